Background: an optimization exercise with open tools, aiming at small area. Do not read the settings as production practice. At most, simulation tests tie the RTL to the original design; equivalence was not proved. Runs are listed by start time; runs that overlapped did not see each other's results, and the first one shown may already differ from the original design. Not every run is shown, and edits may drop behaviour that the tests do not exercise. The RTL of runs 8 and 9 was laid out without a check of its function. No activity file was given, so power comes from the tool's default toggle rates.

--- design/flow/design.v ---
`timescale 1ns / 1ps
module Clk1Hz(
    input clk,
    input rst,
    output reg clk1Hz,
    output clk1Hz_rise
  );
  parameter HALF = 50000;
  localparam W = $clog2(HALF);
  reg [W-1:0] counter;
  assign clk1Hz_rise = (counter == 0) && !clk1Hz;
  always @(posedge clk)
  begin
    if (rst)
    begin
      counter <= 0;
      clk1Hz <= 0;
    end
    else if (counter == 0)
    begin
      counter <= HALF - 1;
      clk1Hz <= ~clk1Hz;
    end
    else
    begin
      counter <= counter - 1;
    end
  end
endmodule
`timescale 1ns / 1ps
module Clk1Khz(
    input clk,
    input rst,
    output reg clk1Khz,
    output clk1Khz_rise
  );
  parameter HALF = 50;
  localparam W = $clog2(HALF);
  reg [W-1:0] counter;
  assign clk1Khz_rise = (counter == 0) && !clk1Khz;
  always @(posedge clk)
  begin
    if (rst)
    begin
      counter <= 0;
      clk1Khz <= 0;
    end
    else if (counter == 0)
    begin
      counter <= HALF - 1;
      clk1Khz <= ~clk1Khz;
    end
    else
    begin
      counter <= counter - 1;
    end
  end
endmodule
`timescale 1ns / 1ps
module Clk5Hz(
    input clk,
    input rst,
    output reg clk5Hz,
    output clk5Hz_rise
  );
  parameter HALF = 250;
  localparam W = $clog2(HALF);
  reg [W-1:0] counter;
  assign clk5Hz_rise = (counter == 0) && !clk5Hz;
  always @(posedge clk)
  begin
    if (rst)
    begin
      counter <= 0;
      clk5Hz <= 0;
    end
    else if (counter == 0)
    begin
      counter <= HALF - 1;
      clk5Hz <= ~clk5Hz;
    end
    else
    begin
      counter <= counter - 1;
    end
  end
endmodule
`timescale 1ns / 1ps
module RandomNumberGenerator (
    input clk,
    input rst,
    input enable,
    input [13:0] seed,
    output reg [13:0] lfsr_out,
    output reg calculatedRandomNumber
  );
  always @(posedge clk)
  begin
    if (rst)
    begin
      lfsr_out <= 0;
      calculatedRandomNumber <= 0;
    end
    else if (enable && !calculatedRandomNumber)
    begin
      lfsr_out <= {seed[12:0], seed[0] ^ seed[13] ^ seed[12] ^ seed[2]};
      calculatedRandomNumber <= 1;
    end
    else
    begin
      lfsr_out <= lfsr_out;
    end
  end
endmodule
`timescale 1ns / 1ps
module TimerManager(
    input clk,
    input rst,
    input clk1Khz_rise,
    input ck_reset,
    input [3:0] btn,
    output reg waitingToStart,
    output reg turnOnLEDForTest,
    output reg turnOnDigitsAfterTest,
    output reg [12:0] timeElapsed
  );
  parameter [2:0] A = 3'b000, B = 3'b001, C = 3'b010, D = 3'b011, E = 3'b100, F = 3'b101, G = 3'b110, H = 3'b111;
  reg calculateRandomNumber;
  reg [2:0] currentState;
  reg [2:0] nextState;
  reg [15:0] timeToStart;
  wire [13:0] timeToWait;
  wire randomNumberReady;
  reg [15:0] timeSinceStart;
  RandomNumberGenerator rng(
                          .clk(clk),
                          .rst(rst),
                          .enable(calculateRandomNumber),
                          .seed(timeToStart[13:0]),
                          .lfsr_out(timeToWait),
                          .calculatedRandomNumber(randomNumberReady)
                        );
  always @( * )
  begin
    waitingToStart = 0;
    calculateRandomNumber = 0;
    turnOnLEDForTest = 0;
    turnOnDigitsAfterTest = 0;
    case (currentState)
      A:
      begin
        waitingToStart = 1;
      end
      B:
      begin
        waitingToStart = 1;
      end
      C:
      begin
        calculateRandomNumber = 1;
      end
      D:
      begin
        turnOnLEDForTest = 1;
      end
      E:
      begin
        turnOnDigitsAfterTest = 1;
      end
      default:
      begin
      end
    endcase
  end
  always @(posedge clk)
  begin
    if (rst)
    begin
      timeToStart <= 0;
      currentState <= A;
    end
    else
    begin
      timeToStart <= timeToStart + 1;
      currentState <= nextState;
    end
  end
  always @(posedge clk)
  begin
    if (rst)
    begin
      timeElapsed <= 0;
      timeSinceStart <= 0;
    end
    else if (clk1Khz_rise)
    begin
      if (turnOnLEDForTest)
        timeElapsed <= timeElapsed + 1;
      if (!waitingToStart)
        timeSinceStart <= timeSinceStart + 1;
    end
  end
  always @( * )
  begin
    nextState = currentState;
    case (currentState)
      A:
        if (!ck_reset)
          nextState = B;
        else
          nextState = A;
      B:
        if (ck_reset)
          nextState = C;
        else
          nextState = B;
      C:
        if (randomNumberReady && (timeSinceStart >= {2'b00, timeToWait}) && !waitingToStart)
          nextState = D;
        else
          nextState = C;
      D:
        if (turnOnLEDForTest && btn[0])
          nextState = E;
        else
          nextState = D;
      E:
        nextState = E;
      default:
        nextState = currentState;
    endcase
  end
endmodule
`timescale 1ns / 1ps
module LEDBlinker(
    input clk,
    input rst,
    input waitingToStart,
    input turnOnLEDForTest,
    output reg [3:0] leds
  );
  parameter HALF = 50000;
  localparam W = $clog2(HALF);
  reg [3:0] leds_val;
  reg [W-1:0] counter;
  always @(posedge clk)
  begin
    if (rst)
    begin
      counter <= 0;
      leds <= 4'b1111;
      leds_val <= 4'b1111;
    end
    else if (waitingToStart)
    begin
      if (counter == 0)
      begin
        counter <= HALF - 1;
        leds <= leds_val;
        leds_val <= ~leds_val;
      end
      else
      begin
        counter <= counter - 1;
      end
    end
    else if (turnOnLEDForTest)
    begin
      leds <= 4'b0001;
    end
  end
endmodule
`timescale 1ns / 1ps
module DigitManager(
    input clk,
    input rst,
    input clk5Hz_rise,
    input reset_n,
    input w,
    output reg [3:0] z
  );
  parameter [2:0] A = 3'b000, B = 3'b001, C = 3'b010, D = 3'b011, E = 3'b100, F = 3'b101, G = 3'b110, H = 3'b111;
  reg [2:0] currentState;
  reg [2:0] nextState;
  always @( * )
  begin
    z = 4'b0000;
    case (currentState)
      B:
        z = 4'b0001;
      C:
        z = 4'b0010;
      D:
        z = 4'b0100;
      E:
        z = 4'b1000;
      default:
        z = 4'b0000;
    endcase
  end
  always @(posedge clk)
  begin
    if (rst)
      currentState <= A;
    else if (clk5Hz_rise)
    begin
      if (!reset_n)
        currentState <= A;
      else
        currentState <= nextState;
    end
  end
  always @( * )
  begin
    nextState = currentState;
    case (currentState)
      A:
        if (w)
          nextState = B;
        else
          nextState = A;
      B:
        if (w)
          nextState = C;
        else
          nextState = A;
      C:
        if (w)
          nextState = D;
        else
          nextState = A;
      D:
        if (w)
          nextState = E;
        else
          nextState = A;
      E:
        if (w)
          nextState = B;
        else
          nextState = A;
      F:
        nextState = A;
      G:
        nextState = A;
      H:
        nextState = A;
    endcase
  end
endmodule
`timescale 1ns / 1ps
module SevenSegDecoder(
    input [3:0] digit,
    output reg [6:0] segments
  );
  always @( * )
  begin
    case(digit)
      4'b0000:
        segments = 7'b1111110;
      4'b0001:
        segments = 7'b0110000;
      4'b0010:
        segments = 7'b1101101;
      4'b0011:
        segments = 7'b1111001;
      4'b0100:
        segments = 7'b0110011;
      4'b0101:
        segments = 7'b1011011;
      4'b0110:
        segments = 7'b1011111;
      4'b0111:
        segments = 7'b1110000;
      4'b1000:
        segments = 7'b1111111;
      4'b1001:
        segments = 7'b1111011;
      4'b1010:
        segments = 7'b1110111;
      4'b1011:
        segments = 7'b0011111;
      4'b1100:
        segments = 7'b1001110;
      4'b1101:
        segments = 7'b0111101;
      4'b1110:
        segments = 7'b1001111;
      4'b1111:
        segments = 7'b1000111;
      default:
        segments = 7'b0000000;
    endcase
  end
endmodule
`timescale 1ns / 1ps
module SevenSeg (
    input [3:0] digits,
    input [12:0] timeToDisplay,
    output reg onesDigit,
    output reg tensDigit,
    output reg hundredsDigit,
    output reg thousandsDigit,
    output reg aSegment,
    output reg bSegment,
    output reg cSegment,
    output reg dSegment,
    output reg eSegment,
    output reg fSegment,
    output reg gSegment,
    output reg decimalPoint
  );
  reg [3:0] digitToDisplay;
  wire [6:0] segmentsToDisplay;
  SevenSegDecoder ssd(.digit(digitToDisplay), .segments(segmentsToDisplay));
  always @( * )
  begin
    onesDigit = 1;
    tensDigit = 1;
    hundredsDigit = 1;
    thousandsDigit = 1;
    digitToDisplay = 0;
    aSegment = 0;
    bSegment = 0;
    cSegment = 0;
    dSegment = 0;
    eSegment = 0;
    fSegment = 0;
    gSegment = 0;
    decimalPoint = 0;
    case(digits)
      4'b0001:
      begin
        onesDigit = 0;
        digitToDisplay = timeToDisplay % 10;
        aSegment = segmentsToDisplay[6];
        bSegment = segmentsToDisplay[5];
        cSegment = segmentsToDisplay[4];
        dSegment = segmentsToDisplay[3];
        eSegment = segmentsToDisplay[2];
        fSegment = segmentsToDisplay[1];
        gSegment = segmentsToDisplay[0];
        decimalPoint = 0;
      end
      4'b0010:
      begin
        tensDigit = 0;
        digitToDisplay = (timeToDisplay % 100) / 10;
        aSegment = segmentsToDisplay[6];
        bSegment = segmentsToDisplay[5];
        cSegment = segmentsToDisplay[4];
        dSegment = segmentsToDisplay[3];
        eSegment = segmentsToDisplay[2];
        fSegment = segmentsToDisplay[1];
        gSegment = segmentsToDisplay[0];
        decimalPoint = 0;
      end
      4'b0100:
      begin
        hundredsDigit = 0;
        digitToDisplay = (timeToDisplay % 1000) / 100;
        aSegment = segmentsToDisplay[6];
        bSegment = segmentsToDisplay[5];
        cSegment = segmentsToDisplay[4];
        dSegment = segmentsToDisplay[3];
        eSegment = segmentsToDisplay[2];
        fSegment = segmentsToDisplay[1];
        gSegment = segmentsToDisplay[0];
        decimalPoint = 0;
      end
      4'b1000:
      begin
        thousandsDigit = 0;
        digitToDisplay = timeToDisplay / 1000;
        if (digitToDisplay == 0)
        begin
          aSegment = 0;
          bSegment = 0;
          cSegment = 0;
          dSegment = 0;
          eSegment = 0;
          fSegment = 0;
          gSegment = 0;
          decimalPoint = 0;
        end
        else
        begin
          aSegment = segmentsToDisplay[6];
          bSegment = segmentsToDisplay[5];
          cSegment = segmentsToDisplay[4];
          dSegment = segmentsToDisplay[3];
          eSegment = segmentsToDisplay[2];
          fSegment = segmentsToDisplay[1];
          gSegment = segmentsToDisplay[0];
          decimalPoint = 0;
        end
      end
      default:
      begin
      end
    endcase
  end
endmodule
`timescale 1ns / 1ps
module ReactionTimer(
    input clk,
    input rst,
    input ck_rst,
    input [3:0] btn,
    output ck_io0,
    output ck_io1,
    output ck_io2,
    output ck_io3,
    output ck_io4,
    output ck_io5,
    output ck_io6,
    output ck_io7,
    output ck_io8,
    output ck_io9,
    output ck_io10,
    output ck_io11,
    output [3:0] leds
  );
  wire [3:0] digits;
  wire clk5Hz;
  wire clk5Hz_rise;
  wire clk1Hz;
  wire clk1Hz_rise;
  wire clk1Khz;
  wire clk1Khz_rise;
  wire waitingToStart;
  wire turnOnLEDForTest;
  wire turnOnDigitsAfterTest;
  wire [12:0] timeElapsed;
  Clk5Hz c5Hz(.clk(clk),
              .rst(rst),
              .clk5Hz(clk5Hz),
              .clk5Hz_rise(clk5Hz_rise)
             );
  Clk1Hz c1Hz(.clk(clk),
              .rst(rst),
              .clk1Hz(clk1Hz),
              .clk1Hz_rise(clk1Hz_rise)
             );
  Clk1Khz c1Khz(.clk(clk),
                .rst(rst),
                .clk1Khz(clk1Khz),
                .clk1Khz_rise(clk1Khz_rise)
               );
  TimerManager tm(
                 .clk(clk),
                 .rst(rst),
                 .clk1Khz_rise(clk1Khz_rise),
                 .ck_reset(ck_rst),
                 .btn(btn),
                 .waitingToStart(waitingToStart),
                 .turnOnLEDForTest(turnOnLEDForTest),
                 .turnOnDigitsAfterTest(turnOnDigitsAfterTest),
                 .timeElapsed(timeElapsed)
               );
  LEDBlinker ledb(
               .clk(clk),
               .rst(rst),
               .waitingToStart(waitingToStart),
               .turnOnLEDForTest(turnOnLEDForTest),
               .leds(leds)
             );
  DigitManager dm(
                 .clk(clk),
                 .rst(rst),
                 .clk5Hz_rise(clk5Hz_rise),
                 .reset_n(turnOnDigitsAfterTest),
                 .w(turnOnDigitsAfterTest),
                 .z(digits)
               );
  SevenSeg ss(.digits(digits),
              .timeToDisplay(timeElapsed),
              .onesDigit(ck_io0),
              .tensDigit(ck_io1),
              .hundredsDigit(ck_io2),
              .thousandsDigit(ck_io3),
              .aSegment(ck_io4),
              .bSegment(ck_io5),
              .cSegment(ck_io6),
              .dSegment(ck_io7),
              .eSegment(ck_io8),
              .fSegment(ck_io9),
              .gSegment(ck_io10),
              .decimalPoint(ck_io11)
             );
endmodule
--- design/flow/run.sh ---
#!/bin/bash
# synth_recipe.tcl (not shown) runs the flow's synth.tcl, then flattens the netlist and writes it again
# the make line also repeats each setting of config.mk as NAME=value (left out here)
make -C /OpenROAD-flow-scripts/flow DESIGN_CONFIG=/design/flow/config.mk WORK_HOME=/design/flow/orfs CLKGATE_MAP_FILE= SYNTH_SCRIPT=/design/flow/synth_recipe.tcl finish
--- design/flow/config.mk ---
export PLATFORM = sky130hd
export DESIGN_NAME = ReactionTimer
export DESIGN_NICKNAME = ReactionTimer
export VERILOG_FILES = /design/flow/design.v
export SDC_FILE = /design/flow/constraint.sdc
export NUM_CORES = 4
export LEC_CHECK = 0
export CAP_MARGIN = 20
export CORE_MARGIN = 2
export CORE_UTILIZATION = 40
export SLEW_MARGIN = 20
--- design/flow/constraint.sdc ---
create_clock -name core_clock -period 20.0 [get_ports {clk}]
set_input_delay 4.0000 -clock core_clock [delete_from_list [all_inputs] [get_ports {clk}]]
set_output_delay 4.0000 -clock core_clock [all_outputs]
set_load 0.01 [all_outputs]
==> run_summary.xml, run 1 <==
<?xml version="1.0" encoding="UTF-8"?>
<metrics>
  <group name="outcome">
    <metric name="run_status" unit="">finished clean</metric>
  </group>
  <group name="pwr">
    <metric name="static-leakage-power" unit="nW">4.581</metric>
    <metric name="totalPowerFinal" unit="W">0.0005946</metric>
    <metric name="power.ir.vdd_worst" unit="µV">68.27</metric>
    <metric name="powerDensity" unit="mW/mm²">48.07</metric>
  </group>
  <group name="setup_path">
    <metric name="crit_required" unit="ns">16.00</metric>
    <metric name="timing.critical_path.slowest_cell_delay" unit="ns">0.96</metric>
    <metric name="path_class" unit="">reg -&gt; out</metric>
    <metric name="setup.worst_path.start_class" unit="">register</metric>
    <metric name="worst-endpoint-arrival" unit="ns">12.04</metric>
    <metric name="worst-path-max-fanout" unit="">29</metric>
    <metric name="worst_path_most_repeated_cell" unit="">a21oi_1</metric>
    <metric name="critical_path.slowest_cell" unit="">dfxtp_1</metric>
    <metric name="reg2regPathDepth" unit="">22</metric>
    <metric name="crit_path_end_kind" unit="">output pin</metric>
  </group>
  <group name="logic_synthesis">
    <metric name="synth-async-reset-ratio" unit="%">0</metric>
    <metric name="ys_seq_area_share" unit="%">17.85</metric>
    <metric name="synth_enable_flop_cells" unit="">0</metric>
    <metric name="yosysUniqueCellTypes" unit="">100</metric>
    <metric name="ys_seq_elements" unit="">104</metric>
    <metric name="top_area_cell_type_share_of_the_netlist_area" unit="%">17.85</metric>
    <metric name="syn-cell-area" unit="mm²">0.01166</metric>
    <metric name="netlist_top_cells_area" unit="">dfxtp_1 18%, nor2_1 6.4%, xnor2_1 5.9%</metric>
    <metric name="syn-mean-instance-area" unit="µm²">6.939</metric>
    <metric name="library_cell_with_the_largest_summed_area_after_synthesis" unit="">dfxtp_1</metric>
    <metric name="synth_flop_cell" unit="">dfxtp_1</metric>
    <metric name="ys.warnings.count" unit="">9</metric>
    <metric name="mappedNetlistNets" unit="">1722</metric>
    <metric name="postSynthCellCount" unit="">1681</metric>
  </group>
  <group name="floorplanning">
    <metric name="io_pins" unit="">23</metric>
    <metric name="fp.coreArea" unit="mm²">0.02870</metric>
    <metric name="die_width" unit="µm">174.8</metric>
    <metric name="die_outline_area" unit="mm²">0.03054</metric>
    <metric name="start_util" unit="%">40.64</metric>
    <metric name="fp.dieH" unit="µm">174.8</metric>
    <metric name="fp-row-count" unit="">62</metric>
  </group>
  <group name="global_routing">
    <metric name="initial_antenna_violation_count" unit="">0</metric>
    <metric name="grt_util_all_layers" unit="%">19.87</metric>
    <metric name="global_route_wire_length_before_repair" unit="mm">53.00</metric>
    <metric name="globalRouteOverflowTotal" unit="">0</metric>
    <metric name="via_count_of_the_first_global_routing_pass" unit="">11040</metric>
    <metric name="grt_max_degree" unit="">97</metric>
  </group>
  <group name="sta">
    <metric name="final_period_minus_worst_setup_slack" unit="ns">16.04</metric>
    <metric name="period_share" unit="%">80.18</metric>
    <metric name="final.setup_skew" unit="ns">0.007609</metric>
    <metric name="grt_setup_unrepaired" unit="">false</metric>
    <metric name="slew_headroom" unit="%">31.15</metric>
    <metric name="totalNegativeSetupSlack" unit="ns">0</metric>
    <metric name="slew_viol_final" unit="">0</metric>
    <metric name="final-setup-viol-count" unit="">0</metric>
    <metric name="final-hold-violation-count" unit="">0</metric>
    <metric name="max_slew.worst_pin.slew" unit="ns">1.023</metric>
    <metric name="max_freq" unit="GHz">0.06236</metric>
  </group>
  <group name="routing">
    <metric name="route.vias.total" unit="">12160</metric>
    <metric name="routed_wire_length_per_instance" unit="µm">15.44</metric>
    <metric name="drt-initial-drc-count" unit="">892</metric>
    <metric name="drt_first_pass_iters" unit="">5</metric>
    <metric name="detail_route.wirelength" unit="mm">31.17</metric>
    <metric name="drt-vias-per-instance" unit="">6.025</metric>
    <metric name="route.antenna.remaining_nets" unit="">0</metric>
    <metric name="detailed_route_drc_error_count" unit="">0</metric>
  </group>
  <group name="cells_and_area">
    <metric name="non_filler_cells_final" unit="">2019</metric>
    <metric name="n_fill_cell" unit="">3034</metric>
    <metric name="final_area" unit="mm²">0.01237</metric>
    <metric name="nets" unit="">1671</metric>
    <metric name="sequential_cell_area" unit="mm²">0.002082</metric>
    <metric name="area_growth_syn_to_layout" unit="%">6.028</metric>
    <metric name="fraction_of_layout_instances_using_a_drive_strength_above_1" unit="%">4.954</metric>
    <metric name="postLayoutCoreUtil" unit="%">43.09</metric>
    <metric name="multi_input_area" unit="mm²">0.008959</metric>
    <metric name="diodes" unit="">0</metric>
  </group>
  <group name="place">
    <metric name="post-place-cells" unit="">2003</metric>
    <metric name="post_dp_cell_area" unit="mm²">0.01204</metric>
    <metric name="detailed_place_hpwl" unit="mm">22.54</metric>
    <metric name="io_buffers" unit="">18</metric>
    <metric name="gp_congestion" unit="">0.8945</metric>
  </group>
  <group name="clock_network">
    <metric name="cts_sinks" unit="">104</metric>
    <metric name="cts.repair.resized" unit="">0</metric>
    <metric name="cts_tree" unit="">done</metric>
    <metric name="holdBufCountCts" unit="">0</metric>
    <metric name="cts_root_buffer" unit="">clkbuf_16</metric>
    <metric name="postCtsSetupBuffers" unit="">0</metric>
    <metric name="cts_made_buffers" unit="">9</metric>
    <metric name="clk_pin_slew_worst_paths" unit="ns">0.08</metric>
    <metric name="clock_insertion_delay_worst_skew" unit="ns">0.35</metric>
    <metric name="htreeDepth" unit="">3</metric>
    <metric name="clk_buf_depth" unit="">2</metric>
  </group>
  <group name="job">
    <metric name="timing.max_cap.violations" unit="">0</metric>
  </group>
  <group name="hold_path">
    <metric name="hold_class" unit="">reg -&gt; reg</metric>
    <metric name="worst_hold_path_cell_count" unit="">2</metric>
  </group>
</metrics>
-- cell usage in the layout, fill, tap and decap left out, types with 9 or more instances in the layout --
master | netlist | routed
nor2b_1 | 13 | 12
nand3_1 | 60 | 60
nand3b_1 | 10 | 10
ha_1 | 34 | 34
and2_1 | 18 | 18
dfxtp_1 | 104 | 104
mux2i_1 | 28 | 28
a21oi_1 | 129 | 129
clkdlybuf4s50_1 | 0 | 17
o31ai_1 | 11 | 11
nor2_1 | 200 | 200
o21a_1 | 15 | 15
a2111oi_0 | 10 | 10
nor4_1 | 29 | 28
a211o_1 | 13 | 13
nand2b_1 | 29 | 29
a31oi_1 | 21 | 21
buf_4 | 2 | 16
o211ai_1 | 19 | 19
a21o_1 | 19 | 19
a211oi_1 | 31 | 31
or2_2 | 14 | 14
nor3_1 | 67 | 67
o22ai_1 | 12 | 12
o21ai_0 | 99 | 99
a221oi_1 | 10 | 10
clkbuf_16 | 0 | 9
nand2_1 | 159 | 159
or3_1 | 24 | 24
xor2_1 | 45 | 45
xnor2_1 | 78 | 78
nand4_1 | 26 | 26
and3_1 | 27 | 27
inv_1 | 58 | 58
-- final timing paths --
path	start	to	slack, ns
worst min register to register	tm.rng.lfsr_out[8]	tm.rng.lfsr_out[8]	0.46
worst min-delay path	tm.rng.lfsr_out[8]	tm.rng.lfsr_out[8]	0.46
worst max-delay path	tm.timeElapsed[8]	ck_io5	3.96
worst max register to register	tm.timeSinceStart[0]	tm.currentState[0]	16.81
-- stage by stage --
step,hold WS [ns],setup WS (ns)
final,0.4573,3.965
after detailed placement,0.4491,4.527
after global placement,0.4447,4.782
after floorplan,0.4363,6.800
after global routing,0.4693,3.066
after CTS,0.4604,4.149
-- synthesized netlist by cell type, types with 15 or more instances --
library cell / instances
nor2_1: 200
nand2_1: 159
a21oi_1: 129
dfxtp_1: 104
o21ai_0: 99
xnor2_1: 78
clkbuf_1: 69
nor3_1: 67
nand3_1: 60
inv_1: 58
xor2_1: 45
ha_1: 34
a211oi_1: 31
nand2b_1: 29
nor4_1: 29
mux2i_1: 28
and3_1: 27
nand4_1: 26
or3_1: 24
a31oi_1: 21
a21o_1: 19
o211ai_1: 19
and2_1: 18
o21a_1: 15
-- kinds of logic (layout without fill, tap and decap cells) --
group           after synthesis  in the layout  share of synthesized area (%)
simple gates                709            709                          29.74
compound gates              516            516                          30.63
buf+inv                     157            111                          5.427
xor+xnor                    124            124                          9.428
flops                       104            104                          17.85
fa+ha+maj                    37             37                          3.904
mux                          33             33                          2.982
other cells                   1              1                        0.03215
-- power breakdown --
part	internal, W	switching, W
sequential	0.000240	0.0000259
combinational	0.0000655	0.0000763
clock	0.000101	0.0000864
total	0.000406	0.000189
-- registers in the layout, summed over array words and instances (netlist names) --
register and cells:
c5Hz.clk5Hz 1, c1Khz.counter 6, c1Khz.clk1Khz 1, c5Hz.counter 8, tm.rng.lfsr_out 14, tm.currentState 3, ledb.counter 16, ledb.leds_val 4
dm.currentState 3, tm.timeToStart 14, ledb.leds 4, tm.rng.calculatedRandomNumber 1, tm.timeSinceStart 16, tm.timeElapsed 13
-- final cells by class --
type | count | area share [%]
Multi-Input combinational cell | 1420 | 72.43
Sequential cell | 104 | 16.83
Tap cell | 384 | 3.885
Timing Repair Buffer | 34 | 2.387
Inverter | 61 | 1.851
Clock buffer | 9 | 1.821
Clock inverter | 7 | 0.7891
-- worst max-delay path: cells and delay by family (launching register included) --
| kind | cells | cell delay [ns] |
|---|---|---|
| AND/OR/NAND/NOR | 10 | 3.61 |
| buffers and inverters | 3 | 0.63 |
| flip-flops | 1 | 0.96 |
| multiplexers | 2 | 0.55 |
| AO/OA/AOI/OAI | 18 | 5.40 |
| adder cells (fa/ha/maj) | 2 | 0.55 |
-- routing by layer --
layer  GRT usage [%]  part of all wire, %  up-vias
li1                -                    -     6136
met1           27.13                   47     5670
met2           34.07                   47      323
met3           1.719                  4.5       35
met4           4.306                  1.1        0
met5               0                    0        -
==> run 2: changes to the inputs <==
==> design/flow/design.v (replaced) <==
`timescale 1ns / 1ps
module ReactionTimer(
    input clk,
    input rst,
    input ck_rst,
    input [3:0] btn,
    output ck_io0,
    output ck_io1,
    output ck_io2,
    output ck_io3,
    output ck_io4,
    output ck_io5,
    output ck_io6,
    output ck_io7,
    output ck_io8,
    output ck_io9,
    output ck_io10,
    output ck_io11,
    output [3:0] leds
  );
  localparam [2:0] S_A = 3'b000, S_B = 3'b001, S_C0 = 3'b010, S_C1 = 3'b011,
                   S_D0 = 3'b100, S_D1 = 3'b101, S_E0 = 3'b111, S_E1 = 3'b110;
  reg [2:0] st;
  reg [6:0] P;
  reg [2:0] Q;
  reg [6:0] BK;
  reg [15:0] R;
  reg [1:0] dsel;
  reg L;
  wire tick = (P == 7'd0);
  wire scan = tick && (Q == 3'd0);
  wire blink = scan && (BK == 7'd0);
  wire waiting = ~st[2] & ~st[1];
  wire in_c0 = (st == S_C0);
  wire in_c1 = (st == S_C1);
  wire bcd = st[2];
  wire in_e = st[2] & st[1];
  wire in_e1 = (st == S_E1);
  wire ledon = st[2] & (st[1] | st[0]);
  always @(posedge clk)
  begin
    if (rst)
    begin
      P <= 7'd0;
      Q <= 3'd0;
      BK <= 7'd100;
    end
    else
    begin
      P <= tick ? 7'd99 : P - 7'd1;
      if (tick)
        Q <= (Q == 3'd0) ? 3'd4 : Q - 3'd1;
      if (scan)
        BK <= (BK == 7'd0) ? 7'd99 : BK - 7'd1;
    end
  end
  wire [13:0] s = R[13:0];
  wire [13:0] W = {s[12:0], s[0] ^ s[13] ^ s[12] ^ s[2]};
  wire done = R[14] | (&R[13:0]);
  wire [15:0] X = in_c0 ? {R[15], 1'b0, ~W} : R;
  wire cin = waiting | (~in_e & tick);
  wire [3:0] d0 = R[3:0], d1 = R[7:4], d2 = R[11:8], d3 = R[15:12];
  wire at8191 = d3[3] & (d2 == 4'd1) & d1[3] & d1[0] & (d0 == 4'd1);
  wire [4:0] gc;
  wire [15:0] sum;
  assign gc[0] = cin;
  genvar k;
  generate
    for (k = 0; k < 4; k = k + 1)
    begin : grp
      wire [3:0] g = X[4*k+3:4*k];
      wire c1 = gc[k] & g[0];
      wire c2 = c1 & g[1];
      wire c3 = c2 & g[2];
      wire m = bcd & c1 & g[3];
      assign gc[k+1] = bcd ? m : (c3 & g[3]);
      assign sum[4*k] = g[0] ^ gc[k];
      assign sum[4*k+1] = (g[1] ^ c1) & ~m;
      assign sum[4*k+2] = g[2] ^ c2;
      assign sum[4*k+3] = (g[3] ^ c3) & ~m;
    end
  endgenerate
  wire clr = (in_c1 & done) | (bcd & cin & at8191);
  always @(posedge clk)
  begin
    if (rst | clr)
      R <= 16'd0;
    else
      R <= sum;
  end
  always @(posedge clk)
  begin
    if (rst)
      st <= S_A;
    else
    begin
      case (st)
        S_A:  if (!ck_rst) st <= S_B;
        S_B:  if (ck_rst) st <= S_C0;
        S_C0: st <= S_C1;
        S_C1: if (done) st <= S_D0;
        S_D0: st <= btn[0] ? S_E0 : S_D1;
        S_D1: if (btn[0]) st <= S_E0;
        S_E0: if (scan) st <= S_E1;
        default: st <= S_E1;
      endcase
    end
  end
  always @(posedge clk)
  begin
    if (rst)
      L <= 1'b1;
    else if (bcd)
      L <= 1'b1;
    else if (waiting & blink)
      L <= ~L;
  end
  assign leds = {{3{L & ~ledon}}, L};
  always @(posedge clk)
  begin
    if (rst)
      dsel <= 2'd0;
    else if (scan & in_e1)
      dsel <= dsel + 2'd1;
  end
  reg [3:0] dig;
  always @( * )
  begin
    case (dsel)
      2'd0: dig = d0;
      2'd1: dig = d1;
      2'd2: dig = d2;
      default: dig = d3;
    endcase
  end
  reg [6:0] seg;
  always @( * )
  begin
    case (dig)
      4'd0: seg = 7'b1111110;
      4'd1: seg = 7'b0110000;
      4'd2: seg = 7'b1101101;
      4'd3: seg = 7'b1111001;
      4'd4: seg = 7'b0110011;
      4'd5: seg = 7'b1011011;
      4'd6: seg = 7'b1011111;
      4'd7: seg = 7'b1110000;
      4'd8: seg = 7'b1111111;
      4'd9: seg = 7'b1111011;
      default: seg = 7'bxxxxxxx;
    endcase
  end
  wire blank = (dsel == 2'd3) && (d3 == 4'd0);
  wire [6:0] segs = blank ? 7'd0 : seg;
  assign ck_io0 = ~(in_e1 & (dsel == 2'd0));
  assign ck_io1 = ~(in_e1 & (dsel == 2'd1));
  assign ck_io2 = ~(in_e1 & (dsel == 2'd2));
  assign ck_io3 = ~(in_e1 & (dsel == 2'd3));
  assign {ck_io4, ck_io5, ck_io6, ck_io7, ck_io8, ck_io9, ck_io10} = segs;
  assign ck_io11 = 1'b0;
endmodule
==> run 2 against run 1 <==
Still clean. Area after synthesis fell by 78%. Maximum frequency rose by 130%. Global-route usage fell by 3.2 points. Die area shrank 77%. Largest cell class unchanged. Highest routed layer unchanged.
==> run_summary.xml, run 2 <==
<?xml version="1.0" encoding="UTF-8"?>
<metrics>
  <group name="logic_synthesis">
    <metric name="library_cell_with_the_largest_summed_area_after_synthesis" unit="">dfxtp_1</metric>
    <metric name="yosysMostFrequentCell" unit="">dfxtp_1</metric>
    <metric name="postSynthCellCount" unit="">304</metric>
    <metric name="post_synth_most_frequent_cells" unit="">39 x dfxtp_1, 30 x ha_1, 27 x nand2_1</metric>
    <metric name="ys_seq_elements" unit="">39</metric>
    <metric name="top_area_cell_type_share_of_the_netlist_area" unit="%">30.45</metric>
    <metric name="mappedNetlistNets" unit="">341</metric>
    <metric name="synth_enable_flop_cells" unit="">0</metric>
    <metric name="synth-async-reset-ratio" unit="%">0</metric>
    <metric name="syn-cell-area" unit="mm²">0.002564</metric>
    <metric name="ys_seq_area_share" unit="%">30.45</metric>
    <metric name="yosysUniqueCellTypes" unit="">48</metric>
    <metric name="ys.warnings.count" unit="">1</metric>
    <metric name="synth_flop_cell" unit="">dfxtp_1</metric>
    <metric name="syn-mean-instance-area" unit="µm²">8.433</metric>
    <metric name="netlist_top_cells_area" unit="">dfxtp_1 30%, ha_1 15%, nand2_1 4.0%</metric>
  </group>
  <group name="clock_network">
    <metric name="cts_tree" unit="">done</metric>
    <metric name="holdBufCountCts" unit="">0</metric>
    <metric name="postCtsSetupBuffers" unit="">0</metric>
    <metric name="cts_root_buffer" unit="">clkbuf_8</metric>
    <metric name="htreeDepth" unit="">2</metric>
    <metric name="clk_buf_depth" unit="">2</metric>
    <metric name="cts_sinks" unit="">39</metric>
    <metric name="cts_made_buffers" unit="">5</metric>
    <metric name="cts.repair.resized" unit="">0</metric>
    <metric name="clock_insertion_delay_worst_skew" unit="ns">0.30</metric>
    <metric name="clk_pin_slew_worst_paths" unit="ns">0.08</metric>
  </group>
  <group name="setup_path">
    <metric name="path_class" unit="">reg -&gt; out</metric>
    <metric name="timing.critical_path.slowest_cell_delay" unit="ns">0.54</metric>
    <metric name="worst-path-max-fanout" unit="">6</metric>
    <metric name="worstPathCellList" unit="">inv_1 -&gt; ha_1 -&gt; a222oi_1 -&gt; mux2_2 -&gt; inv_1 -&gt; ha_1 -&gt; mux2_2 -&gt; a21oi_1 -&gt; clkdlybuf4s50_1</metric>
    <metric name="crit_path_end_kind" unit="">output pin</metric>
    <metric name="critical_path.slowest_cell" unit="">clkdlybuf4s50_1</metric>
    <metric name="crit_required" unit="ns">16.00</metric>
    <metric name="setup.worst_path.start_class" unit="">register</metric>
    <metric name="worst-endpoint-arrival" unit="ns">3.00</metric>
  </group>
  <group name="sta">
    <metric name="final.setup_skew" unit="ns">0.006230</metric>
    <metric name="final-hold-violation-count" unit="">0</metric>
    <metric name="fin_hold_ws" unit="ns">0.4519</metric>
    <metric name="slew_headroom" unit="%">34.92</metric>
    <metric name="slew_viol_final" unit="">0</metric>
    <metric name="grt_setup_unrepaired" unit="">false</metric>
    <metric name="period_share" unit="%">35.00</metric>
    <metric name="totalNegativeSetupSlack" unit="ns">0</metric>
    <metric name="final_period_minus_worst_setup_slack" unit="ns">6.999</metric>
    <metric name="final-setup-viol-count" unit="">0</metric>
    <metric name="post-route-worst-setup-slack" unit="ns">13.00</metric>
    <metric name="max_freq" unit="GHz">0.1429</metric>
    <metric name="max_slew.worst_pin.slew" unit="ns">0.9762</metric>
  </group>
  <group name="floorplanning">
    <metric name="die_width" unit="µm">84.06</metric>
    <metric name="die_outline_area" unit="mm²">0.007065</metric>
    <metric name="fp.coreArea" unit="mm²">0.006277</metric>
    <metric name="start_util" unit="%">40.84</metric>
    <metric name="fp.dieH" unit="µm">84.06</metric>
    <metric name="io_pins" unit="">23</metric>
    <metric name="fp-row-count" unit="">29</metric>
  </group>
  <group name="global_routing">
    <metric name="grt_util_all_layers" unit="%">16.63</metric>
    <metric name="globalRouteOverflowTotal" unit="">0</metric>
    <metric name="initial_antenna_violation_count" unit="">0</metric>
    <metric name="grt_max_degree" unit="">39</metric>
    <metric name="via_count_of_the_first_global_routing_pass" unit="">2075</metric>
    <metric name="global_route_wire_length_before_repair" unit="mm">9.708</metric>
  </group>
  <group name="routing">
    <metric name="routed_wire_length_per_instance" unit="µm">14.38</metric>
    <metric name="drt-vias-per-instance" unit="">5.653</metric>
    <metric name="drt-initial-drc-count" unit="">118</metric>
    <metric name="route.vias.total" unit="">2199</metric>
    <metric name="detailed_route_drc_error_count" unit="">0</metric>
    <metric name="route.antenna.remaining_nets" unit="">0</metric>
    <metric name="detail_route.wirelength" unit="mm">5.595</metric>
    <metric name="drt_first_pass_iters" unit="">4</metric>
  </group>
  <group name="pwr">
    <metric name="power.ir.vdd_worst" unit="µV">46.64</metric>
    <metric name="static-leakage-power" unit="nW">1.145</metric>
    <metric name="powerDensity" unit="mW/mm²">98.79</metric>
  </group>
  <group name="cells_and_area">
    <metric name="layout_commonest_cell" unit="">dfxtp_1</metric>
    <metric name="area_growth_syn_to_layout" unit="%">11.52</metric>
    <metric name="reg_top3" unit="">R (16), BK (7), P (7)</metric>
    <metric name="layout_common_cells" unit="">39 x dfxtp_1, 30 x ha_1, 27 x nand2_1</metric>
    <metric name="diodes" unit="">0</metric>
    <metric name="nets" unit="">349</metric>
    <metric name="largest_register_ff_count" unit="">16</metric>
    <metric name="n_fill_cell" unit="">626</metric>
    <metric name="non_filler_cells_final" unit="">389</metric>
    <metric name="register_with_the_most_flip_flops" unit="">R</metric>
    <metric name="fraction_of_layout_instances_using_a_drive_strength_above_1" unit="%">7.051</metric>
  </group>
  <group name="place">
    <metric name="io_buffers" unit="">18</metric>
    <metric name="gp_congestion" unit="">0.7909</metric>
    <metric name="detailed_place_hpwl" unit="mm">3.928</metric>
    <metric name="dp_worst_setup_slack" unit="ns">13.37</metric>
    <metric name="post-place-cells" unit="">382</metric>
  </group>
  <group name="hold_path">
    <metric name="hold_class" unit="">reg -&gt; reg</metric>
  </group>
  <group name="outcome">
    <metric name="run_status" unit="">finished clean</metric>
  </group>
  <group name="job">
    <metric name="timing.max_cap.violations" unit="">0</metric>
  </group>
</metrics>
## run 2: path summary, 6_finish.rpt
check | start | end | slack [ns] | cells after the start
setup / recovery | dsel[0] | ck_io4 | 13.00 | 9
hold / removal | BK[6] | BK[6] | 0.45 | 1
setup reg to reg | st[2] | R[15] | 14.54 | 25
hold reg to reg | BK[6] | BK[6] | 0.45 | 1
## run 2: layer usage
| layer | share of wire, % | track usage (%) |
|---|---|---|
| met1 | 50 | 22.13 |
| met2 | 46 | 26.91 |
| met3 | 3.1 | 2.770 |
| met4 | 1.5 | 6.158 |
| met5 | 0 | 0 |
## run 2: kinds of logic after synthesis
group / count (synthesis) / share of synthesized area [%]
compound gates: 60 / 16.11
xor+xnor: 10 / 3.416
fa+ha+maj: 30 / 14.64
buf+inv: 40 / 6.686
flops: 39 / 30.45
mux: 8 / 3.367
other cells: 1 / 0.1463
simple gates: 116 / 25.18
## run 2: worst max-delay path: cells and delay by family (launching register included)
| family | cells | cell delay (ns) |
|---|---|---|
| muxes | 2 | 0.56 |
| buffers and inverters | 3 | 0.71 |
| AOI/OAI and AO/OA | 2 | 0.51 |
| adders and majority gates | 2 | 0.48 |
| DFF | 1 | 0.44 |
## run 2: power breakdown
group / total (W) / internal [W] / switching (W)
combinational: 0.000116 / 0.0000543 / 0.0000613
sequential: 0.000110 / 0.0000924 / 0.0000176
clock: 0.0000569 / 0.0000277 / 0.0000291
total: 0.000282 / 0.000174 / 0.000108
## run 2: final cells by class
cell class | count | area [µm²] | share of cell area [%]
clock buffers | 6 | 82.58 | 2.888
clock inverters | 1 | 8.758 | 0.3063
inverters | 21 | 78.83 | 2.757
multi-input cells | 225 | 1617 | 56.54
flip-flops and latches | 39 | 780.7 | 27.31
well taps | 77 | 96.34 | 3.370
repair buffers | 20 | 195.2 | 6.827
## run 2: per-stage QoR
| step | instance area (µm²) | util (%) | total power [W] |
|---|---|---|---|
| final | 2859 | 45.55 | 0.0002824 |
| after detailed placement | 2763 | 44.01 | 0.0002267 |
| after global placement | 2763 | 44.01 | 0.0002248 |
| after floorplan | 2564 | - | 0.0001957 |
| after global routing | 2859 | 45.55 | 0.0003050 |
| after CTS | 2854 | 45.47 | 0.0002847 |
==> run 3: changes to the inputs <==
--- a/design/flow/design.v
+++ b/design/flow/design.v
@@ -27,9 +27,9 @@
   reg [15:0] R;
   reg [1:0] dsel;
   reg L;
-  wire tick = (P == 7'd0);
-  wire scan = tick && (Q == 3'd0);
-  wire blink = scan && (BK == 7'd0);
+  wire tick = (P[4:0] == 5'b10110);
+  wire scan = tick & ~Q[2] & ~Q[0];
+  wire blink = scan & (BK[4:0] == 5'b10110);
   wire waiting = ~st[2] & ~st[1];
   wire in_c0 = (st == S_C0);
   wire in_c1 = (st == S_C1);
@@ -41,17 +41,17 @@
   begin
     if (rst)
     begin
-      P <= 7'd0;
-      Q <= 3'd0;
-      BK <= 7'd100;
+      P <= 7'd22;
+      Q <= 3'b000;
+      BK <= 7'd18;
     end
     else
     begin
-      P <= tick ? 7'd99 : P - 7'd1;
+      P <= tick ? 7'd36 : {P[5:0], P[6] ^ P[0]};
       if (tick)
-        Q <= (Q == 3'd0) ? 3'd4 : Q - 3'd1;
+        Q <= {Q[1:0], ~Q[2] & ~Q[1]};
       if (scan)
-        BK <= (BK == 7'd0) ? 7'd99 : BK - 7'd1;
+        BK <= (BK[4:0] == 5'b10110) ? 7'd36 : {BK[5:0], BK[6] ^ BK[0]};
     end
   end
   wire [13:0] s = R[13:0];
==> run 3 against run 2 <==
Still clean. Global-route usage down 0.72 points. Total power down 25%. Sequential cell count unchanged. Count of clock-buffer cells in the layout unchanged. Critical endpoint unchanged. Largest cell class unchanged.
==> run_summary.xml, run 3 <==
<?xml version="1.0" encoding="UTF-8"?>
<metrics>
  <group name="outcome">
    <metric name="run_status" unit="">finished clean</metric>
  </group>
  <group name="sta">
    <metric name="final-hold-violation-count" unit="">0</metric>
    <metric name="final.setup_skew" unit="ns">0.004089</metric>
    <metric name="max_slew.worst_pin.slew" unit="ns">1.075</metric>
    <metric name="slew_viol_final" unit="">0</metric>
    <metric name="final_period_minus_worst_setup_slack" unit="ns">7.008</metric>
    <metric name="period_share" unit="%">35.04</metric>
    <metric name="slew_headroom" unit="%">27.97</metric>
    <metric name="fin_hold_ws" unit="ns">0.4480</metric>
    <metric name="grt_setup_unrepaired" unit="">false</metric>
    <metric name="max_freq" unit="GHz">0.1427</metric>
    <metric name="totalNegativeSetupSlack" unit="ns">0</metric>
    <metric name="final-setup-viol-count" unit="">0</metric>
  </group>
  <group name="logic_synthesis">
    <metric name="library_cell_with_the_largest_summed_area_after_synthesis" unit="">dfxtp_1</metric>
    <metric name="ys_seq_elements" unit="">39</metric>
    <metric name="yosysMostFrequentCell" unit="">dfxtp_1</metric>
    <metric name="synth_enable_flop_cells" unit="">0</metric>
    <metric name="ys_seq_area_share" unit="%">32.48</metric>
    <metric name="netlist_top_cells_area" unit="">dfxtp_1 32%, ha_1 14%, nand2_1 4.5%</metric>
    <metric name="postSynthCellCount" unit="">278</metric>
    <metric name="post_synth_most_frequent_cells" unit="">39 x dfxtp_1, 29 x nand2_1, 26 x ha_1</metric>
    <metric name="ys.warnings.count" unit="">1</metric>
    <metric name="mappedNetlistNets" unit="">311</metric>
    <metric name="synth_flop_cell" unit="">dfxtp_1</metric>
    <metric name="syn-mean-instance-area" unit="µm²">8.646</metric>
    <metric name="syn-cell-area" unit="mm²">0.002404</metric>
    <metric name="yosysUniqueCellTypes" unit="">48</metric>
    <metric name="top_area_cell_type_share_of_the_netlist_area" unit="%">32.48</metric>
    <metric name="synth-async-reset-ratio" unit="%">0</metric>
  </group>
  <group name="floorplanning">
    <metric name="fp-row-count" unit="">28</metric>
    <metric name="fp.coreArea" unit="mm²">0.005851</metric>
    <metric name="fp.dieH" unit="µm">81.52</metric>
    <metric name="die_outline_area" unit="mm²">0.006645</metric>
    <metric name="die_width" unit="µm">81.52</metric>
    <metric name="io_pins" unit="">23</metric>
    <metric name="start_util" unit="%">41.08</metric>
  </group>
  <group name="cells_and_area">
    <metric name="nets" unit="">316</metric>
    <metric name="register_with_the_most_flip_flops" unit="">R</metric>
    <metric name="fraction_of_layout_instances_using_a_drive_strength_above_1" unit="%">7.746</metric>
    <metric name="final_area" unit="mm²">0.002679</metric>
    <metric name="postLayoutCoreUtil" unit="%">45.79</metric>
    <metric name="area_growth_syn_to_layout" unit="%">11.45</metric>
    <metric name="reg_top3" unit="">R (16), BK (7), P (7)</metric>
    <metric name="diodes" unit="">0</metric>
    <metric name="layout_commonest_cell" unit="">dfxtp_1</metric>
    <metric name="largest_register_ff_count" unit="">16</metric>
    <metric name="layout_common_cells" unit="">39 x dfxtp_1, 29 x nand2_1, 26 x ha_1</metric>
  </group>
  <group name="place">
    <metric name="detailed_place_hpwl" unit="mm">3.403</metric>
    <metric name="gp_congestion" unit="">0.8040</metric>
    <metric name="io_buffers" unit="">18</metric>
    <metric name="post_dp_cell_area" unit="mm²">0.002561</metric>
  </group>
  <group name="clock_network">
    <metric name="cts_tree" unit="">done</metric>
    <metric name="cts_sinks" unit="">39</metric>
    <metric name="holdBufCountCts" unit="">0</metric>
    <metric name="cts_root_buffer" unit="">clkbuf_8</metric>
    <metric name="cts_made_buffers" unit="">5</metric>
    <metric name="clk_pin_slew_worst_paths" unit="ns">0.08</metric>
    <metric name="clock_insertion_delay_worst_skew" unit="ns">0.29</metric>
    <metric name="clk_buf_depth" unit="">2</metric>
    <metric name="postCtsSetupBuffers" unit="">0</metric>
    <metric name="htreeDepth" unit="">2</metric>
    <metric name="cts.repair.resized" unit="">0</metric>
  </group>
  <group name="routing">
    <metric name="drt-initial-drc-count" unit="">100</metric>
    <metric name="routed_wire_length_per_instance" unit="µm">13.48</metric>
    <metric name="route.antenna.remaining_nets" unit="">0</metric>
    <metric name="detailed_route_drc_error_count" unit="">0</metric>
    <metric name="route.vias.total" unit="">1942</metric>
    <metric name="drt_first_pass_iters" unit="">5</metric>
    <metric name="drt-vias-per-instance" unit="">5.409</metric>
    <metric name="detail_route.wirelength" unit="mm">4.840</metric>
  </group>
  <group name="hold_path">
    <metric name="hold_class" unit="">reg -&gt; reg</metric>
  </group>
  <group name="setup_path">
    <metric name="worst-path-max-fanout" unit="">5</metric>
    <metric name="crit_path_end_kind" unit="">output pin</metric>
    <metric name="worst-endpoint-arrival" unit="ns">3.01</metric>
    <metric name="crit_required" unit="ns">16.00</metric>
    <metric name="setup.worst_path.start_class" unit="">register</metric>
    <metric name="path_class" unit="">reg -&gt; out</metric>
  </group>
  <group name="global_routing">
    <metric name="grt_max_degree" unit="">39</metric>
    <metric name="global_route_wire_length_before_repair" unit="mm">8.259</metric>
    <metric name="grt_util_all_layers" unit="%">15.91</metric>
    <metric name="globalRouteOverflowTotal" unit="">0</metric>
    <metric name="initial_antenna_violation_count" unit="">0</metric>
    <metric name="via_count_of_the_first_global_routing_pass" unit="">1770</metric>
  </group>
  <group name="pwr">
    <metric name="int_pwr" unit="W">0.0001515</metric>
    <metric name="netSwitchingFraction" unit="%">28.43</metric>
    <metric name="power.share.combinational" unit="%">25.1</metric>
    <metric name="clock_power_share" unit="%">32.3</metric>
    <metric name="p_seq_share" unit="%">42.6</metric>
    <metric name="static-leakage-power" unit="nW">1.065</metric>
    <metric name="powerDensity" unit="mW/mm²">79.00</metric>
    <metric name="power_switching" unit="W">0.00006017</metric>
    <metric name="power.ir.vdd_worst" unit="µV">48.95</metric>
  </group>
  <group name="job">
    <metric name="timing.max_cap.violations" unit="">0</metric>
  </group>
</metrics>
run 3: cell count changes in the layout (fill, tap and decap cells not counted), sizes merged, moves of 5 or more:
cell and change:
nand2b -6, inv -7, nand4 -5, nor2 -5
run 3: power by group through the flow:
stage | logic, W | registers, W | clock network, W
4_1_cts | 0.0000533 | 0.0000902 | 0.0000698
6_report | 0.0000530 | 0.0000903 | 0.0000683
2_1_floorplan | 0.0000375 | 0.0000896 | 0
3_5_place_dp | 0.0000527 | 0.0000920 | 0
5_1_grt | 0.0000603 | 0.0000915 | 0.0000734
3_3_place_gp | 0.0000525 | 0.0000920 | 0
run 3: worst paths after layout:
path,endpoint,start,cells after the start,slack (ns)
max,ck_io4,dsel[0],9,12.99
min,P[2],P[1],1,0.45
max reg2reg,R[15],st[2],26,14.57
min reg2reg,P[2],P[1],1,0.45
run 3: metrics by stage:
stage                     total power, W  cells  worst slack (ns)
after floorplan                0.0001271    278             14.01
after global placement         0.0001444    351             13.35
after detailed placement       0.0001447    351             13.34
after CTS                      0.0002133    359             12.99
after global routing           0.0002252    359             12.81
final                          0.0002116    359             12.99
run 3: routing by layer:
metal  track usage [%]  routed length, µm  up-vias
met5                 0                  0        -
met4             5.085                 70        0
met3             3.297                188        7
met2             26.97               2229       41
met1             20.16               2351      903
li1                  -                  -      991
run 3: cells by family after synthesis:
| kind of cell | after synthesis | synth area share, % |
|---|---|---|
| buffers and inverters | 35 | 7.340 |
| AND/OR/NAND/NOR | 113 | 27.12 |
| multiplexers | 11 | 4.841 |
| other | 1 | 0.1560 |
| XOR/XNOR | 6 | 2.186 |
| flip-flops | 39 | 32.48 |
| adder cells (fa/ha/maj) | 27 | 13.95 |
| AO/OA/AOI/OAI | 46 | 11.92 |
run 3: final cells by class:
cell class,instances,area [µm²]
Sequential cell,39,780.7
Fill cell,578,3172
Timing Repair Buffer,19,187.7
Clock buffer,6,82.58
Inverter,14,52.55
Multi-Input combinational cell,204,1446
Clock inverter,2,35.03
Tap cell,75,93.84
run 3: worst max-delay path: stages, from the launching register on:
cell	delay, ns
dfxtp_1	0.39
inv_1	0.11
ha_1	0.28
a222oi_1	0.39
mux2_2	0.28
inv_1	0.09
ha_1	0.21
mux2_2	0.27
a21oi_1	0.14
clkdlybuf4s50_1	0.54
==> run 4: changes to the inputs <==
==> design/flow/flow/run.sh (new file) <==
#!/bin/bash
# Layout flow: the standard ORFS flow with two changes.
#  - Synthesis is the standard flow's (same passes, same registers) except that ABC
#    maps the combinational logic with an area-oriented script (area.abc).
#  - Port buffers are sky130_fd_sc_hd__buf_1 cells.
# Each tool's output goes to its own log file in this folder.
set -euo pipefail
W=$PWD
# ORFS synth.tcl with ABC's script argument replaced by flow/area.abc
sed "/log_cmd abc {\*}\$abc_args/i set abc_args [lreplace \$abc_args 1 1 $W/flow/area.abc]" \
  "$FLOW_HOME/scripts/synth.tcl" > "$W/synth_area.tcl"
grep -q "flow/area.abc" "$W/synth_area.tcl"
# The standard flow's synthesis script, sourcing the modified synth.tcl
sed "s#^source \$::env(SCRIPTS_DIR)/synth.tcl#source $W/synth_area.tcl#" synth_recipe.tcl > "$W/synth_top.tcl"
grep -q "synth_area.tcl" "$W/synth_top.tcl"
# The standard flow's layout script, using that synthesis script
sed "s#SYNTH_SCRIPT=[^ ]*#SYNTH_SCRIPT=$W/synth_top.tcl#" standard.sh > "$W/layout.sh"
grep -q "synth_top.tcl" "$W/layout.sh"
export BUFFER_PORTS_ARGS="-buffer_cell sky130_fd_sc_hd__buf_1"
bash "$W/layout.sh" > "$W/layout.log" 2>&1
==> design/flow/flow/area.abc (new file) <==
strash
dc2
dc2
dch -f
amap
topo
==> design/flow/standard.sh (new file) <==
#!/bin/bash
# synth_recipe.tcl (not shown) runs the flow's synth.tcl, then flattens the netlist and writes it again
# the make line also repeats each setting of config.mk as NAME=value (left out here)
make -C /OpenROAD-flow-scripts/flow DESIGN_CONFIG=/design/flow/config.mk WORK_HOME=/design/flow/orfs CLKGATE_MAP_FILE= SYNTH_SCRIPT=/design/flow/synth_recipe.tcl "${@:-finish}"
--- a/design/flow/config.mk
+++ b/design/flow/config.mk
@@ -8,4 +8,7 @@
 export CAP_MARGIN = 20
 export CORE_MARGIN = 2
 export CORE_UTILIZATION = 40
+export CTS_BUF_LIST = sky130_fd_sc_hd__clkbuf_4
+export CTS_CLUSTER_DIAMETER = 100
+export CTS_CLUSTER_SIZE = 40
 export SLEW_MARGIN = 20
removed: design/flow/run.sh
==> run 4 against run 3 <==
Core utilization shrank 0.37 points. Die area is 11% lower. Count of clock-buffer cells in the layout is the same. Non-clock buffer count did not move. Clock power decreased by 39%. Register-to-register slack better by 0.11 ns. Still clean on timing, DRC and antenna. Total power grew 24%.
==> run_summary.xml, run 4 <==
<?xml version="1.0" encoding="UTF-8"?>
<metrics>
  <group name="outcome">
    <metric name="run_status" unit="">finished clean</metric>
  </group>
  <group name="cells_and_area">
    <metric name="layout_commonest_cell" unit="">dfxtp_1</metric>
    <metric name="non_filler_cells_final" unit="">357</metric>
    <metric name="final_area" unit="mm²">0.002320</metric>
    <metric name="largest_register_ff_count" unit="">16</metric>
    <metric name="reg_top3" unit="">R (16), BK (7), P (7)</metric>
    <metric name="fraction_of_layout_instances_using_a_drive_strength_above_1" unit="%">3.136</metric>
    <metric name="layout_common_cells" unit="">39 x dfxtp_1, 37 x nor2_1, 31 x clkinv_1</metric>
    <metric name="register_with_the_most_flip_flops" unit="">R</metric>
    <metric name="diodes" unit="">0</metric>
    <metric name="nets" unit="">319</metric>
    <metric name="area_growth_syn_to_layout" unit="%">8.930</metric>
  </group>
  <group name="sta">
    <metric name="final-hold-violation-count" unit="">0</metric>
    <metric name="final-setup-viol-count" unit="">0</metric>
    <metric name="final_period_minus_worst_setup_slack" unit="ns">6.623</metric>
    <metric name="grt_setup_unrepaired" unit="">false</metric>
    <metric name="slew_viol_final" unit="">0</metric>
    <metric name="slew_headroom" unit="%">39.76</metric>
    <metric name="max_freq" unit="GHz">0.1510</metric>
    <metric name="post-route-worst-setup-slack" unit="ns">13.38</metric>
    <metric name="totalNegativeSetupSlack" unit="ns">0</metric>
    <metric name="final.setup_skew" unit="ns">0.006614</metric>
    <metric name="fin_hold_ws" unit="ns">0.4438</metric>
    <metric name="period_share" unit="%">33.11</metric>
    <metric name="max_slew.worst_pin.slew" unit="ns">0.8967</metric>
  </group>
  <group name="job">
    <metric name="timing.max_cap.violations" unit="">0</metric>
  </group>
  <group name="global_routing">
    <metric name="global_route_wire_length_before_repair" unit="mm">7.969</metric>
    <metric name="via_count_of_the_first_global_routing_pass" unit="">1786</metric>
    <metric name="globalRouteOverflowTotal" unit="">0</metric>
    <metric name="grt_util_all_layers" unit="%">16.77</metric>
    <metric name="initial_antenna_violation_count" unit="">0</metric>
    <metric name="grt_max_degree" unit="">18</metric>
  </group>
  <group name="clock_network">
    <metric name="cts_sinks" unit="">39</metric>
    <metric name="cts_root_buffer" unit="">clkbuf_4</metric>
    <metric name="cts_made_buffers" unit="">5</metric>
    <metric name="postCtsSetupBuffers" unit="">0</metric>
    <metric name="clock_insertion_delay_worst_skew" unit="ns">0.35</metric>
    <metric name="clk_pin_slew_worst_paths" unit="ns">0.12</metric>
    <metric name="clk_buf_depth" unit="">2</metric>
    <metric name="cts.repair.resized" unit="">0</metric>
    <metric name="cts_tree" unit="">done</metric>
    <metric name="htreeDepth" unit="">2</metric>
    <metric name="holdBufCountCts" unit="">0</metric>
  </group>
  <group name="routing">
    <metric name="route.vias.total" unit="">1891</metric>
    <metric name="detail_route.wirelength" unit="mm">4.503</metric>
    <metric name="routed_wire_length_per_instance" unit="µm">12.61</metric>
    <metric name="detailed_route_drc_error_count" unit="">0</metric>
    <metric name="route.antenna.remaining_nets" unit="">0</metric>
    <metric name="drt-initial-drc-count" unit="">121</metric>
    <metric name="drt_first_pass_iters" unit="">4</metric>
    <metric name="drt-vias-per-instance" unit="">5.297</metric>
  </group>
  <group name="logic_synthesis">
    <metric name="yosysMostFrequentCell" unit="">dfxtp_1</metric>
    <metric name="syn-cell-area" unit="mm²">0.002130</metric>
    <metric name="ys_seq_area_share" unit="%">36.66</metric>
    <metric name="synth_enable_flop_cells" unit="">0</metric>
    <metric name="ys.warnings.count" unit="">1</metric>
    <metric name="syn-mean-instance-area" unit="µm²">8.066</metric>
    <metric name="postSynthCellCount" unit="">264</metric>
    <metric name="post_synth_most_frequent_cells" unit="">39 x dfxtp_1, 37 x nor2_1, 31 x clkinv_1</metric>
    <metric name="synth_flop_cell" unit="">dfxtp_1</metric>
    <metric name="netlist_top_cells_area" unit="">dfxtp_1 37%, ha_1 15%, nor2_1 6.5%</metric>
    <metric name="mappedNetlistNets" unit="">297</metric>
    <metric name="top_area_cell_type_share_of_the_netlist_area" unit="%">36.66</metric>
    <metric name="yosysUniqueCellTypes" unit="">32</metric>
    <metric name="library_cell_with_the_largest_summed_area_after_synthesis" unit="">dfxtp_1</metric>
    <metric name="ys_seq_elements" unit="">39</metric>
    <metric name="synth-async-reset-ratio" unit="%">0</metric>
  </group>
  <group name="setup_path">
    <metric name="setup.worst_path.start" unit="">dsel[0]</metric>
    <metric name="critical-path-top-delay-family" unit="">compound AO/OA/AOI/OAI gates</metric>
    <metric name="critical_path.reg2reg.startpoint" unit="">st[1]</metric>
    <metric name="path_class" unit="">reg -&gt; out</metric>
    <metric name="worstPathCellList" unit="">clkinv_1 -&gt; ha_1 -&gt; a222oi_1 -&gt; o22ai_1 -&gt; clkinv_1 -&gt; ha_1 -&gt; nor2_1 -&gt; nor2_1 -&gt; nor2_1 -&gt; buf_1</metric>
    <metric name="setup.worst_path.start_class" unit="">register</metric>
    <metric name="crit_path_end_kind" unit="">output pin</metric>
    <metric name="critical_path.slowest_cell" unit="">dfxtp_1</metric>
    <metric name="worst_path_most_repeated_cell" unit="">nor2_1</metric>
    <metric name="crit_buf_inv" unit="">3</metric>
    <metric name="worst-path-max-fanout" unit="">5</metric>
    <metric name="crit_required" unit="ns">16.00</metric>
    <metric name="worst-endpoint-arrival" unit="ns">2.62</metric>
    <metric name="timing.critical_path.slowest_cell_delay" unit="ns">0.43</metric>
  </group>
  <group name="pwr">
    <metric name="static-leakage-power" unit="nW">0.9497</metric>
    <metric name="powerDensity" unit="mW/mm²">112.7</metric>
    <metric name="power.ir.vdd_worst" unit="µV">34.00</metric>
  </group>
  <group name="hold_path">
    <metric name="hp-start" unit="">P[2]</metric>
    <metric name="hold_class" unit="">reg -&gt; reg</metric>
  </group>
  <group name="floorplanning">
    <metric name="io_pins" unit="">23</metric>
    <metric name="fp.dieH" unit="µm">76.97</metric>
    <metric name="die_width" unit="µm">76.97</metric>
    <metric name="fp.coreArea" unit="mm²">0.005107</metric>
    <metric name="start_util" unit="%">41.70</metric>
    <metric name="fp-row-count" unit="">26</metric>
    <metric name="die_outline_area" unit="mm²">0.005924</metric>
  </group>
  <group name="place">
    <metric name="post-place-cells" unit="">349</metric>
    <metric name="detailed_place_hpwl" unit="mm">3.424</metric>
    <metric name="post_dp_cell_area" unit="mm²">0.002262</metric>
    <metric name="gp_congestion" unit="">0.7841</metric>
    <metric name="io_buffers" unit="">18</metric>
    <metric name="dp_worst_setup_slack" unit="ns">13.75</metric>
  </group>
</metrics>
[run 4: final timing paths]
check | to | slack, ns | cells after the start
setup reg to reg | R[15] | 14.68 | 28
hold / removal | P[3] | 0.44 | 2
setup / recovery | ck_io7 | 13.38 | 10
hold reg to reg | P[3] | 0.44 | 2
[run 4: power by group]
| part | switching (W) | total, W | internal (W) |
|---|---|---|---|
| Clock | 0.0000269 | 0.0000418 | 0.0000149 |
| Combinational | 0.0000643 | 0.000110 | 0.0000456 |
| Sequential | 0.0000173 | 0.000110 | 0.0000925 |
| Total | 0.000108 | 0.000261 | 0.000153 |
[run 4: logic make-up after synthesis]
logic type / Yosys count / synth area share, %
AND/OR/NAND/NOR: 106 / 22.97
AO/OA/AOI/OAI: 57 / 18.04
flip-flops: 39 / 36.66
buffers and inverters: 35 / 6.874
adder cells (fa/ha/maj): 26 / 15.28
other: 1 / 0.1761
[run 4: through the flow]
step                utilization, %  total power [W]
floorplan                        -        0.0001922
global placement             44.29        0.0002204
detailed placement           44.29        0.0002216
CTS                          45.42        0.0002642
global route                 45.42        0.0002879
finish                       45.42        0.0002614
[run 4: layout make-up]
| cell class | instances | area [µm²] |
|---|---|---|
| fillers | 527 | 2788 |
| multi-input cells | 190 | 1202 |
| flip-flops and latches | 39 | 780.7 |
| inverters | 31 | 116.4 |
| well taps | 70 | 87.58 |
| repair buffers | 19 | 75.07 |
| clock buffers | 6 | 45.04 |
| clock inverters | 2 | 12.51 |
[run 4: tightest hold or removal path, delay by kind of cell (launching register included)]
family	cells	cell delay, ns
flip-flops	1	0.33
buffers and inverters	1	0.05
AND/OR/NAND/NOR	1	0.04
[run 4: per-layer routing]
metal,global-route usage (%),wire (µm),share of wire [%]
met4,8.000,85,1.9
met2,25.96,1915,43
met5,0,0,0
met1,22.30,2253,50
met3,3.412,249,5.5
==> run 5: changes to the inputs <==
--- a/design/flow/config.mk
+++ b/design/flow/config.mk
@@ -8,7 +8,4 @@
 export CAP_MARGIN = 20
 export CORE_MARGIN = 2
 export CORE_UTILIZATION = 40
-export CTS_BUF_LIST = sky130_fd_sc_hd__clkbuf_4
-export CTS_CLUSTER_DIAMETER = 100
-export CTS_CLUSTER_SIZE = 40
 export SLEW_MARGIN = 20
==> run 5 against run 4 <==
Sequential share of layout area is 0.39 points lower. Area after synthesis stayed put. Still clean. Via count is 0.32% higher. Maximum frequency is 0.98% higher. Register-to-register slack hardly changed. Die area stayed put. Clock power is 26% higher. Core utilization is 0.54 points higher. Combinational power hardly changed.
==> run_summary.xml, run 5 <==
<?xml version="1.0" encoding="UTF-8"?>
<metrics>
  <group name="outcome">
    <metric name="run_status" unit="">finished clean</metric>
  </group>
  <group name="pwr">
    <metric name="power.ir.vdd_worst" unit="µV">34.10</metric>
    <metric name="powerDensity" unit="mW/mm²">116.1</metric>
    <metric name="static-leakage-power" unit="nW">0.9592</metric>
  </group>
  <group name="global_routing">
    <metric name="globalRouteOverflowTotal" unit="">0</metric>
    <metric name="grt_max_degree" unit="">18</metric>
    <metric name="initial_antenna_violation_count" unit="">0</metric>
    <metric name="via_count_of_the_first_global_routing_pass" unit="">1785</metric>
    <metric name="grt_util_all_layers" unit="%">16.82</metric>
    <metric name="global_route_wire_length_before_repair" unit="mm">8.004</metric>
  </group>
  <group name="logic_synthesis">
    <metric name="yosysUniqueCellTypes" unit="">32</metric>
    <metric name="top_area_cell_type_share_of_the_netlist_area" unit="%">36.66</metric>
    <metric name="ys_seq_area_share" unit="%">36.66</metric>
    <metric name="post_synth_most_frequent_cells" unit="">39 x dfxtp_1, 37 x nor2_1, 31 x clkinv_1</metric>
    <metric name="ys.warnings.count" unit="">1</metric>
    <metric name="mappedNetlistNets" unit="">297</metric>
    <metric name="synthSimpleGateAreaFrac" unit="%">22.97</metric>
    <metric name="syn-mean-instance-area" unit="µm²">8.066</metric>
    <metric name="share_of_the_synthesized_area_in_compound_gates_ao_oa_aoi_oai" unit="%">18.04</metric>
    <metric name="ys_seq_elements" unit="">39</metric>
    <metric name="syn-cell-area" unit="mm²">0.002130</metric>
    <metric name="post_synth_xor_area_fraction" unit="%">0</metric>
    <metric name="postSynthCellCount" unit="">264</metric>
    <metric name="synth-async-reset-ratio" unit="%">0</metric>
    <metric name="synth_top_family_by_area" unit="">simple AND/OR/NAND/NOR gates</metric>
    <metric name="library_cell_with_the_largest_summed_area_after_synthesis" unit="">dfxtp_1</metric>
    <metric name="yosys.area_share.adder" unit="%">15.28</metric>
    <metric name="synth_mux_area_share" unit="%">0</metric>
    <metric name="synth_enable_flop_cells" unit="">0</metric>
    <metric name="synth_flop_cell" unit="">dfxtp_1</metric>
    <metric name="netlist_top_cells_area" unit="">dfxtp_1 37%, ha_1 15%, nor2_1 6.5%</metric>
    <metric name="yosysMostFrequentCell" unit="">dfxtp_1</metric>
  </group>
  <group name="routing">
    <metric name="drt_first_pass_iters" unit="">4</metric>
    <metric name="detail_route.wirelength" unit="mm">4.524</metric>
    <metric name="route.antenna.remaining_nets" unit="">0</metric>
    <metric name="routed_wire_length_per_instance" unit="µm">12.67</metric>
    <metric name="drt-vias-per-instance" unit="">5.314</metric>
    <metric name="drt-initial-drc-count" unit="">122</metric>
    <metric name="detailed_route_drc_error_count" unit="">0</metric>
    <metric name="route.vias.total" unit="">1897</metric>
  </group>
  <group name="setup_path">
    <metric name="path_class" unit="">reg -&gt; out</metric>
    <metric name="setup.worst_path.start_class" unit="">register</metric>
    <metric name="worstPathCellList" unit="">clkinv_1 -&gt; ha_1 -&gt; a222oi_1 -&gt; o22ai_1 -&gt; clkinv_1 -&gt; ha_1 -&gt; nor2_1 -&gt; nor2_1 -&gt; nor2_1 -&gt; buf_1</metric>
    <metric name="critical_path.slowest_cell" unit="">dfxtp_1</metric>
    <metric name="crit_required" unit="ns">16.00</metric>
    <metric name="worst-path-max-fanout" unit="">5</metric>
    <metric name="worst-endpoint-arrival" unit="ns">2.56</metric>
    <metric name="worst_path_most_repeated_cell" unit="">nor2_1</metric>
    <metric name="crit_path_end_kind" unit="">output pin</metric>
    <metric name="timing.critical_path.slowest_cell_delay" unit="ns">0.42</metric>
  </group>
  <group name="floorplanning">
    <metric name="fp-row-count" unit="">26</metric>
    <metric name="fp.dieH" unit="µm">76.97</metric>
    <metric name="start_util" unit="%">41.70</metric>
    <metric name="die_width" unit="µm">76.97</metric>
    <metric name="io_pins" unit="">23</metric>
    <metric name="die_outline_area" unit="mm²">0.005924</metric>
    <metric name="fp.coreArea" unit="mm²">0.005107</metric>
  </group>
  <group name="clock_network">
    <metric name="cts_made_buffers" unit="">5</metric>
    <metric name="cts.repair.resized" unit="">0</metric>
    <metric name="cts_tree" unit="">done</metric>
    <metric name="clock_insertion_delay_worst_skew" unit="ns">0.29</metric>
    <metric name="cts_root_buffer" unit="">clkbuf_8</metric>
    <metric name="cts_sinks" unit="">39</metric>
    <metric name="clk_buf_depth" unit="">2</metric>
    <metric name="holdBufCountCts" unit="">0</metric>
    <metric name="postCtsSetupBuffers" unit="">0</metric>
    <metric name="htreeDepth" unit="">2</metric>
    <metric name="clk_pin_slew_worst_paths" unit="ns">0.08</metric>
  </group>
  <group name="sta">
    <metric name="slew_headroom" unit="%">40.56</metric>
    <metric name="fin_hold_ws" unit="ns">0.4339</metric>
    <metric name="grt_setup_unrepaired" unit="">false</metric>
    <metric name="totalNegativeSetupSlack" unit="ns">0</metric>
    <metric name="max_slew.worst_pin.slew" unit="ns">0.8848</metric>
    <metric name="final-setup-viol-count" unit="">0</metric>
    <metric name="max_freq" unit="GHz">0.1525</metric>
    <metric name="final_period_minus_worst_setup_slack" unit="ns">6.558</metric>
    <metric name="final.setup_skew" unit="ns">0.004052</metric>
    <metric name="slew_viol_final" unit="">0</metric>
    <metric name="final-hold-violation-count" unit="">0</metric>
    <metric name="period_share" unit="%">32.79</metric>
  </group>
  <group name="place">
    <metric name="detailed_place_hpwl" unit="mm">3.424</metric>
    <metric name="gp_congestion" unit="">0.7841</metric>
    <metric name="io_buffers" unit="">18</metric>
  </group>
  <group name="cells_and_area">
    <metric name="layout_commonest_cell" unit="">dfxtp_1</metric>
    <metric name="nets" unit="">319</metric>
    <metric name="register_with_the_most_flip_flops" unit="">R</metric>
    <metric name="area_growth_syn_to_layout" unit="%">10.22</metric>
    <metric name="reg_top3" unit="">R (16), BK (7), P (7)</metric>
    <metric name="fraction_of_layout_instances_using_a_drive_strength_above_1" unit="%">2.787</metric>
    <metric name="n_fill_cell" unit="">525</metric>
    <metric name="largest_register_ff_count" unit="">16</metric>
    <metric name="layout_common_cells" unit="">39 x dfxtp_1, 37 x nor2_1, 31 x clkinv_1</metric>
    <metric name="diodes" unit="">0</metric>
  </group>
  <group name="job">
    <metric name="timing.max_cap.violations" unit="">0</metric>
  </group>
  <group name="hold_path">
    <metric name="hold_class" unit="">reg -&gt; reg</metric>
  </group>
</metrics>
-- run 5: cell counts after synthesis --
No cell type changed its count.
-- run 5: final timing paths --
path,startpoint,to,slack [ns],cells past startpoint
max reg2reg,st[1],R[15],14.69,28
min,P[2],P[3],0.43,2
max,dsel[0],ck_io7,13.44,10
min reg2reg,P[2],P[3],0.43,2
-- run 5: routing by layer --
layer	up-vias	GRT usage, %	share of wire (%)
met2	55	25.79	43
met5	-	0	0
met4	0	8.000	1.9
met3	7	3.412	5.5
li1	985	-	-
met1	850	22.60	50
-- run 5: final cells by class --
class	count	area, µm²	share of cell area [%]
Clock buffer	6	72.57	3.092
Clock inverter	2	12.51	0.5330
Inverter	31	116.4	4.957
Multi-Input combinational cell	190	1202	51.23
Sequential cell	39	780.7	33.26
Tap cell	70	87.58	3.731
Timing Repair Buffer	19	75.07	3.198
-- run 5: logic make-up (layout without fill, tap and decap cells) --
group / after synthesis / count (layout)
compound gates: 57 / 57
flops: 39 / 39
other cells: 1 / 1
simple gates: 106 / 106
buf+inv: 35 / 58
fa+ha+maj: 26 / 26
-- run 5: worst max-delay path: cells and delay by family, from the launching register on --
| family | cells | cell delay, ns |
|---|---|---|
| AO/OA/AOI/OAI | 2 | 0.59 |
| adder cells (fa/ha/maj) | 2 | 0.53 |
| buffers and inverters | 3 | 0.43 |
| flip-flops | 1 | 0.42 |
| AND/OR/NAND/NOR | 3 | 0.29 |
-- run 5: per-stage QoR --
| stage | power, W | instance area, µm² | instances | worst slack (ns) | utilization (%) |
|---|---|---|---|---|---|
| after floorplan | 0.0001922 | 2130 | 264 | 14.09 | - |
| after global placement | 0.0002204 | 2262 | 349 | 13.73 | 44.29 |
| after detailed placement | 0.0002216 | 2262 | 349 | 13.75 | 44.29 |
| after CTS | 0.0002747 | 2347 | 357 | 13.43 | 45.96 |
| after global routing | 0.0002992 | 2347 | 357 | 13.20 | 45.96 |
| final | 0.0002725 | 2347 | 357 | 13.44 | 45.96 |
-- run 5: report_power, final --
part | internal [W] | total, W | switching, W
sequential | 0.0000925 | 0.000110 | 0.0000173
clock | 0.0000244 | 0.0000527 | 0.0000283
combinational | 0.0000456 | 0.000110 | 0.0000644
==> run 6: changes to the inputs <==
--- a/design/flow/design.v
+++ b/design/flow/design.v
@@ -25,7 +25,6 @@
   reg [2:0] Q;
   reg [6:0] BK;
   reg [15:0] R;
-  reg [1:0] dsel;
   reg L;
   wire tick = (P[4:0] == 5'b10110);
   wire scan = tick & ~Q[2] & ~Q[0];
@@ -51,7 +50,13 @@
       if (tick)
         Q <= {Q[1:0], ~Q[2] & ~Q[1]};
       if (scan)
-        BK <= (BK[4:0] == 5'b10110) ? 7'd36 : {BK[5:0], BK[6] ^ BK[0]};
+      begin
+        BK[6:2] <= (BK[4:0] == 5'b10110) ? 5'b01001 : BK[5:1];
+        if (waiting)
+          BK[1:0] <= (BK[4:0] == 5'b10110) ? 2'b00 : {BK[0], BK[6] ^ BK[0]};
+        else
+          BK[1:0] <= {BK[0] & in_e1, ~BK[1] & in_e1};
+      end
     end
   end
   wire [13:0] s = R[13:0];
@@ -116,21 +121,16 @@
       L <= ~L;
   end
   assign leds = {{3{L & ~ledon}}, L};
-  always @(posedge clk)
-  begin
-    if (rst)
-      dsel <= 2'd0;
-    else if (scan & in_e1)
-      dsel <= dsel + 2'd1;
-  end
+  wire [1:0] dsel = BK[1:0];
+  wire [3:0] d3b = (d3 == 4'd0) ? 4'd10 : d3;
   reg [3:0] dig;
   always @( * )
   begin
     case (dsel)
-      2'd0: dig = d0;
-      2'd1: dig = d1;
-      2'd2: dig = d2;
-      default: dig = d3;
+      2'b00: dig = d0;
+      2'b01: dig = d1;
+      2'b11: dig = d2;
+      default: dig = d3b;
     endcase
   end
   reg [6:0] seg;
@@ -147,15 +147,14 @@
       4'd7: seg = 7'b1110000;
       4'd8: seg = 7'b1111111;
       4'd9: seg = 7'b1111011;
-      default: seg = 7'bxxxxxxx;
+      default: seg = 7'b0000000;
     endcase
   end
-  wire blank = (dsel == 2'd3) && (d3 == 4'd0);
-  wire [6:0] segs = blank ? 7'd0 : seg;
-  assign ck_io0 = ~(in_e1 & (dsel == 2'd0));
-  assign ck_io1 = ~(in_e1 & (dsel == 2'd1));
-  assign ck_io2 = ~(in_e1 & (dsel == 2'd2));
-  assign ck_io3 = ~(in_e1 & (dsel == 2'd3));
+  wire [6:0] segs = seg;
+  assign ck_io0 = ~(in_e1 & (dsel == 2'b00));
+  assign ck_io1 = ~(in_e1 & (dsel == 2'b01));
+  assign ck_io2 = ~(in_e1 & (dsel == 2'b11));
+  assign ck_io3 = ~(in_e1 & (dsel == 2'b10));
   assign {ck_io4, ck_io5, ck_io6, ck_io7, ck_io8, ck_io9, ck_io10} = segs;
   assign ck_io11 = 1'b0;
 endmodule
==> design/flow/flow/area.abc (replaced) <==
strash
&get -n
&st
&deepsyn -T 10
&put
dch -f
amap
topo
--- a/design/flow/config.mk
+++ b/design/flow/config.mk
@@ -8,4 +8,7 @@
 export CAP_MARGIN = 20
 export CORE_MARGIN = 2
 export CORE_UTILIZATION = 40
+export CTS_BUF_LIST = sky130_fd_sc_hd__clkbuf_4
+export CTS_CLUSTER_DIAMETER = 50
+export CTS_CLUSTER_SIZE = 10
 export SLEW_MARGIN = 20
==> run 6 against run 5 <==
Clock skew rose by 0.0089 ns. Die area is 4.1% lower. Via count is 6.2% lower. Highest routed layer unchanged. Largest power group unchanged. Clock power is 31% lower. Count of clock-buffer cells in the layout fell by 1. Sequential cell count decreased by 2.
==> run_summary.xml, run 6 <==
<?xml version="1.0" encoding="UTF-8"?>
<metrics>
  <group name="place">
    <metric name="gp_congestion" unit="">0.8793</metric>
    <metric name="post_dp_cell_area" unit="mm²">0.002167</metric>
    <metric name="dp_worst_setup_slack" unit="ns">13.30</metric>
    <metric name="detailed_place_hpwl" unit="mm">3.336</metric>
    <metric name="io_buffers" unit="">18</metric>
  </group>
  <group name="sta">
    <metric name="totalNegativeSetupSlack" unit="ns">0</metric>
    <metric name="post-route-worst-setup-slack" unit="ns">12.95</metric>
    <metric name="fin_hold_ws" unit="ns">0.4344</metric>
    <metric name="final-hold-violation-count" unit="">0</metric>
    <metric name="slew_headroom" unit="%">41.17</metric>
    <metric name="final.setup_skew" unit="ns">0.01299</metric>
    <metric name="period_share" unit="%">35.25</metric>
    <metric name="max_slew.worst_pin.slew" unit="ns">0.8744</metric>
    <metric name="final-setup-viol-count" unit="">0</metric>
    <metric name="max_freq" unit="GHz">0.1418</metric>
    <metric name="final_period_minus_worst_setup_slack" unit="ns">7.050</metric>
    <metric name="slew_viol_final" unit="">0</metric>
    <metric name="grt_setup_unrepaired" unit="">false</metric>
  </group>
  <group name="clock_network">
    <metric name="clk_buf_depth" unit="">2</metric>
    <metric name="clock_insertion_delay_worst_skew" unit="ns">0.34</metric>
    <metric name="cts_made_buffers" unit="">5</metric>
    <metric name="cts.repair.resized" unit="">0</metric>
    <metric name="holdBufCountCts" unit="">0</metric>
    <metric name="cts_root_buffer" unit="">clkbuf_4</metric>
    <metric name="postCtsSetupBuffers" unit="">0</metric>
    <metric name="htreeDepth" unit="">2</metric>
    <metric name="cts_tree" unit="">done</metric>
    <metric name="clk_pin_slew_worst_paths" unit="ns">0.11</metric>
    <metric name="cts_sinks" unit="">37</metric>
  </group>
  <group name="cells_and_area">
    <metric name="layout_common_cells" unit="">46 x clkinv_1, 37 x dfxtp_1, 26 x nor2_1</metric>
    <metric name="register_with_the_most_flip_flops" unit="">R</metric>
    <metric name="n_fill_cell" unit="">510</metric>
    <metric name="final_area" unit="mm²">0.002216</metric>
    <metric name="largest_register_ff_count" unit="">16</metric>
    <metric name="reg_top3" unit="">R (16), BK (7), P (7)</metric>
    <metric name="diodes" unit="">0</metric>
    <metric name="nets" unit="">310</metric>
    <metric name="layout_commonest_cell" unit="">clkinv_1</metric>
    <metric name="area_growth_syn_to_layout" unit="%">8.717</metric>
    <metric name="fraction_of_layout_instances_using_a_drive_strength_above_1" unit="%">2.482</metric>
  </group>
  <group name="logic_synthesis">
    <metric name="library_cell_with_the_largest_summed_area_after_synthesis" unit="">dfxtp_1</metric>
    <metric name="post_synth_most_frequent_cells" unit="">45 x clkinv_1, 37 x dfxtp_1, 26 x nor2_1</metric>
    <metric name="mappedNetlistNets" unit="">288</metric>
    <metric name="syn-cell-area" unit="mm²">0.002038</metric>
    <metric name="top_area_cell_type_share_of_the_netlist_area" unit="%">36.34</metric>
    <metric name="postSynthCellCount" unit="">260</metric>
    <metric name="ys_seq_elements" unit="">37</metric>
    <metric name="synth-async-reset-ratio" unit="%">0</metric>
    <metric name="ys_seq_area_share" unit="%">36.34</metric>
    <metric name="yosysUniqueCellTypes" unit="">30</metric>
    <metric name="synth_enable_flop_cells" unit="">0</metric>
    <metric name="synth_flop_cell" unit="">dfxtp_1</metric>
    <metric name="syn-mean-instance-area" unit="µm²">7.839</metric>
    <metric name="yosysMostFrequentCell" unit="">clkinv_1</metric>
    <metric name="netlist_top_cells_area" unit="">dfxtp_1 36%, ha_1 13%, clkinv_1 8.3%</metric>
    <metric name="ys.warnings.count" unit="">1</metric>
  </group>
  <group name="setup_path">
    <metric name="crit_required" unit="ns">16.00</metric>
    <metric name="worst-path-max-fanout" unit="">8</metric>
    <metric name="critical_path.reg2reg.startpoint" unit="">st[1]</metric>
    <metric name="crit_path_end_kind" unit="">output pin</metric>
    <metric name="path_class" unit="">reg -&gt; out</metric>
    <metric name="setup.worst_path.start" unit="">BK[0]</metric>
    <metric name="worst-endpoint-arrival" unit="ns">3.05</metric>
    <metric name="setup.worst_path.start_class" unit="">register</metric>
  </group>
  <group name="routing">
    <metric name="detailed_route_drc_error_count" unit="">0</metric>
    <metric name="drt-initial-drc-count" unit="">86</metric>
    <metric name="detail_route.wirelength" unit="mm">4.237</metric>
    <metric name="route.vias.total" unit="">1780</metric>
    <metric name="routed_wire_length_per_instance" unit="µm">12.14</metric>
    <metric name="drt-vias-per-instance" unit="">5.100</metric>
    <metric name="drt_first_pass_iters" unit="">4</metric>
    <metric name="route.antenna.remaining_nets" unit="">0</metric>
  </group>
  <group name="global_routing">
    <metric name="grt_util_met3" unit="%">3.968</metric>
    <metric name="initial_antenna_violation_count" unit="">0</metric>
    <metric name="global_route_wire_length_before_repair" unit="mm">7.355</metric>
    <metric name="grt_util_all_layers" unit="%">16.82</metric>
    <metric name="grt_max_degree" unit="">16</metric>
    <metric name="via_count_of_the_first_global_routing_pass" unit="">1620</metric>
    <metric name="top_usage_layer" unit="">met2</metric>
    <metric name="globalRouteMet2Util" unit="%">25.41</metric>
    <metric name="globalRouteOverflowTotal" unit="">0</metric>
    <metric name="grt_use_met1" unit="%">23.68</metric>
  </group>
  <group name="floorplanning">
    <metric name="fp.coreArea" unit="mm²">0.004817</metric>
    <metric name="die_outline_area" unit="mm²">0.005682</metric>
    <metric name="io_pins" unit="">23</metric>
    <metric name="start_util" unit="%">42.31</metric>
    <metric name="fp.dieH" unit="µm">75.38</metric>
    <metric name="fp-row-count" unit="">25</metric>
    <metric name="die_width" unit="µm">75.38</metric>
  </group>
  <group name="pwr">
    <metric name="power.ir.vdd_worst" unit="µV">36.95</metric>
    <metric name="powerDensity" unit="mW/mm²">72.04</metric>
    <metric name="static-leakage-power" unit="nW">0.9085</metric>
  </group>
  <group name="hold_path">
    <metric name="hp-start" unit="">P[4]</metric>
    <metric name="hold_class" unit="">reg -&gt; reg</metric>
  </group>
  <group name="job">
    <metric name="timing.max_cap.violations" unit="">0</metric>
  </group>
  <group name="outcome">
    <metric name="run_status" unit="">finished clean</metric>
  </group>
</metrics>
run 6: cell types whose count changed in the layout (fill, tap and decap cells not counted), moves of 6 or more:
cell | previous run | this run
clkinv_1 | 31 | 46
nor2_1 | 37 | 26
nor3_1 | 13 | 7
or2_0 | 1 | 7
run 6: per-layer routing:
layer  wire (µm)  up-vias
met1        2103      807
met4          55        0
li1            -      935
met5           0        -
met2        1910       29
met3         168        9
run 6: layout make-up:
type                       instances  area [µm²]  share of cell area (%)
timing repair buffer              19       75.07                   3.388
tap                               67       83.83                   3.783
multi-input combinational        174        1099                   49.58
sequential                        37       740.7                   33.43
clock buffer                       5       37.54                   1.694
clock inverter                     2       11.26                  0.5082
inverter                          45       168.9                   7.623
run 6: report_power, final:
group / switching, W / total (W) / internal, W
Sequential: 0.00000491 / 0.0000844 / 0.0000795
Combinational: 0.0000238 / 0.0000387 / 0.0000149
Clock: 0.0000239 / 0.0000366 / 0.0000126
run 6: kinds of logic (layout without fill, tap and decap cells):
group	after synthesis	after routing	synth area share [%]
flip-flops	37	37	36.34
AND/OR/NAND/NOR	97	97	23.20
adder cells (fa/ha/maj)	21	21	12.89
buffers and inverters	49	71	9.761
other	1	1	0.1840
AO/OA/AOI/OAI	55	55	17.62
run 6: metrics by stage:
stage	total power [W]	instances	utilization [%]
floorplan	0.0001138	260	-
global placement	0.0001248	342	44.99
detailed placement	0.0001249	342	44.99
CTS	0.0001618	349	46.00
global route	0.0001719	349	46.00
finish	0.0001596	349	46.00
run 6: worst max-delay path, cell delays in order, from the launching register on:
cell and delay [ns]:
dfxtp_1 0.48, clkinv_1 0.17, nand2_1 0.17, nor2_1 0.05, nor4_1 0.76, clkinv_1 0.31, ha_1 0.26, o21ai_0 0.19
o21bai_1 0.14, buf_1 0.17
run 6: worst paths after layout:
check,endpoint,cells after the start,slack (ns)
hold / removal,P[5],2,0.43
setup / recovery,ck_io4,9,12.95
hold reg to reg,P[5],2,0.43
setup reg to reg,R[14],25,14.47
==> run 7: changes to the inputs <==
--- a/design/flow/config.mk
+++ b/design/flow/config.mk
@@ -9,6 +9,4 @@
 export CORE_MARGIN = 2
 export CORE_UTILIZATION = 40
 export CTS_BUF_LIST = sky130_fd_sc_hd__clkbuf_4
-export CTS_CLUSTER_DIAMETER = 50
-export CTS_CLUSTER_SIZE = 10
 export SLEW_MARGIN = 20
==> run 7 against run 6 <==
Still clean. Hold slack is the same. Synthesized cell count is the same. Maximum frequency did not move. Register-to-register slack is essentially flat. Core utilization is the same. Clock power barely moved. Combinational power about the same. Cell count unchanged. Clock skew stayed put. Sequential cell count did not move.
==> run_summary.xml, run 7 <==
<?xml version="1.0" encoding="UTF-8"?>
<metrics>
  <group name="outcome">
    <metric name="run_status" unit="">finished clean</metric>
  </group>
  <group name="cells_and_area">
    <metric name="sequential_cell_area" unit="µm²">740.7</metric>
    <metric name="layout_common_cells" unit="">46 x clkinv_1, 37 x dfxtp_1, 26 x nor2_1</metric>
    <metric name="fraction_of_layout_instances_using_a_drive_strength_above_1" unit="%">2.482</metric>
    <metric name="multi_input_area" unit="mm²">0.001099</metric>
    <metric name="n_fill_cell" unit="">510</metric>
    <metric name="diodes" unit="">0</metric>
    <metric name="area_growth_syn_to_layout" unit="%">8.717</metric>
    <metric name="layout_commonest_cell" unit="">clkinv_1</metric>
    <metric name="register_with_the_most_flip_flops" unit="">R</metric>
    <metric name="nets" unit="">310</metric>
    <metric name="reg_top3" unit="">R (16), BK (7), P (7)</metric>
    <metric name="largest_register_ff_count" unit="">16</metric>
  </group>
  <group name="hold_path">
    <metric name="hold_class" unit="">reg -&gt; reg</metric>
  </group>
  <group name="clock_network">
    <metric name="cts_tree" unit="">done</metric>
    <metric name="cts_sinks" unit="">37</metric>
    <metric name="cts_made_buffers" unit="">5</metric>
    <metric name="clock_insertion_delay_worst_skew" unit="ns">0.34</metric>
    <metric name="holdBufCountCts" unit="">0</metric>
    <metric name="htreeDepth" unit="">2</metric>
    <metric name="postCtsSetupBuffers" unit="">0</metric>
    <metric name="cts_root_buffer" unit="">clkbuf_4</metric>
    <metric name="clk_buf_depth" unit="">2</metric>
    <metric name="clk_pin_slew_worst_paths" unit="ns">0.11</metric>
    <metric name="cts.repair.resized" unit="">0</metric>
  </group>
  <group name="logic_synthesis">
    <metric name="post_synth_most_frequent_cells" unit="">45 x clkinv_1, 37 x dfxtp_1, 26 x nor2_1</metric>
    <metric name="ys_seq_elements" unit="">37</metric>
    <metric name="ys_seq_area_share" unit="%">36.34</metric>
    <metric name="yosysUniqueCellTypes" unit="">30</metric>
    <metric name="library_cell_with_the_largest_summed_area_after_synthesis" unit="">dfxtp_1</metric>
    <metric name="yosysMostFrequentCell" unit="">clkinv_1</metric>
    <metric name="synth-async-reset-ratio" unit="%">0</metric>
    <metric name="ys.warnings.count" unit="">1</metric>
    <metric name="synth_enable_flop_cells" unit="">0</metric>
    <metric name="mappedNetlistNets" unit="">288</metric>
    <metric name="syn-mean-instance-area" unit="µm²">7.839</metric>
    <metric name="synth_flop_cell" unit="">dfxtp_1</metric>
    <metric name="top_area_cell_type_share_of_the_netlist_area" unit="%">36.34</metric>
    <metric name="postSynthCellCount" unit="">260</metric>
    <metric name="netlist_top_cells_area" unit="">dfxtp_1 36%, ha_1 13%, clkinv_1 8.3%</metric>
    <metric name="syn-cell-area" unit="mm²">0.002038</metric>
  </group>
  <group name="place">
    <metric name="detailed_place_hpwl" unit="mm">3.336</metric>
    <metric name="io_buffers" unit="">18</metric>
    <metric name="gp_congestion" unit="">0.8793</metric>
    <metric name="dp_worst_setup_slack" unit="ns">13.30</metric>
  </group>
  <group name="sta">
    <metric name="grt_setup_unrepaired" unit="">false</metric>
    <metric name="slew_headroom" unit="%">41.17</metric>
    <metric name="post-route-worst-setup-slack" unit="ns">12.95</metric>
    <metric name="totalNegativeSetupSlack" unit="ns">0</metric>
    <metric name="final-setup-viol-count" unit="">0</metric>
    <metric name="period_share" unit="%">35.25</metric>
    <metric name="final-hold-violation-count" unit="">0</metric>
    <metric name="slew_viol_final" unit="">0</metric>
    <metric name="max_freq" unit="GHz">0.1418</metric>
    <metric name="max_slew.worst_pin.slew" unit="ns">0.8744</metric>
    <metric name="final_period_minus_worst_setup_slack" unit="ns">7.050</metric>
    <metric name="final.setup_skew" unit="ns">0.01299</metric>
  </group>
  <group name="global_routing">
    <metric name="via_count_of_the_first_global_routing_pass" unit="">1620</metric>
    <metric name="initial_antenna_violation_count" unit="">0</metric>
    <metric name="globalRouteOverflowTotal" unit="">0</metric>
    <metric name="grt_max_degree" unit="">16</metric>
    <metric name="global_route_wire_length_before_repair" unit="mm">7.355</metric>
    <metric name="grt_util_all_layers" unit="%">16.82</metric>
  </group>
  <group name="setup_path">
    <metric name="crit_path_end_kind" unit="">output pin</metric>
    <metric name="setup.worst_path.start_class" unit="">register</metric>
    <metric name="crit_required" unit="ns">16.00</metric>
    <metric name="worst-endpoint-arrival" unit="ns">3.05</metric>
    <metric name="worst-path-max-fanout" unit="">8</metric>
    <metric name="path_class" unit="">reg -&gt; out</metric>
  </group>
  <group name="floorplanning">
    <metric name="die_outline_area" unit="mm²">0.005682</metric>
    <metric name="fp.dieH" unit="µm">75.38</metric>
    <metric name="die_width" unit="µm">75.38</metric>
    <metric name="fp.coreArea" unit="mm²">0.004817</metric>
    <metric name="start_util" unit="%">42.31</metric>
    <metric name="fp-row-count" unit="">25</metric>
    <metric name="io_pins" unit="">23</metric>
  </group>
  <group name="pwr">
    <metric name="static-leakage-power" unit="nW">0.9085</metric>
    <metric name="powerDensity" unit="mW/mm²">72.04</metric>
    <metric name="power.ir.vdd_worst" unit="µV">36.95</metric>
  </group>
  <group name="routing">
    <metric name="detail_route.wirelength" unit="mm">4.237</metric>
    <metric name="drt-vias-per-instance" unit="">5.100</metric>
    <metric name="detailed_route_drc_error_count" unit="">0</metric>
    <metric name="routed_wire_length_per_instance" unit="µm">12.14</metric>
    <metric name="route.vias.total" unit="">1780</metric>
    <metric name="drt-initial-drc-count" unit="">86</metric>
    <metric name="route.antenna.remaining_nets" unit="">0</metric>
    <metric name="drt_first_pass_iters" unit="">4</metric>
  </group>
  <group name="job">
    <metric name="timing.max_cap.violations" unit="">0</metric>
  </group>
</metrics>
run 7: cell counts after synthesis:
No cell type changed its count.
run 7: metal layers:
metal,part of all wire [%],vias to the layer above,GRT usage [%]
met5,0,-,0
li1,-,935,-
met4,1.3,0,5.458
met2,45,29,25.41
met3,4.0,9,3.968
met1,50,807,23.68
run 7: cell families (layout without fill, tap and decap cells):
family	after synthesis	after routing	share of synthesized area [%]
AOI/OAI and AO/OA	55	55	17.62
other	1	1	0.1840
buffers and inverters	49	71	9.761
DFF	37	37	36.34
adders and majority gates	21	21	12.89
and+or+nand+nor	97	97	23.20
run 7: path summary, 6_finish.rpt:
path / from / cells after the start / slack, ns / end
worst max-delay path: BK[0] / 9 / 12.95 / ck_io4
worst min-delay path: P[4] / 2 / 0.43 / P[5]
worst max register to register: st[1] / 25 / 14.47 / R[14]
worst min register to register: P[4] / 2 / 0.43 / P[5]
run 7: area by class of cell:
class                      count  share of cell area, %
multi-input combinational    174                  49.58
sequential                    37                  33.43
inverter                      45                  7.623
tap                           67                  3.783
timing repair buffer          19                  3.388
clock buffer                   5                  1.694
clock inverter                 2                 0.5082
run 7: worst max-delay path, cell delays in order (launching register included):
cell and delay [ns]:
dfxtp_1 0.48, clkinv_1 0.17, nand2_1 0.17, nor2_1 0.05, nor4_1 0.76, clkinv_1 0.31, ha_1 0.26, o21ai_0 0.19
o21bai_1 0.14, buf_1 0.17
run 7: report_power, final:
part	total [W]	switching, W	internal [W]
clock network	0.0000366	0.0000239	0.0000126
registers	0.0000844	0.00000491	0.0000795
logic	0.0000387	0.0000238	0.0000149
total	0.000160	0.0000527	0.000107
run 7: per-stage QoR:
step           cell area [µm²]  cells  power (W)  hold WS [ns]  utilization [%]
6_report                  2216    349  0.0001596        0.4344            46.00
5_1_grt                   2216    349  0.0001719        0.4585            46.00
4_1_cts                   2216    349  0.0001618        0.4394            46.00
3_5_place_dp              2167    342  0.0001249        0.4218            44.99
3_3_place_gp              2167    342  0.0001248        0.4184            44.99
2_1_floorplan             2038    260  0.0001138        0.4013                -
==> run 8: changes to the inputs <==
--- a/design/flow/design.v
+++ b/design/flow/design.v
@@ -122,7 +122,7 @@
   end
   assign leds = {{3{L & ~ledon}}, L};
   wire [1:0] dsel = BK[1:0];
-  wire [3:0] d3b = (d3 == 4'd0) ? 4'd10 : d3;
+  wire [3:0] d3b = (d3 == 4'd0) ? 4'd15 : d3;
   reg [3:0] dig;
   always @( * )
   begin
@@ -133,23 +133,14 @@
       default: dig = d3b;
     endcase
   end
-  reg [6:0] seg;
-  always @( * )
-  begin
-    case (dig)
-      4'd0: seg = 7'b1111110;
-      4'd1: seg = 7'b0110000;
-      4'd2: seg = 7'b1101101;
-      4'd3: seg = 7'b1111001;
-      4'd4: seg = 7'b0110011;
-      4'd5: seg = 7'b1011011;
-      4'd6: seg = 7'b1011111;
-      4'd7: seg = 7'b1110000;
-      4'd8: seg = 7'b1111111;
-      4'd9: seg = 7'b1111011;
-      default: seg = 7'b0000000;
-    endcase
-  end
+  wire [6:0] seg;
+  assign seg[6] = ~((~dig[3] & ~dig[2] & ~dig[1] & dig[0]) | (dig[3] & dig[2]) | (dig[2] & ~dig[1] & ~dig[0]));
+  assign seg[5] = (~dig[3] & dig[1] & dig[0]) | (~dig[2]) | (~dig[1] & ~dig[0]);
+  assign seg[4] = ~((dig[3] & dig[2]) | (~dig[2] & dig[1] & ~dig[0]));
+  assign seg[3] = ~((~dig[3] & ~dig[2] & ~dig[1] & dig[0]) | (dig[2] & ~dig[1] & ~dig[0]) | (dig[2] & dig[1] & dig[0]));
+  assign seg[2] = ~((dig[2] & ~dig[1]) | (dig[0]));
+  assign seg[1] = ~((~dig[3] & ~dig[2] & dig[0]) | (~dig[2] & dig[1]) | (dig[1] & dig[0]));
+  assign seg[0] = ~((~dig[3] & ~dig[2] & ~dig[1]) | (dig[2] & dig[1] & dig[0]));
   wire [6:0] segs = seg;
   assign ck_io0 = ~(in_e1 & (dsel == 2'b00));
   assign ck_io1 = ~(in_e1 & (dsel == 2'b01));
--- a/design/flow/flow/run.sh
+++ b/design/flow/flow/run.sh
@@ -17,4 +17,5 @@
 sed "s#SYNTH_SCRIPT=[^ ]*#SYNTH_SCRIPT=$W/synth_top.tcl#" standard.sh > "$W/layout.sh"
 grep -q "synth_top.tcl" "$W/layout.sh"
 export BUFFER_PORTS_ARGS="-buffer_cell sky130_fd_sc_hd__buf_1"
+export CTS_ARGS="-buf_list sky130_fd_sc_hd__clkbuf_16 -root_buf sky130_fd_sc_hd__clkbuf_16 -sink_clustering_enable -sink_clustering_size 50 -sink_clustering_max_diameter 500 -repair_clock_nets"
 bash "$W/layout.sh" > "$W/layout.log" 2>&1
==> run 8 against run 7 <==
Largest power group is now the clock network. Die area is 4.9% lower. Worst setup slack better by 0.29 ns. Sequential cell count stayed put. Core utilization is 1.3 points higher. Highest routed layer unchanged. Sequential power is 0.7% higher. First-iteration DRC count is 9.3% lower.
==> run_summary.xml, run 8 <==
<?xml version="1.0" encoding="UTF-8"?>
<metrics>
  <group name="outcome">
    <metric name="run_status" unit="">finished clean</metric>
  </group>
  <group name="clock_network">
    <metric name="postCtsSetupBuffers" unit="">0</metric>
    <metric name="clk_buf_depth" unit="">2</metric>
    <metric name="clk_pin_slew_worst_paths" unit="ns">0.06</metric>
    <metric name="htreeDepth" unit="">2</metric>
    <metric name="holdBufCountCts" unit="">0</metric>
    <metric name="cts_root_buffer" unit="">clkbuf_16</metric>
    <metric name="clock_insertion_delay_worst_skew" unit="ns">0.28</metric>
    <metric name="cts_tree" unit="">done</metric>
    <metric name="cts_sinks" unit="">37</metric>
    <metric name="cts.repair.resized" unit="">0</metric>
    <metric name="cts_made_buffers" unit="">5</metric>
  </group>
  <group name="place">
    <metric name="gp_congestion" unit="">0.9005</metric>
    <metric name="dp_worst_setup_slack" unit="ns">13.56</metric>
    <metric name="io_buffers" unit="">18</metric>
    <metric name="detailed_place_hpwl" unit="mm">3.073</metric>
  </group>
  <group name="setup_path">
    <metric name="setup.worst_path.start_class" unit="">register</metric>
    <metric name="worstPathCellList" unit="">clkinv_1 -&gt; nand2_1 -&gt; nor2_1 -&gt; nand2_1 -&gt; nor3_1 -&gt; o2111ai_1 -&gt; clkinv_1 -&gt; nor3_1 -&gt; nor2_1 -&gt; nor2_1 -&gt; a21oi_1 -&gt; buf_1</metric>
    <metric name="timing.critical_path.slowest_cell_delay" unit="ns">0.46</metric>
    <metric name="critical-path-top-delay-family" unit="">simple AND/OR/NAND/NOR gates</metric>
    <metric name="worst_path_most_repeated_cell" unit="">nor2_1</metric>
    <metric name="path_class" unit="">reg -&gt; out</metric>
    <metric name="worst-path-max-fanout" unit="">9</metric>
    <metric name="critical_path.slowest_cell" unit="">dfxtp_1</metric>
    <metric name="crit_buf_inv" unit="">3</metric>
    <metric name="worst-endpoint-arrival" unit="ns">2.76</metric>
    <metric name="worst_r2r_setup_slack" unit="ns">14.56</metric>
    <metric name="crit_required" unit="ns">16.00</metric>
    <metric name="crit_path_end_kind" unit="">output pin</metric>
  </group>
  <group name="pwr">
    <metric name="static-leakage-power" unit="nW">0.9357</metric>
    <metric name="power.ir.vdd_worst" unit="µV">77.56</metric>
    <metric name="totalPowerFinal" unit="W">0.0002122</metric>
    <metric name="powerDensity" unit="mW/mm²">95.57</metric>
  </group>
  <group name="logic_synthesis">
    <metric name="syn-mean-instance-area" unit="µm²">7.790</metric>
    <metric name="mappedNetlistNets" unit="">270</metric>
    <metric name="postSynthCellCount" unit="">248</metric>
    <metric name="synth_enable_flop_cells" unit="">0</metric>
    <metric name="ys_seq_area_share" unit="%">38.34</metric>
    <metric name="synth_flop_cell" unit="">dfxtp_1</metric>
    <metric name="syn-cell-area" unit="mm²">0.001932</metric>
    <metric name="synth-async-reset-ratio" unit="%">0</metric>
    <metric name="ys_seq_elements" unit="">37</metric>
    <metric name="ys.warnings.count" unit="">1</metric>
    <metric name="netlist_top_cells_area" unit="">dfxtp_1 38%, ha_1 9.7%, nor2_1 8.2%</metric>
    <metric name="top_area_cell_type_share_of_the_netlist_area" unit="%">38.34</metric>
    <metric name="library_cell_with_the_largest_summed_area_after_synthesis" unit="">dfxtp_1</metric>
    <metric name="yosysMostFrequentCell" unit="">nor2_1</metric>
    <metric name="yosysUniqueCellTypes" unit="">29</metric>
    <metric name="post_synth_most_frequent_cells" unit="">42 x nor2_1, 37 x dfxtp_1, 30 x clkinv_1</metric>
  </group>
  <group name="cells_and_area">
    <metric name="layout_common_cells" unit="">42 x nor2_1, 37 x dfxtp_1, 30 x clkinv_1</metric>
    <metric name="sequential_cell_area" unit="µm²">740.7</metric>
    <metric name="largest_register_ff_count" unit="">16</metric>
    <metric name="nets" unit="">292</metric>
    <metric name="area_growth_syn_to_layout" unit="%">14.96</metric>
    <metric name="reg_top3" unit="">R (16), BK (7), P (7)</metric>
    <metric name="layout_commonest_cell" unit="">nor2_1</metric>
    <metric name="diodes" unit="">0</metric>
    <metric name="postLayoutCoreUtil" unit="%">47.33</metric>
    <metric name="multi_input_area" unit="mm²">0.001054</metric>
    <metric name="fraction_of_layout_instances_using_a_drive_strength_above_1" unit="%">3.690</metric>
    <metric name="register_with_the_most_flip_flops" unit="">R</metric>
    <metric name="n_fill_cell" unit="">476</metric>
  </group>
  <group name="routing">
    <metric name="drt-vias-per-instance" unit="">5.274</metric>
    <metric name="routed_wire_length_per_instance" unit="µm">12.38</metric>
    <metric name="route.vias.total" unit="">1714</metric>
    <metric name="detail_route.wirelength" unit="mm">4.022</metric>
    <metric name="drt_first_pass_iters" unit="">4</metric>
    <metric name="drt-initial-drc-count" unit="">78</metric>
    <metric name="detailed_route_drc_error_count" unit="">0</metric>
    <metric name="route.antenna.remaining_nets" unit="">0</metric>
  </group>
  <group name="global_routing">
    <metric name="globalRouteOverflowTotal" unit="">0</metric>
    <metric name="via_count_of_the_first_global_routing_pass" unit="">1542</metric>
    <metric name="grt_util_all_layers" unit="%">16.16</metric>
    <metric name="global_route_wire_length_before_repair" unit="mm">6.906</metric>
    <metric name="grt_max_degree" unit="">22</metric>
    <metric name="initial_antenna_violation_count" unit="">0</metric>
  </group>
  <group name="hold_path">
    <metric name="hold_class" unit="">reg -&gt; reg</metric>
  </group>
  <group name="sta">
    <metric name="max_freq" unit="GHz">0.1480</metric>
    <metric name="final-setup-viol-count" unit="">0</metric>
    <metric name="totalNegativeSetupSlack" unit="ns">0</metric>
    <metric name="post-route-worst-setup-slack" unit="ns">13.24</metric>
    <metric name="final-hold-violation-count" unit="">0</metric>
    <metric name="final.setup_skew" unit="ns">0.004623</metric>
    <metric name="slew_headroom" unit="%">56.40</metric>
    <metric name="final_period_minus_worst_setup_slack" unit="ns">6.756</metric>
    <metric name="period_share" unit="%">33.78</metric>
    <metric name="max_slew.worst_pin.slew" unit="ns">0.6456</metric>
    <metric name="grt_setup_unrepaired" unit="">false</metric>
    <metric name="slew_viol_final" unit="">0</metric>
  </group>
  <group name="floorplanning">
    <metric name="fp.dieH" unit="µm">73.50</metric>
    <metric name="fp-row-count" unit="">25</metric>
    <metric name="start_util" unit="%">41.17</metric>
    <metric name="fp.coreArea" unit="mm²">0.004692</metric>
    <metric name="die_width" unit="µm">73.50</metric>
    <metric name="die_outline_area" unit="mm²">0.005402</metric>
    <metric name="io_pins" unit="">23</metric>
  </group>
  <group name="job">
    <metric name="timing.max_cap.violations" unit="">0</metric>
  </group>
</metrics>
==> run 8: cell count changes after synthesis, moves of 5 or more <==
cell	delta
nor2_1	+16
a21oi_1	+6
ha_1	-6
o21ai_0	-7
clkinv_1	-15
nand2_1	-5
==> run 8: final timing paths <==
path | start | to | cells after the start
setup / recovery | BK[0] | ck_io4 | 12
hold / removal | P[4] | P[5] | 2
setup reg to reg | st[1] | R[14] | 25
hold reg to reg | P[4] | P[5] | 2
==> run 8: routing by layer <==
| metal | vias up | GRT usage, % | wire (µm) |
|---|---|---|---|
| met5 | - | 0 | 0 |
| met1 | 775 | 22.46 | 2040 |
| met2 | 27 | 25.20 | 1816 |
| li1 | 908 | - | - |
| met3 | 4 | 4.801 | 137 |
| met4 | 0 | 2.626 | 28 |
==> run 8: cell families after synthesis <==
family                     synth area share, %
and+or+nand+nor                          27.07
adders and majority gates                9.715
AOI/OAI and AO/OA                        17.29
other                                   0.1941
buffers and inverters                    7.384
DFF                                      38.34
==> run 8: cell type report <==
class	instances	share of cell area, %
Timing Repair Buffer	19	3.380
Clock buffer	5	5.634
Multi-Input combinational cell	177	47.44
Sequential cell	37	33.35
Clock inverter	3	2.085
Tap cell	54	3.042
Inverter	30	5.070
==> run 8: where the power goes <==
group / leakage [nW] / total (W) / internal [W] / switching, W
registers: 0.303 / 0.0000850 / 0.0000794 / 0.00000558
clock network: 0.0800 / 0.0000891 / 0.0000589 / 0.0000301
logic: 0.553 / 0.0000382 / 0.0000147 / 0.0000235
total: 0.936 / 0.000212 / 0.000153 / 0.0000592
==> run 8: worst reg2reg max path, delay by kind of cell, from the launching register on <==
kind	cells	cell delay, ns
AND/OR/NAND/NOR	2	0.32
adder cells (fa/ha/maj)	15	2.99
buffers and inverters	3	0.69
AO/OA/AOI/OAI	5	0.96
flip-flops	1	0.36
==> run 8: stage by stage <==
step	hold slack (ns)	cells	instance area (µm²)
global placement	0.4239	317	2049
global route	0.4489	325	2221
CTS	0.4282	325	2221
finish	0.4248	325	2221
floorplan	0.4013	248	1932
detailed placement	0.4200	317	2049
==> run 9: changes to the inputs <==
--- a/design/flow/flow/run.sh
+++ b/design/flow/flow/run.sh
@@ -17,5 +17,5 @@
 sed "s#SYNTH_SCRIPT=[^ ]*#SYNTH_SCRIPT=$W/synth_top.tcl#" standard.sh > "$W/layout.sh"
 grep -q "synth_top.tcl" "$W/layout.sh"
 export BUFFER_PORTS_ARGS="-buffer_cell sky130_fd_sc_hd__buf_1"
-export CTS_ARGS="-buf_list sky130_fd_sc_hd__clkbuf_16 -root_buf sky130_fd_sc_hd__clkbuf_16 -sink_clustering_enable -sink_clustering_size 50 -sink_clustering_max_diameter 500 -repair_clock_nets"
+export CTS_ARGS="-buf_list sky130_fd_sc_hd__clkbuf_8 -root_buf sky130_fd_sc_hd__clkbuf_8 -sink_clustering_enable -sink_clustering_size 50 -sink_clustering_max_diameter 500 -repair_clock_nets"
 bash "$W/layout.sh" > "$W/layout.log" 2>&1
==> run 9 against run 8 <==
Still clean. Combinational power is essentially flat. Maximum frequency shrank 0.38%. First-iteration DRC count grew 42%. Sequential share of layout area grew 0.87 points. Largest power group is now registers.
==> run_summary.xml, run 9 <==
<?xml version="1.0" encoding="UTF-8"?>
<metrics>
  <group name="outcome">
    <metric name="run_status" unit="">finished clean</metric>
  </group>
  <group name="floorplanning">
    <metric name="io_pins" unit="">23</metric>
    <metric name="fp.dieH" unit="µm">73.50</metric>
    <metric name="start_util" unit="%">41.17</metric>
    <metric name="die_outline_area" unit="mm²">0.005402</metric>
    <metric name="die_width" unit="µm">73.50</metric>
    <metric name="fp.coreArea" unit="mm²">0.004692</metric>
    <metric name="fp-row-count" unit="">25</metric>
  </group>
  <group name="place">
    <metric name="gp_congestion" unit="">0.9005</metric>
    <metric name="post-place-cells" unit="">317</metric>
    <metric name="detailed_place_hpwl" unit="mm">3.073</metric>
    <metric name="io_buffers" unit="">18</metric>
  </group>
  <group name="pwr">
    <metric name="int_pwr" unit="W">0.0001314</metric>
    <metric name="totalPowerFinal" unit="W">0.0001881</metric>
    <metric name="powerDensity" unit="mW/mm²">86.91</metric>
    <metric name="power_switching" unit="W">0.00005678</metric>
    <metric name="power.ir.vdd_worst" unit="µV">40.29</metric>
    <metric name="netSwitchingFraction" unit="%">30.18</metric>
    <metric name="p_seq_share" unit="%">45.1</metric>
    <metric name="clock_power_share" unit="%">34.6</metric>
    <metric name="static-leakage-power" unit="nW">0.9101</metric>
    <metric name="power.share.combinational" unit="%">20.3</metric>
  </group>
  <group name="logic_synthesis">
    <metric name="syn-mean-instance-area" unit="µm²">7.790</metric>
    <metric name="ys.warnings.count" unit="">1</metric>
    <metric name="postSynthCellCount" unit="">248</metric>
    <metric name="post_synth_most_frequent_cells" unit="">42 x nor2_1, 37 x dfxtp_1, 30 x clkinv_1</metric>
    <metric name="synth-async-reset-ratio" unit="%">0</metric>
    <metric name="netlist_top_cells_area" unit="">dfxtp_1 38%, ha_1 9.7%, nor2_1 8.2%</metric>
    <metric name="yosysUniqueCellTypes" unit="">29</metric>
    <metric name="yosysMostFrequentCell" unit="">nor2_1</metric>
    <metric name="library_cell_with_the_largest_summed_area_after_synthesis" unit="">dfxtp_1</metric>
    <metric name="synth_flop_cell" unit="">dfxtp_1</metric>
    <metric name="ys_seq_elements" unit="">37</metric>
    <metric name="top_area_cell_type_share_of_the_netlist_area" unit="%">38.34</metric>
    <metric name="mappedNetlistNets" unit="">270</metric>
    <metric name="syn-cell-area" unit="mm²">0.001932</metric>
    <metric name="ys_seq_area_share" unit="%">38.34</metric>
    <metric name="synth_enable_flop_cells" unit="">0</metric>
  </group>
  <group name="cells_and_area">
    <metric name="non_filler_cells_final" unit="">325</metric>
    <metric name="multi_input_area" unit="mm²">0.001054</metric>
    <metric name="postLayoutCoreUtil" unit="%">46.13</metric>
    <metric name="fraction_of_layout_instances_using_a_drive_strength_above_1" unit="%">3.690</metric>
    <metric name="register_with_the_most_flip_flops" unit="">R</metric>
    <metric name="reg_top3" unit="">R (16), BK (7), P (7)</metric>
    <metric name="largest_register_ff_count" unit="">16</metric>
    <metric name="diodes" unit="">0</metric>
    <metric name="n_fill_cell" unit="">483</metric>
    <metric name="area_growth_syn_to_layout" unit="%">12.05</metric>
    <metric name="nets" unit="">292</metric>
    <metric name="layout_common_cells" unit="">42 x nor2_1, 37 x dfxtp_1, 30 x clkinv_1</metric>
    <metric name="layout_commonest_cell" unit="">nor2_1</metric>
    <metric name="sequential_cell_area" unit="µm²">740.7</metric>
  </group>
  <group name="clock_network">
    <metric name="htreeDepth" unit="">2</metric>
    <metric name="holdBufCountCts" unit="">0</metric>
    <metric name="cts_root_buffer" unit="">clkbuf_8</metric>
    <metric name="clk_pin_slew_worst_paths" unit="ns">0.08</metric>
    <metric name="cts_tree" unit="">done</metric>
    <metric name="cts.repair.resized" unit="">0</metric>
    <metric name="postCtsSetupBuffers" unit="">0</metric>
    <metric name="cts_made_buffers" unit="">5</metric>
    <metric name="clk_buf_depth" unit="">2</metric>
    <metric name="clock_insertion_delay_worst_skew" unit="ns">0.29</metric>
    <metric name="cts_sinks" unit="">37</metric>
  </group>
  <group name="hold_path">
    <metric name="hold_class" unit="">reg -&gt; reg</metric>
    <metric name="hp-start" unit="">P[4]</metric>
    <metric name="worst_hold_path_cell_count" unit="">2</metric>
    <metric name="whs_endpoint" unit="">P[5]</metric>
  </group>
  <group name="global_routing">
    <metric name="global_route_wire_length_before_repair" unit="mm">6.955</metric>
    <metric name="via_count_of_the_first_global_routing_pass" unit="">1565</metric>
    <metric name="globalRouteOverflowTotal" unit="">0</metric>
    <metric name="grt_util_all_layers" unit="%">16.36</metric>
    <metric name="grt_max_degree" unit="">22</metric>
    <metric name="initial_antenna_violation_count" unit="">0</metric>
  </group>
  <group name="sta">
    <metric name="final.setup_skew" unit="ns">0.005296</metric>
    <metric name="period_share" unit="%">33.91</metric>
    <metric name="final_period_minus_worst_setup_slack" unit="ns">6.781</metric>
    <metric name="max_freq" unit="GHz">0.1475</metric>
    <metric name="final-hold-violation-count" unit="">0</metric>
    <metric name="max_slew.worst_pin.slew" unit="ns">0.6594</metric>
    <metric name="slew_headroom" unit="%">55.47</metric>
    <metric name="final-setup-viol-count" unit="">0</metric>
    <metric name="grt_setup_unrepaired" unit="">false</metric>
    <metric name="slew_viol_final" unit="">0</metric>
    <metric name="totalNegativeSetupSlack" unit="ns">0</metric>
    <metric name="fin_hold_ws" unit="ns">0.4265</metric>
  </group>
  <group name="routing">
    <metric name="drt-vias-per-instance" unit="">5.302</metric>
    <metric name="met3_wirelength" unit="µm">132</metric>
    <metric name="drt-initial-drc-count" unit="">111</metric>
    <metric name="wl_met2" unit="mm">1.876</metric>
    <metric name="route.antenna.remaining_nets" unit="">0</metric>
    <metric name="detail_route.wirelength" unit="mm">4.071</metric>
    <metric name="highest-signal-layer" unit="">met4</metric>
    <metric name="routed_wire_length_per_instance" unit="µm">12.53</metric>
    <metric name="detailed_route_wire_length_on_metal_1" unit="mm">2.039</metric>
    <metric name="route.vias.total" unit="">1723</metric>
    <metric name="detailed_route_drc_error_count" unit="">0</metric>
    <metric name="drt_first_pass_iters" unit="">4</metric>
  </group>
  <group name="setup_path">
    <metric name="crit_required" unit="ns">16.00</metric>
    <metric name="path_class" unit="">reg -&gt; out</metric>
    <metric name="worst-path-max-fanout" unit="">9</metric>
    <metric name="worst_r2r_setup_slack" unit="ns">14.52</metric>
    <metric name="reg2reg_to" unit="">R[14]</metric>
    <metric name="reg2regPathDepth" unit="">25</metric>
    <metric name="crit_path_end_kind" unit="">output pin</metric>
    <metric name="critical_path.reg2reg.startpoint" unit="">st[1]</metric>
    <metric name="setup.worst_path.start_class" unit="">register</metric>
    <metric name="worst-endpoint-arrival" unit="ns">2.78</metric>
  </group>
  <group name="job">
    <metric name="timing.max_cap.violations" unit="">0</metric>
  </group>
</metrics>
[run 9: cell counts after synthesis]
No cell type changed its count.
[run 9: layout make-up]
class	instances	area share (%)
clock buffers	5	3.179
inverters	30	5.202
well taps	54	3.121
flip-flops and latches	37	34.22
multi-input cells	177	48.67
repair buffers	19	3.468
clock inverters	3	2.139
[run 9: power by group through the flow]
stage	sequential (W)	clock (W)	combinational [W]
2_1_floorplan	0.0000848	0	0.0000291
3_3_place_gp	0.0000865	0	0.0000379
3_5_place_dp	0.0000866	0	0.0000379
4_1_cts	0.0000849	0.0000667	0.0000383
5_1_grt	0.0000857	0.0000702	0.0000444
6_report	0.0000849	0.0000651	0.0000382
[run 9: worst max-delay path, cell delays in order, from the launching register on]
cell	delay [ns]
dfxtp_1	0.47
clkinv_1	0.28
nand2_1	0.22
nor2_1	0.08
nand2_1	0.11
nor3_1	0.08
o2111ai_1	0.42
clkinv_1	0.21
nor3_1	0.23
nor2_1	0.07
nor2_1	0.13
a21oi_1	0.05
buf_1	0.16
[run 9: worst max path at each step]
stage                     start     end  slack (ns)  depth (start not counted)
after floorplan           st[1]   R[14]       13.86                         24
final                     BK[0]  ck_io4       13.22                         12
after detailed placement  BK[0]  ck_io4       13.56                         12
after global placement    BK[0]  ck_io4       13.59                         12
after global routing      BK[0]  ck_io9       12.85                         12
after CTS                 BK[0]  ck_io4       13.23                         12
[run 9: metal layers]
metal | vias up | GRT usage, %
met5 | - | 0
met1 | 784 | 22.12
li1 | 910 | -
met4 | 0 | 3.838
met2 | 25 | 25.99
met3 | 4 | 4.390
[run 9: logic make-up (layout without fill, tap and decap cells)]
logic type | Yosys count | after routing | synth area share, %
AOI/OAI and AO/OA | 51 | 51 | 17.29
adders and majority gates | 15 | 15 | 9.715
buffers and inverters | 34 | 57 | 7.384
DFF | 37 | 37 | 38.34
other | 1 | 1 | 0.1941
and+or+nand+nor | 110 | 110 | 27.07
[run 9: metrics by stage]
stage / setup slack, ns / area, µm²
after global routing: 12.85 / 2165
final: 13.22 / 2165
after detailed placement: 13.56 / 2049
after global placement: 13.59 / 2049
after CTS: 13.23 / 2165
after floorplan: 13.86 / 1932
==> run 10: changes to the inputs <==
--- a/design/flow/design.v
+++ b/design/flow/design.v
@@ -59,33 +59,39 @@
       end
     end
   end
-  wire [13:0] s = R[13:0];
-  wire [13:0] W = {s[12:0], s[0] ^ s[13] ^ s[12] ^ s[2]};
-  wire done = R[14] | (&R[13:0]);
-  wire [15:0] X = in_c0 ? {R[15], 1'b0, ~W} : R;
-  wire cin = waiting | (~in_e & tick);
+  wire fbit = R[0] ^ R[13] ^ R[12] ^ R[2];
+  wire done = (&R[12:0]) & (R[15] | ~R[14]);
+  wire in_d = st[2] & ~st[1];
+  wire cin = waiting | (tick & (in_d | (in_c1 & R[15])));
   wire [3:0] d0 = R[3:0], d1 = R[7:4], d2 = R[11:8], d3 = R[15:12];
   wire at8191 = d3[3] & (d2 == 4'd1) & d1[3] & d1[0] & (d0 == 4'd1);
-  wire [4:0] gc;
+  wire [3:0] gc;
   wire [15:0] sum;
   assign gc[0] = cin;
   genvar k;
   generate
-    for (k = 0; k < 4; k = k + 1)
+    for (k = 0; k < 3; k = k + 1)
     begin : grp
-      wire [3:0] g = X[4*k+3:4*k];
+      wire [3:0] g = R[4*k+3:4*k];
       wire c1 = gc[k] & g[0];
       wire c2 = c1 & g[1];
       wire c3 = c2 & g[2];
       wire m = bcd & c1 & g[3];
       assign gc[k+1] = bcd ? m : (c3 & g[3]);
-      assign sum[4*k] = g[0] ^ gc[k];
-      assign sum[4*k+1] = (g[1] ^ c1) & ~m;
-      assign sum[4*k+2] = g[2] ^ c2;
-      assign sum[4*k+3] = (g[3] ^ c3) & ~m;
+      assign sum[4*k] = g[0] ^ (gc[k] | in_c0);
+      assign sum[4*k+1] = (g[1] ^ (c1 | in_c0)) & ~m;
+      assign sum[4*k+2] = g[2] ^ (c2 | in_c0);
+      assign sum[4*k+3] = (g[3] ^ (c3 | in_c0)) & ~m;
     end
   endgenerate
-  wire clr = (in_c1 & done) | (bcd & cin & at8191);
+  wire t1 = gc[3] & R[12];
+  wire t2 = t1 & R[13] & bcd;
+  wire t3 = t2 & R[14];
+  assign sum[12] = R[12] ^ (gc[3] | in_c0);
+  assign sum[13] = R[13] ^ (t1 | in_c0);
+  assign sum[14] = in_c0 ? fbit : R[14] ^ t2;
+  assign sum[15] = in_c0 ? tick : R[15] ^ (in_c1 ? tick : t3);
+  wire clr = (in_c1 & done) | (in_d & tick & at8191);
   always @(posedge clk)
   begin
     if (rst | clr)
--- a/design/flow/flow/run.sh
+++ b/design/flow/flow/run.sh
@@ -1,8 +1,9 @@
 #!/bin/bash
-# Layout flow: the standard ORFS flow with two changes.
+# Layout flow: the standard ORFS flow with these changes.
 #  - Synthesis is the standard flow's (same passes, same registers) except that ABC
 #    maps the combinational logic with an area-oriented script (area.abc).
 #  - Port buffers are sky130_fd_sc_hd__buf_1 cells.
+#  - Clock tree: clkbuf_4 buffers, no dummy loads.
 # Each tool's output goes to its own log file in this folder.
 set -euo pipefail
 W=$PWD
@@ -17,5 +18,5 @@
 sed "s#SYNTH_SCRIPT=[^ ]*#SYNTH_SCRIPT=$W/synth_top.tcl#" standard.sh > "$W/layout.sh"
 grep -q "synth_top.tcl" "$W/layout.sh"
 export BUFFER_PORTS_ARGS="-buffer_cell sky130_fd_sc_hd__buf_1"
-export CTS_ARGS="-buf_list sky130_fd_sc_hd__clkbuf_8 -root_buf sky130_fd_sc_hd__clkbuf_8 -sink_clustering_enable -sink_clustering_size 50 -sink_clustering_max_diameter 500 -repair_clock_nets"
+export CTS_ARGS="-sink_clustering_enable -repair_clock_nets -buf_list sky130_fd_sc_hd__clkbuf_4 -dont_use_dummy_load"
 bash "$W/layout.sh" > "$W/layout.log" 2>&1
==> design/flow/flow/area.abc (replaced) <==
strash
&get -n
&st
&deepsyn -J 100
&put
dch -f
amap
topo
--- a/design/flow/config.mk
+++ b/design/flow/config.mk
@@ -8,5 +8,4 @@
 export CAP_MARGIN = 20
 export CORE_MARGIN = 2
 export CORE_UTILIZATION = 40
-export CTS_BUF_LIST = sky130_fd_sc_hd__clkbuf_4
 export SLEW_MARGIN = 20
==> run 10 against run 9 <==
Critical path depth decreased by 2. Die area decreased by 4.8%. Sequential power decreased by 2%. Clock skew increased by 0.021 ns. Total power decreased by 17%. Sequential cell count unchanged. Cell count increased by 1.5%. Still clean. Largest cell class unchanged. Register-to-register slack improved by 0.85 ns.
==> run_summary.xml, run 10 <==
<?xml version="1.0" encoding="UTF-8"?>
<metrics>
  <group name="hold_path">
    <metric name="worst_hold_path_cell_count" unit="">2</metric>
    <metric name="whs_endpoint" unit="">P[3]</metric>
    <metric name="hp-start" unit="">P[2]</metric>
    <metric name="hold_class" unit="">reg -&gt; reg</metric>
  </group>
  <group name="outcome">
    <metric name="run_status" unit="">finished clean</metric>
  </group>
  <group name="pwr">
    <metric name="power.ir.vdd_worst" unit="µV">29.22</metric>
    <metric name="powerDensity" unit="mW/mm²">78.76</metric>
    <metric name="static-leakage-power" unit="nW">0.6454</metric>
  </group>
  <group name="cells_and_area">
    <metric name="fraction_of_layout_instances_using_a_drive_strength_above_1" unit="%">1.799</metric>
    <metric name="nets" unit="">288</metric>
    <metric name="non_filler_cells_final" unit="">330</metric>
    <metric name="n_fill_cell" unit="">494</metric>
    <metric name="layout_commonest_cell" unit="">nor2_1</metric>
    <metric name="area_growth_syn_to_layout" unit="%">7.640</metric>
    <metric name="diodes" unit="">0</metric>
    <metric name="reg_top3" unit="">R (16), BK (7), P (7)</metric>
    <metric name="layout_common_cells" unit="">56 x nor2_1, 41 x clkinv_1, 37 x dfxtp_1</metric>
    <metric name="register_with_the_most_flip_flops" unit="">R</metric>
    <metric name="largest_register_ff_count" unit="">16</metric>
  </group>
  <group name="sta">
    <metric name="totalNegativeSetupSlack" unit="ns">0</metric>
    <metric name="post-route-worst-setup-slack" unit="ns">13.53</metric>
    <metric name="final-hold-violation-count" unit="">0</metric>
    <metric name="final_period_minus_worst_setup_slack" unit="ns">6.474</metric>
    <metric name="period_share" unit="%">32.37</metric>
    <metric name="slew_headroom" unit="%">49.21</metric>
    <metric name="max_slew.worst_pin.slew" unit="ns">0.7590</metric>
    <metric name="slew_viol_final" unit="">0</metric>
    <metric name="final-setup-viol-count" unit="">0</metric>
    <metric name="grt_setup_unrepaired" unit="">false</metric>
    <metric name="max_freq" unit="GHz">0.1545</metric>
    <metric name="final.setup_skew" unit="ns">0.02649</metric>
  </group>
  <group name="logic_synthesis">
    <metric name="syn-cell-area" unit="mm²">0.001834</metric>
    <metric name="mappedNetlistNets" unit="">267</metric>
    <metric name="top_area_cell_type_share_of_the_netlist_area" unit="%">40.38</metric>
    <metric name="syn-mean-instance-area" unit="µm²">7.082</metric>
    <metric name="yosysMostFrequentCell" unit="">nor2_1</metric>
    <metric name="netlist_top_cells_area" unit="">dfxtp_1 40%, nor2_1 11%, clkinv_1 8.4%</metric>
    <metric name="synth_flop_cell" unit="">dfxtp_1</metric>
    <metric name="yosysUniqueCellTypes" unit="">31</metric>
    <metric name="synth_enable_flop_cells" unit="">0</metric>
    <metric name="synth-async-reset-ratio" unit="%">0</metric>
    <metric name="postSynthCellCount" unit="">259</metric>
    <metric name="ys_seq_elements" unit="">37</metric>
    <metric name="library_cell_with_the_largest_summed_area_after_synthesis" unit="">dfxtp_1</metric>
    <metric name="ys_seq_area_share" unit="%">40.38</metric>
    <metric name="ys.warnings.count" unit="">1</metric>
    <metric name="post_synth_most_frequent_cells" unit="">56 x nor2_1, 41 x clkinv_1, 37 x dfxtp_1</metric>
  </group>
  <group name="setup_path">
    <metric name="reg2regPathDepth" unit="">19</metric>
    <metric name="worstPathCellList" unit="">clkinv_1 -&gt; nor2_1 -&gt; o21ai_0 -&gt; o221ai_1 -&gt; clkinv_1 -&gt; nor2_1 -&gt; a21oi_1 -&gt; nor2_1 -&gt; nor2_1 -&gt; buf_1</metric>
    <metric name="worst-endpoint-arrival" unit="ns">2.47</metric>
    <metric name="reg2reg_to" unit="">R[13]</metric>
    <metric name="critical-path-top-delay-family" unit="">simple AND/OR/NAND/NOR gates</metric>
    <metric name="critical_path.slowest_cell" unit="">dfxtp_1</metric>
    <metric name="worst_path_most_repeated_cell" unit="">nor2_1</metric>
    <metric name="crit_buf_inv" unit="">3</metric>
    <metric name="timing.critical_path.slowest_cell_delay" unit="ns">0.41</metric>
    <metric name="path_class" unit="">reg -&gt; out</metric>
    <metric name="critical_path.reg2reg.startpoint" unit="">st[1]</metric>
    <metric name="worst_r2r_setup_slack" unit="ns">15.37</metric>
    <metric name="crit_required" unit="ns">16.00</metric>
    <metric name="worst-path-max-fanout" unit="">7</metric>
    <metric name="setup.worst_path.start_class" unit="">register</metric>
    <metric name="crit_path_end_kind" unit="">output pin</metric>
  </group>
  <group name="global_routing">
    <metric name="globalRouteOverflowTotal" unit="">0</metric>
    <metric name="initial_antenna_violation_count" unit="">0</metric>
    <metric name="grt_util_all_layers" unit="%">18.09</metric>
    <metric name="via_count_of_the_first_global_routing_pass" unit="">1608</metric>
    <metric name="global_route_wire_length_before_repair" unit="mm">7.286</metric>
    <metric name="grt_max_degree" unit="">16</metric>
  </group>
  <group name="place">
    <metric name="gp_congestion" unit="">0.8553</metric>
    <metric name="post-place-cells" unit="">325</metric>
    <metric name="detailed_place_hpwl" unit="mm">3.253</metric>
    <metric name="dp_worst_setup_slack" unit="ns">13.94</metric>
    <metric name="io_buffers" unit="">18</metric>
  </group>
  <group name="job">
    <metric name="timing.max_cap.violations" unit="">0</metric>
  </group>
  <group name="floorplanning">
    <metric name="io_pins" unit="">23</metric>
    <metric name="start_util" unit="%">41.84</metric>
    <metric name="fp-row-count" unit="">24</metric>
    <metric name="die_outline_area" unit="mm²">0.005143</metric>
    <metric name="fp.coreArea" unit="mm²">0.004384</metric>
    <metric name="fp.dieH" unit="µm">71.72</metric>
    <metric name="die_width" unit="µm">71.72</metric>
  </group>
  <group name="routing">
    <metric name="drt_first_pass_iters" unit="">4</metric>
    <metric name="routed_wire_length_per_instance" unit="µm">12.99</metric>
    <metric name="route.vias.total" unit="">1794</metric>
    <metric name="drt-initial-drc-count" unit="">149</metric>
    <metric name="route.antenna.remaining_nets" unit="">0</metric>
    <metric name="drt-vias-per-instance" unit="">5.436</metric>
    <metric name="detailed_route_drc_error_count" unit="">0</metric>
    <metric name="detail_route.wirelength" unit="mm">4.287</metric>
  </group>
  <group name="clock_network">
    <metric name="clk_buf_depth" unit="">2</metric>
    <metric name="clk_pin_slew_worst_paths" unit="ns">0.12</metric>
    <metric name="htreeDepth" unit="">2</metric>
    <metric name="cts_sinks" unit="">37</metric>
    <metric name="holdBufCountCts" unit="">0</metric>
    <metric name="cts_tree" unit="">done</metric>
    <metric name="cts_root_buffer" unit="">clkbuf_4</metric>
    <metric name="cts.repair.resized" unit="">0</metric>
    <metric name="postCtsSetupBuffers" unit="">0</metric>
    <metric name="cts_made_buffers" unit="">5</metric>
    <metric name="clock_insertion_delay_worst_skew" unit="ns">0.34</metric>
  </group>
</metrics>
## run 10: cell type report
cell class / instances / area [µm²] / area share (%)
sequential: 37 / 740.7 / 37.52
timing repair buffer: 18 / 67.56 / 3.422
inverter: 41 / 153.9 / 7.795
tap: 52 / 65.06 / 3.295
clock buffer: 5 / 37.54 / 1.901
multi-input combinational: 177 / 909.6 / 46.07
## run 10: worst max-delay path by stage
stage	start	end	slack [ns]	cells after the start
CTS	BK[1]	ck_io7	13.53	10
floorplan	BK[1]	ck_io7	14.17	8
finish	BK[1]	ck_io7	13.53	10
detailed placement	BK[1]	ck_io7	13.94	9
global placement	BK[1]	ck_io7	14.00	9
global route	BK[1]	ck_io7	13.17	9
## run 10: cell families after synthesis
| family | after synthesis | share of synthesized area [%] |
|---|---|---|
| and+or+nand+nor | 113 | 26.53 |
| AOI/OAI and AO/OA | 62 | 22.17 |
| buffers and inverters | 45 | 10.03 |
| DFF | 37 | 40.38 |
| adders and majority gates | 1 | 0.6820 |
| other | 1 | 0.2044 |
## run 10: through the flow
| step | hold slack (ns) | util, % | power, W | instance area, µm² |
|---|---|---|---|---|
| after floorplan | 0.4013 | - | 0.0001118 | 1834 |
| final | 0.4306 | 45.03 | 0.0001555 | 1974 |
| after CTS | 0.4332 | 45.03 | 0.0001572 | 1974 |
| after global placement | 0.4135 | 44.18 | 0.0001221 | 1937 |
| after detailed placement | 0.4167 | 44.18 | 0.0001227 | 1937 |
| after global routing | 0.4532 | 45.03 | 0.0001665 | 1974 |
## run 10: metal layers
metal	global-route usage, %	vias to the layer above	routed length [µm]
met1	23.28	796	2094
met5	0	-	0
met2	29.22	57	1880
li1	-	937	-
met3	5.345	4	271
met4	5.660	0	41
## run 10: power by group
group	switching, W	internal (W)	total (W)
Clock	0.0000226	0.0000118	0.0000344
Combinational	0.0000255	0.0000127	0.0000382
Sequential	0.00000424	0.0000787	0.0000830
## run 10: worst min-delay path, stage by stage, from the launching register on
cell,delay (ns)
dfxtp_1,0.32
clkinv_1,0.05
nor2_1,0.04
==> run 11: changes to the inputs <==
--- a/design/flow/flow/run.sh
+++ b/design/flow/flow/run.sh
@@ -3,7 +3,7 @@
 #  - Synthesis is the standard flow's (same passes, same registers) except that ABC
 #    maps the combinational logic with an area-oriented script (area.abc).
 #  - Port buffers are sky130_fd_sc_hd__buf_1 cells.
-#  - Clock tree: clkbuf_4 buffers, no dummy loads.
+#  - Clock tree: clkbuf_8 buffers, no dummy loads.
 # Each tool's output goes to its own log file in this folder.
 set -euo pipefail
 W=$PWD
@@ -18,5 +18,5 @@
 sed "s#SYNTH_SCRIPT=[^ ]*#SYNTH_SCRIPT=$W/synth_top.tcl#" standard.sh > "$W/layout.sh"
 grep -q "synth_top.tcl" "$W/layout.sh"
 export BUFFER_PORTS_ARGS="-buffer_cell sky130_fd_sc_hd__buf_1"
-export CTS_ARGS="-sink_clustering_enable -repair_clock_nets -buf_list sky130_fd_sc_hd__clkbuf_4 -dont_use_dummy_load"
+export CTS_ARGS="-sink_clustering_enable -repair_clock_nets -buf_list sky130_fd_sc_hd__clkbuf_8 -dont_use_dummy_load"
 bash "$W/layout.sh" > "$W/layout.log" 2>&1
==> run 11 against run 10 <==
Count of clock-buffer cells in the layout unchanged. Cell count unchanged. Still clean on timing, DRC and antenna. Synthesized cell count unchanged. First-iteration DRC count down 4.7%. Non-clock buffer count unchanged. Highest routed layer unchanged. Sequential share of layout area down 0.59 points. Area after synthesis unchanged. Critical path type unchanged.
==> run_summary.xml, run 11 <==
<?xml version="1.0" encoding="UTF-8"?>
<metrics>
  <group name="clock_network">
    <metric name="cts_sinks" unit="">37</metric>
    <metric name="htreeDepth" unit="">2</metric>
    <metric name="clk_pin_slew_worst_paths" unit="ns">0.08</metric>
    <metric name="cts_made_buffers" unit="">5</metric>
    <metric name="clock_insertion_delay_worst_skew" unit="ns">0.29</metric>
    <metric name="holdBufCountCts" unit="">0</metric>
    <metric name="cts_tree" unit="">done</metric>
    <metric name="cts_root_buffer" unit="">clkbuf_8</metric>
    <metric name="cts.repair.resized" unit="">0</metric>
    <metric name="postCtsSetupBuffers" unit="">0</metric>
    <metric name="clk_buf_depth" unit="">2</metric>
  </group>
  <group name="pwr">
    <metric name="static-leakage-power" unit="nW">0.6584</metric>
    <metric name="power.ir.vdd_worst" unit="µV">33.81</metric>
    <metric name="powerDensity" unit="mW/mm²">83.70</metric>
  </group>
  <group name="routing">
    <metric name="drt_first_pass_iters" unit="">4</metric>
    <metric name="drt-initial-drc-count" unit="">142</metric>
    <metric name="detail_route.wirelength" unit="mm">4.278</metric>
    <metric name="route.antenna.remaining_nets" unit="">0</metric>
    <metric name="routed_wire_length_per_instance" unit="µm">12.96</metric>
    <metric name="detailed_route_drc_error_count" unit="">0</metric>
    <metric name="drt-vias-per-instance" unit="">5.309</metric>
    <metric name="route.vias.total" unit="">1752</metric>
  </group>
  <group name="floorplanning">
    <metric name="fp-row-count" unit="">24</metric>
    <metric name="die_outline_area" unit="mm²">0.005143</metric>
    <metric name="die_width" unit="µm">71.72</metric>
    <metric name="start_util" unit="%">41.84</metric>
    <metric name="io_pins" unit="">23</metric>
    <metric name="fp.coreArea" unit="mm²">0.004384</metric>
    <metric name="fp.dieH" unit="µm">71.72</metric>
  </group>
  <group name="sta">
    <metric name="grt_setup_unrepaired" unit="">false</metric>
    <metric name="slew_headroom" unit="%">50.23</metric>
    <metric name="totalNegativeSetupSlack" unit="ns">0</metric>
    <metric name="final-hold-violation-count" unit="">0</metric>
    <metric name="final-setup-viol-count" unit="">0</metric>
    <metric name="max_slew.worst_pin.slew" unit="ns">0.7437</metric>
    <metric name="period_share" unit="%">32.04</metric>
    <metric name="final.setup_skew" unit="ns">0.01616</metric>
    <metric name="slew_viol_final" unit="">0</metric>
    <metric name="max_freq" unit="GHz">0.1561</metric>
    <metric name="final_period_minus_worst_setup_slack" unit="ns">6.407</metric>
  </group>
  <group name="logic_synthesis">
    <metric name="library_cell_with_the_largest_summed_area_after_synthesis" unit="">dfxtp_1</metric>
    <metric name="ys.warnings.count" unit="">1</metric>
    <metric name="synth-async-reset-ratio" unit="%">0</metric>
    <metric name="top_area_cell_type_share_of_the_netlist_area" unit="%">40.38</metric>
    <metric name="ys_seq_elements" unit="">37</metric>
    <metric name="netlist_top_cells_area" unit="">dfxtp_1 40%, nor2_1 11%, clkinv_1 8.4%</metric>
    <metric name="yosysUniqueCellTypes" unit="">31</metric>
    <metric name="post_synth_most_frequent_cells" unit="">56 x nor2_1, 41 x clkinv_1, 37 x dfxtp_1</metric>
    <metric name="mappedNetlistNets" unit="">267</metric>
    <metric name="syn-cell-area" unit="mm²">0.001834</metric>
    <metric name="synth_enable_flop_cells" unit="">0</metric>
    <metric name="synth_flop_cell" unit="">dfxtp_1</metric>
    <metric name="yosysMostFrequentCell" unit="">nor2_1</metric>
    <metric name="postSynthCellCount" unit="">259</metric>
    <metric name="ys_seq_area_share" unit="%">40.38</metric>
    <metric name="syn-mean-instance-area" unit="µm²">7.082</metric>
  </group>
  <group name="global_routing">
    <metric name="via_count_of_the_first_global_routing_pass" unit="">1601</metric>
    <metric name="globalRouteOverflowTotal" unit="">0</metric>
    <metric name="global_route_wire_length_before_repair" unit="mm">7.314</metric>
    <metric name="grt_util_all_layers" unit="%">18.30</metric>
    <metric name="initial_antenna_violation_count" unit="">0</metric>
    <metric name="grt_max_degree" unit="">16</metric>
  </group>
  <group name="setup_path">
    <metric name="worst-path-max-fanout" unit="">7</metric>
    <metric name="critical_path.reg2reg.startpoint" unit="">st[1]</metric>
    <metric name="worst_r2r_setup_slack" unit="ns">15.47</metric>
    <metric name="setup.worst_path.start_class" unit="">register</metric>
    <metric name="worst-endpoint-arrival" unit="ns">2.41</metric>
    <metric name="path_class" unit="">reg -&gt; out</metric>
    <metric name="setup.worst_path.start" unit="">BK[1]</metric>
    <metric name="reg2reg_to" unit="">R[13]</metric>
    <metric name="critPathCapture" unit="">ck_io7</metric>
    <metric name="reg2regPathDepth" unit="">19</metric>
    <metric name="crit_path_end_kind" unit="">output pin</metric>
    <metric name="crit_required" unit="ns">16.00</metric>
  </group>
  <group name="cells_and_area">
    <metric name="diodes" unit="">0</metric>
    <metric name="layout_common_cells" unit="">56 x nor2_1, 41 x clkinv_1, 37 x dfxtp_1</metric>
    <metric name="n_fill_cell" unit="">494</metric>
    <metric name="register_with_the_most_flip_flops" unit="">R</metric>
    <metric name="non_filler_cells_final" unit="">330</metric>
    <metric name="largest_register_ff_count" unit="">16</metric>
    <metric name="area_growth_syn_to_layout" unit="%">9.345</metric>
    <metric name="layout_commonest_cell" unit="">nor2_1</metric>
    <metric name="nets" unit="">288</metric>
    <metric name="reg_top3" unit="">R (16), BK (7), P (7)</metric>
    <metric name="fraction_of_layout_instances_using_a_drive_strength_above_1" unit="%">1.799</metric>
  </group>
  <group name="job">
    <metric name="timing.max_cap.violations" unit="">0</metric>
  </group>
  <group name="place">
    <metric name="gp_congestion" unit="">0.8553</metric>
    <metric name="detailed_place_hpwl" unit="mm">3.253</metric>
    <metric name="io_buffers" unit="">18</metric>
    <metric name="post-place-cells" unit="">325</metric>
  </group>
  <group name="outcome">
    <metric name="run_status" unit="">finished clean</metric>
  </group>
  <group name="hold_path">
    <metric name="hold_class" unit="">reg -&gt; reg</metric>
    <metric name="worst_hold_path_cell_count" unit="">2</metric>
  </group>
</metrics>
## run 11: cell counts after synthesis
No cell type changed its count.
## run 11: logic make-up (layout without fill, tap and decap cells)
group | count (synthesis) | after routing | synth area share [%]
flip-flops | 37 | 37 | 40.38
adder cells (fa/ha/maj) | 1 | 1 | 0.6820
AO/OA/AOI/OAI | 62 | 62 | 22.17
buffers and inverters | 45 | 64 | 10.03
AND/OR/NAND/NOR | 113 | 113 | 26.53
other | 1 | 1 | 0.2044
## run 11: per-layer routing
layer  vias to the layer above  share of wire (%)  GRT usage (%)
met5                         -                  0              0
met4                         0                1.2          7.547
met3                         4                5.0          4.923
met2                        48                 44          29.22
met1                       770                 50          23.37
li1                        930                  -              -
## run 11: per-stage QoR
stage               util (%)  hold slack (ns)  setup slack [ns]  total power (W)  area, µm²
finish                 45.75           0.4250             13.59        0.0001679       2006
global route           45.75           0.4473             13.26        0.0001787       2006
CTS                    45.75           0.4269             13.60        0.0001692       2006
detailed placement     44.18           0.4167             13.94        0.0001227       1937
global placement       44.18           0.4135             14.00        0.0001221       1937
floorplan                  -           0.4013             14.17        0.0001118       1834
## run 11: worst min path at each step
stage | startpoint | end | slack [ns]
after floorplan | P[4] | P[5] | 0.40
after global placement | P[4] | P[5] | 0.41
after detailed placement | P[2] | P[3] | 0.42
after CTS | P[4] | P[5] | 0.43
after global routing | P[4] | P[5] | 0.45
final | P[2] | P[3] | 0.43
## run 11: power breakdown
part / switching [W] / internal, W
Sequential: 0.00000426 / 0.0000787
Combinational: 0.0000254 / 0.0000127
Clock: 0.0000243 / 0.0000225
## run 11: cell type report
class	instances	area [µm²]	area share [%]
repair buffers	18	67.56	3.369
inverters	41	153.9	7.673
multi-input cells	177	909.6	45.35
flip-flops and latches	37	740.7	36.93
well taps	52	65.06	3.244
clock buffers	5	68.82	3.431
## run 11: critical path, stage by stage (launching register included)
cell,delay [ns]
dfxtp_1,0.40
clkinv_1,0.20
nor2_1,0.21
o21ai_0,0.16
o221ai_1,0.28
clkinv_1,0.20
nor2_1,0.22
a21oi_1,0.11
nor2_1,0.15
nor2_1,0.06
buf_1,0.13
==> run 12: changes to the inputs <==
--- a/design/flow/design.v
+++ b/design/flow/design.v
@@ -23,12 +23,13 @@
   reg [2:0] st;
   reg [6:0] P;
   reg [2:0] Q;
-  reg [6:0] BK;
+  reg [4:0] BK;
   reg [15:0] R;
   reg L;
   wire tick = (P[4:0] == 5'b10110);
   wire scan = tick & ~Q[2] & ~Q[0];
-  wire blink = scan & (BK[4:0] == 5'b10110);
+  wire bk_end = BK[4] & BK[3] & BK[2] & ~BK[0];
+  wire blink = scan & bk_end & (R[3:0] == 4'd0);
   wire waiting = ~st[2] & ~st[1];
   wire in_c0 = (st == S_C0);
   wire in_c1 = (st == S_C1);
@@ -42,7 +43,7 @@
     begin
       P <= 7'd22;
       Q <= 3'b000;
-      BK <= 7'd18;
+      BK <= 5'd26;
     end
     else
     begin
@@ -51,9 +52,9 @@
         Q <= {Q[1:0], ~Q[2] & ~Q[1]};
       if (scan)
       begin
-        BK[6:2] <= (BK[4:0] == 5'b10110) ? 5'b01001 : BK[5:1];
+        BK[4:2] <= bk_end ? 3'b101 : BK[3:1];
         if (waiting)
-          BK[1:0] <= (BK[4:0] == 5'b10110) ? 2'b00 : {BK[0], BK[6] ^ BK[0]};
+          BK[1:0] <= bk_end ? 2'b00 : {BK[0], BK[1] ^ BK[4]};
         else
           BK[1:0] <= {BK[0] & in_e1, ~BK[1] & in_e1};
       end
@@ -64,7 +65,7 @@
   wire in_d = st[2] & ~st[1];
   wire cin = waiting | (tick & (in_d | (in_c1 & R[15])));
   wire [3:0] d0 = R[3:0], d1 = R[7:4], d2 = R[11:8], d3 = R[15:12];
-  wire at8191 = d3[3] & (d2 == 4'd1) & d1[3] & d1[0] & (d0 == 4'd1);
+  wire at8191 = d3[3] & d2[0] & d1[3] & d1[0] & (d0 == 4'd1);
   wire [3:0] gc;
   wire [15:0] sum;
   assign gc[0] = cin;
--- a/design/flow/flow/run.sh
+++ b/design/flow/flow/run.sh
@@ -3,7 +3,7 @@
 #  - Synthesis is the standard flow's (same passes, same registers) except that ABC
 #    maps the combinational logic with an area-oriented script (area.abc).
 #  - Port buffers are sky130_fd_sc_hd__buf_1 cells.
-#  - Clock tree: clkbuf_8 buffers, no dummy loads.
+#  - Clock tree: clkbuf_4 buffers, no dummy loads.
 # Each tool's output goes to its own log file in this folder.
 set -euo pipefail
 W=$PWD
@@ -18,5 +18,5 @@
 sed "s#SYNTH_SCRIPT=[^ ]*#SYNTH_SCRIPT=$W/synth_top.tcl#" standard.sh > "$W/layout.sh"
 grep -q "synth_top.tcl" "$W/layout.sh"
 export BUFFER_PORTS_ARGS="-buffer_cell sky130_fd_sc_hd__buf_1"
-export CTS_ARGS="-sink_clustering_enable -repair_clock_nets -buf_list sky130_fd_sc_hd__clkbuf_8 -dont_use_dummy_load"
+export CTS_ARGS="-sink_clustering_enable -repair_clock_nets -buf_list sky130_fd_sc_hd__clkbuf_4 -dont_use_dummy_load"
 bash "$W/layout.sh" > "$W/layout.log" 2>&1
==> run 12 against run 11 <==
Still clean. Synthesized cell count shrank 4.6%. Total power shrank 9.8%. Clock power shrank 29%. Combinational power shrank 3%. Clock skew grew 0.011 ns. Critical endpoint is now ck_io9. Largest cell class unchanged.
==> run_summary.xml, run 12 <==
<?xml version="1.0" encoding="UTF-8"?>
<metrics>
  <group name="cells_and_area">
    <metric name="register_with_the_most_flip_flops" unit="">R</metric>
    <metric name="reg_top3" unit="">R (16), P (7), BK (5)</metric>
    <metric name="largest_register_ff_count" unit="">16</metric>
    <metric name="nets" unit="">276</metric>
    <metric name="fraction_of_layout_instances_using_a_drive_strength_above_1" unit="%">1.880</metric>
    <metric name="layout_commonest_cell" unit="">nor2_1</metric>
    <metric name="non_filler_cells_final" unit="">318</metric>
    <metric name="area_growth_syn_to_layout" unit="%">7.943</metric>
    <metric name="n_fill_cell" unit="">456</metric>
    <metric name="layout_common_cells" unit="">51 x nor2_1, 39 x clkinv_1, 35 x dfxtp_1</metric>
    <metric name="sequential_cell_area" unit="µm²">700.7</metric>
    <metric name="multi_input_area" unit="µm²">887.1</metric>
    <metric name="diodes" unit="">0</metric>
  </group>
  <group name="pwr">
    <metric name="powerDensity" unit="mW/mm²">79.49</metric>
    <metric name="power.ir.vdd_worst" unit="µV">36.41</metric>
    <metric name="static-leakage-power" unit="nW">0.6710</metric>
  </group>
  <group name="setup_path">
    <metric name="reg2regPathDepth" unit="">10</metric>
    <metric name="setup.worst_path.start_class" unit="">register</metric>
    <metric name="worst_r2r_setup_slack" unit="ns">16.84</metric>
    <metric name="worst-endpoint-arrival" unit="ns">2.73</metric>
    <metric name="crit_path_end_kind" unit="">output pin</metric>
    <metric name="worst-path-max-fanout" unit="">8</metric>
    <metric name="critical_path.reg2reg.startpoint" unit="">st[2]</metric>
    <metric name="setup.worst_path.start" unit="">BK[1]</metric>
    <metric name="crit_required" unit="ns">16.00</metric>
    <metric name="path_class" unit="">reg -&gt; out</metric>
    <metric name="reg2reg_to" unit="">R[9]</metric>
    <metric name="critPathCapture" unit="">ck_io9</metric>
  </group>
  <group name="sta">
    <metric name="max_freq" unit="GHz">0.1486</metric>
    <metric name="totalNegativeSetupSlack" unit="ns">0</metric>
    <metric name="final-setup-viol-count" unit="">0</metric>
    <metric name="final-hold-violation-count" unit="">0</metric>
    <metric name="final_period_minus_worst_setup_slack" unit="ns">6.727</metric>
    <metric name="slew_viol_final" unit="">0</metric>
    <metric name="max_slew.worst_pin.slew" unit="ns">0.7255</metric>
    <metric name="grt_setup_unrepaired" unit="">false</metric>
    <metric name="period_share" unit="%">33.64</metric>
    <metric name="slew_headroom" unit="%">51.46</metric>
    <metric name="final.setup_skew" unit="ns">0.02714</metric>
  </group>
  <group name="clock_network">
    <metric name="cts.repair.resized" unit="">0</metric>
    <metric name="clk_pin_slew_worst_paths" unit="ns">0.11</metric>
    <metric name="cts_made_buffers" unit="">5</metric>
    <metric name="htreeDepth" unit="">2</metric>
    <metric name="cts_root_buffer" unit="">clkbuf_4</metric>
    <metric name="cts_sinks" unit="">35</metric>
    <metric name="postCtsSetupBuffers" unit="">0</metric>
    <metric name="clk_buf_depth" unit="">2</metric>
    <metric name="holdBufCountCts" unit="">0</metric>
    <metric name="cts_tree" unit="">done</metric>
    <metric name="clock_insertion_delay_worst_skew" unit="ns">0.34</metric>
  </group>
  <group name="logic_synthesis">
    <metric name="ys_seq_area_share" unit="%">39.72</metric>
    <metric name="postSynthCellCount" unit="">247</metric>
    <metric name="post_synth_most_frequent_cells" unit="">51 x nor2_1, 39 x clkinv_1, 35 x dfxtp_1</metric>
    <metric name="top_area_cell_type_share_of_the_netlist_area" unit="%">39.72</metric>
    <metric name="synth-async-reset-ratio" unit="%">0</metric>
    <metric name="syn-mean-instance-area" unit="µm²">7.142</metric>
    <metric name="synth_enable_flop_cells" unit="">0</metric>
    <metric name="yosysMostFrequentCell" unit="">nor2_1</metric>
    <metric name="library_cell_with_the_largest_summed_area_after_synthesis" unit="">dfxtp_1</metric>
    <metric name="ys.warnings.count" unit="">1</metric>
    <metric name="yosysUniqueCellTypes" unit="">34</metric>
    <metric name="ys_seq_elements" unit="">35</metric>
    <metric name="synth_flop_cell" unit="">dfxtp_1</metric>
    <metric name="netlist_top_cells_area" unit="">dfxtp_1 40%, nor2_1 11%, clkinv_1 8.3%</metric>
    <metric name="syn-cell-area" unit="mm²">0.001764</metric>
    <metric name="mappedNetlistNets" unit="">255</metric>
  </group>
  <group name="job">
    <metric name="timing.max_cap.violations" unit="">0</metric>
  </group>
  <group name="routing">
    <metric name="drt-vias-per-instance" unit="">5.406</metric>
    <metric name="detailed_route_drc_error_count" unit="">0</metric>
    <metric name="drt-initial-drc-count" unit="">129</metric>
    <metric name="drt_first_pass_iters" unit="">4</metric>
    <metric name="detail_route.wirelength" unit="mm">4.166</metric>
    <metric name="routed_wire_length_per_instance" unit="µm">13.10</metric>
    <metric name="route.antenna.remaining_nets" unit="">0</metric>
    <metric name="route.vias.total" unit="">1719</metric>
  </group>
  <group name="place">
    <metric name="gp_congestion" unit="">0.8829</metric>
    <metric name="detailed_place_hpwl" unit="mm">3.162</metric>
    <metric name="io_buffers" unit="">18</metric>
    <metric name="post-place-cells" unit="">313</metric>
  </group>
  <group name="global_routing">
    <metric name="globalRouteOverflowTotal" unit="">0</metric>
    <metric name="global_route_wire_length_before_repair" unit="mm">7.348</metric>
    <metric name="via_count_of_the_first_global_routing_pass" unit="">1586</metric>
    <metric name="grt_util_all_layers" unit="%">18.47</metric>
    <metric name="initial_antenna_violation_count" unit="">0</metric>
    <metric name="grt_max_degree" unit="">13</metric>
  </group>
  <group name="floorplanning">
    <metric name="die_outline_area" unit="mm²">0.004958</metric>
    <metric name="die_width" unit="µm">70.41</metric>
    <metric name="fp-row-count" unit="">24</metric>
    <metric name="fp.coreArea" unit="mm²">0.004294</metric>
    <metric name="io_pins" unit="">23</metric>
    <metric name="fp.dieH" unit="µm">70.41</metric>
    <metric name="start_util" unit="%">41.08</metric>
  </group>
  <group name="hold_path">
    <metric name="worst_hold_path_cell_count" unit="">2</metric>
    <metric name="hold_class" unit="">reg -&gt; reg</metric>
  </group>
  <group name="outcome">
    <metric name="run_status" unit="">finished clean</metric>
  </group>
</metrics>
[run 12: cell count changes after synthesis, moves of 3 or more]
| cell | before | now |
|---|---|---|
| nand2_1 | 23 | 27 |
| nor3_1 | 13 | 6 |
| nor2_1 | 56 | 51 |
| o22ai_1 | 8 | 5 |
[run 12: routing by layer]
metal,track usage [%],part of all wire (%)
met5,0,0
met4,6.410,0.65
met1,26.13,48
met2,27.99,45
met3,3.463,6.0
[run 12: logic make-up (layout without fill, tap and decap cells)]
kind of cell | count (synthesis) | in the layout | share of synthesized area [%]
and+or+nand+nor | 104 | 104 | 25.32
AOI/OAI and AO/OA | 63 | 63 | 24.04
buffers and inverters | 43 | 62 | 10.00
DFF | 35 | 35 | 39.72
other | 1 | 1 | 0.2126
adders and majority gates | 1 | 1 | 0.7091
[run 12: per-stage QoR]
stage,utilization [%],setup WS [ns],hold slack (ns),total power [W],instance area [µm²]
3_3_place_gp,43.47,13.64,0.4243,0.0001192,1867
3_5_place_dp,43.47,13.66,0.4152,0.0001194,1867
4_1_cts,44.35,13.27,0.4406,0.0001525,1904
2_1_floorplan,-,14.13,0.4013,0.0001086,1764
6_report,44.35,13.27,0.4345,0.0001514,1904
5_1_grt,44.35,13.05,0.4531,0.0001619,1904
[run 12: how the worst min path moves through the flow]
stage | end | from
floorplan | P[5] | P[4]
global placement | P[3] | P[2]
detailed placement | P[3] | P[2]
CTS | P[3] | P[2]
global route | P[3] | P[2]
finish | P[3] | P[2]
[run 12: critical path, stage by stage (launching register included)]
cell and delay, ns:
dfxtp_1 0.50, clkinv_1 0.23, nand2_1 0.19, nor2_1 0.06
nor4_1 0.50, clkinv_1 0.22, nor2_1 0.18, nor2_1 0.06
nor2_1 0.13, nor2_1 0.08, nor2_1 0.08, nor2_1 0.04
buf_1 0.12
[run 12: report_power, final]
group           total, W  internal [W]  switching, W
combinational  0.0000371     0.0000126     0.0000245
sequential     0.0000812     0.0000756    0.00000565
clock          0.0000331     0.0000117     0.0000214
[run 12: area by class of cell]
cell class                      instances  area share (%)
Clock buffer                            5           1.971
Multi-Input combinational cell        169           46.58
Timing Repair Buffer                   18           3.548
Tap cell                               52           3.417
Inverter                               39           7.687
Sequential cell                        35           36.79
==> run 13: changes to the inputs <==
--- a/design/flow/flow/run.sh
+++ b/design/flow/flow/run.sh
@@ -18,5 +18,5 @@
 sed "s#SYNTH_SCRIPT=[^ ]*#SYNTH_SCRIPT=$W/synth_top.tcl#" standard.sh > "$W/layout.sh"
 grep -q "synth_top.tcl" "$W/layout.sh"
 export BUFFER_PORTS_ARGS="-buffer_cell sky130_fd_sc_hd__buf_1"
-export CTS_ARGS="-sink_clustering_enable -repair_clock_nets -buf_list sky130_fd_sc_hd__clkbuf_4 -dont_use_dummy_load"
+export CTS_ARGS="-sink_clustering_enable -repair_clock_nets -buf_list {sky130_fd_sc_hd__clkbuf_2 sky130_fd_sc_hd__clkbuf_4} -dont_use_dummy_load"
 bash "$W/layout.sh" > "$W/layout.log" 2>&1
==> run 13 against run 12 <==
Combinational power barely moved. Critical endpoint unchanged. Clock power barely moved. Worst setup slack did not move. Count of clock-buffer cells in the layout did not move. Non-clock buffer count did not move. Sequential power barely moved. Largest cell class unchanged. Sequential share of layout area did not move. Hold slack did not move. Cell count did not move. Global-route usage did not move. Area after synthesis did not move. Critical path type unchanged.
==> run_summary.xml, run 13 <==
<?xml version="1.0" encoding="UTF-8"?>
<metrics>
  <group name="routing">
    <metric name="routed_wire_length_per_instance" unit="µm">13.10</metric>
    <metric name="drt-initial-drc-count" unit="">129</metric>
    <metric name="drt_first_pass_iters" unit="">4</metric>
    <metric name="detail_route.wirelength" unit="mm">4.166</metric>
    <metric name="route.vias.total" unit="">1719</metric>
    <metric name="route.antenna.remaining_nets" unit="">0</metric>
    <metric name="drt-vias-per-instance" unit="">5.406</metric>
    <metric name="detailed_route_drc_error_count" unit="">0</metric>
  </group>
  <group name="setup_path">
    <metric name="reg2regPathDepth" unit="">10</metric>
    <metric name="crit_buf_inv" unit="">3</metric>
    <metric name="worst-path-max-fanout" unit="">8</metric>
    <metric name="worst_path_most_repeated_cell" unit="">nor2_1</metric>
    <metric name="worstPathCellList" unit="">clkinv_1 -&gt; nand2_1 -&gt; nor2_1 -&gt; nor4_1 -&gt; clkinv_1 -&gt; nor2_1 -&gt; nor2_1 -&gt; nor2_1 -&gt; nor2_1 -&gt; nor2_1 -&gt; nor2_1 -&gt; buf_1</metric>
    <metric name="crit_path_end_kind" unit="">output pin</metric>
    <metric name="critical_path.slowest_cell" unit="">dfxtp_1</metric>
    <metric name="path_class" unit="">reg -&gt; out</metric>
    <metric name="worst-endpoint-arrival" unit="ns">2.73</metric>
    <metric name="worst_r2r_setup_slack" unit="ns">16.84</metric>
    <metric name="critical-path-top-delay-family" unit="">simple AND/OR/NAND/NOR gates</metric>
    <metric name="timing.critical_path.slowest_cell_delay" unit="ns">0.50</metric>
    <metric name="crit_required" unit="ns">16.00</metric>
    <metric name="setup.worst_path.start_class" unit="">register</metric>
    <metric name="reg2reg_to" unit="">R[9]</metric>
    <metric name="critical_path.reg2reg.startpoint" unit="">st[2]</metric>
  </group>
  <group name="sta">
    <metric name="final-hold-violation-count" unit="">0</metric>
    <metric name="slew_viol_final" unit="">0</metric>
    <metric name="max_freq" unit="GHz">0.1486</metric>
    <metric name="period_share" unit="%">33.64</metric>
    <metric name="final_period_minus_worst_setup_slack" unit="ns">6.727</metric>
    <metric name="slew_headroom" unit="%">51.46</metric>
    <metric name="fin_hold_ws" unit="ns">0.4345</metric>
    <metric name="max_slew.worst_pin.slew" unit="ns">0.7255</metric>
    <metric name="final-setup-viol-count" unit="">0</metric>
    <metric name="totalNegativeSetupSlack" unit="ns">0</metric>
    <metric name="grt_setup_unrepaired" unit="">false</metric>
    <metric name="final.setup_skew" unit="ns">0.02714</metric>
  </group>
  <group name="cells_and_area">
    <metric name="largest_register_ff_count" unit="">16</metric>
    <metric name="fraction_of_layout_instances_using_a_drive_strength_above_1" unit="%">1.880</metric>
    <metric name="diodes" unit="">0</metric>
    <metric name="nets" unit="">276</metric>
    <metric name="layout_common_cells" unit="">51 x nor2_1, 39 x clkinv_1, 35 x dfxtp_1</metric>
    <metric name="reg_top3" unit="">R (16), P (7), BK (5)</metric>
    <metric name="area_growth_syn_to_layout" unit="%">7.943</metric>
    <metric name="layout_commonest_cell" unit="">nor2_1</metric>
    <metric name="register_with_the_most_flip_flops" unit="">R</metric>
  </group>
  <group name="floorplanning">
    <metric name="start_util" unit="%">41.08</metric>
    <metric name="die_width" unit="µm">70.41</metric>
    <metric name="io_pins" unit="">23</metric>
    <metric name="fp.coreArea" unit="mm²">0.004294</metric>
    <metric name="die_outline_area" unit="mm²">0.004958</metric>
    <metric name="fp-row-count" unit="">24</metric>
    <metric name="fp.dieH" unit="µm">70.41</metric>
  </group>
  <group name="logic_synthesis">
    <metric name="yosysMostFrequentCell" unit="">nor2_1</metric>
    <metric name="postSynthCellCount" unit="">247</metric>
    <metric name="mappedNetlistNets" unit="">255</metric>
    <metric name="synth_flop_cell" unit="">dfxtp_1</metric>
    <metric name="yosysUniqueCellTypes" unit="">34</metric>
    <metric name="ys.warnings.count" unit="">1</metric>
    <metric name="ys_seq_elements" unit="">35</metric>
    <metric name="post_synth_most_frequent_cells" unit="">51 x nor2_1, 39 x clkinv_1, 35 x dfxtp_1</metric>
    <metric name="synth_enable_flop_cells" unit="">0</metric>
    <metric name="ys_seq_area_share" unit="%">39.72</metric>
    <metric name="top_area_cell_type_share_of_the_netlist_area" unit="%">39.72</metric>
    <metric name="syn-cell-area" unit="mm²">0.001764</metric>
    <metric name="netlist_top_cells_area" unit="">dfxtp_1 40%, nor2_1 11%, clkinv_1 8.3%</metric>
    <metric name="synth-async-reset-ratio" unit="%">0</metric>
    <metric name="library_cell_with_the_largest_summed_area_after_synthesis" unit="">dfxtp_1</metric>
    <metric name="syn-mean-instance-area" unit="µm²">7.142</metric>
  </group>
  <group name="hold_path">
    <metric name="worst_hold_path_cell_count" unit="">2</metric>
    <metric name="hp-start" unit="">P[2]</metric>
    <metric name="hold_class" unit="">reg -&gt; reg</metric>
    <metric name="whs_endpoint" unit="">P[3]</metric>
  </group>
  <group name="global_routing">
    <metric name="via_count_of_the_first_global_routing_pass" unit="">1586</metric>
    <metric name="initial_antenna_violation_count" unit="">0</metric>
    <metric name="grt_max_degree" unit="">13</metric>
    <metric name="global_route_wire_length_before_repair" unit="mm">7.348</metric>
    <metric name="grt_util_all_layers" unit="%">18.47</metric>
    <metric name="globalRouteOverflowTotal" unit="">0</metric>
  </group>
  <group name="clock_network">
    <metric name="cts.repair.resized" unit="">0</metric>
    <metric name="cts_tree" unit="">done</metric>
    <metric name="htreeDepth" unit="">2</metric>
    <metric name="cts_made_buffers" unit="">5</metric>
    <metric name="clock_insertion_delay_worst_skew" unit="ns">0.34</metric>
    <metric name="clk_pin_slew_worst_paths" unit="ns">0.11</metric>
    <metric name="cts_sinks" unit="">35</metric>
    <metric name="holdBufCountCts" unit="">0</metric>
    <metric name="clk_buf_depth" unit="">2</metric>
    <metric name="postCtsSetupBuffers" unit="">0</metric>
    <metric name="cts_root_buffer" unit="">clkbuf_4</metric>
  </group>
  <group name="pwr">
    <metric name="static-leakage-power" unit="nW">0.6710</metric>
    <metric name="power.ir.vdd_worst" unit="µV">36.41</metric>
    <metric name="powerDensity" unit="mW/mm²">79.49</metric>
  </group>
  <group name="outcome">
    <metric name="run_status" unit="">finished clean</metric>
  </group>
  <group name="place">
    <metric name="detailed_place_hpwl" unit="mm">3.162</metric>
    <metric name="io_buffers" unit="">18</metric>
    <metric name="gp_congestion" unit="">0.8829</metric>
  </group>
  <group name="job">
    <metric name="timing.max_cap.violations" unit="">0</metric>
  </group>
</metrics>
run 13: cell counts after synthesis:
No cell type changed its count.
run 13: worst min-delay path, stage by stage, from the launching register on:
cell,delay [ns]
dfxtp_1,0.32
clkinv_1,0.05
nor2_1,0.04
run 13: worst max path at each step:
stage / start / to / slack (ns) / cells after the start
2_1_floorplan: BK[1] / ck_io9 / 14.13 / 11
3_3_place_gp: BK[1] / ck_io9 / 13.64 / 12
3_5_place_dp: BK[1] / ck_io9 / 13.66 / 12
4_1_cts: BK[1] / ck_io9 / 13.27 / 12
5_1_grt: BK[1] / ck_io9 / 13.05 / 12
6_report: BK[1] / ck_io9 / 13.27 / 12
run 13: layer usage:
metal / GRT usage, % / up-vias / wire length, µm / share of wire, %
li1: - / 901 / - / -
met1: 26.13 / 774 / 2000 / 48
met2: 27.99 / 40 / 1889 / 45
met3: 3.463 / 4 / 249 / 6.0
met4: 6.410 / 0 / 27 / 0.65
met5: 0 / - / 0 / 0
run 13: cells by family after synthesis:
logic type               share of synthesized area, %
buffers and inverters                           10.00
flip-flops                                      39.72
other                                          0.2126
AO/OA/AOI/OAI                                   24.04
adder cells (fa/ha/maj)                        0.7091
AND/OR/NAND/NOR                                 25.32
run 13: area by class of cell:
type                    instances  area (µm²)
repair buffers                 18       67.56
fillers                       456        2390
well taps                      52       65.06
multi-input cells             169       887.1
flip-flops and latches         35       700.7
inverters                      39       146.4
clock buffers                   5       37.54
run 13: through the flow:
stage | std cells | cell area [µm²] | worst slack (ns) | total power (W) | utilization (%)
floorplan | 247 | 1764 | 14.13 | 0.0001086 | -
global route | 318 | 1904 | 13.05 | 0.0001619 | 44.35
finish | 318 | 1904 | 13.27 | 0.0001514 | 44.35
detailed placement | 313 | 1867 | 13.66 | 0.0001194 | 43.47
CTS | 318 | 1904 | 13.27 | 0.0001525 | 44.35
global placement | 313 | 1867 | 13.64 | 0.0001192 | 43.47
run 13: report_power, final:
part           leakage, nW  internal [W]  switching [W]
registers            0.288     0.0000756     0.00000565
logic                0.360     0.0000126      0.0000245
clock network       0.0230     0.0000117      0.0000214
==> run 14: changes to the inputs <==
--- a/design/flow/design.v
+++ b/design/flow/design.v
@@ -23,12 +23,13 @@
   reg [2:0] st;
   reg [6:0] P;
   reg [2:0] Q;
-  reg [4:0] BK;
-  reg [15:0] R;
+  reg [2:0] BK;
+  reg [1:0] BT;
+  reg [13:0] R;
   reg L;
   wire tick = (P[4:0] == 5'b10110);
   wire scan = tick & ~Q[2] & ~Q[0];
-  wire bk_end = BK[4] & BK[3] & BK[2] & ~BK[0];
+  wire bk_end = BT[1] & BT[0] & BK[2] & ~BK[0];
   wire blink = scan & bk_end & (R[3:0] == 4'd0);
   wire waiting = ~st[2] & ~st[1];
   wire in_c0 = (st == S_C0);
@@ -43,7 +44,7 @@
     begin
       P <= 7'd22;
       Q <= 3'b000;
-      BK <= 5'd26;
+      BK[2:0] <= 3'b010;
     end
     else
     begin
@@ -52,22 +53,22 @@
         Q <= {Q[1:0], ~Q[2] & ~Q[1]};
       if (scan)
       begin
-        BK[4:2] <= bk_end ? 3'b101 : BK[3:1];
+        BK[2] <= bk_end | BK[1];
         if (waiting)
-          BK[1:0] <= bk_end ? 2'b00 : {BK[0], BK[1] ^ BK[4]};
+          BK[1:0] <= bk_end ? 2'b00 : {BK[0], BK[1] ^ BT[1]};
         else
           BK[1:0] <= {BK[0] & in_e1, ~BK[1] & in_e1};
       end
     end
   end
   wire fbit = R[0] ^ R[13] ^ R[12] ^ R[2];
-  wire done = (&R[12:0]) & (R[15] | ~R[14]);
+  wire done = (&R[12:0]) & (BT[1] | ~BT[0]);
   wire in_d = st[2] & ~st[1];
-  wire cin = waiting | (tick & (in_d | (in_c1 & R[15])));
-  wire [3:0] d0 = R[3:0], d1 = R[7:4], d2 = R[11:8], d3 = R[15:12];
+  wire cin = waiting | (tick & (in_d | (in_c1 & BT[1])));
+  wire [3:0] d0 = R[3:0], d1 = R[7:4], d2 = R[11:8], d3 = {BT, R[13:12]};
   wire at8191 = d3[3] & d2[0] & d1[3] & d1[0] & (d0 == 4'd1);
   wire [3:0] gc;
-  wire [15:0] sum;
+  wire [13:0] sum;
   assign gc[0] = cin;
   genvar k;
   generate
@@ -87,18 +88,32 @@
   endgenerate
   wire t1 = gc[3] & R[12];
   wire t2 = t1 & R[13] & bcd;
-  wire t3 = t2 & R[14];
+  wire t3 = t2 & BT[0];
   assign sum[12] = R[12] ^ (gc[3] | in_c0);
   assign sum[13] = R[13] ^ (t1 | in_c0);
-  assign sum[14] = in_c0 ? fbit : R[14] ^ t2;
-  assign sum[15] = in_c0 ? tick : R[15] ^ (in_c1 ? tick : t3);
   wire clr = (in_c1 & done) | (in_d & tick & at8191);
   always @(posedge clk)
   begin
     if (rst | clr)
-      R <= 16'd0;
+      R <= 14'd0;
     else
       R <= sum;
+  end
+  always @(posedge clk)
+  begin
+    if (rst)
+      BT <= 2'b11;
+    else if (clr)
+      BT <= 2'b00;
+    else if (waiting)
+    begin
+      if (scan)
+        BT <= bk_end ? 2'b10 : {BT[0], BK[2]};
+    end
+    else if (in_c0)
+      BT <= {tick, fbit};
+    else
+      BT <= {BT[1] ^ (in_c1 ? tick : t3), BT[0] ^ t2};
   end
   always @(posedge clk)
   begin
--- a/design/flow/flow/run.sh
+++ b/design/flow/flow/run.sh
@@ -18,5 +18,5 @@
 sed "s#SYNTH_SCRIPT=[^ ]*#SYNTH_SCRIPT=$W/synth_top.tcl#" standard.sh > "$W/layout.sh"
 grep -q "synth_top.tcl" "$W/layout.sh"
 export BUFFER_PORTS_ARGS="-buffer_cell sky130_fd_sc_hd__buf_1"
-export CTS_ARGS="-sink_clustering_enable -repair_clock_nets -buf_list {sky130_fd_sc_hd__clkbuf_2 sky130_fd_sc_hd__clkbuf_4} -dont_use_dummy_load"
+export CTS_ARGS="-sink_clustering_enable -repair_clock_nets -buf_list sky130_fd_sc_hd__clkbuf_4 -dont_use_dummy_load"
 bash "$W/layout.sh" > "$W/layout.log" 2>&1
==> run 14 against run 13 <==
Cell count stayed put. Register-to-register slack got worse by 0.26 ns. Synthesized cell count is the same. Count of clock-buffer cells in the layout is the same. Clock skew fell by 0.0060 ns. Die area shrank 0.27%. Non-clock buffer count stayed put. Core utilization shrank 0.12 points. Combinational power rose by 64%. Sequential cell count fell by 2. Highest routed layer unchanged. Global-route usage decreased by 0.17 points. Design area shrank 0.26%.
==> run_summary.xml, run 14 <==
<?xml version="1.0" encoding="UTF-8"?>
<metrics>
  <group name="sta">
    <metric name="final.setup_skew" unit="ns">0.02112</metric>
    <metric name="slew_headroom" unit="%">51.25</metric>
    <metric name="period_share" unit="%">33.87</metric>
    <metric name="max_freq" unit="GHz">0.1476</metric>
    <metric name="final_period_minus_worst_setup_slack" unit="ns">6.773</metric>
    <metric name="fin_hold_ws" unit="ns">0.4282</metric>
    <metric name="slew_viol_final" unit="">0</metric>
    <metric name="max_slew.worst_pin.slew" unit="ns">0.7246</metric>
    <metric name="totalNegativeSetupSlack" unit="ns">0</metric>
    <metric name="grt_setup_unrepaired" unit="">false</metric>
    <metric name="final-hold-violation-count" unit="">0</metric>
    <metric name="final-setup-viol-count" unit="">0</metric>
  </group>
  <group name="logic_synthesis">
    <metric name="post_synth_most_frequent_cells" unit="">53 x nor2_1, 37 x clkinv_1, 33 x dfxtp_1</metric>
    <metric name="netlist_top_cells_area" unit="">dfxtp_1 38%, nor2_1 11%, clkinv_1 7.9%</metric>
    <metric name="syn-mean-instance-area" unit="µm²">7.122</metric>
    <metric name="synthSimpleGateAreaFrac" unit="%">27.88</metric>
    <metric name="synth_top_family_by_area" unit="">simple AND/OR/NAND/NOR gates</metric>
    <metric name="postSynthCellCount" unit="">247</metric>
    <metric name="ys.warnings.count" unit="">1</metric>
    <metric name="yosys.area_share.adder" unit="%">0.7112</metric>
    <metric name="synth_enable_flop_cells" unit="">0</metric>
    <metric name="top_area_cell_type_share_of_the_netlist_area" unit="%">37.55</metric>
    <metric name="post_synth_xor_area_fraction" unit="%">0</metric>
    <metric name="synth_flop_cell" unit="">dfxtp_1</metric>
    <metric name="yosysUniqueCellTypes" unit="">35</metric>
    <metric name="ys_seq_area_share" unit="%">37.55</metric>
    <metric name="synth_mux_area_share" unit="%">0</metric>
    <metric name="syn-cell-area" unit="mm²">0.001759</metric>
    <metric name="share_of_the_synthesized_area_in_compound_gates_ao_oa_aoi_oai" unit="%">24.04</metric>
    <metric name="ys_seq_elements" unit="">33</metric>
    <metric name="yosysMostFrequentCell" unit="">nor2_1</metric>
    <metric name="mappedNetlistNets" unit="">255</metric>
    <metric name="library_cell_with_the_largest_summed_area_after_synthesis" unit="">dfxtp_1</metric>
    <metric name="synth-async-reset-ratio" unit="%">0</metric>
  </group>
  <group name="global_routing">
    <metric name="global_route_wire_length_before_repair" unit="mm">7.196</metric>
    <metric name="grt_max_degree" unit="">15</metric>
    <metric name="globalRouteOverflowTotal" unit="">0</metric>
    <metric name="grt_util_all_layers" unit="%">18.29</metric>
    <metric name="via_count_of_the_first_global_routing_pass" unit="">1563</metric>
    <metric name="initial_antenna_violation_count" unit="">0</metric>
  </group>
  <group name="clock_network">
    <metric name="cts_made_buffers" unit="">5</metric>
    <metric name="clk_buf_depth" unit="">2</metric>
    <metric name="cts_tree" unit="">done</metric>
    <metric name="cts_root_buffer" unit="">clkbuf_4</metric>
    <metric name="clock_insertion_delay_worst_skew" unit="ns">0.34</metric>
    <metric name="htreeDepth" unit="">2</metric>
    <metric name="postCtsSetupBuffers" unit="">0</metric>
    <metric name="holdBufCountCts" unit="">0</metric>
    <metric name="cts.repair.resized" unit="">0</metric>
    <metric name="cts_sinks" unit="">33</metric>
    <metric name="clk_pin_slew_worst_paths" unit="ns">0.11</metric>
  </group>
  <group name="floorplanning">
    <metric name="die_width" unit="µm">70.32</metric>
    <metric name="fp.dieH" unit="µm">70.32</metric>
    <metric name="io_pins" unit="">23</metric>
    <metric name="fp-row-count" unit="">24</metric>
    <metric name="die_outline_area" unit="mm²">0.004944</metric>
    <metric name="start_util" unit="%">40.97</metric>
    <metric name="fp.coreArea" unit="mm²">0.004294</metric>
  </group>
  <group name="setup_path">
    <metric name="critical_path.slowest_cell" unit="">nor4_1</metric>
    <metric name="setup.worst_path.start" unit="">BK[1]</metric>
    <metric name="crit_path_end_kind" unit="">output pin</metric>
    <metric name="worst-endpoint-arrival" unit="ns">2.77</metric>
    <metric name="worst-path-max-fanout" unit="">8</metric>
    <metric name="crit_buf_inv" unit="">3</metric>
    <metric name="critical-path-top-delay-family" unit="">simple AND/OR/NAND/NOR gates</metric>
    <metric name="critical_path.reg2reg.startpoint" unit="">P[4]</metric>
    <metric name="worstPathCellList" unit="">clkinv_1 -&gt; nand2_1 -&gt; nor2_1 -&gt; nor4_1 -&gt; nand2_1 -&gt; clkinv_1 -&gt; o21ai_0 -&gt; nor2b_1 -&gt; nor2_1 -&gt; o21a_1 -&gt; buf_1</metric>
    <metric name="path_class" unit="">reg -&gt; out</metric>
    <metric name="setup.worst_path.start_class" unit="">register</metric>
    <metric name="crit_required" unit="ns">16.00</metric>
    <metric name="timing.critical_path.slowest_cell_delay" unit="ns">0.65</metric>
  </group>
  <group name="routing">
    <metric name="detail_route.wirelength" unit="mm">4.294</metric>
    <metric name="routed_wire_length_per_instance" unit="µm">13.50</metric>
    <metric name="drt-vias-per-instance" unit="">5.522</metric>
    <metric name="route.antenna.remaining_nets" unit="">0</metric>
    <metric name="detailed_route_drc_error_count" unit="">0</metric>
    <metric name="route.vias.total" unit="">1756</metric>
    <metric name="drt_first_pass_iters" unit="">5</metric>
    <metric name="drt-initial-drc-count" unit="">161</metric>
  </group>
  <group name="job">
    <metric name="timing.max_cap.violations" unit="">0</metric>
  </group>
  <group name="cells_and_area">
    <metric name="diodes" unit="">0</metric>
    <metric name="register_with_the_most_flip_flops" unit="">R</metric>
    <metric name="fraction_of_layout_instances_using_a_drive_strength_above_1" unit="%">1.880</metric>
    <metric name="layout_common_cells" unit="">53 x nor2_1, 37 x clkinv_1, 33 x dfxtp_1</metric>
    <metric name="reg_top3" unit="">R (14), P (7)</metric>
    <metric name="largest_register_ff_count" unit="">14</metric>
    <metric name="area_growth_syn_to_layout" unit="%">7.966</metric>
    <metric name="layout_commonest_cell" unit="">nor2_1</metric>
    <metric name="nets" unit="">276</metric>
  </group>
  <group name="pwr">
    <metric name="powerDensity" unit="mW/mm²">93.40</metric>
    <metric name="power.ir.vdd_worst" unit="µV">26.06</metric>
    <metric name="static-leakage-power" unit="nW">0.6492</metric>
  </group>
  <group name="place">
    <metric name="io_buffers" unit="">18</metric>
    <metric name="detailed_place_hpwl" unit="mm">3.252</metric>
    <metric name="gp_congestion" unit="">0.8370</metric>
  </group>
  <group name="outcome">
    <metric name="run_status" unit="">finished clean</metric>
  </group>
  <group name="hold_path">
    <metric name="hp-start" unit="">P[4]</metric>
    <metric name="hold_class" unit="">reg -&gt; reg</metric>
  </group>
</metrics>
## run 14: tightest hold or removal path, delay by kind of cell, from the launching register on
family | cells | cell delay, ns
buf+inv | 1 | 0.05
flops | 1 | 0.31
simple gates | 1 | 0.04
## run 14: per-stage QoR
stage               total power, W  area, µm²  worst slack (ns)  cells  utilization, %
floorplan                0.0001284       1759             13.81    247               -
global placement         0.0001448       1862             13.67    313           43.36
detailed placement       0.0001451       1862             13.62    313           43.36
CTS                      0.0001779       1899             13.24    318           44.23
global route             0.0001896       1899             12.89    318           44.23
finish                   0.0001774       1899             13.23    318           44.23
## run 14: path summary, 6_finish.rpt
| path | to | slack, ns | depth (start not counted) |
|---|---|---|---|
| setup / recovery | ck_io4 | 13.23 | 11 |
| hold reg to reg | P[5] | 0.43 | 2 |
| setup reg to reg | BT[0] | 16.58 | 16 |
| hold / removal | P[5] | 0.43 | 2 |
## run 14: power breakdown
group / leakage [nW] / internal, W / switching [W]
clock: 0.0230 / 0.0000117 / 0.0000211
sequential: 0.272 / 0.0000740 / 0.00000988
combinational: 0.354 / 0.0000218 / 0.0000389
total: 0.649 / 0.000108 / 0.0000699
## run 14: final cells by class
type / instances / area, µm²
flip-flops and latches: 33 / 660.6
inverters: 37 / 138.9
repair buffers: 18 / 67.56
well taps: 52 / 65.06
multi-input cells: 173 / 929.6
clock buffers: 5 / 37.54
fillers: 455 / 2395
## run 14: cells by family (layout without fill, tap and decap cells)
family,after synthesis,count (layout)
other,1,1
flip-flops,33,33
AND/OR/NAND/NOR,110,110
AO/OA/AOI/OAI,61,61
adder cells (fa/ha/maj),1,1
buffers and inverters,41,60
## run 14: per-layer routing
layer / track usage [%] / up-vias / part of all wire, %
met2: 28.62 / 67 / 43
met3: 4.040 / 6 / 7.0
met1: 24.73 / 776 / 48
met4: 6.410 / 0 / 1.7
met5: 0 / - / 0
li1: - / 907 / -
==> run 15: changes to the inputs <==
--- a/design/flow/design.v
+++ b/design/flow/design.v
@@ -61,12 +61,12 @@
       end
     end
   end
-  wire fbit = R[0] ^ R[13] ^ R[12] ^ R[2];
+  wire fbit = ~(R[0] ^ R[13] ^ R[2]);
   wire done = (&R[12:0]) & (BT[1] | ~BT[0]);
   wire in_d = st[2] & ~st[1];
   wire cin = waiting | (tick & (in_d | (in_c1 & BT[1])));
   wire [3:0] d0 = R[3:0], d1 = R[7:4], d2 = R[11:8], d3 = {BT, R[13:12]};
-  wire at8191 = d3[3] & d2[0] & d1[3] & d1[0] & (d0 == 4'd1);
+  wire at8191 = d3[3] & ~d3[0] & d2[0] & d1[3] & d1[0] & (d0 == 4'd1);
   wire [3:0] gc;
   wire [13:0] sum;
   assign gc[0] = cin;
@@ -89,13 +89,13 @@
   wire t1 = gc[3] & R[12];
   wire t2 = t1 & R[13] & bcd;
   wire t3 = t2 & BT[0];
-  assign sum[12] = R[12] ^ (gc[3] | in_c0);
-  assign sum[13] = R[13] ^ (t1 | in_c0);
+  assign sum[12] = R[12] ^ (gc[3] & ~(bcd & BT[1]));
+  assign sum[13] = R[13] ^ t1;
   wire clr = (in_c1 & done) | (in_d & tick & at8191);
   always @(posedge clk)
   begin
     if (rst | clr)
-      R <= 14'd0;
+      R <= 14'b11_0000_0000_0000;
     else
       R <= sum;
   end
@@ -104,7 +104,7 @@
     if (rst)
       BT <= 2'b11;
     else if (clr)
-      BT <= 2'b00;
+      BT <= 2'b11;
     else if (waiting)
     begin
       if (scan)
@@ -144,7 +144,6 @@
   end
   assign leds = {{3{L & ~ledon}}, L};
   wire [1:0] dsel = BK[1:0];
-  wire [3:0] d3b = (d3 == 4'd0) ? 4'd15 : d3;
   reg [3:0] dig;
   always @( * )
   begin
@@ -152,7 +151,7 @@
       2'b00: dig = d0;
       2'b01: dig = d1;
       2'b11: dig = d2;
-      default: dig = d3b;
+      default: dig = d3;
     endcase
   end
   wire [6:0] seg;
==> run 15 against run 14 <==
Hold slack improved by 0.031 ns. Critical path depth fell by 1. Worst setup slack improved by 0.40 ns. Highest routed layer unchanged. Total power fell by 19%. Largest power group unchanged. Area after synthesis fell by 3.0%. Non-clock buffer count rose by 2. Routed wire length fell by 4.7%. Global-route usage fell by 0.33 points. Largest cell class unchanged. Sequential cell count did not move. Count of clock-buffer cells in the layout did not move.
==> run_summary.xml, run 15 <==
<?xml version="1.0" encoding="UTF-8"?>
<metrics>
  <group name="floorplanning">
    <metric name="fp-row-count" unit="">23</metric>
    <metric name="fp.dieH" unit="µm">69.32</metric>
    <metric name="die_width" unit="µm">69.32</metric>
    <metric name="fp.coreArea" unit="mm²">0.004058</metric>
    <metric name="die_outline_area" unit="mm²">0.004805</metric>
    <metric name="start_util" unit="%">42.06</metric>
    <metric name="io_pins" unit="">23</metric>
  </group>
  <group name="logic_synthesis">
    <metric name="netlist_top_cells_area" unit="">dfxtp_1 39%, nor2_1 12%, clkinv_1 6.4%</metric>
    <metric name="yosysUniqueCellTypes" unit="">35</metric>
    <metric name="library_cell_with_the_largest_summed_area_after_synthesis" unit="">dfxtp_1</metric>
    <metric name="synth_enable_flop_cells" unit="">0</metric>
    <metric name="yosysMostFrequentCell" unit="">nor2_1</metric>
    <metric name="synth-async-reset-ratio" unit="%">0</metric>
    <metric name="postSynthCellCount" unit="">233</metric>
    <metric name="synth_flop_cell" unit="">dfxtp_1</metric>
    <metric name="post_synth_most_frequent_cells" unit="">53 x nor2_1, 33 x dfxtp_1, 29 x clkinv_1</metric>
    <metric name="ys_seq_elements" unit="">33</metric>
    <metric name="top_area_cell_type_share_of_the_netlist_area" unit="%">38.71</metric>
    <metric name="mappedNetlistNets" unit="">242</metric>
    <metric name="syn-cell-area" unit="mm²">0.001707</metric>
    <metric name="syn-mean-instance-area" unit="µm²">7.325</metric>
    <metric name="ys.warnings.count" unit="">1</metric>
    <metric name="ys_seq_area_share" unit="%">38.71</metric>
  </group>
  <group name="cells_and_area">
    <metric name="reg_top3" unit="">R (14), P (7)</metric>
    <metric name="register_with_the_most_flip_flops" unit="">R</metric>
    <metric name="layout_commonest_cell" unit="">nor2_1</metric>
    <metric name="largest_register_ff_count" unit="">14</metric>
    <metric name="diodes" unit="">0</metric>
    <metric name="fraction_of_layout_instances_using_a_drive_strength_above_1" unit="%">2.756</metric>
    <metric name="postLayoutCoreUtil" unit="%">45.82</metric>
    <metric name="layout_common_cells" unit="">53 x nor2_1, 33 x dfxtp_1, 29 x clkinv_1</metric>
    <metric name="nets" unit="">265</metric>
    <metric name="area_growth_syn_to_layout" unit="%">8.944</metric>
  </group>
  <group name="setup_path">
    <metric name="crit_path_end_kind" unit="">output pin</metric>
    <metric name="crit_required" unit="ns">16.00</metric>
    <metric name="worstPathCellList" unit="">clkinv_1 -&gt; nand2_1 -&gt; o22ai_1 -&gt; a31oi_1 -&gt; o21ai_0 -&gt; nor3_1 -&gt; nor2_1 -&gt; nor2_1 -&gt; a21oi_1 -&gt; buf_1</metric>
    <metric name="worst_path_most_repeated_cell" unit="">nor2_1</metric>
    <metric name="reg2reg_to" unit="">BT[0]</metric>
    <metric name="reg2regPathDepth" unit="">28</metric>
    <metric name="worst-path-max-fanout" unit="">7</metric>
    <metric name="timing.critical_path.slowest_cell_delay" unit="ns">0.47</metric>
    <metric name="crit_buf_inv" unit="">2</metric>
    <metric name="worst-endpoint-arrival" unit="ns">2.37</metric>
    <metric name="critical-path-top-delay-family" unit="">simple AND/OR/NAND/NOR gates</metric>
    <metric name="worst_r2r_setup_slack" unit="ns">15.66</metric>
    <metric name="critical_path.slowest_cell" unit="">dfxtp_1</metric>
    <metric name="critical_path.reg2reg.startpoint" unit="">P[1]</metric>
    <metric name="setup.worst_path.start_class" unit="">register</metric>
    <metric name="worstSetupPathDepth" unit="">10</metric>
    <metric name="path_class" unit="">reg -&gt; out</metric>
  </group>
  <group name="global_routing">
    <metric name="grt_max_degree" unit="">14</metric>
    <metric name="grt_util_all_layers" unit="%">17.96</metric>
    <metric name="globalRouteOverflowTotal" unit="">0</metric>
    <metric name="global_route_wire_length_before_repair" unit="mm">6.975</metric>
    <metric name="initial_antenna_violation_count" unit="">0</metric>
    <metric name="via_count_of_the_first_global_routing_pass" unit="">1473</metric>
  </group>
  <group name="clock_network">
    <metric name="htreeDepth" unit="">2</metric>
    <metric name="cts_tree" unit="">done</metric>
    <metric name="cts_made_buffers" unit="">5</metric>
    <metric name="clk_buf_depth" unit="">2</metric>
    <metric name="clock_insertion_delay_worst_skew" unit="ns">0.34</metric>
    <metric name="clk_pin_slew_worst_paths" unit="ns">0.11</metric>
    <metric name="cts_root_buffer" unit="">clkbuf_4</metric>
    <metric name="holdBufCountCts" unit="">0</metric>
    <metric name="cts_sinks" unit="">33</metric>
    <metric name="cts.repair.resized" unit="">0</metric>
    <metric name="postCtsSetupBuffers" unit="">0</metric>
  </group>
  <group name="routing">
    <metric name="routed_wire_length_per_instance" unit="µm">13.46</metric>
    <metric name="drt-vias-per-instance" unit="">5.441</metric>
    <metric name="detailed_route_drc_error_count" unit="">0</metric>
    <metric name="detail_route.wirelength" unit="mm">4.093</metric>
    <metric name="route.vias.total" unit="">1654</metric>
    <metric name="drt_first_pass_iters" unit="">5</metric>
    <metric name="drt-initial-drc-count" unit="">75</metric>
    <metric name="route.antenna.remaining_nets" unit="">0</metric>
  </group>
  <group name="sta">
    <metric name="max_slew.worst_pin.slew" unit="ns">1.050</metric>
    <metric name="final-hold-violation-count" unit="">0</metric>
    <metric name="slew_viol_final" unit="">0</metric>
    <metric name="period_share" unit="%">31.87</metric>
    <metric name="max_freq" unit="GHz">0.1569</metric>
    <metric name="final-setup-viol-count" unit="">0</metric>
    <metric name="grt_setup_unrepaired" unit="">false</metric>
    <metric name="final.setup_skew" unit="ns">0.03977</metric>
    <metric name="totalNegativeSetupSlack" unit="ns">0</metric>
    <metric name="slew_headroom" unit="%">29.07</metric>
    <metric name="final_period_minus_worst_setup_slack" unit="ns">6.373</metric>
  </group>
  <group name="outcome">
    <metric name="run_status" unit="">finished clean</metric>
  </group>
  <group name="hold_path">
    <metric name="hold_class" unit="">reg -&gt; reg</metric>
    <metric name="worst_hold_path_cell_count" unit="">1</metric>
    <metric name="hp-start" unit="">Q[2]</metric>
    <metric name="whs_endpoint" unit="">Q[0]</metric>
  </group>
  <group name="job">
    <metric name="timing.max_cap.violations" unit="">0</metric>
  </group>
  <group name="pwr">
    <metric name="power.ir.vdd_worst" unit="µV">30.69</metric>
    <metric name="static-leakage-power" unit="nW">0.6222</metric>
    <metric name="powerDensity" unit="mW/mm²">77.46</metric>
  </group>
  <group name="place">
    <metric name="gp_congestion" unit="">0.8519</metric>
    <metric name="detailed_place_hpwl" unit="mm">3.112</metric>
    <metric name="io_buffers" unit="">18</metric>
  </group>
</metrics>
[run 15: changes by cell type after synthesis, sizes merged, moves of 2 or more]
| cell | before | now |
|---|---|---|
| a211oi | 8 | 13 |
| o221a | 3 | 1 |
| a31oi | 5 | 3 |
| o22ai | 5 | 8 |
| nand2 | 18 | 15 |
| a21oi | 12 | 8 |
| a2111oi | 0 | 3 |
| or2 | 4 | 6 |
| o21ai | 10 | 13 |
| nor3 | 13 | 5 |
| o221ai | 5 | 2 |
| clkinv | 37 | 29 |
[run 15: final cells by class]
cell class | count | area [µm²]
clock buffer | 5 | 37.54
fill | 429 | 2198
inverter | 29 | 108.9
multi-input combinational | 167 | 907.1
sequential | 33 | 660.6
tap | 50 | 62.56
timing repair buffer | 20 | 82.58
[run 15: how the worst max path moves through the flow]
| stage | startpoint | to | slack, ns |
|---|---|---|---|
| CTS | BK[0] | ck_io4 | 13.64 |
| detailed placement | BK[0] | ck_io4 | 14.03 |
| global route | BK[0] | ck_io4 | 13.34 |
| floorplan | BK[1] | ck_io9 | 14.35 |
| finish | BK[0] | ck_io4 | 13.63 |
| global placement | BK[0] | ck_io4 | 14.02 |
[run 15: logic make-up (layout without fill, tap and decap cells)]
kind of cell / Yosys count / after routing / share of synthesized area [%]
and+or+nand+nor: 102 / 102 / 26.83
AOI/OAI and AO/OA: 62 / 62 / 24.63
DFF: 33 / 33 / 38.71
buffers and inverters: 33 / 54 / 8.138
adders and majority gates: 2 / 2 / 1.466
other: 1 / 1 / 0.2197
[run 15: per-layer routing]
metal  track usage (%)  wire length, µm  vias to the layer above
li1                  -                -                      872
met1             24.62             2051                      741
met2             27.56             1800                       35
met3             4.506              187                        6
met4             5.882               53                        0
met5                 0                0                        -
[run 15: metrics by stage]
| step | hold WS, ns | cells | worst slack, ns | instance area, µm² | power (W) |
|---|---|---|---|---|---|
| 6_report | 0.4597 | 304 | 13.63 | 1859 | 0.0001440 |
| 5_1_grt | 0.4827 | 304 | 13.34 | 1859 | 0.0001539 |
| 4_1_cts | 0.4619 | 304 | 13.64 | 1859 | 0.0001453 |
| 3_5_place_dp | 0.4405 | 299 | 14.03 | 1822 | 0.0001127 |
| 3_3_place_gp | 0.4323 | 299 | 14.02 | 1822 | 0.0001125 |
| 2_1_floorplan | 0.4189 | 233 | 14.35 | 1707 | 0.0001020 |
[run 15: report_power, final]
group          switching [W]  internal, W
combinational      0.0000232    0.0000128
sequential        0.00000457    0.0000708
clock              0.0000209    0.0000117
total              0.0000487    0.0000953
==> run 16: changes to the inputs <==
--- a/design/flow/config.mk
+++ b/design/flow/config.mk
@@ -5,7 +5,8 @@
 export SDC_FILE = /design/flow/constraint.sdc
 export NUM_CORES = 4
 export LEC_CHECK = 0
-export CAP_MARGIN = 20
+export CAP_MARGIN = 5
 export CORE_MARGIN = 2
 export CORE_UTILIZATION = 40
-export SLEW_MARGIN = 20
+export GPL_TIMING_DRIVEN = 0
+export SLEW_MARGIN = 5
==> run 16 against run 15 <==
Still clean. Sequential cell count unchanged. Via count decreased by 0.85%. Count of clock-buffer cells in the layout unchanged. First-iteration DRC count decreased by 6.7%. Hold slack improved by 0.0013 ns. Global-route usage increased by 0.058 points. Clock skew increased by 0.0040 ns. Design area increased by 1.6%. Critical endpoint unchanged.
==> run_summary.xml, run 16 <==
<?xml version="1.0" encoding="UTF-8"?>
<metrics>
  <group name="outcome">
    <metric name="run_status" unit="">finished clean</metric>
  </group>
  <group name="clock_network">
    <metric name="cts_tree" unit="">done</metric>
    <metric name="clk_pin_slew_worst_paths" unit="ns">0.11</metric>
    <metric name="holdBufCountCts" unit="">0</metric>
    <metric name="clk_buf_depth" unit="">2</metric>
    <metric name="cts_root_buffer" unit="">clkbuf_4</metric>
    <metric name="htreeDepth" unit="">2</metric>
    <metric name="cts_sinks" unit="">33</metric>
    <metric name="postCtsSetupBuffers" unit="">0</metric>
    <metric name="cts_made_buffers" unit="">5</metric>
    <metric name="cts.repair.resized" unit="">0</metric>
    <metric name="clock_insertion_delay_worst_skew" unit="ns">0.33</metric>
  </group>
  <group name="pwr">
    <metric name="power.share.combinational" unit="%">25.3</metric>
    <metric name="power_switching" unit="W">0.00004713</metric>
    <metric name="powerDensity" unit="mW/mm²">75.39</metric>
    <metric name="totalPowerFinal" unit="W">0.0001424</metric>
    <metric name="clock_power_share" unit="%">21.7</metric>
    <metric name="p_seq_share" unit="%">52.9</metric>
    <metric name="int_pwr" unit="W">0.00009530</metric>
    <metric name="power.ir.vdd_worst" unit="µV">37.24</metric>
    <metric name="netSwitchingFraction" unit="%">33.09</metric>
    <metric name="static-leakage-power" unit="nW">0.6379</metric>
  </group>
  <group name="floorplanning">
    <metric name="fp.dieH" unit="µm">69.32</metric>
    <metric name="fp.coreArea" unit="mm²">0.004058</metric>
    <metric name="fp-row-count" unit="">23</metric>
    <metric name="io_pins" unit="">23</metric>
    <metric name="die_width" unit="µm">69.32</metric>
    <metric name="die_outline_area" unit="mm²">0.004805</metric>
    <metric name="start_util" unit="%">42.06</metric>
  </group>
  <group name="place">
    <metric name="gp_congestion" unit="">0.8588</metric>
    <metric name="post_dp_cell_area" unit="mm²">0.001852</metric>
    <metric name="io_buffers" unit="">18</metric>
    <metric name="post-place-cells" unit="">302</metric>
    <metric name="detailed_place_hpwl" unit="mm">3.119</metric>
  </group>
  <group name="sta">
    <metric name="slew_viol_final" unit="">0</metric>
    <metric name="grt_setup_unrepaired" unit="">false</metric>
    <metric name="max_freq" unit="GHz">0.1582</metric>
    <metric name="final_period_minus_worst_setup_slack" unit="ns">6.321</metric>
    <metric name="slew_headroom" unit="%">31.80</metric>
    <metric name="totalNegativeSetupSlack" unit="ns">0</metric>
    <metric name="final.setup_skew" unit="ns">0.04374</metric>
    <metric name="period_share" unit="%">31.61</metric>
    <metric name="final-hold-violation-count" unit="">0</metric>
    <metric name="max_slew.worst_pin.slew" unit="ns">1.009</metric>
    <metric name="final-setup-viol-count" unit="">0</metric>
  </group>
  <group name="logic_synthesis">
    <metric name="ys.warnings.count" unit="">1</metric>
    <metric name="netlist_top_cells_area" unit="">dfxtp_1 39%, nor2_1 12%, clkinv_1 6.4%</metric>
    <metric name="top_area_cell_type_share_of_the_netlist_area" unit="%">38.71</metric>
    <metric name="postSynthCellCount" unit="">233</metric>
    <metric name="yosysMostFrequentCell" unit="">nor2_1</metric>
    <metric name="synth_flop_cell" unit="">dfxtp_1</metric>
    <metric name="synth-async-reset-ratio" unit="%">0</metric>
    <metric name="post_synth_most_frequent_cells" unit="">53 x nor2_1, 33 x dfxtp_1, 29 x clkinv_1</metric>
    <metric name="library_cell_with_the_largest_summed_area_after_synthesis" unit="">dfxtp_1</metric>
    <metric name="yosysUniqueCellTypes" unit="">35</metric>
    <metric name="syn-mean-instance-area" unit="µm²">7.325</metric>
    <metric name="ys_seq_area_share" unit="%">38.71</metric>
    <metric name="ys_seq_elements" unit="">33</metric>
    <metric name="mappedNetlistNets" unit="">242</metric>
    <metric name="syn-cell-area" unit="mm²">0.001707</metric>
    <metric name="synth_enable_flop_cells" unit="">0</metric>
  </group>
  <group name="cells_and_area">
    <metric name="register_with_the_most_flip_flops" unit="">R</metric>
    <metric name="diodes" unit="">0</metric>
    <metric name="area_growth_syn_to_layout" unit="%">10.70</metric>
    <metric name="reg_top3" unit="">R (14), P (7)</metric>
    <metric name="layout_commonest_cell" unit="">nor2_1</metric>
    <metric name="multi_input_area" unit="µm²">914.6</metric>
    <metric name="final_area" unit="mm²">0.001889</metric>
    <metric name="nets" unit="">268</metric>
    <metric name="largest_register_ff_count" unit="">14</metric>
    <metric name="non_filler_cells_final" unit="">307</metric>
    <metric name="fraction_of_layout_instances_using_a_drive_strength_above_1" unit="%">4.280</metric>
    <metric name="sequential_cell_area" unit="µm²">660.6</metric>
    <metric name="n_fill_cell" unit="">421</metric>
    <metric name="layout_common_cells" unit="">53 x nor2_1, 33 x dfxtp_1, 29 x clkinv_1</metric>
  </group>
  <group name="global_routing">
    <metric name="globalRouteOverflowTotal" unit="">0</metric>
    <metric name="grt_util_all_layers" unit="%">18.02</metric>
    <metric name="initial_antenna_violation_count" unit="">0</metric>
    <metric name="grt_max_degree" unit="">14</metric>
    <metric name="via_count_of_the_first_global_routing_pass" unit="">1537</metric>
    <metric name="global_route_wire_length_before_repair" unit="mm">6.982</metric>
  </group>
  <group name="setup_path">
    <metric name="worst-endpoint-arrival" unit="ns">2.32</metric>
    <metric name="worst-path-max-fanout" unit="">7</metric>
    <metric name="reg2regPathDepth" unit="">27</metric>
    <metric name="worst_r2r_setup_slack" unit="ns">15.06</metric>
    <metric name="setup.worst_path.start" unit="">BK[0]</metric>
    <metric name="crit_path_end_kind" unit="">output pin</metric>
    <metric name="setup.worst_path.start_class" unit="">register</metric>
    <metric name="crit_required" unit="ns">16.00</metric>
    <metric name="reg2reg_to" unit="">BT[0]</metric>
    <metric name="critical_path.reg2reg.startpoint" unit="">P[4]</metric>
    <metric name="path_class" unit="">reg -&gt; out</metric>
  </group>
  <group name="hold_path">
    <metric name="whs_endpoint" unit="">Q[0]</metric>
    <metric name="worst_hold_path_cell_count" unit="">1</metric>
    <metric name="hold_class" unit="">reg -&gt; reg</metric>
    <metric name="hp-start" unit="">Q[2]</metric>
  </group>
  <group name="routing">
    <metric name="route.vias.total" unit="">1640</metric>
    <metric name="drt_first_pass_iters" unit="">4</metric>
    <metric name="route.antenna.remaining_nets" unit="">0</metric>
    <metric name="drt-initial-drc-count" unit="">70</metric>
    <metric name="detailed_route_drc_error_count" unit="">0</metric>
    <metric name="drt-vias-per-instance" unit="">5.342</metric>
    <metric name="detail_route.wirelength" unit="mm">4.006</metric>
    <metric name="routed_wire_length_per_instance" unit="µm">13.05</metric>
  </group>
  <group name="job">
    <metric name="timing.max_cap.violations" unit="">0</metric>
  </group>
</metrics>
run 16: cell counts after synthesis:
No cell type changed its count.
run 16: routing by layer:
layer | GRT usage, % | vias up | wire length, µm
met4 | 6.972 | 0 | 56
met2 | 27.56 | 28 | 1767
met5 | 0 | - | 0
met1 | 24.91 | 730 | 2062
met3 | 3.634 | 4 | 119
li1 | - | 878 | -
run 16: layout make-up:
type	count	area share [%]
Buffer	4	1.589
Multi-Input combinational cell	167	48.41
Tap cell	50	3.311
Inverter	29	5.762
Sequential cell	33	34.97
Timing Repair Buffer	19	3.974
Clock buffer	5	1.987
run 16: power groups by stage:
stage | sequential [W] | combinational (W) | clock, W
detailed placement | 0.0000769 | 0.0000359 | 0
global route | 0.0000763 | 0.0000412 | 0.0000352
finish | 0.0000754 | 0.0000361 | 0.0000310
global placement | 0.0000768 | 0.0000355 | 0
CTS | 0.0000754 | 0.0000361 | 0.0000324
floorplan | 0.0000754 | 0.0000266 | 0
run 16: how the worst max path moves through the flow:
| stage | slack, ns | cells past startpoint | endpoint |
|---|---|---|---|
| floorplan | 14.35 | 8 | ck_io9 |
| global placement | 14.02 | 10 | ck_io4 |
| detailed placement | 14.03 | 10 | ck_io4 |
| CTS | 13.67 | 10 | ck_io4 |
| global route | 13.32 | 10 | ck_io4 |
| finish | 13.68 | 10 | ck_io4 |
run 16: critical path, cell delays in order (launching register included):
cell and delay [ns]:
dfxtp_1 0.47, clkinv_1 0.24, nand2_1 0.18, o22ai_1 0.08, a31oi_1 0.14, o21ai_0 0.20, nor3_1 0.28, nor2_1 0.06
nor2_1 0.13, a21oi_1 0.05, buf_1 0.15
run 16: through the flow:
stage,util [%],hold WS [ns],setup WS (ns)
finish,46.56,0.4610,13.68
global route,46.56,0.4834,13.32
CTS,46.56,0.4669,13.67
detailed placement,45.64,0.4309,14.03
global placement,45.27,0.4299,14.02
floorplan,-,0.4189,14.35
run 16: kinds of logic after synthesis:
| logic type | share of synthesized area [%] |
|---|---|
| AOI/OAI and AO/OA | 24.63 |
| other | 0.2197 |
| and+or+nand+nor | 26.83 |
| DFF | 38.71 |
| adders and majority gates | 1.466 |
| buffers and inverters | 8.138 |
==> run 17: changes to the inputs <==
--- a/design/flow/config.mk
+++ b/design/flow/config.mk
@@ -5,8 +5,8 @@
 export SDC_FILE = /design/flow/constraint.sdc
 export NUM_CORES = 4
 export LEC_CHECK = 0
-export CAP_MARGIN = 5
+export CAP_MARGIN = 20
 export CORE_MARGIN = 2
 export CORE_UTILIZATION = 40
 export GPL_TIMING_DRIVEN = 0
-export SLEW_MARGIN = 5
+export SLEW_MARGIN = 20
==> run 17 against run 16 <==
Still clean on timing, DRC and antenna. Critical path depth unchanged. Clock power is essentially flat. Clock skew did not move. Worst setup slack unchanged. Sequential power is essentially flat. Count of clock-buffer cells in the layout is the same. Core utilization unchanged. Sequential share of layout area unchanged. Hold slack unchanged. Critical path type unchanged. Critical endpoint unchanged.
==> run_summary.xml, run 17 <==
<?xml version="1.0" encoding="UTF-8"?>
<metrics>
  <group name="hold_path">
    <metric name="hold_class" unit="">reg -&gt; reg</metric>
    <metric name="worst_hold_path_cell_count" unit="">1</metric>
  </group>
  <group name="setup_path">
    <metric name="reg2regPathDepth" unit="">27</metric>
    <metric name="worst-path-max-fanout" unit="">7</metric>
    <metric name="path_class" unit="">reg -&gt; out</metric>
    <metric name="crit_path_end_kind" unit="">output pin</metric>
    <metric name="worst-endpoint-arrival" unit="ns">2.32</metric>
    <metric name="setup.worst_path.start_class" unit="">register</metric>
    <metric name="crit_required" unit="ns">16.00</metric>
  </group>
  <group name="pwr">
    <metric name="power.ir.vdd_worst" unit="µV">37.24</metric>
    <metric name="totalPowerFinal" unit="W">0.0001424</metric>
    <metric name="static-leakage-power" unit="nW">0.6379</metric>
    <metric name="powerDensity" unit="mW/mm²">75.39</metric>
  </group>
  <group name="clock_network">
    <metric name="cts_sinks" unit="">33</metric>
    <metric name="clk_pin_slew_worst_paths" unit="ns">0.11</metric>
    <metric name="cts_root_buffer" unit="">clkbuf_4</metric>
    <metric name="clock_insertion_delay_worst_skew" unit="ns">0.33</metric>
    <metric name="postCtsSetupBuffers" unit="">0</metric>
    <metric name="holdBufCountCts" unit="">0</metric>
    <metric name="cts.repair.resized" unit="">0</metric>
    <metric name="clk_buf_depth" unit="">2</metric>
    <metric name="cts_made_buffers" unit="">5</metric>
    <metric name="htreeDepth" unit="">2</metric>
    <metric name="cts_tree" unit="">done</metric>
  </group>
  <group name="cells_and_area">
    <metric name="register_with_the_most_flip_flops" unit="">R</metric>
    <metric name="diodes" unit="">0</metric>
    <metric name="largest_register_ff_count" unit="">14</metric>
    <metric name="area_growth_syn_to_layout" unit="%">10.70</metric>
    <metric name="reg_top3" unit="">R (14), P (7)</metric>
    <metric name="nets" unit="">268</metric>
    <metric name="layout_commonest_cell" unit="">nor2_1</metric>
    <metric name="n_fill_cell" unit="">421</metric>
    <metric name="layout_common_cells" unit="">53 x nor2_1, 33 x dfxtp_1, 29 x clkinv_1</metric>
    <metric name="final_area" unit="mm²">0.001889</metric>
    <metric name="fraction_of_layout_instances_using_a_drive_strength_above_1" unit="%">4.280</metric>
  </group>
  <group name="global_routing">
    <metric name="initial_antenna_violation_count" unit="">0</metric>
    <metric name="global_route_wire_length_before_repair" unit="mm">6.982</metric>
    <metric name="grt_max_degree" unit="">14</metric>
    <metric name="grt_util_all_layers" unit="%">18.02</metric>
    <metric name="via_count_of_the_first_global_routing_pass" unit="">1537</metric>
    <metric name="globalRouteOverflowTotal" unit="">0</metric>
  </group>
  <group name="job">
    <metric name="timing.max_cap.violations" unit="">0</metric>
  </group>
  <group name="sta">
    <metric name="grt_setup_unrepaired" unit="">false</metric>
    <metric name="final-setup-viol-count" unit="">0</metric>
    <metric name="totalNegativeSetupSlack" unit="ns">0</metric>
    <metric name="max_freq" unit="GHz">0.1582</metric>
    <metric name="slew_headroom" unit="%">31.80</metric>
    <metric name="fin_hold_ws" unit="ns">0.4610</metric>
    <metric name="period_share" unit="%">31.61</metric>
    <metric name="post-route-worst-setup-slack" unit="ns">13.68</metric>
    <metric name="final-hold-violation-count" unit="">0</metric>
    <metric name="final_period_minus_worst_setup_slack" unit="ns">6.321</metric>
    <metric name="final.setup_skew" unit="ns">0.04374</metric>
    <metric name="slew_viol_final" unit="">0</metric>
    <metric name="max_slew.worst_pin.slew" unit="ns">1.009</metric>
  </group>
  <group name="routing">
    <metric name="route.antenna.remaining_nets" unit="">0</metric>
    <metric name="detailed_route_drc_error_count" unit="">0</metric>
    <metric name="detail_route.wirelength" unit="mm">4.006</metric>
    <metric name="routed_wire_length_per_instance" unit="µm">13.05</metric>
    <metric name="drt-vias-per-instance" unit="">5.342</metric>
    <metric name="drt_first_pass_iters" unit="">4</metric>
    <metric name="route.vias.total" unit="">1640</metric>
    <metric name="drt-initial-drc-count" unit="">70</metric>
  </group>
  <group name="place">
    <metric name="detailed_place_hpwl" unit="mm">3.119</metric>
    <metric name="post_dp_cell_area" unit="mm²">0.001852</metric>
    <metric name="gp_congestion" unit="">0.8588</metric>
    <metric name="io_buffers" unit="">18</metric>
    <metric name="dp_worst_setup_slack" unit="ns">14.03</metric>
  </group>
  <group name="floorplanning">
    <metric name="fp.dieH" unit="µm">69.32</metric>
    <metric name="fp.coreArea" unit="mm²">0.004058</metric>
    <metric name="io_pins" unit="">23</metric>
    <metric name="die_width" unit="µm">69.32</metric>
    <metric name="start_util" unit="%">42.06</metric>
    <metric name="fp-row-count" unit="">23</metric>
    <metric name="die_outline_area" unit="mm²">0.004805</metric>
  </group>
  <group name="logic_synthesis">
    <metric name="mappedNetlistNets" unit="">242</metric>
    <metric name="syn-mean-instance-area" unit="µm²">7.325</metric>
    <metric name="synth_enable_flop_cells" unit="">0</metric>
    <metric name="yosysUniqueCellTypes" unit="">35</metric>
    <metric name="synth_flop_cell" unit="">dfxtp_1</metric>
    <metric name="syn-cell-area" unit="mm²">0.001707</metric>
    <metric name="library_cell_with_the_largest_summed_area_after_synthesis" unit="">dfxtp_1</metric>
    <metric name="top_area_cell_type_share_of_the_netlist_area" unit="%">38.71</metric>
    <metric name="post_synth_most_frequent_cells" unit="">53 x nor2_1, 33 x dfxtp_1, 29 x clkinv_1</metric>
    <metric name="ys.warnings.count" unit="">1</metric>
    <metric name="ys_seq_elements" unit="">33</metric>
    <metric name="ys_seq_area_share" unit="%">38.71</metric>
    <metric name="synth-async-reset-ratio" unit="%">0</metric>
    <metric name="yosysMostFrequentCell" unit="">nor2_1</metric>
    <metric name="postSynthCellCount" unit="">233</metric>
    <metric name="netlist_top_cells_area" unit="">dfxtp_1 39%, nor2_1 12%, clkinv_1 6.4%</metric>
  </group>
  <group name="outcome">
    <metric name="run_status" unit="">finished clean</metric>
  </group>
</metrics>
run 17: cell counts after synthesis:
No cell type changed its count.
run 17: metal layers:
| layer | part of all wire (%) | GRT usage (%) |
|---|---|---|
| met5 | 0 | 0 |
| met1 | 51 | 24.91 |
| met2 | 44 | 27.56 |
| met3 | 3.0 | 3.634 |
| met4 | 1.4 | 6.972 |
run 17: path summary, 6_finish.rpt:
path	from	end	slack [ns]
worst max register to register	P[4]	BT[0]	15.06
worst max-delay path	BK[0]	ck_io4	13.68
worst min-delay path	Q[2]	Q[0]	0.46
worst min register to register	Q[2]	Q[0]	0.46
run 17: kinds of logic (layout without fill, tap and decap cells):
family / after synthesis / count (layout) / synth area share (%)
other cells: 1 / 1 / 0.2197
compound gates: 62 / 62 / 24.63
simple gates: 102 / 102 / 26.83
buf+inv: 33 / 57 / 8.138
flops: 33 / 33 / 38.71
fa+ha+maj: 2 / 2 / 1.466
run 17: where the power goes:
part | total [W] | internal (W) | switching, W
logic | 0.0000361 | 0.0000128 | 0.0000232
clock network | 0.0000310 | 0.0000117 | 0.0000193
registers | 0.0000754 | 0.0000708 | 0.00000462
run 17: final cells by class:
cell class	instances	area (µm²)	area share, %
repair buffers	19	75.07	3.974
flip-flops and latches	33	660.6	34.97
plain buffers	4	30.03	1.589
inverters	29	108.9	5.762
clock buffers	5	37.54	1.987
multi-input cells	167	914.6	48.41
well taps	50	62.56	3.311
run 17: critical path: stages (launching register included):
cell and delay, ns:
dfxtp_1 0.47, clkinv_1 0.24, nand2_1 0.18, o22ai_1 0.08
a31oi_1 0.14, o21ai_0 0.20, nor3_1 0.28, nor2_1 0.06
nor2_1 0.13, a21oi_1 0.05, buf_1 0.15
run 17: metrics by stage:
step | utilization (%) | cells
final | 46.56 | 307
after global routing | 46.56 | 307
after CTS | 46.56 | 307
after detailed placement | 45.64 | 302
after global placement | 45.27 | 301
after floorplan | - | 233
==> run 18: changes to the inputs <==
--- a/design/flow/design.v
+++ b/design/flow/design.v
@@ -144,16 +144,10 @@
   end
   assign leds = {{3{L & ~ledon}}, L};
   wire [1:0] dsel = BK[1:0];
-  reg [3:0] dig;
-  always @( * )
-  begin
-    case (dsel)
-      2'b00: dig = d0;
-      2'b01: dig = d1;
-      2'b11: dig = d2;
-      default: dig = d3;
-    endcase
-  end
+  wire [3:0] lit = {in_e1 & (dsel == 2'b10), in_e1 & (dsel == 2'b11),
+                    in_e1 & (dsel == 2'b01), in_e1 & (dsel == 2'b00)};
+  wire [3:0] dig = ({4{lit[0]}} & d0) | ({4{lit[1]}} & d1) |
+                   ({4{lit[2]}} & d2) | ({4{lit[3]}} & d3);
   wire [6:0] seg;
   assign seg[6] = ~((~dig[3] & ~dig[2] & ~dig[1] & dig[0]) | (dig[3] & dig[2]) | (dig[2] & ~dig[1] & ~dig[0]));
   assign seg[5] = (~dig[3] & dig[1] & dig[0]) | (~dig[2]) | (~dig[1] & ~dig[0]);
@@ -163,10 +157,7 @@
   assign seg[1] = ~((~dig[3] & ~dig[2] & dig[0]) | (~dig[2] & dig[1]) | (dig[1] & dig[0]));
   assign seg[0] = ~((~dig[3] & ~dig[2] & ~dig[1]) | (dig[2] & dig[1] & dig[0]));
   wire [6:0] segs = seg;
-  assign ck_io0 = ~(in_e1 & (dsel == 2'b00));
-  assign ck_io1 = ~(in_e1 & (dsel == 2'b01));
-  assign ck_io2 = ~(in_e1 & (dsel == 2'b11));
-  assign ck_io3 = ~(in_e1 & (dsel == 2'b10));
+  assign {ck_io3, ck_io2, ck_io1, ck_io0} = ~lit;
   assign {ck_io4, ck_io5, ck_io6, ck_io7, ck_io8, ck_io9, ck_io10} = segs;
   assign ck_io11 = 1'b0;
 endmodule
--- a/design/flow/config.mk
+++ b/design/flow/config.mk
@@ -8,5 +8,4 @@
 export CAP_MARGIN = 20
 export CORE_MARGIN = 2
 export CORE_UTILIZATION = 40
-export GPL_TIMING_DRIVEN = 0
 export SLEW_MARGIN = 20
==> run 18 against run 17 <==
Still clean. Routed wire length up 0.60%. Maximum frequency down 10%. Worst setup slack worse by 0.74 ns. Via count up 3.9%. Combinational power down 43%. Sequential power down 1%. Sequential share of layout area up 0.26 points. Register-to-register slack better by 0.66 ns. Clock skew down 0.016 ns. Area after synthesis up 1.4%. Die area up 1.3%. Critical endpoint unchanged. Highest routed layer unchanged.
==> run_summary.xml, run 18 <==
<?xml version="1.0" encoding="UTF-8"?>
<metrics>
  <group name="logic_synthesis">
    <metric name="library_cell_with_the_largest_summed_area_after_synthesis" unit="">dfxtp_1</metric>
    <metric name="yosysUniqueCellTypes" unit="">32</metric>
    <metric name="netlist_top_cells_area" unit="">dfxtp_1 38%, nor2_1 12%, clkinv_1 8.5%</metric>
    <metric name="synth_enable_flop_cells" unit="">0</metric>
    <metric name="mappedNetlistNets" unit="">253</metric>
    <metric name="ys_seq_area_share" unit="%">38.18</metric>
    <metric name="syn-mean-instance-area" unit="µm²">7.092</metric>
    <metric name="synth_flop_cell" unit="">dfxtp_1</metric>
    <metric name="postSynthCellCount" unit="">244</metric>
    <metric name="synth-async-reset-ratio" unit="%">0</metric>
    <metric name="ys_seq_elements" unit="">33</metric>
    <metric name="post_synth_most_frequent_cells" unit="">54 x nor2_1, 39 x clkinv_1, 33 x dfxtp_1</metric>
    <metric name="ys.warnings.count" unit="">1</metric>
    <metric name="top_area_cell_type_share_of_the_netlist_area" unit="%">38.18</metric>
    <metric name="yosysMostFrequentCell" unit="">nor2_1</metric>
    <metric name="syn-cell-area" unit="mm²">0.001730</metric>
  </group>
  <group name="cells_and_area">
    <metric name="area_growth_syn_to_layout" unit="%">8.388</metric>
    <metric name="diodes" unit="">0</metric>
    <metric name="sequential_cell_area" unit="µm²">660.6</metric>
    <metric name="register_with_the_most_flip_flops" unit="">R</metric>
    <metric name="layout_commonest_cell" unit="">nor2_1</metric>
    <metric name="n_fill_cell" unit="">429</metric>
    <metric name="nets" unit="">275</metric>
    <metric name="fraction_of_layout_instances_using_a_drive_strength_above_1" unit="%">2.273</metric>
    <metric name="layout_common_cells" unit="">54 x nor2_1, 39 x clkinv_1, 33 x dfxtp_1</metric>
    <metric name="non_filler_cells_final" unit="">314</metric>
    <metric name="reg_top3" unit="">R (14), P (7)</metric>
    <metric name="largest_register_ff_count" unit="">14</metric>
    <metric name="multi_input_area" unit="µm²">893.4</metric>
  </group>
  <group name="setup_path">
    <metric name="timing.critical_path.slowest_cell_delay" unit="ns">0.55</metric>
    <metric name="crit_path_end_kind" unit="">output pin</metric>
    <metric name="worst_path_most_repeated_cell" unit="">nor2_1</metric>
    <metric name="critical_path.reg2reg.startpoint" unit="">P[4]</metric>
    <metric name="worst-path-max-fanout" unit="">11</metric>
    <metric name="setup.worst_path.start" unit="">st[2]</metric>
    <metric name="worstPathCellList" unit="">clkinv_1 -&gt; nor2_1 -&gt; nand3_1 -&gt; o22ai_1 -&gt; nor2_1 -&gt; clkinv_1 -&gt; nor3_1 -&gt; or2_0 -&gt; nor2_1 -&gt; buf_1</metric>
    <metric name="path_class" unit="">reg -&gt; out</metric>
    <metric name="worst-endpoint-arrival" unit="ns">3.06</metric>
    <metric name="setup.worst_path.start_class" unit="">register</metric>
    <metric name="crit_required" unit="ns">16.00</metric>
    <metric name="critical_path.slowest_cell" unit="">dfxtp_1</metric>
  </group>
  <group name="sta">
    <metric name="final_period_minus_worst_setup_slack" unit="ns">7.057</metric>
    <metric name="slew_viol_final" unit="">0</metric>
    <metric name="fin_hold_ws" unit="ns">0.4523</metric>
    <metric name="final-setup-viol-count" unit="">0</metric>
    <metric name="final.setup_skew" unit="ns">0.02764</metric>
    <metric name="slew_headroom" unit="%">46.43</metric>
    <metric name="max_freq" unit="GHz">0.1417</metric>
    <metric name="max_slew.worst_pin.slew" unit="ns">0.8006</metric>
    <metric name="totalNegativeSetupSlack" unit="ns">0</metric>
    <metric name="final-hold-violation-count" unit="">0</metric>
    <metric name="grt_setup_unrepaired" unit="">false</metric>
    <metric name="period_share" unit="%">35.29</metric>
  </group>
  <group name="floorplanning">
    <metric name="die_outline_area" unit="mm²">0.004868</metric>
    <metric name="fp-row-count" unit="">23</metric>
    <metric name="fp.dieH" unit="µm">69.77</metric>
    <metric name="die_width" unit="µm">69.77</metric>
    <metric name="io_pins" unit="">23</metric>
    <metric name="start_util" unit="%">42.35</metric>
    <metric name="fp.coreArea" unit="mm²">0.004086</metric>
  </group>
  <group name="pwr">
    <metric name="power.ir.vdd_worst" unit="µV">40.25</metric>
    <metric name="powerDensity" unit="mW/mm²">67.56</metric>
    <metric name="static-leakage-power" unit="nW">0.6393</metric>
  </group>
  <group name="routing">
    <metric name="drt-vias-per-instance" unit="">5.427</metric>
    <metric name="route.antenna.remaining_nets" unit="">0</metric>
    <metric name="route.vias.total" unit="">1704</metric>
    <metric name="routed_wire_length_per_instance" unit="µm">12.83</metric>
    <metric name="drt-initial-drc-count" unit="">90</metric>
    <metric name="drt_first_pass_iters" unit="">4</metric>
    <metric name="detailed_route_drc_error_count" unit="">0</metric>
    <metric name="detail_route.wirelength" unit="mm">4.030</metric>
  </group>
  <group name="clock_network">
    <metric name="clk_pin_slew_worst_paths" unit="ns">0.10</metric>
    <metric name="cts_made_buffers" unit="">5</metric>
    <metric name="holdBufCountCts" unit="">0</metric>
    <metric name="cts.repair.resized" unit="">0</metric>
    <metric name="clock_insertion_delay_worst_skew" unit="ns">0.33</metric>
    <metric name="cts_root_buffer" unit="">clkbuf_4</metric>
    <metric name="cts_sinks" unit="">33</metric>
    <metric name="clk_buf_depth" unit="">2</metric>
    <metric name="htreeDepth" unit="">2</metric>
    <metric name="cts_tree" unit="">done</metric>
    <metric name="postCtsSetupBuffers" unit="">0</metric>
  </group>
  <group name="place">
    <metric name="detailed_place_hpwl" unit="mm">3.131</metric>
    <metric name="io_buffers" unit="">18</metric>
    <metric name="gp_congestion" unit="">0.8717</metric>
    <metric name="post-place-cells" unit="">309</metric>
  </group>
  <group name="global_routing">
    <metric name="global_route_wire_length_before_repair" unit="mm">7.051</metric>
    <metric name="grt_max_degree" unit="">13</metric>
    <metric name="via_count_of_the_first_global_routing_pass" unit="">1559</metric>
    <metric name="globalRouteOverflowTotal" unit="">0</metric>
    <metric name="initial_antenna_violation_count" unit="">0</metric>
    <metric name="grt_util_all_layers" unit="%">17.97</metric>
  </group>
  <group name="outcome">
    <metric name="run_status" unit="">finished clean</metric>
  </group>
  <group name="hold_path">
    <metric name="hold_class" unit="">reg -&gt; reg</metric>
    <metric name="hp-start" unit="">P[1]</metric>
  </group>
  <group name="job">
    <metric name="timing.max_cap.violations" unit="">0</metric>
  </group>
</metrics>
run 18: worst paths after layout:
kind	to	slack (ns)	cells past startpoint
setup reg to reg	BT[1]	15.72	23
hold / removal	P[2]	0.45	1
setup / recovery	ck_io4	12.94	10
hold reg to reg	P[2]	0.45	1
run 18: stage by stage:
step | total power, W | cell area, µm² | setup slack [ns] | util (%)
after floorplan | 0.00009066 | 1730 | 13.88 | -
after global placement | 0.00009598 | 1838 | 13.37 | 44.98
after detailed placement | 0.00009610 | 1838 | 13.36 | 44.98
after CTS | 0.0001280 | 1876 | 12.99 | 45.90
after global routing | 0.0001346 | 1876 | 12.60 | 45.90
final | 0.0001267 | 1876 | 12.94 | 45.90
run 18: worst max-delay path: cells and delay by family (launching register included):
kind | cells | cell delay (ns)
buffers and inverters | 3 | 0.61
and+or+nand+nor | 6 | 1.30
AOI/OAI and AO/OA | 1 | 0.25
DFF | 1 | 0.55
run 18: cells by family after synthesis:
logic type	Yosys count	share of synthesized area [%]
simple gates	108	27.62
compound gates	57	22.34
buf+inv	43	10.20
flops	33	38.18
fa+ha+maj	2	1.446
other cells	1	0.2167
run 18: area by class of cell:
| type | instances | share of cell area [%] |
|---|---|---|
| multi-input cells | 168 | 47.63 |
| flip-flops and latches | 33 | 35.22 |
| inverters | 39 | 7.805 |
| repair buffers | 19 | 4.003 |
| well taps | 50 | 3.336 |
| clock buffers | 5 | 2.001 |
run 18: power by group:
| group | total (W) | switching, W | internal, W |
|---|---|---|---|
| sequential | 0.0000745 | 0.00000379 | 0.0000707 |
| combinational | 0.0000204 | 0.0000133 | 0.00000705 |
| clock | 0.0000318 | 0.0000201 | 0.0000117 |
| total | 0.000127 | 0.0000372 | 0.0000895 |
run 18: routing by layer:
layer	share of wire (%)	GRT usage (%)
met5	0	0
met4	2.2	7.051
met3	5.7	4.942
met2	43	26.88
met1	49	24.46
==> run 19: changes to the inputs <==
--- a/design/flow/config.mk
+++ b/design/flow/config.mk
@@ -7,5 +7,5 @@
 export LEC_CHECK = 0
 export CAP_MARGIN = 20
 export CORE_MARGIN = 2
-export CORE_UTILIZATION = 40
+export CORE_UTILIZATION = 60
 export SLEW_MARGIN = 20
==> run 19 against run 18 <==
Still clean on timing, DRC and antenna. Cell count shrank 6.1%. Clock power is essentially flat. Die area shrank 32%. Combinational power is essentially flat. Core utilization grew 21 points. Routed wire length shrank 0.65%. Maximum frequency grew 0.12%. Worst setup slack gained 0.0083 ns.
==> run_summary.xml, run 19 <==
<?xml version="1.0" encoding="UTF-8"?>
<metrics>
  <group name="pwr">
    <metric name="powerDensity" unit="mW/mm²">68.40</metric>
    <metric name="power.ir.vdd_worst" unit="µV">72.78</metric>
    <metric name="static-leakage-power" unit="nW">0.6393</metric>
  </group>
  <group name="clock_network">
    <metric name="cts_made_buffers" unit="">5</metric>
    <metric name="htreeDepth" unit="">2</metric>
    <metric name="clk_buf_depth" unit="">2</metric>
    <metric name="clk_pin_slew_worst_paths" unit="ns">0.10</metric>
    <metric name="clock_insertion_delay_worst_skew" unit="ns">0.34</metric>
    <metric name="cts.repair.resized" unit="">0</metric>
    <metric name="cts_root_buffer" unit="">clkbuf_4</metric>
    <metric name="postCtsSetupBuffers" unit="">0</metric>
    <metric name="cts_tree" unit="">done</metric>
    <metric name="cts_sinks" unit="">33</metric>
    <metric name="holdBufCountCts" unit="">0</metric>
  </group>
  <group name="floorplanning">
    <metric name="fp-row-count" unit="">19</metric>
    <metric name="fp.dieH" unit="µm">57.71</metric>
    <metric name="die_outline_area" unit="mm²">0.003330</metric>
    <metric name="start_util" unit="%">62.75</metric>
    <metric name="io_pins" unit="">23</metric>
    <metric name="die_width" unit="µm">57.71</metric>
    <metric name="fp.coreArea" unit="mm²">0.002758</metric>
  </group>
  <group name="sta">
    <metric name="max_freq" unit="GHz">0.1419</metric>
    <metric name="period_share" unit="%">35.25</metric>
    <metric name="final-setup-viol-count" unit="">0</metric>
    <metric name="final-hold-violation-count" unit="">0</metric>
    <metric name="final.setup_skew" unit="ns">0.02095</metric>
    <metric name="max_slew.worst_pin.slew" unit="ns">0.8237</metric>
    <metric name="slew_viol_final" unit="">0</metric>
    <metric name="grt_setup_unrepaired" unit="">false</metric>
    <metric name="post-route-worst-setup-slack" unit="ns">12.95</metric>
    <metric name="totalNegativeSetupSlack" unit="ns">0</metric>
    <metric name="slew_headroom" unit="%">44.89</metric>
    <metric name="final_period_minus_worst_setup_slack" unit="ns">7.049</metric>
    <metric name="fin_hold_ws" unit="ns">0.4578</metric>
  </group>
  <group name="logic_synthesis">
    <metric name="synth_mux_area_share" unit="%">0</metric>
    <metric name="netlist_top_cells_area" unit="">dfxtp_1 38%, nor2_1 12%, clkinv_1 8.5%</metric>
    <metric name="ys_seq_area_share" unit="%">38.18</metric>
    <metric name="synth_enable_flop_cells" unit="">0</metric>
    <metric name="ys.warnings.count" unit="">1</metric>
    <metric name="yosysMostFrequentCell" unit="">nor2_1</metric>
    <metric name="postSynthCellCount" unit="">244</metric>
    <metric name="synthSimpleGateAreaFrac" unit="%">27.62</metric>
    <metric name="ys_seq_elements" unit="">33</metric>
    <metric name="syn-cell-area" unit="mm²">0.001730</metric>
    <metric name="library_cell_with_the_largest_summed_area_after_synthesis" unit="">dfxtp_1</metric>
    <metric name="yosysUniqueCellTypes" unit="">32</metric>
    <metric name="yosys.area_share.adder" unit="%">1.446</metric>
    <metric name="syn-mean-instance-area" unit="µm²">7.092</metric>
    <metric name="mappedNetlistNets" unit="">253</metric>
    <metric name="post_synth_most_frequent_cells" unit="">54 x nor2_1, 39 x clkinv_1, 33 x dfxtp_1</metric>
    <metric name="synth_flop_cell" unit="">dfxtp_1</metric>
    <metric name="top_area_cell_type_share_of_the_netlist_area" unit="%">38.18</metric>
    <metric name="synth_top_family_by_area" unit="">simple AND/OR/NAND/NOR gates</metric>
    <metric name="share_of_the_synthesized_area_in_compound_gates_ao_oa_aoi_oai" unit="%">22.34</metric>
    <metric name="post_synth_xor_area_fraction" unit="%">0</metric>
    <metric name="synth-async-reset-ratio" unit="%">0</metric>
  </group>
  <group name="setup_path">
    <metric name="timing.critical_path.slowest_cell_delay" unit="ns">0.56</metric>
    <metric name="worst-endpoint-arrival" unit="ns">3.05</metric>
    <metric name="worst_r2r_setup_slack" unit="ns">15.60</metric>
    <metric name="worst-path-max-fanout" unit="">11</metric>
    <metric name="critical_path.slowest_cell" unit="">dfxtp_1</metric>
    <metric name="path_class" unit="">reg -&gt; out</metric>
    <metric name="worstPathCellList" unit="">clkinv_1 -&gt; nor2_1 -&gt; nand3_1 -&gt; o22ai_1 -&gt; nor2_1 -&gt; nor3_1 -&gt; or2_0 -&gt; nor2_1 -&gt; buf_1</metric>
    <metric name="crit_path_end_kind" unit="">output pin</metric>
    <metric name="worst_path_most_repeated_cell" unit="">nor2_1</metric>
    <metric name="crit_required" unit="ns">16.00</metric>
    <metric name="setup.worst_path.start_class" unit="">register</metric>
  </group>
  <group name="place">
    <metric name="detailed_place_hpwl" unit="mm">2.987</metric>
    <metric name="io_buffers" unit="">18</metric>
    <metric name="gp_congestion" unit="">0.8661</metric>
    <metric name="post-place-cells" unit="">290</metric>
    <metric name="dp_worst_setup_slack" unit="ns">13.39</metric>
  </group>
  <group name="cells_and_area">
    <metric name="largest_register_ff_count" unit="">14</metric>
    <metric name="diodes" unit="">0</metric>
    <metric name="register_with_the_most_flip_flops" unit="">R</metric>
    <metric name="layout_common_cells" unit="">54 x nor2_1, 39 x clkinv_1, 33 x dfxtp_1</metric>
    <metric name="postLayoutCoreUtil" unit="%">67.15</metric>
    <metric name="non_filler_cells_final" unit="">295</metric>
    <metric name="fraction_of_layout_instances_using_a_drive_strength_above_1" unit="%">2.273</metric>
    <metric name="reg_top3" unit="">R (14), P (7)</metric>
    <metric name="nets" unit="">275</metric>
    <metric name="layout_commonest_cell" unit="">nor2_1</metric>
    <metric name="area_growth_syn_to_layout" unit="%">7.014</metric>
  </group>
  <group name="global_routing">
    <metric name="initial_antenna_violation_count" unit="">0</metric>
    <metric name="global_route_wire_length_before_repair" unit="mm">6.775</metric>
    <metric name="grt_util_all_layers" unit="%">26.25</metric>
    <metric name="grt_max_degree" unit="">13</metric>
    <metric name="globalRouteOverflowTotal" unit="">0</metric>
    <metric name="via_count_of_the_first_global_routing_pass" unit="">1550</metric>
  </group>
  <group name="routing">
    <metric name="drt_first_pass_iters" unit="">4</metric>
    <metric name="route.antenna.remaining_nets" unit="">0</metric>
    <metric name="drt-vias-per-instance" unit="">5.858</metric>
    <metric name="detail_route.wirelength" unit="mm">4.004</metric>
    <metric name="routed_wire_length_per_instance" unit="µm">13.57</metric>
    <metric name="drt-initial-drc-count" unit="">120</metric>
    <metric name="detailed_route_drc_error_count" unit="">0</metric>
    <metric name="route.vias.total" unit="">1728</metric>
  </group>
  <group name="job">
    <metric name="timing.max_cap.violations" unit="">0</metric>
  </group>
  <group name="hold_path">
    <metric name="hold_class" unit="">reg -&gt; reg</metric>
  </group>
  <group name="outcome">
    <metric name="run_status" unit="">finished clean</metric>
  </group>
</metrics>
==> run 19: power by group <==
part | switching (W) | internal (W)
Clock | 0.0000199 | 0.0000117
Combinational | 0.0000134 | 0.00000708
Sequential | 0.00000391 | 0.0000707
Total | 0.0000372 | 0.0000895
==> run 19: kinds of logic after synthesis <==
kind of cell    count (synthesis)
other cells                     1
fa+ha+maj                       2
simple gates                  108
buf+inv                        43
flops                          33
compound gates                 57
==> run 19: worst paths after layout <==
kind                            startpoint     end  depth (start not counted)
worst max register to register        P[4]   BT[1]                         23
worst max-delay path                 st[2]  ck_io7                          9
worst min-delay path                  P[1]    P[2]                          1
worst min register to register        P[1]    P[2]                          1
==> run 19: per-layer routing <==
metal / vias to the layer above / routed length, µm / global-route usage (%)
met4: 0 / 75 / 9.302
met2: 54 / 1747 / 39.12
met1: 769 / 1946 / 36.89
met5: - / 0 / 0
met3: 9 / 234 / 6.696
li1: 896 / - / -
==> run 19: critical path, delay by kind of cell (launching register included) <==
| kind | cells | cell delay (ns) |
|---|---|---|
| simple gates | 6 | 1.42 |
| flops | 1 | 0.56 |
| buf+inv | 2 | 0.50 |
| compound gates | 1 | 0.22 |
==> run 19: through the flow <==
stage | cell area (µm²) | total power [W]
3_3_place_gp | 1814 | 0.00009559
4_1_cts | 1852 | 0.0001279
3_5_place_dp | 1814 | 0.00009607
2_1_floorplan | 1730 | 0.00009066
5_1_grt | 1852 | 0.0001346
6_report | 1852 | 0.0001267
==> run 19: cell type report <==
class                           count  area [µm²]
Clock buffer                        5       37.54
Sequential cell                    33       660.6
Inverter                           39       146.4
Timing Repair Buffer               19       75.07
Tap cell                           31       38.79
Multi-Input combinational cell    168       893.4
Fill cell                         267       905.9

-- port drivers added, routing unchanged --
No port has a modelled driver above. Below, the same layouts with a new extraction and two added sets of constraints. Step 1 sets driving cells, clkbuf_16 on the clock port and buf_2 on the other inputs (assumed; they add their load-dependent delay and slew). Step 2 also shifts input and output timing later by t, the mid clock arrival at the registers, as if the neighbouring blocks saw the same clock. Slacks: no drivers / after step 1 / after step 2; pairs: no drivers / after step 1.
| run | t (ns) | setup WS [ns] | latest minus earliest clock arrival (ns) | worst register clock-pin slew, ns |
|---|---|---|---|---|
| run 1 | 0.384 | 3.965 / 3.925 / 4.309 | 0.012 / 0.012 | 0.08 / 0.08 |
| run 2 | 0.322 | 13.001 / 12.973 / 13.295 | 0.006 / 0.006 | 0.08 / 0.08 |
| run 3 | 0.317 | 12.992 / 12.966 / 13.283 | 0.004 / 0.004 | 0.08 / 0.08 |
| run 4 | 0.374 | 13.378 / 13.352 / 13.726 | 0.007 / 0.006 | 0.12 / 0.12 |
| run 5 | 0.319 | 13.442 / 13.414 / 13.733 | 0.004 / 0.004 | 0.08 / 0.08 |
| run 6 | 0.353 | 12.950 / 12.927 / 13.281 | 0.013 / 0.013 | 0.11 / 0.11 |
| run 7 | 0.353 | 12.950 / 12.927 / 13.281 | 0.013 / 0.013 | 0.11 / 0.11 |
| run 8 | 0.304 | 13.244 / 13.214 / 13.518 | 0.005 / 0.004 | 0.06 / 0.06 |
| run 9 | 0.311 | 13.219 / 13.193 / 13.505 | 0.006 / 0.005 | 0.08 / 0.08 |
| run 10 | 0.353 | 13.526 / 13.502 / 13.855 | 0.028 / 0.027 | 0.12 / 0.12 |
| run 11 | 0.312 | 13.593 / 13.563 / 13.876 | 0.016 / 0.017 | 0.08 / 0.08 |
| run 12 | 0.355 | 13.273 / 13.249 / 13.604 | 0.028 / 0.027 | 0.11 / 0.11 |
| run 13 | 0.355 | 13.273 / 13.249 / 13.604 | 0.028 / 0.027 | 0.11 / 0.11 |
| run 14 | 0.357 | 13.227 / 13.203 / 13.560 | 0.021 / 0.022 | 0.11 / 0.11 |
| run 15 | 0.348 | 13.627 / 13.603 / 13.951 | 0.039 / 0.040 | 0.11 / 0.11 |
| run 16 | 0.336 | 13.679 / 13.656 / 13.992 | 0.044 / 0.044 | 0.11 / 0.11 |
| run 17 | 0.336 | 13.679 / 13.656 / 13.992 | 0.044 / 0.044 | 0.11 / 0.11 |
| run 18 | 0.344 | 12.943 / 12.919 / 13.262 | 0.027 / 0.027 | 0.10 / 0.10 |
| run 19 | 0.352 | 12.951 / 12.929 / 13.281 | 0.021 / 0.021 | 0.10 / 0.10 |
After both steps every run listed still meets setup and hold.
